From an optimization exercise on the open Yosys and OpenROAD flow, aimed at small area; shortcuts taken in it are not production practice.
RTL that was checked went through simulation tests only; none was proved equivalent to the original.
Order is by start time. A run may have started before the one above it ended, and the first run may already hold edits.
Not every run is shown, and edits may drop behaviour that the tests do not exercise.
For runs 8 and 10, only the layout was checked, not whether the RTL still works.
Power and IR drop assume default switching activity.

==> flow/design.v <==
`timescale 1ns / 1ps
module alu #
(
     parameter DATA_WIDTH = 8,
     parameter ADDR_WIDTH = 4
)
(
     input [DATA_WIDTH-1:0]a_in_temp,
     input [DATA_WIDTH-1:0]b_in_temp,
     input [ADDR_WIDTH-1:0]opcode_temp,
     input clk, rst,
     output [DATA_WIDTH-1:0]data_out_temp,
     output carry_out_temp
);
 reg [DATA_WIDTH:0]res_temp;
 always@(*)
 begin
    case(opcode_temp)
         4'b0000 : res_temp = a_in_temp;
         4'b0001 : res_temp = a_in_temp + b_in_temp;
         4'b0010 : res_temp = a_in_temp + b_in_temp + 1;
         4'b0011 : res_temp = a_in_temp - b_in_temp;
         4'b0100 : res_temp = a_in_temp - b_in_temp - 1;
         4'b0101 : res_temp = a_in_temp + 1;
         4'b0110 : res_temp = a_in_temp - 1;
         4'b0111 : res_temp = b_in_temp;
         4'b1000 : res_temp = a_in_temp | b_in_temp;
         4'b1001 : res_temp = a_in_temp ^ b_in_temp;
         4'b1010 : res_temp = a_in_temp & b_in_temp;
         4'b1011 : res_temp = ~a_in_temp;
         default : res_temp = 0;
    endcase
 end
 assign {carry_out_temp,data_out_temp} = res_temp;
endmodule
`timescale 1ns / 1ps
module memory #
(
 parameter DATA_WIDTH = 8,
 parameter ADDR_WIDTH = 4
)
(
 input clk,
 input CS,wr_en,
 input [DATA_WIDTH-1:0] data_in,
 input [ADDR_WIDTH-1:0] addr_in,
 output [DATA_WIDTH-1:0] data_out
);
 reg [DATA_WIDTH-1:0]memory[0:15];
 reg [DATA_WIDTH-1:0]temp_reg;
 always@(posedge clk)
 begin
     if(CS && wr_en)
         memory[addr_in]<=data_in;
end
 always@(posedge clk)
 begin
     if(CS && !wr_en)
         temp_reg<=memory[addr_in];
 end
 assign data_out = (CS&&!wr_en)?temp_reg:{DATA_WIDTH{1'b0}};
endmodule
`timescale 1ns / 1ps
module top #
(
 parameter DATA_WIDTH = 8,
 parameter ADDR_WIDTH = 4
)
(
 input clk,
 input reset_n,
 input [ADDR_WIDTH-1:0]opcode_in,
 input CS_0,CS_1,
 input wr_en_0,wr_en_1,
 input [ADDR_WIDTH-1:0]addr_in_0,addr_in_1,
 input [DATA_WIDTH-1:0]a_in,
 input [DATA_WIDTH-1:0]b_in,
 output reg carry_out,
 output reg [DATA_WIDTH-1:0]result_out
);
 wire [DATA_WIDTH-1:0]data_out_0,data_out_1;
 wire [DATA_WIDTH-1:0]data_out_temp;
 wire carry_out_temp;
 reg [ADDR_WIDTH-1:0]opcode_temp;
 memory ram_0(
     .clk(clk),
     .CS(CS_0),
     .wr_en(wr_en_0),
     .data_in(a_in),
     .addr_in(addr_in_0),
     .data_out(data_out_0)
);
 memory ram_1(
     .clk(clk),
     .CS(CS_1),
     .wr_en(wr_en_1),
     .data_in(b_in),
     .addr_in(addr_in_1),
     .data_out(data_out_1)
);
 always@(posedge clk,negedge reset_n)
 begin
    if(!reset_n)
        opcode_temp <= 4'd0;
    else
        opcode_temp <= opcode_in;
 end
 alu alu0(
     .a_in_temp(data_out_0),
     .b_in_temp(data_out_1),
     .opcode_temp(opcode_temp),
     .data_out_temp(data_out_temp),
     .carry_out_temp(carry_out_temp)
);
always@(posedge clk,negedge reset_n)
 begin
    if(!reset_n)
        {carry_out,result_out} <= 0;
    else
        {carry_out,result_out} <= {carry_out_temp,data_out_temp};
 end 
endmodule
==> flow/run.sh <==
#!/bin/bash
# synth_recipe.tcl (not shown) runs the flow's synth.tcl, then flattens the netlist and writes it again
# the make line also repeats each setting of config.mk as NAME=value (left out here)
make -C /OpenROAD-flow-scripts/flow DESIGN_CONFIG=/design/flow/config.mk WORK_HOME=/design/flow/orfs CLKGATE_MAP_FILE= SYNTH_SCRIPT=/design/flow/synth_recipe.tcl finish
==> flow/config.mk <==
export PLATFORM = sky130hd
export DESIGN_NAME = top
export DESIGN_NICKNAME = top
export VERILOG_FILES = /design/flow/design.v
export SDC_FILE = /design/flow/constraint.sdc
export NUM_CORES = 4
export LEC_CHECK = 0
export CAP_MARGIN = 20
export CORE_MARGIN = 2
export CORE_UTILIZATION = 40
export SLEW_MARGIN = 20
==> flow/constraint.sdc <==
create_clock -name core_clock -period 3.8 [get_ports {clk}]
set_input_delay 0.7600 -clock core_clock [delete_from_list [all_inputs] [get_ports {clk}]]
set_output_delay 0.7600 -clock core_clock [all_outputs]
set_load 0.01 [all_outputs]
==> results of run 1 <==
==> kinds of logic (layout without fill, tap and decap cells) <==
group,Yosys count,in the layout,synth area share
buffers and inverters,69,200,0.0285
AOI/OAI and AO/OA,123,123,0.0613
DFF,285,285,0.649
and+or+nand+nor,166,166,0.0617
xor gates and xnor gates,13,13,0.00870
adders and majority gates,36,36,0.0361
muxes,86,86,0.155
==> report_power, final <==
part	switching [mW]	internal, mW	leakage (nW)
clock network	1.17	1.85	0.507
logic	0.332	0.293	2.25
registers	0.0247	3.51	2.62
==> synth_stat cells, types with 3 or more instances <==
cell type  count
xnor2_1       10
a21o_1         4
clkbuf_1      11
inv_1         28
o31a_1         3
mux2i_1        6
nand2_1       38
buf_2         16
o21a_1         3
buf_1          5
xor2_1         3
edfxtp_1     272
nand4_1        3
nand2b_1      18
a31oi_1        6
nor4_1         3
a21oi_1       31
a32oi_1        3
buf_8          4
or3_1          4
fa_1           3
nor2_1        52
mux4_1        44
and3_1         3
ha_1          33
dfrtp_1       13
a22oi_1        8
nor2b_1       11
o21ai_0       30
nor3_1        20
nand3b_1       3
o31ai_1        3
a211oi_1       4
mux4_2        36
o22ai_1        9
==> per-stage QoR <==
step,instances,instance area [µm²],utilization,hold WS [ns]
3_5_place_dp,1295,14400,0.443,0.710
5_1_grt,1351,15400,0.475,0.608
2_1_floorplan,778,13100,-,0.464
3_3_place_gp,1295,14400,0.443,0.705
4_1_cts,1351,15400,0.475,0.605
6_report,1351,15400,0.475,0.599
==> worst max-delay path, cell delays in order (launching register included) <==
cell and delay [ns]:
dfrtp_1 0.59, nor2b_1 0.32, nand2_1 0.08, a21o_1 0.33, a31oi_1 0.23, o21ai_0 0.14
ha_1 0.37, o21ai_0 0.10, a21oi_1 0.19, o21ai_0 0.13, buf_4 0.15, a21boi_0 0.17
o31ai_1 0.09, a221o_1 0.28
==> layer usage <==
layer,global-route usage,wire length [µm]
met1,0.231,12300
met2,0.266,12900
met3,0.0254,1370
met4,0.0444,580
met5,0,0
==> cell type report <==
type | count | share of cell area
flip-flops and latches | 285 | 0.552
multi-input cells | 424 | 0.274
repair buffers | 116 | 0.0636
clock buffers | 33 | 0.0495
well taps | 442 | 0.0359
clock inverters | 23 | 0.0180
inverters | 28 | 0.00683
==> final timing paths <==
kind                                     startpoint                        to  slack (ns)  cells past startpoint
max in group asynchronous                   reset_n   result_out[7]$_DFF_PN0_        2.79                      1
min reg2reg                opcode_temp[1]$_DFF_PN0_   result_out[0]$_DFF_PN0_        0.72                      2
min                                         reset_n   result_out[0]$_DFF_PN0_        0.60                      1
max                        opcode_temp[0]$_DFF_PN0_   result_out[5]$_DFF_PN0_        0.49                     13
min in group core_clock                opcode_in[2]  opcode_temp[2]$_DFF_PN0_        0.63                      1
max reg2reg                opcode_temp[0]$_DFF_PN0_   result_out[5]$_DFF_PN0_        0.49                     13
==> impl_metrics.tcl, run 1 <==
set metrics [dict create \
    outcome "finished clean" \
    root_buffer "clkbuf_16" \
    fillers 2796 \
    path_clk_slew_ns 0.06 \
    syn_to_final_growth_pct 17.6 \
    syn_inst 778 \
    start_kind "flip-flop" \
    core-area_um2 32400 \
    hold_buffers 0 \
    grt_max_degree 37 \
    die_w_um 185 \
    synth-main-ff-cell "edfxtp_1" \
    hold_viol 0 \
    finalSetupViolCount 0 \
    syn_avg_cell_area_um2 16.8 \
    worst_slew_pin_slew_ns 0.985 \
    worstSetupEndpointType "flip-flop" \
    antenna_found_initial 0 \
    syn-num-nets 848 \
    vias 7232 \
    yosysWarningCount 3 \
    irDropWorstVdd_mv 0.381 \
    critPathKind "flip-flop to flip-flop" \
    maxCapViolCount 0 \
    netlist_area_um2 13100 \
    drtIter0Drc 590 \
    final_common_cell "edfxtp_1" \
    dp_hpwl_um 19300 \
    io_pins 43 \
    post-place-ws_ns 0.0491 \
    nNetsFinal 955 \
    required_ns 4.24 \
    synth_seq_cells 285 \
    avgRoutedWirePerCell_um 20.2 \
    dr.pass1.iters 5 \
    setup_tns_ns 0 \
    clock-sinks 285 \
    ys_types 62 \
    worst_ep_arrival_time_ns 3.75 \
    yosys-top-cells-area "edfxtp_1 (62%), mux4_1 (8.8%), mux4_2 (6.2%)" \
    grt_pass1_vias 7339 \
    power.total_mw 7.18 \
    seqCellArea_um2 8490 \
    hp-class "primary input to asynchronous set/reset pin" \
    p_per_area_nw_per_um2 466 \
    h-tree-depth 1 \
    drt-vias-per-instance 5.35 \
    layout_worst_path_cycle_share 0.871 \
    layout_common_cells "edfxtp_1 (272), buf_4 (73), nor2_1 (52), mux4_1 (44), clkdlybuf4s50_1 (40)" \
    port_buffers 42 \
    yosysSeqAreaShare 0.649 \
    post_cts.repair.setup_buffers 0 \
    cts_resized 0 \
    grt_pass1_wl_um 42600 \
    synth_edf_count 272 \
    start_util 0.404 \
    routed_wl_um 27200 \
    final-max-slew-violation-count 0 \
    grt.overflow.total 0 \
    drive_above_1_share 0.183 \
    synth_top_area_frac 0.624 \
    clock_latency_ns 0.56 \
    diodes 0 \
    crit_fanout 13 \
    rsz0062_at_grt "no" \
    synthArstFlopShare 0.0456 \
    core.rowCount 66 \
    fmax_mhz 302 \
    slew-limit-headroom 0.338 \
    period_minus_slack_ns 3.31 \
    layout_setup_ws_ns 0.488 \
    cts_buffers 30 \
    top_regs "ram_0.memory: 128 flops, ram_1.memory: 128 flops" \
    leakage_nw 5.37 \
    ant_nets 0 \
    synth_top_area_cell "edfxtp_1" \
    drc 0 \
    gp_congestion 0.890 \
    fin_worst_skew_ns 0.0139 \
    die_area_um2 34200 \
    clockBufferDepth 3 \
    tritoncts "built" \
    grt_use_total 0.164 \
    multiInputGateArea_um2 4220 \
    dieHeight_um 185 \
]
==> run 2: changes to the inputs <==
==> flow/design.v (replaced) <==
`timescale 1ns / 1ps
module alu #
(
     parameter DATA_WIDTH = 8,
     parameter ADDR_WIDTH = 4
)
(
     input [DATA_WIDTH-1:0]a_in_temp,
     input [DATA_WIDTH-1:0]b_in_temp,
     input ena, enb,
     input [ADDR_WIDTH-1:0]opcode_temp,
     output [DATA_WIDTH-1:0]data_out_temp,
     output carry_out_temp
);
 wire [3:0] op = opcode_temp;
 reg asel, bsel, yinv, cin, ce, lp, lg;
 always @(*) begin
   case (op)
     4'd0:  {asel,bsel,yinv,cin,ce,lp,lg} = 7'b1000110;
     4'd1:  {asel,bsel,yinv,cin,ce,lp,lg} = 7'b1100110;
     4'd2:  {asel,bsel,yinv,cin,ce,lp,lg} = 7'b1101110;
     4'd3:  {asel,bsel,yinv,cin,ce,lp,lg} = 7'b1111110;
     4'd4:  {asel,bsel,yinv,cin,ce,lp,lg} = 7'b1110110;
     4'd5:  {asel,bsel,yinv,cin,ce,lp,lg} = 7'b1001110;
     4'd6:  {asel,bsel,yinv,cin,ce,lp,lg} = 7'b1010110;
     4'd7:  {asel,bsel,yinv,cin,ce,lp,lg} = 7'b0100110;
     4'd8:  {asel,bsel,yinv,cin,ce,lp,lg} = 7'b1100011;
     4'd9:  {asel,bsel,yinv,cin,ce,lp,lg} = 7'b1100010;
     4'd10: {asel,bsel,yinv,cin,ce,lp,lg} = 7'b1100001;
     4'd11: {asel,bsel,yinv,cin,ce,lp,lg} = 7'b1010010;
     default: {asel,bsel,yinv,cin,ce,lp,lg} = 7'b0000000;
   endcase
 end
 wire [DATA_WIDTH-1:0] a = a_in_temp & {DATA_WIDTH{asel & ena}};
 wire [DATA_WIDTH-1:0] y = (b_in_temp & {DATA_WIDTH{bsel & enb}}) ^ {DATA_WIDTH{yinv}};
 wire [DATA_WIDTH-1:0] p = a ^ y;
 wire [DATA_WIDTH-1:0] g = a & y;
 wire [DATA_WIDTH:0] c;
 assign c[0] = cin;
 genvar k;
 generate
   for (k = 0; k < DATA_WIDTH; k = k + 1) begin : chain
     assign c[k+1] = ce & (g[k] | (p[k] & c[k]));
   end
 endgenerate
 assign data_out_temp = ((p & {DATA_WIDTH{lp}}) | (g & {DATA_WIDTH{lg}})) ^ c[DATA_WIDTH-1:0];
 assign carry_out_temp = c[DATA_WIDTH] ^ yinv;
endmodule
`timescale 1ns / 1ps
module memory #
(
 parameter DATA_WIDTH = 8,
 parameter ADDR_WIDTH = 4
)
(
 input clk,
 input CS,wr_en,
 input [DATA_WIDTH-1:0] data_in,
 input [ADDR_WIDTH-1:0] addr_in,
 output reg [DATA_WIDTH-1:0] temp_reg,
 output rd
);
 wire wr = CS & wr_en;
 assign rd = CS & ~wr_en;
 reg [16*DATA_WIDTH-1:0] mem;
 wire [15:0] sel;
 genvar w;
 generate
   for (w = 0; w < 16; w = w + 1) begin : word
     assign sel[w] = (addr_in == w);
     always @(posedge clk)
       if (wr & sel[w])
         mem[w*DATA_WIDTH +: DATA_WIDTH] <= data_in;
   end
 endgenerate
 reg [DATA_WIDTH-1:0] rdata;
 integer i;
 always @(*) begin
   rdata = {DATA_WIDTH{1'b0}};
   for (i = 0; i < 16; i = i + 1)
     rdata = rdata | ({DATA_WIDTH{sel[i]}} & mem[i*DATA_WIDTH +: DATA_WIDTH]);
 end
 always @(posedge clk)
   if (rd)
     temp_reg <= rdata;
endmodule
`timescale 1ns / 1ps
module top #
(
 parameter DATA_WIDTH = 8,
 parameter ADDR_WIDTH = 4
)
(
 input clk,
 input reset_n,
 input [ADDR_WIDTH-1:0]opcode_in,
 input CS_0,CS_1,
 input wr_en_0,wr_en_1,
 input [ADDR_WIDTH-1:0]addr_in_0,addr_in_1,
 input [DATA_WIDTH-1:0]a_in,
 input [DATA_WIDTH-1:0]b_in,
 output reg carry_out,
 output reg [DATA_WIDTH-1:0]result_out
);
 wire [DATA_WIDTH-1:0]data_out_0,data_out_1;
 wire rd_0, rd_1;
 wire [DATA_WIDTH-1:0]data_out_temp;
 wire carry_out_temp;
 reg [ADDR_WIDTH-1:0]opcode_temp;
 memory ram_0(
     .clk(clk),
     .CS(CS_0),
     .wr_en(wr_en_0),
     .data_in(a_in),
     .addr_in(addr_in_0),
     .temp_reg(data_out_0),
     .rd(rd_0)
);
 memory ram_1(
     .clk(clk),
     .CS(CS_1),
     .wr_en(wr_en_1),
     .data_in(b_in),
     .addr_in(addr_in_1),
     .temp_reg(data_out_1),
     .rd(rd_1)
);
 always@(posedge clk,negedge reset_n)
 begin
    if(!reset_n)
        opcode_temp <= 4'd0;
    else
        opcode_temp <= opcode_in;
 end
 alu alu0(
     .a_in_temp(data_out_0),
     .b_in_temp(data_out_1),
     .ena(rd_0),
     .enb(rd_1),
     .opcode_temp(opcode_temp),
     .data_out_temp(data_out_temp),
     .carry_out_temp(carry_out_temp)
);
always@(posedge clk,negedge reset_n)
 begin
    if(!reset_n)
        {carry_out,result_out} <= 0;
    else
        {carry_out,result_out} <= {carry_out_temp,data_out_temp};
 end
endmodule
--- a/flow/config.mk
+++ b/flow/config.mk
@@ -6,4 +6,5 @@
 export NUM_CORES = 4
 export LEC_CHECK = 0
+export ABC_AREA = 1
 export CAP_MARGIN = 20
 export CORE_MARGIN = 2
==> impl_metrics.tcl, run 2 <==
set metrics [dict create \
    drt-vias-per-instance 5.11 \
    post_cts.repair.setup_buffers 0 \
    final-max-slew-violation-count 0 \
    synthArstFlopShare 0.0456 \
    slew-limit-headroom 0.471 \
    final_cell_area_um2 13200 \
    netlist_area_um2 11100 \
    worst_slew_pin_slew_ns 0.791 \
    synth_edf_count 272 \
    h-tree-depth 1 \
    synth_top_area_cell "edfxtp_1" \
    yosysWarningCount 3 \
    worstSetupEndpointType "flip-flop" \
    grt_pass1_wl_um 36000 \
    ant_nets 0 \
    clock_latency_ns 0.55 \
    synth-main-ff-cell "edfxtp_1" \
    drive_above_1_share 0.111 \
    irDropWorstVdd_mv 0.415 \
    drtIter0Drc 466 \
    top_regs "ram_0.mem: 128 flops, ram_1.mem: 128 flops" \
    syn_avg_cell_area_um2 14.4 \
    layout_worst_path_cycle_share 0.813 \
    die_w_um 171 \
    syn_inst 773 \
    core.rowCount 61 \
    routed_wl_um 23600 \
    maxCapViolCount 0 \
    antenna_found_initial 0 \
    hp-class "flip-flop to flip-flop" \
    syn-num-nets 821 \
    synth_seq_cells 285 \
    root_buffer "clkbuf_16" \
    setup_tns_ns 0 \
    grt_pass1_vias 6323 \
    required_ns 4.23 \
    ys_types 30 \
    critPathKind "flip-flop to flip-flop" \
    io_pins 43 \
    worst_ep_arrival_time_ns 3.52 \
    diodes 0 \
    drc 0 \
    path_clk_slew_ns 0.06 \
    cts_buffers 29 \
    cts_resized 0 \
    layout_common_cells "edfxtp_1 (272), nand2_1 (118), nor2_1 (68), inv_1 (57), a221oi_1 (50)" \
    leakage_nw 4.53 \
    slowest_delay_ns 0.45 \
    syn_to_final_growth_pct 18.5 \
    placed_cell_area_um2 12300 \
    vias 6526 \
    die_area_um2 29200 \
    grt_use_total 0.163 \
    hold_buffers 0 \
    p_per_area_nw_per_um2 504 \
    fillers 2450 \
    clockBufferDepth 3 \
    port_buffers 42 \
    crit_fanout 8 \
    start_util 0.403 \
    gp_congestion 0.792 \
    nNetsFinal 924 \
    synth.most_common_cell "edfxtp_1" \
    rsz0062_at_grt "no" \
    hold_viol 0 \
    ys_top_cells_by_count "edfxtp_1 (272), nand2_1 (118), nor2_1 (68), inv_1 (57), a221oi_1 (50)" \
    synth_top_area_frac 0.733 \
    dp_hpwl_um 15600 \
    outcome "finished clean" \
    clock-sinks 285 \
    fmax_mhz 324 \
    cpMaxStageDelayCell "dfrtp_1" \
    dr.pass1.iters 7 \
    final_common_cell "edfxtp_1" \
    critPathMostFrequentCell "nand2_2" \
    fin_worst_skew_ns 0.0152 \
    period_minus_slack_ns 3.09 \
    start_kind "flip-flop" \
    avgRoutedWirePerCell_um 18.5 \
    grt.overflow.total 0 \
    yosys-top-cells-area "edfxtp_1 (73%), nand2_1 (4.0%), a221oi_1 (3.9%)" \
    grt_max_degree 29 \
    dieHeight_um 171 \
    finalSetupViolCount 0 \
    core-area_um2 27600 \
    tritoncts "built" \
    yosysSeqAreaShare 0.762 \
]
run 2: metal layers:
metal / global-route usage / part of all wire
met4: 0.0357 / 0.017
met5: 0 / 0
met2: 0.258 / 0.47
met3: 0.0250 / 0.052
met1: 0.240 / 0.46
run 2: report_power, final:
part	switching, mW	internal, mW
Combinational	0.237	0.132
Sequential	0.0161	3.50
Clock	1.15	1.62
Total	1.40	5.25
run 2: final cells by class:
type / count / area [µm²] / area share
sequential: 285 / 8490 / 0.643
multi-input combinational: 424 / 2380 / 0.180
clock buffer: 36 / 752 / 0.0569
timing repair buffer: 76 / 676 / 0.0512
tap: 378 / 473 / 0.0358
inverter: 60 / 251 / 0.0190
clock inverter: 17 / 183 / 0.0138
run 2: through the flow:
step / utilization / hold WS, ns / instances / power, mW / worst slack, ns
finish: 0.478 / 0.546 / 1276 / 6.65 / 0.712
global route: 0.478 / 0.583 / 1276 / 6.87 / 0.410
CTS: 0.478 / 0.551 / 1276 / 6.71 / 0.682
detailed placement: 0.444 / 0.531 / 1223 / 3.96 / 0.305
global placement: 0.444 / 0.531 / 1223 / 3.95 / 0.354
floorplan: - / 0.464 / 773 / 3.76 / 0.606
run 2: final timing paths:
path | startpoint | end | slack (ns) | depth (start not counted)
worst min register to register | ram_1.mem[106]$_DFFE_PP_ | ram_1.temp_reg[2]$_DFFE_PN_ | 0.55 | 2
min in group asynchronous | reset_n | opcode_temp[3]$_DFF_PN0_ | 0.59 | 1
worst max register to register | opcode_temp[1]$_DFF_PN0_ | carry_out$_DFF_PN0_ | 0.71 | 25
worst min-delay path | ram_1.mem[106]$_DFFE_PP_ | ram_1.temp_reg[2]$_DFFE_PN_ | 0.55 | 2
worst max-delay path | opcode_temp[1]$_DFF_PN0_ | carry_out$_DFF_PN0_ | 0.71 | 25
max in group asynchronous | reset_n | result_out[2]$_DFF_PN0_ | 2.83 | 1
run 2: cell families (layout without fill, tap and decap cells):
logic type,Yosys count,count (layout),synth area share
fa+ha+maj,14,14,0.0157
simple gates,279,279,0.110
compound gates,123,123,0.0813
buf+inv,64,189,0.0243
xor+xnor,8,8,0.00629
flops,285,285,0.762
run 2: critical path, delay by kind of cell, from the launching register on:
family | cells | cell delay [ns]
buffers and inverters | 2 | 0.27
AO/OA/AOI/OAI | 1 | 0.09
adder cells (fa/ha/maj) | 2 | 0.52
AND/OR/NAND/NOR | 19 | 1.46
XOR/XNOR | 1 | 0.17
flip-flops | 1 | 0.45
==> run 3: changes to the inputs <==
--- a/flow/config.mk
+++ b/flow/config.mk
@@ -9,4 +9,5 @@
 export CAP_MARGIN = 20
 export CORE_MARGIN = 2
-export CORE_UTILIZATION = 40
+export CORE_UTILIZATION = 60
+export CTS_BUF_LIST = sky130_fd_sc_hd__clkbuf_4
 export SLEW_MARGIN = 20
==> impl_metrics.tcl, run 3 <==
set metrics [dict create \
    setup_tns_ns 0 \
    syn_to_final_growth_pct 15.7 \
    worstSetupEndpointType "flip-flop" \
    slowest_delay_ns 0.51 \
    finalSetupViolCount 0 \
    post_cts.repair.setup_buffers 0 \
    multiInputGateArea_um2 2380 \
    ys_types 30 \
    fin_worst_skew_ns 0.0285 \
    yosysWarningCount 3 \
    syn-num-nets 821 \
    layout_common_cells "edfxtp_1 (272), nand2_1 (118), clkbuf_4 (102), nor2_1 (68), inv_1 (57)" \
    rsz0062_at_grt "no" \
    die_w_um 140 \
    power_frac_seq 0.559 \
    cts_resized 0 \
    synth_seq_cells 285 \
    diodes 0 \
    swShare 0.218 \
    outcome "finished clean" \
    clock_latency_ns 0.66 \
    clock-sinks 285 \
    path_clk_slew_ns 0.07 \
    critPathMostFrequentCell "nand2_2" \
    final-max-slew-violation-count 0 \
    hold_viol 0 \
    start_kind "flip-flop" \
    antenna_found_initial 0 \
    syn_inst 773 \
    irDropWorstVdd_mv 0.297 \
    ff2ff_path_depth 23 \
    core-area_um2 18100 \
    synth-main-ff-cell "edfxtp_1" \
    synth_edf_count 272 \
    power.switching_mw 1.38 \
    routed_wl_um 23800 \
    slew-limit-headroom 0.466 \
    tritoncts "built" \
    p_int_mw 4.92 \
    cpMaxStageDelayCell "o211ai_1" \
    grt_pass1_vias 6890 \
    grt.overflow.total 0 \
    start_util 0.616 \
    clkPwrFrac 0.383 \
    final_util 0.713 \
    yosysSeqAreaShare 0.762 \
    ys_top_cells_by_count "edfxtp_1 (272), nand2_1 (118), nor2_1 (68), inv_1 (57), a221oi_1 (50)" \
    die_area_um2 19700 \
    synth_top_area_cell "edfxtp_1" \
    dp_hpwl_um 15900 \
    drtIter0Drc 581 \
    drt-vias-per-instance 5.88 \
    synth.most_common_cell "edfxtp_1" \
    p_per_area_nw_per_um2 489 \
    worst_slew_pin_slew_ns 0.798 \
    synthArstFlopShare 0.0456 \
    netlist_area_um2 11100 \
    seqCellArea_um2 8490 \
    fmax_mhz 303 \
    critPathKind "flip-flop to flip-flop" \
    final_common_cell "edfxtp_1" \
    grt_pass1_wl_um 36800 \
    grt_use_total 0.250 \
    top_regs "ram_0.mem: 128 flops, ram_1.mem: 128 flops" \
    path_cells "inv_1 -> ha_1 -> o211ai_1 -> nand4_1 -> xor2_1 -> ha_1 -> nand3_2 -> nand2_2 -> nand2_2 -> nand2_2 -> nand2_2 -> nand2_2 -> nand2_2 -> nand2_2 -> nand2_2 -> nand2_2 -> nand2_2 -> nand2_2 -> nand3_2 -> nand2_2 -> nand2_2 -> nand3_1 -> nand2_1" \
    h-tree-depth 3 \
    maxCapViolCount 0 \
    dr.pass1.iters 5 \
    port_buffers 42 \
    grt_max_degree 29 \
    clockBufferDepth 3 \
    fillers 1236 \
    critPathLaunch "opcode_temp[1]$_DFF_PN0_" \
    ant_nets 0 \
    syn_avg_cell_area_um2 14.4 \
    reg2reg_from "opcode_temp[1]$_DFF_PN0_" \
    layout_worst_path_cycle_share 0.868 \
    nNetsFinal 961 \
    drc 0 \
    io_pins 43 \
    dieHeight_um 140 \
    combPwrFrac 0.059 \
    synth_top_area_frac 0.733 \
    worst_ep_arrival_time_ns 3.83 \
    hp-class "primary input to asynchronous set/reset pin" \
    core.rowCount 49 \
    vias 6970 \
    yosys-top-cells-area "edfxtp_1 (73%), nand2_1 (4.0%), a221oi_1 (3.9%)" \
    avgRoutedWirePerCell_um 20.1 \
    crit_fanout 8 \
    gp_congestion 0.830 \
    cts_buffers 72 \
    leakage_nw 4.56 \
    period_minus_slack_ns 3.30 \
    hold_buffers 0 \
    root_buffer "clkbuf_4" \
    required_ns 4.33 \
    drive_above_1_share 0.163 \
]
run 3: cell counts after synthesis:
No cell type changed its count.
run 3: cell type report:
type	instances	area share
sequential	285	0.659
inverter	60	0.0195
clock inverter	16	0.00679
tap	229	0.0222
timing repair buffer	70	0.0489
clock buffer	102	0.0594
multi-input combinational	424	0.184
run 3: stage by stage:
step | power, mW | worst slack [ns] | hold slack, ns | area (µm²) | std cells
2_1_floorplan | 3.76 | 0.606 | 0.464 | 11100 | 773
3_3_place_gp | 3.94 | 0.395 | 0.536 | 12000 | 1068
3_5_place_dp | 3.95 | 0.308 | 0.533 | 12000 | 1068
4_1_cts | 6.36 | 0.478 | 0.464 | 12900 | 1186
5_1_grt | 6.56 | 0.112 | 0.514 | 12900 | 1186
6_report | 6.30 | 0.501 | 0.485 | 12900 | 1186
run 3: worst paths after layout:
check                                         endpoint  slack [ns]
max reg2reg                        carry_out$_DFF_PN0_        0.50
max in group asynchronous     opcode_temp[0]$_DFF_PN0_        2.92
min                            result_out[3]$_DFF_PN0_        0.48
min in group core_clock    ram_1.temp_reg[2]$_DFFE_PN_        0.54
max                                carry_out$_DFF_PN0_        0.50
min reg2reg                ram_1.temp_reg[2]$_DFFE_PN_        0.54
run 3: metal layers:
| metal | vias to the layer above | share of wire | wire, µm | global-route usage |
|---|---|---|---|---|
| li1 | 3269 | - | - | - |
| met5 | - | 0 | 0 | 0 |
| met3 | 38 | 0.088 | 2100 | 0.0687 |
| met4 | 0 | 0.018 | 423 | 0.0872 |
| met2 | 301 | 0.46 | 10800 | 0.369 |
| met1 | 3362 | 0.44 | 10400 | 0.366 |
run 3: logic make-up after synthesis:
group / after synthesis / share of synthesized area
flip-flops: 285 / 0.762
AND/OR/NAND/NOR: 279 / 0.110
AO/OA/AOI/OAI: 123 / 0.0813
buffers and inverters: 64 / 0.0243
adder cells (fa/ha/maj): 14 / 0.0157
XOR/XNOR: 8 / 0.00629
run 3: critical path: cells and delay by family, from the launching register on:
kind,cells,cell delay [ns]
fa+ha+maj,2,0.61
buf+inv,1,0.09
simple gates,18,1.33
xor+xnor,1,0.19
flops,1,0.45
compound gates,1,0.51
run 3: power by group through the flow:
stage	clock network [mW]	registers, mW	logic [mW]
6_report	2.41	3.52	0.370
5_1_grt	2.63	3.52	0.405
4_1_cts	2.47	3.52	0.368
3_5_place_dp	0	3.59	0.366
3_3_place_gp	0	3.58	0.359
2_1_floorplan	0	3.59	0.173
==> run 4: changes to the inputs <==
==> flow/flow/run.sh (new file) <==
#!/bin/bash
# Own layout flow: the standard ORFS flow (standard.sh) with
#  - synthesis through synth_own.tcl (standard synthesis, own ABC mapping script),
#  - port buffers of buf_2 instead of the resizer's default pick,
#  - clock tree of clkbuf_8 leaf clusters, without dummy loads.
# All tool output goes to standard.log here; ORFS keeps its per-step logs in orfs/logs.
set -euo pipefail
F=$PWD/flow
bash standard.sh \
  SYNTH_SCRIPT=$F/synth_own.tcl \
  CORE_UTILIZATION=60 \
  CAP_MARGIN=0 SLEW_MARGIN=0 \
  "BUFFER_PORTS_ARGS=-buffer_cell sky130_fd_sc_hd__buf_2" \
  "CTS_ARGS=-sink_clustering_enable -repair_clock_nets -dont_use_dummy_load -buf_list sky130_fd_sc_hd__clkbuf_8 -sink_clustering_size 20 -sink_clustering_max_diameter 60" \
  finish > standard.log 2>&1
==> flow/flow/abc_own.script (new file) <==
&get -n
&st
&dch -f
&nf -R 2000 -C 32
&put
==> flow/flow/synth_own.tcl (new file) <==
set own_abc_script [file join [file dirname [file normalize [info script]]] abc_own.script]
proc synth {args} { yosys synth -nofsm -noshare {*}$args }
proc abc {args} {
  global own_abc_script
  set i [lsearch -exact $args -script]
  if { $i >= 0 } { lset args [expr {$i + 1}] $own_abc_script }
  yosys abc {*}$args
}
source $::env(SCRIPTS_DIR)/synth.tcl
# left out here: clear keep_hierarchy, flatten, clean up, hide names made inside functions, write 1_2_yosys.v
==> flow/standard.sh (new file) <==
#!/bin/bash
# synth_recipe.tcl (not shown) runs the flow's synth.tcl, then flattens the netlist and writes it again
# the make line also repeats each setting of config.mk as NAME=value (left out here)
make -C /OpenROAD-flow-scripts/flow DESIGN_CONFIG=/design/flow/config.mk WORK_HOME=/design/flow/orfs CLKGATE_MAP_FILE= SYNTH_SCRIPT=/design/flow/synth_recipe.tcl "${@:-finish}"
--- a/flow/config.mk
+++ b/flow/config.mk
@@ -6,8 +6,6 @@
 export NUM_CORES = 4
 export LEC_CHECK = 0
-export ABC_AREA = 1
 export CAP_MARGIN = 20
 export CORE_MARGIN = 2
-export CORE_UTILIZATION = 60
-export CTS_BUF_LIST = sky130_fd_sc_hd__clkbuf_4
+export CORE_UTILIZATION = 40
 export SLEW_MARGIN = 20
removed: flow/run.sh
==> impl_metrics.tcl, run 4 <==
set metrics [dict create \
    required_ns 4.16 \
    netlist_area_um2 10700 \
    synth-main-ff-cell "edfxtp_1" \
    rsz0062_at_grt "no" \
    worst_ep_arrival_time_ns 3.93 \
    routed_wl_um 21700 \
    drt-vias-per-instance 6.58 \
    hold_buffers 0 \
    synth_top_area_frac 0.765 \
    final_cell_area_um2 11600 \
    syn_avg_cell_area_um2 17.8 \
    setup_tns_ns 0 \
    leakage_nw 3.93 \
    yosysWarningCount 3 \
    final_util 0.671 \
    hold_viol 0 \
    yosysSeqAreaShare 0.796 \
    dieHeight_um 137 \
    final-max-slew-violation-count 0 \
    critPathLaunch "opcode_temp[0]$_DFF_PN0_" \
    layout_setup_ws_ns 0.228 \
    core.rowCount 48 \
    diodes 0 \
    die_area_um2 18900 \
    synth.most_common_cell "edfxtp_1" \
    yosys-top-cells-area "edfxtp_1 (77%), a222oi_1 (5.3%), dfrtp_1 (3.0%)" \
    tritoncts "built" \
    critPathKind "flip-flop to flip-flop" \
    hp-class "primary input to asynchronous set/reset pin" \
    clockBufferDepth 3 \
    placed_cell_area_um2 11400 \
    dr.pass1.iters 7 \
    post-place-ws_ns 0.0632 \
    top_regs "ram_0.mem: 128 flops, ram_1.mem: 128 flops" \
    port_buffers 42 \
    crit_fanout 4 \
    outcome "finished clean" \
    irDropWorstVdd_mv 0.358 \
    syn-num-nets 647 \
    start_kind "flip-flop" \
    worst_slew_pin_slew_ns 0.897 \
    drc 0 \
    path_clk_slew_ns 0.10 \
    fillers 1198 \
    post_cts.repair.setup_buffers 0 \
    syn_inst 599 \
    drive_above_1_share 0.132 \
    grt_pass1_vias 5899 \
    slew-limit-headroom 0.397 \
    synth_seq_cells 285 \
    p_per_area_nw_per_um2 441 \
    worstSetupEndpointType "flip-flop" \
    clock_latency_ns 0.53 \
    grt_use_total 0.237 \
    vias 6010 \
    final_common_cell "edfxtp_1" \
    fin_hold_ws_ns 0.116 \
    grt_pass1_wl_um 32700 \
    io_pins 43 \
    fin_worst_skew_ns 0.0458 \
    synthArstFlopShare 0.0456 \
    finalSetupViolCount 0 \
    root_buffer "clkbuf_8" \
    clock-sinks 285 \
    cts_resized 0 \
    ys_types 26 \
    ant_nets 0 \
    maxCapViolCount 0 \
    core-area_um2 17400 \
    gp_congestion 0.889 \
    antenna_found_initial 0 \
    grt_max_degree 21 \
    start_util 0.615 \
    ys_top_cells_by_count "edfxtp_1 (272), a222oi_1 (56), nand2_1 (52), and3_1 (42), nor2_1 (24)" \
    synth_edf_count 272 \
    die_w_um 137 \
    dp_hpwl_um 14400 \
    h-tree-depth 1 \
    period_minus_slack_ns 3.57 \
    layout_worst_path_cycle_share 0.940 \
    synth_top_area_cell "edfxtp_1" \
    cts_buffers 19 \
    grt.overflow.total 0 \
    syn_to_final_growth_pct 9.13 \
    drtIter0Drc 796 \
    layout_common_cells "edfxtp_1 (272), a222oi_1 (56), nand2_1 (52), and3_1 (42), buf_2 (42)" \
    fmax_mhz 280 \
    avgRoutedWirePerCell_um 23.8 \
    nNetsFinal 738 \
    reg2reg_from "opcode_temp[0]$_DFF_PN0_" \
]
[run 4: logic make-up after synthesis]
logic type,Yosys count,share of synthesized area
DFF,285,0.796
and+or+nand+nor,174,0.0857
AOI/OAI and AO/OA,113,0.0926
adders and majority gates,14,0.0164
xor gates and xnor gates,9,0.00739
buffers and inverters,3,0.00106
muxes,1,0.000938
[run 4: through the flow]
stage	power (mW)	instances
after global routing	5.32	913
after floorplan	3.74	599
after CTS	5.18	913
after global placement	3.90	894
after detailed placement	3.91	894
final	5.14	913
[run 4: path summary, 6_finish.rpt]
| path | slack [ns] | cells past startpoint | to |
|---|---|---|---|
| max in group asynchronous | 3.45 | 1 | result_out[6]$_DFF_PN0_ |
| max | 0.23 | 19 | result_out[7]$_DFF_PN0_ |
| min in group core_clock | 0.38 | 1 | opcode_temp[3]$_DFF_PN0_ |
| min | 0.12 | 1 | result_out[5]$_DFF_PN0_ |
| min reg2reg | 0.54 | 2 | ram_0.temp_reg[5]$_DFFE_PN_ |
| max reg2reg | 0.23 | 19 | result_out[7]$_DFF_PN0_ |
[run 4: layer usage]
layer  global-route usage  wire length (µm)
met1                0.345              8880
met3               0.0316              1640
met5                    0                 0
met4               0.0584               414
met2                0.388             10800
[run 4: worst max-delay path: stages, from the launching register on]
cell and delay, ns:
dfrtp_1 0.43, clkinv_1 0.15, ha_1 0.31, nand2_1 0.07, nand3_1 0.09, a21oi_2 0.14
nand2_1 0.08, xor2_1 0.14, ha_1 0.32, a21o_1 0.17, a21o_1 0.19, a21o_1 0.20
a21o_1 0.19, a21o_1 0.20, a21oi_1 0.15, nor2_1 0.08, a21oi_1 0.14, nor2_1 0.08
a221oi_1 0.25, a21oi_1 0.07
[run 4: final cells by class]
| type | instances | area [µm²] | area share |
|---|---|---|---|
| multi-input cells | 311 | 2180 | 0.187 |
| repair buffers | 70 | 420 | 0.0361 |
| flip-flops and latches | 285 | 8490 | 0.729 |
| well taps | 225 | 282 | 0.0242 |
| inverters | 3 | 11.3 | 0.000967 |
| clock buffers | 19 | 262 | 0.0225 |
[run 4: report_power, final]
group / switching, mW / internal [mW]
Combinational: 0.213 / 0.114
Sequential: 0.0179 / 3.50
Clock: 0.844 / 0.453
==> run 5: changes to the inputs <==
--- a/flow/flow/run.sh
+++ b/flow/flow/run.sh
@@ -12,4 +12,4 @@
   CAP_MARGIN=0 SLEW_MARGIN=0 \
   "BUFFER_PORTS_ARGS=-buffer_cell sky130_fd_sc_hd__buf_2" \
-  "CTS_ARGS=-sink_clustering_enable -repair_clock_nets -dont_use_dummy_load -buf_list sky130_fd_sc_hd__clkbuf_8 -sink_clustering_size 20 -sink_clustering_max_diameter 60" \
+  "CTS_ARGS=-sink_clustering_enable -repair_clock_nets -dont_use_dummy_load -buf_list sky130_fd_sc_hd__clkbuf_4 -sink_clustering_size 12 -sink_clustering_max_diameter 50" \
   finish > standard.log 2>&1
==> impl_metrics.tcl, run 5 <==
set metrics [dict create \
    synth_top_area_cell "edfxtp_1" \
    ant_nets 0 \
    core.rowCount 48 \
    core-area_um2 17400 \
    start_kind "flip-flop" \
    dieHeight_um 137 \
    port_buffers 42 \
    required_ns 4.32 \
    grt.overflow.total 0 \
    final-max-slew-violation-count 0 \
    netlist_area_um2 10700 \
    power.total_mw 5.02 \
    gp_congestion 0.889 \
    avgRoutedWirePerCell_um 23.5 \
    setup_tns_ns 0 \
    yosys-top-cells-area "edfxtp_1 (77%), a222oi_1 (5.3%), dfrtp_1 (3.0%)" \
    antenna_found_initial 1 \
    path_buf_inv 1 \
    synth_top_family_by_area "compound AO/OA/AOI/OAI gates" \
    routed_wl_um 21800 \
    top_regs "ram_0.mem: 128 flops, ram_1.mem: 128 flops" \
    clock-sinks 285 \
    path_clk_slew_ns 0.12 \
    slew-limit-headroom 0.406 \
    cts_buffers 28 \
    syn-num-nets 647 \
    synth_compound_area_frac 0.0926 \
    synth_xor_xnor_area_share 0.00739 \
    synth-main-ff-cell "edfxtp_1" \
    vias 6080 \
    clock_latency_ns 0.67 \
    syn_inst 599 \
    ys_top_cells_by_count "edfxtp_1 (272), a222oi_1 (56), nand2_1 (52), and3_1 (42), nor2_1 (24)" \
    p_per_area_nw_per_um2 432 \
    root_buffer "clkbuf_4" \
    worstSetupEndpointType "flip-flop" \
    worst_slew_pin_slew_ns 0.884 \
    fmax_mhz 281 \
    worst_ep_arrival_time_ns 4.08 \
    post-place-ws_ns 0.0632 \
    final_common_cell "edfxtp_1" \
    path_depth 20 \
    yosysWarningCount 3 \
    cpMaxStageDelayCell "dfrtp_1" \
    finalSetupViolCount 0 \
    final_util 0.670 \
    hold_viol 0 \
    yosys.area_share.adder 0.0164 \
    outcome "finished clean" \
    drc 0 \
    ff2ff_setup_slack_ns 0.24 \
    regToRegEndpoint "carry_out$_DFF_PN0_" \
    die_w_um 137 \
    synth_top_area_frac 0.765 \
    syn_to_final_growth_pct 8.92 \
    leakage_nw 3.94 \
    path_cells "clkinv_1 -> ha_1 -> nand2_1 -> nand3_1 -> a21oi_2 -> nand2_1 -> xor2_1 -> ha_1 -> a21o_1 -> a21o_1 -> a21o_1 -> a21o_1 -> a21o_1 -> a21oi_1 -> nor2_1 -> a21oi_1 -> nor2_1 -> a21oi_1 -> nor2_1 -> xnor2_1" \
    start_util 0.615 \
    endpoint "carry_out$_DFF_PN0_" \
    nNetsFinal 750 \
    crit_fanout 3 \
    synth.most_common_cell "edfxtp_1" \
    io_pins 43 \
    maxCapViolCount 0 \
    tritoncts "built" \
    clockBufferDepth 3 \
    synthArstFlopShare 0.0456 \
    syn_avg_cell_area_um2 17.8 \
    rsz0062_at_grt "no" \
    drtIter0Drc 794 \
    synth_simple_gate_area_frac 0.0857 \
    slowest_delay_ns 0.41 \
    grt_use_total 0.238 \
    dp_hpwl_um 14400 \
    fin_worst_skew_ns 0.0411 \
    hp-class "primary input to flip-flop" \
    h-tree-depth 1 \
    synth_seq_cells 285 \
    yosysSeqAreaShare 0.796 \
    die_area_um2 18900 \
    irDropWorstVdd_mv 0.328 \
    grt_max_degree 17 \
    critical-path-top-delay-family "compound AO/OA/AOI/OAI gates" \
    yosys-mux-area-fraction 0.000938 \
    layout_setup_ws_ns 0.238 \
    grt_pass1_vias 5952 \
    layout_worst_path_cycle_share 0.937 \
    ys_types 26 \
    dr.pass1.iters 8 \
    reg2reg_from "opcode_temp[0]$_DFF_PN0_" \
    drt-vias-per-instance 6.57 \
    critPathKind "flip-flop to flip-flop" \
    critPathLaunch "opcode_temp[0]$_DFF_PN0_" \
    grt_pass1_wl_um 32900 \
    drive_above_1_share 0.147 \
    ff2ff_path_depth 20 \
    layout_common_cells "edfxtp_1 (272), a222oi_1 (56), nand2_1 (52), and3_1 (42), buf_2 (42)" \
    critPathMostFrequentCell "a21o_1" \
    period_minus_slack_ns 3.56 \
    synth_edf_count 272 \
]
## run 5: cell types whose count changed in the layout (fill, tap and decap cells not counted), sizes merged
cell         before  now
diode             0    1
buf              70   72
clkbuf           19   28
dlygate4sd3       0    1
## run 5: cell families (layout without fill, tap and decap cells)
group | Yosys count | in the layout
adders and majority gates | 14 | 14
DFF | 285 | 285
muxes | 1 | 1
other | 0 | 1
buffers and inverters | 3 | 104
AOI/OAI and AO/OA | 113 | 113
and+or+nand+nor | 174 | 174
xor gates and xnor gates | 9 | 9
## run 5: worst min path at each step
stage / from / end / slack [ns] / cells past startpoint
2_1_floorplan: reset_n / carry_out$_DFF_PN0_ / 0.46 / 0
3_3_place_gp: ram_0.mem[104]$_DFFE_PP_ / ram_0.temp_reg[0]$_DFFE_PN_ / 0.53 / 2
3_5_place_dp: ram_0.mem[101]$_DFFE_PP_ / ram_0.temp_reg[5]$_DFFE_PN_ / 0.52 / 2
4_1_cts: opcode_in[2] / opcode_temp[2]$_DFF_PN0_ / 0.15 / 1
5_1_grt: opcode_in[0] / opcode_temp[0]$_DFF_PN0_ / 0.15 / 1
6_report: opcode_in[0] / opcode_temp[0]$_DFF_PN0_ / 0.21 / 1
## run 5: repair_timing
| item | CTS | global route |
|---|---|---|
| endpoints found under the hold margin | 13 | 0 |
| resized for setup | 0 | 1 |
| setup endpoints to repair | 0 | 1 |
| hold buffers | 1 | 0 |
| setup buffers | 0 | 2 |
## run 5: final cells by class
class	count	area, µm²
sequential	285	8490
fill	1212	5730
multi-input combinational	311	2180
timing repair buffer	73	445
tap	225	282
clock buffer	28	210
inverter	3	11.3
antenna	1	2.50
## run 5: stage by stage
| stage | hold WS (ns) | area [µm²] | instances |
|---|---|---|---|
| floorplan | 0.464 | 10700 | 599 |
| global placement | 0.531 | 11400 | 894 |
| detailed placement | 0.524 | 11400 | 894 |
| CTS | 0.148 | 11600 | 923 |
| global route | 0.154 | 11600 | 926 |
| finish | 0.210 | 11600 | 926 |
## run 5: power breakdown
group	total, mW	internal [mW]	switching, mW
clock network	1.18	0.339	0.839
registers	3.52	3.50	0.0177
logic	0.330	0.116	0.214
## run 5: per-layer routing
layer | share of wire | global-route usage | vias to the layer above
li1 | - | - | 2767
met1 | 0.42 | 0.345 | 3054
met2 | 0.49 | 0.385 | 221
met3 | 0.071 | 0.0353 | 38
met4 | 0.023 | 0.0664 | 0
met5 | 0 | 0 | -
==> run 6: changes to the inputs <==
--- a/flow/design.v
+++ b/flow/design.v
@@ -64,21 +64,26 @@
  assign rd = CS & ~wr_en;
  reg [16*DATA_WIDTH-1:0] mem;
- wire [15:0] sel;
+ wire [DATA_WIDTH-1:0] m [0:15];
+ wire [DATA_WIDTH-1:0] s [0:15];
+ wire [3:0] lo = 4'b0001 << addr_in[1:0];
+ wire [3:0] hi = 4'b0001 << addr_in[3:2];
  genvar w;
  generate
    for (w = 0; w < 16; w = w + 1) begin : word
-     assign sel[w] = (addr_in == w);
+     wire sel = lo[w % 4] & hi[w / 4];
+     assign m[w] = mem[w*DATA_WIDTH +: DATA_WIDTH];
+     assign s[w] = {DATA_WIDTH{sel}};
      always @(posedge clk)
-       if (wr & sel[w])
+       if (wr & sel)
          mem[w*DATA_WIDTH +: DATA_WIDTH] <= data_in;
    end
  endgenerate
- reg [DATA_WIDTH-1:0] rdata;
- integer i;
- always @(*) begin
-   rdata = {DATA_WIDTH{1'b0}};
-   for (i = 0; i < 16; i = i + 1)
-     rdata = rdata | ({DATA_WIDTH{sel[i]}} & mem[i*DATA_WIDTH +: DATA_WIDTH]);
- end
+ wire [DATA_WIDTH-1:0] n0 = ~((s[0]  & m[0])  | (s[1]  & m[1])  | (s[2]  & m[2]));
+ wire [DATA_WIDTH-1:0] n1 = ~((s[3]  & m[3])  | (s[4]  & m[4])  | (s[5]  & m[5]));
+ wire [DATA_WIDTH-1:0] n2 = ~((s[6]  & m[6])  | (s[7]  & m[7])  | (s[8]  & m[8]));
+ wire [DATA_WIDTH-1:0] n3 = ~((s[9]  & m[9])  | (s[10] & m[10]) | (s[11] & m[11]));
+ wire [DATA_WIDTH-1:0] n4 = ~((s[12] & m[12]) | (s[13] & m[13]) | (s[14] & m[14]));
+ wire [DATA_WIDTH-1:0] n5 = ~(s[15] & m[15]);
+ wire [DATA_WIDTH-1:0] rdata = ~(n0 & n1 & n2 & n3 & n4 & n5);
  always @(posedge clk)
    if (rd)
--- a/flow/flow/run.sh
+++ b/flow/flow/run.sh
@@ -9,5 +9,5 @@
 bash standard.sh \
   SYNTH_SCRIPT=$F/synth_own.tcl \
-  CORE_UTILIZATION=60 \
+  CORE_UTILIZATION=60 GPL_TIMING_DRIVEN=0 \
   CAP_MARGIN=0 SLEW_MARGIN=0 \
   "BUFFER_PORTS_ARGS=-buffer_cell sky130_fd_sc_hd__buf_2" \
==> impl_metrics.tcl, run 6 <==
set metrics [dict create \
    hp-class "primary input to flip-flop" \
    grt_max_degree 18 \
    routed_wl_um 21400 \
    synth_edf_count 272 \
    critPathLaunch "opcode_temp[0]$_DFF_PN0_" \
    clockBufferDepth 3 \
    clock_latency_ns 0.69 \
    yosysWarningCount 3 \
    port_buffers 42 \
    die_area_um2 18700 \
    worst_ep_arrival_time_ns 4.12 \
    fin_worst_skew_ns 0.0732 \
    drt-vias-per-instance 6.67 \
    nNetsFinal 701 \
    reg2reg_from "opcode_temp[0]$_DFF_PN0_" \
    grt_use_total 0.232 \
    dp_hpwl_um 13500 \
    path_depth 20 \
    synth_seq_cells 285 \
    core-area_um2 17200 \
    yosysSeqAreaShare 0.804 \
    final_util 0.663 \
    start_kind "flip-flop" \
    path_cells "inv_2 -> ha_1 -> nand2_1 -> nand3_2 -> a31oi_4 -> nand2_2 -> xor2_2 -> ha_4 -> a21o_1 -> a21o_1 -> a21o_1 -> a21o_1 -> a21o_1 -> a21oi_1 -> nor2_1 -> a21oi_1 -> nor2_1 -> a21oi_1 -> nor2_1 -> xnor2_1" \
    ff2ff_path_depth 20 \
    synth.most_common_cell "edfxtp_1" \
    crit_fanout 3 \
    top_regs "ram_0.mem: 128 flops, ram_1.mem: 128 flops" \
    dr.pass1.iters 9 \
    post-place-ws_ns -0.750 \
    grt_pass1_vias 5717 \
    slew-limit-headroom 0.227 \
    fillers 1183 \
    ys_types 22 \
    final_common_cell "edfxtp_1" \
    synth_top_area_frac 0.773 \
    die_w_um 137 \
    avgRoutedWirePerCell_um 24.3 \
    dieHeight_um 137 \
    clock-sinks 285 \
    regToRegEndpoint "carry_out$_DFF_PN0_" \
    worstSetupEndpointType "flip-flop" \
    critPathKind "flip-flop to flip-flop" \
    fmax_mhz 275 \
    layout_worst_path_cycle_share 0.955 \
    syn_avg_cell_area_um2 18.4 \
    drtIter0Drc 768 \
    synthArstFlopShare 0.0456 \
    required_ns 4.29 \
    core.rowCount 48 \
    hold_viol 0 \
    critPathMostFrequentCell "a21o_1" \
    period_minus_slack_ns 3.63 \
    yosys-top-cells-area "edfxtp_1 (77%), a222oi_1 (8.0%), and3_1 (3.3%)" \
    synth_top_area_cell "edfxtp_1" \
    start_util 0.613 \
    drive_above_1_share 0.141 \
    syn_inst 573 \
    outcome "finished clean" \
    io_pins 43 \
    layout_setup_ws_ns 0.170 \
    path_buf_inv 1 \
    path_clk_slew_ns 0.08 \
    finalSetupViolCount 0 \
    cts_buffers 29 \
    ant_nets 0 \
    endpoint "carry_out$_DFF_PN0_" \
    grt_pass1_wl_um 31700 \
    final-max-slew-violation-count 0 \
    critical-path-top-delay-family "compound AO/OA/AOI/OAI gates" \
    leakage_nw 3.78 \
    worst_slew_pin_slew_ns 1.15 \
    layout_common_cells "edfxtp_1 (272), a222oi_1 (85), and3_1 (56), buf_2 (42), clkbuf_4 (29)" \
    irDropWorstVdd_mv 0.313 \
    synth-main-ff-cell "edfxtp_1" \
    ff2ff_setup_slack_ns 0.17 \
    h-tree-depth 1 \
    netlist_area_um2 10600 \
    syn_to_final_growth_pct 8.06 \
    antenna_found_initial 1 \
    syn-num-nets 621 \
    maxCapViolCount 0 \
    grt.overflow.total 0 \
    p_per_area_nw_per_um2 440 \
    drc 0 \
    ys_top_cells_by_count "edfxtp_1 (272), a222oi_1 (85), and3_1 (56), nand2_1 (29), nor2_1 (23)" \
    slowest_delay_ns 0.40 \
    root_buffer "clkbuf_4" \
    vias 5851 \
    tritoncts "built" \
    gp_congestion 0.806 \
    cpMaxStageDelayCell "dfrtp_1" \
]
-- run 6: per-layer routing --
metal / vias to the layer above / part of all wire / wire (µm) / GRT usage
li1: 2663 / - / - / -
met1: 2938 / 0.42 / 9040 / 0.340
met2: 214 / 0.48 / 10300 / 0.369
met3: 36 / 0.068 / 1460 / 0.0359
met4: 0 / 0.024 / 522 / 0.0625
met5: - / 0 / 0 / 0
-- run 6: stage by stage --
stage          power [mW]  hold WS, ns  TNS, ns  instance area, µm²  instances
6_report             5.02        0.263        0               11400        877
5_1_grt              5.21        0.200  -0.0558               11400        877
4_1_cts              5.05        0.214        0               11300        873
3_5_place_dp         3.89        0.511    -2.18               11100        840
3_3_place_gp         3.88        0.512    -1.83               11100        840
2_1_floorplan        3.74        0.464        0               10600        573
-- run 6: worst min-delay path by stage --
stage	endpoint	from	cells past startpoint
after floorplan	carry_out$_DFF_PN0_	reset_n	0
after global placement	ram_0.temp_reg[0]$_DFFE_PN_	ram_0.mem[120]$_DFFE_PP_	2
after detailed placement	ram_0.temp_reg[0]$_DFFE_PN_	ram_0.mem[120]$_DFFE_PP_	2
after CTS	opcode_temp[3]$_DFF_PN0_	opcode_in[3]	1
after global routing	opcode_temp[3]$_DFF_PN0_	opcode_in[3]	1
final	opcode_temp[3]$_DFF_PN0_	opcode_in[3]	1
-- run 6: cell type report --
class,count,area (µm²),area share
Sequential cell,285,8490,0.744
Clock buffer,29,218,0.0191
Multi-Input combinational cell,284,2140,0.187
Tap cell,225,282,0.0246
Antenna cell,1,2.50,0.000219
Inverter,4,18.8,0.00164
Timing Repair Buffer,49,269,0.0236
-- run 6: kinds of logic after synthesis --
kind of cell             synth area share
AO/OA/AOI/OAI                      0.0953
XOR/XNOR                          0.00746
adder cells (fa/ha/maj)            0.0166
buffers and inverters             0.00142
flip-flops                          0.804
multiplexers                     0.000947
AND/OR/NAND/NOR                    0.0748
-- run 6: what timing repair did --
action | CTS | global route
setup endpoints to repair | 3 | 2
setup buffers | 3 | 3
pin swaps | 0 | 4
hold endpoints to repair | 13 | 0
cloned | 0 | 0
resized for setup | 2 | 13
hold buffers | 1 | 0
-- run 6: power breakdown --
part	internal, mW	switching (mW)	leakage (nW)
logic	0.108	0.215	1.03
registers	3.50	0.0172	2.62
clock network	0.350	0.835	0.133
total	3.96	1.07	3.78
==> run 7: changes to the inputs <==
==> flow/flow/run.sh (replaced) <==
#!/bin/bash
# Own layout flow: the standard ORFS flow (standard.sh) with
#  - no timing-driven global placement,
#  - synthesis through synth_own.tcl (standard synthesis, own ABC mapping script),
#  - port buffers of buf_2 instead of the resizer's default pick,
#  - clock tree of clkbuf_4 leaf clusters of up to 10 sinks, without dummy loads.
# All tool output goes to standard.log here; ORFS keeps its per-step logs in orfs/logs.
set -euo pipefail
F=$PWD/flow
bash standard.sh \
  SYNTH_SCRIPT=$F/synth_own.tcl \
  CORE_UTILIZATION=60 GPL_TIMING_DRIVEN=0 \
  CAP_MARGIN=0 SLEW_MARGIN=0 \
  "BUFFER_PORTS_ARGS=-buffer_cell sky130_fd_sc_hd__buf_2" \
  "CTS_ARGS=-sink_clustering_enable -repair_clock_nets -dont_use_dummy_load -buf_list sky130_fd_sc_hd__clkbuf_4 -sink_clustering_size 10 -sink_clustering_max_diameter 40" \
  finish > standard.log 2>&1
==> impl_metrics.tcl, run 7 <==
set metrics [dict create \
    syn_inst 573 \
    h-tree-depth 2 \
    final_cell_area_um2 11500 \
    netlist_area_um2 10600 \
    slew-limit-headroom 0.200 \
    clock_latency_ns 0.64 \
    grt_max_degree 18 \
    fin_worst_skew_ns 0.0687 \
    synth_edf_count 272 \
    antenna_found_initial 1 \
    hp-class "primary input to asynchronous set/reset pin" \
    grt_pass1_wl_um 32000 \
    top_regs "ram_0.mem: 128 flops, ram_1.mem: 128 flops" \
    gp_congestion 0.806 \
    layout_common_cells "edfxtp_1 (272), a222oi_1 (85), and3_1 (56), buf_2 (42), clkbuf_4 (37)" \
    dp_hpwl_um 13500 \
    ant_nets 0 \
    required_ns 4.25 \
    yosysSeqAreaShare 0.804 \
    worst_slew_pin_slew_ns 1.19 \
    clock-sinks 285 \
    path_clk_slew_ns 0.08 \
    dr.pass1.iters 8 \
    yosysWarningCount 3 \
    drive_above_1_share 0.152 \
    worstSetupEndpointType "flip-flop" \
    die_area_um2 18700 \
    drc 0 \
    drt-vias-per-instance 6.68 \
    irDropWorstVdd_mv 0.326 \
    hold_buffers 0 \
    period_minus_slack_ns 3.64 \
    tritoncts "built" \
    setup_tns_ns 0 \
    port_buffers 42 \
    p_per_area_nw_per_um2 451 \
    grt_use_total 0.236 \
    cts_buffers 37 \
    hold_viol 0 \
    root_buffer "clkbuf_4" \
    start_kind "primary input" \
    io_pins 43 \
    clockBufferDepth 3 \
    ys_top_cells_by_count "edfxtp_1 (272), a222oi_1 (85), and3_1 (56), nand2_1 (29), nor2_1 (23)" \
    placed_cell_area_um2 11100 \
    ff2ff_path_depth 20 \
    finalSetupViolCount 0 \
    drtIter0Drc 745 \
    ys_types 22 \
    nNetsFinal 708 \
    core-area_um2 17200 \
    crit_fanout 17 \
    yosys-top-cells-area "edfxtp_1 (77%), a222oi_1 (8.0%), and3_1 (3.3%)" \
    syn-num-nets 621 \
    routed_wl_um 21600 \
    syn_to_final_growth_pct 8.54 \
    synthArstFlopShare 0.0456 \
    dieHeight_um 137 \
    core.rowCount 48 \
    vias 5903 \
    synth_top_area_frac 0.773 \
    fmax_mhz 275 \
    synth_top_area_cell "edfxtp_1" \
    start_util 0.613 \
    leakage_nw 3.82 \
    syn_avg_cell_area_um2 18.4 \
    outcome "finished clean" \
    synth-main-ff-cell "edfxtp_1" \
    avgRoutedWirePerCell_um 24.4 \
    grt_pass1_vias 5778 \
    worst_ep_arrival_time_ns 4.09 \
    final_util 0.666 \
    synth_seq_cells 285 \
    power.total_mw 5.17 \
    synth.most_common_cell "edfxtp_1" \
    critPathKind "primary input to flip-flop" \
    final_common_cell "edfxtp_1" \
    maxCapViolCount 0 \
    die_w_um 137 \
    layout_worst_path_cycle_share 0.958 \
    final-max-slew-violation-count 0 \
    grt.overflow.total 0 \
]
## run 7: cell counts after synthesis
No cell type changed its count.
## run 7: critical path, cell delays in order
cell	delay, ns
buf_2	0.25
nor2b_4	0.38
nand3_2	0.15
a31oi_4	0.20
nand2_2	0.09
xor2_2	0.22
ha_4	0.24
a21o_1	0.18
a21o_1	0.20
a21o_1	0.21
a21o_1	0.20
a21o_1	0.21
a21oi_1	0.14
nor2_1	0.08
a21oi_1	0.14
nor2_1	0.08
a21oi_1	0.14
nor2_1	0.07
xnor2_1	0.14
## run 7: kinds of logic (layout without fill, tap and decap cells)
logic type / Yosys count / in the layout / share of synthesized area
other: 0 / 1 / 0
buffers and inverters: 4 / 89 / 0.00142
flip-flops: 285 / 285 / 0.804
AND/OR/NAND/NOR: 150 / 150 / 0.0748
multiplexers: 1 / 1 / 0.000947
XOR/XNOR: 9 / 9 / 0.00746
AO/OA/AOI/OAI: 110 / 110 / 0.0953
adder cells (fa/ha/maj): 14 / 14 / 0.0166
## run 7: report_power, final
part | leakage (nW) | internal (mW) | switching [mW]
clock network | 0.170 | 0.451 | 0.885
registers | 2.62 | 3.50 | 0.0171
logic | 1.03 | 0.107 | 0.214
total | 3.82 | 4.06 | 1.12
## run 7: routing by layer
layer	track usage	vias to the layer above	routed length, µm
met5	0	-	0
met4	0.0793	0	482
met3	0.0422	38	1570
met2	0.371	233	10400
met1	0.341	2951	9060
li1	-	2681	-
## run 7: what timing repair did
| action | CTS | global route |
|---|---|---|
| endpoints found under the setup margin | 2 | 2 |
| pin swaps | 0 | 4 |
| buffers inserted | 3 | 3 |
| resized for setup | 2 | 13 |
## run 7: cell type report
cell class,instances,area [µm²]
antenna,1,2.50
sequential,285,8490
tap,225,282
inverter,4,18.8
clock buffer,37,278
timing repair buffer,48,259
multi-input combinational,284,2140
fill,1181,5760
## run 7: worst paths after layout
path / from / to / slack, ns
max: CS_1 / carry_out$_DFF_PN0_ / 0.16
min: reset_n / result_out[7]$_DFF_PN0_ / 0.04
max reg2reg: opcode_temp[0]$_DFF_PN0_ / carry_out$_DFF_PN0_ / 0.18
min reg2reg: ram_1.mem[121]$_DFFE_PP_ / ram_1.temp_reg[1]$_DFFE_PN_ / 0.55
max in group asynchronous: reset_n / opcode_temp[1]$_DFF_PN0_ / 3.50
min in group core_clock: opcode_in[3] / opcode_temp[3]$_DFF_PN0_ / 0.28
## run 7: through the flow
step / instances / hold slack [ns] / setup WS, ns
after floorplan: 573 / 0.464 / 0.00716
after global placement: 840 / 0.512 / -0.705
after detailed placement: 840 / 0.511 / -0.750
after CTS: 880 / 0.00790 / 0.0318
after global routing: 884 / 0.0188 / -0.0560
final: 884 / 0.0450 / 0.160
==> run 8: changes to the inputs <==
--- a/flow/design.v
+++ b/flow/design.v
@@ -79,14 +79,14 @@
    end
  endgenerate
- wire [DATA_WIDTH-1:0] n0 = ~((s[0]  & m[0])  | (s[1]  & m[1])  | (s[2]  & m[2]));
- wire [DATA_WIDTH-1:0] n1 = ~((s[3]  & m[3])  | (s[4]  & m[4])  | (s[5]  & m[5]));
- wire [DATA_WIDTH-1:0] n2 = ~((s[6]  & m[6])  | (s[7]  & m[7])  | (s[8]  & m[8]));
- wire [DATA_WIDTH-1:0] n3 = ~((s[9]  & m[9])  | (s[10] & m[10]) | (s[11] & m[11]));
- wire [DATA_WIDTH-1:0] n4 = ~((s[12] & m[12]) | (s[13] & m[13]) | (s[14] & m[14]));
- wire [DATA_WIDTH-1:0] n5 = ~(s[15] & m[15]);
- wire [DATA_WIDTH-1:0] rdata = ~(n0 & n1 & n2 & n3 & n4 & n5);
+ wire [DATA_WIDTH-1:0] r  = {DATA_WIDTH{rd}};
+ wire [DATA_WIDTH-1:0] h  = {DATA_WIDTH{~rd}};
+ wire [DATA_WIDTH-1:0] n0 = ~((r & s[0]  & m[0])  | (r & s[1]  & m[1])  | (r & s[2]  & m[2]));
+ wire [DATA_WIDTH-1:0] n1 = ~((r & s[3]  & m[3])  | (r & s[4]  & m[4])  | (r & s[5]  & m[5]));
+ wire [DATA_WIDTH-1:0] n2 = ~((r & s[6]  & m[6])  | (r & s[7]  & m[7])  | (r & s[8]  & m[8]));
+ wire [DATA_WIDTH-1:0] n3 = ~((r & s[9]  & m[9])  | (r & s[10] & m[10]) | (r & s[11] & m[11]));
+ wire [DATA_WIDTH-1:0] n4 = ~((r & s[12] & m[12]) | (r & s[13] & m[13]) | (r & s[14] & m[14]));
+ wire [DATA_WIDTH-1:0] n5 = ~((r & s[15] & m[15]) | (h & temp_reg));
  always @(posedge clk)
-   if (rd)
-     temp_reg <= rdata;
+   temp_reg <= ~(n0 & n1 & n2 & n3 & n4 & n5);
 endmodule
 `timescale 1ns / 1ps
==> impl_metrics.tcl, run 8 <==
set metrics [dict create \
    start_util 0.612 \
    gp_congestion 0.775 \
    syn_avg_cell_area_um2 18.2 \
    layout_common_cells "edfxtp_1 (256), a222oi_1 (85), buf_2 (43), clkbuf_4 (38), nor3_1 (35)" \
    layout_worst_path_cycle_share 0.933 \
    power_frac_seq 0.678 \
    outcome "finished clean" \
    ff2ff_setup_slack_ns 0.25 \
    drc 0 \
    nNetsFinal 730 \
    netlist_area_um2 10500 \
    path_clk_slew_ns 0.08 \
    clkPwrFrac 0.258 \
    fin_worst_skew_ns 0.0433 \
    grt_pass1_vias 5925 \
    clock_latency_ns 0.62 \
    period_minus_slack_ns 3.55 \
    die_area_um2 18600 \
    cts_buffers 38 \
    regToRegEndpoint "carry_out$_DFF_PN0_" \
    worstSetupEndpointType "flip-flop" \
    setup_tns_ns 0 \
    io_pins 43 \
    combPwrFrac 0.065 \
    drive_above_1_share 0.197 \
    ff2ff_path_depth 20 \
    avgRoutedWirePerCell_um 24.3 \
    yosys-top-cells-area "edfxtp_1 (73%), a222oi_1 (8.1%), dfrtp_1 (3.1%)" \
    synth_edf_count 256 \
    final_common_cell "edfxtp_1" \
    holdPathEnd "opcode_temp[3]$_DFF_PN0_" \
    swShare 0.217 \
    yosysWarningCount 3 \
    worst_ep_arrival_time_ns 4.06 \
    drtIter0Drc 741 \
    synthArstFlopShare 0.0456 \
    vias 6190 \
    power.switching_mw 1.13 \
    rsz0062_at_grt "no" \
    yosysSeqAreaShare 0.793 \
    antenna_found_initial 1 \
    synth_top_area_cell "edfxtp_1" \
    dr.pass1.iters 8 \
    drt-vias-per-instance 6.83 \
    grt_use_total 0.240 \
    final-max-slew-violation-count 0 \
    synth_seq_cells 285 \
    syn_to_final_growth_pct 10.7 \
    maxCapViolCount 0 \
    clock-sinks 285 \
    die_w_um 136 \
    reg2reg_from "opcode_temp[0]$_DFF_PN0_" \
    dieHeight_um 136 \
    worst_slew_pin_slew_ns 1.29 \
    fmax_mhz 282 \
    dp_hpwl_um 14100 \
    synth-main-ff-cell "edfxtp_1" \
    top_regs "ram_0.mem: 128 flops, ram_1.mem: 128 flops" \
    hold_depth 1 \
    h-tree-depth 2 \
    critPathKind "flip-flop to flip-flop" \
    port_buffers 42 \
    required_ns 4.32 \
    final_util 0.677 \
    hp-start "opcode_in[3]" \
    fillers 1213 \
    leakage_nw 3.65 \
    tritoncts "built" \
    clockBufferDepth 3 \
    root_buffer "clkbuf_4" \
    finalSetupViolCount 0 \
    start_kind "flip-flop" \
    grt.overflow.total 0 \
    grt_max_degree 26 \
    crit_fanout 3 \
    syn-num-nets 625 \
    p_per_area_nw_per_um2 448 \
    core-area_um2 17200 \
    synth.most_common_cell "edfxtp_1" \
    ys_top_cells_by_count "edfxtp_1 (256), a222oi_1 (85), nor3_1 (37), nor4_1 (24)" \
    grt_pass1_wl_um 32600 \
    core.rowCount 48 \
    irDropWorstVdd_mv 0.316 \
    synth_top_area_frac 0.732 \
    ant_nets 0 \
    hp-class "primary input to flip-flop" \
    slew-limit-headroom 0.133 \
    syn_inst 577 \
    hold_viol 0 \
    p_int_mw 4.08 \
    routed_wl_um 22000 \
    ys_types 25 \
]
## run 8: cell families (layout without fill, tap and decap cells)
kind of cell             after synthesis  count (layout)  share of synthesized area
multiplexers                           2               2                    0.00191
XOR/XNOR                               9               9                    0.00750
other                                  0               1                          0
flip-flops                           285             285                      0.793
AO/OA/AOI/OAI                        126             126                      0.107
adder cells (fa/ha/maj)               14              14                     0.0167
AND/OR/NAND/NOR                      138             138                     0.0721
buffers and inverters                  3             106                    0.00107
## run 8: layout make-up
| class | count | area [µm²] | share of cell area |
|---|---|---|---|
| Antenna cell | 1 | 2.50 | 0.000215 |
| Clock buffer | 38 | 285 | 0.0245 |
| Multi-Input combinational cell | 289 | 2320 | 0.200 |
| Timing Repair Buffer | 65 | 389 | 0.0335 |
| Tap cell | 225 | 282 | 0.0242 |
| Sequential cell | 285 | 8330 | 0.717 |
| Inverter | 3 | 12.5 | 0.00108 |
## run 8: routing by layer
layer | up-vias | routed length [µm] | track usage
met1 | 3113 | 9340 | 0.346
met2 | 260 | 10700 | 0.379
met3 | 34 | 1490 | 0.0373
met4 | 0 | 464 | 0.0810
met5 | - | 0 | 0
li1 | 2783 | - | -
## run 8: worst max path at each step
| stage | from | end | slack [ns] | cells past startpoint |
|---|---|---|---|---|
| after detailed placement | wr_en_0 | carry_out$_DFF_PN0_ | -0.62 | 17 |
| after floorplan | wr_en_0 | carry_out$_DFF_PN0_ | 0.02 | 16 |
| after global placement | wr_en_0 | carry_out$_DFF_PN0_ | -0.59 | 17 |
| after global routing | opcode_temp[1]$_DFF_PN0_ | result_out[7]$_DFF_PN0_ | 0.02 | 19 |
| final | opcode_temp[0]$_DFF_PN0_ | carry_out$_DFF_PN0_ | 0.25 | 20 |
| after CTS | opcode_temp[0]$_DFF_PN0_ | carry_out$_DFF_PN0_ | 0.03 | 20 |
## run 8: what timing repair did
action,4_1_cts,5_1_grt
endpoints found under the setup margin,3,2
hold buffers,1,0
resized for setup,9,8
endpoints found under the hold margin,1,0
setup buffers,4,10
pin swaps,2,13
## run 8: stage by stage
step	cells	setup WS (ns)	hold slack (ns)	cell area [µm²]	total power, mW
floorplan	577	0.0208	0.444	10500	3.76
global placement	844	-0.586	0.453	11000	3.89
detailed placement	850	-0.624	0.459	11100	3.91
CTS	893	0.0254	0.228	11500	5.24
global route	906	0.0203	0.243	11600	5.42
finish	906	0.255	0.258	11600	5.21
## run 8: power by group through the flow
stage	combinational, mW	clock (mW)	sequential [mW]
6_report	0.337	1.34	3.53
5_1_grt	0.371	1.51	3.54
4_1_cts	0.319	1.39	3.53
3_5_place_dp	0.308	0	3.60
3_3_place_gp	0.289	0	3.60
2_1_floorplan	0.156	0	3.60
## run 8: critical path, cell delays in order (launching register included)
cell and delay [ns]:
dfrtp_1 0.40, clkinv_2 0.11, ha_4 0.24, mux2i_1 0.17, o21ai_2 0.11, nor2_2 0.15, nand2_2 0.08, xor2_2 0.16
ha_1 0.33, a21o_1 0.18, a21o_1 0.18, a21o_1 0.18, a21o_1 0.18, a21o_1 0.19, a21oi_2 0.15, nor2_2 0.07
a21oi_2 0.14, nor2_2 0.06, a21oi_2 0.13, nor2_1 0.06, xnor2_1 0.18
==> run 9: changes to the inputs <==
--- a/flow/design.v
+++ b/flow/design.v
@@ -79,14 +79,14 @@
    end
  endgenerate
- wire [DATA_WIDTH-1:0] r  = {DATA_WIDTH{rd}};
- wire [DATA_WIDTH-1:0] h  = {DATA_WIDTH{~rd}};
- wire [DATA_WIDTH-1:0] n0 = ~((r & s[0]  & m[0])  | (r & s[1]  & m[1])  | (r & s[2]  & m[2]));
- wire [DATA_WIDTH-1:0] n1 = ~((r & s[3]  & m[3])  | (r & s[4]  & m[4])  | (r & s[5]  & m[5]));
- wire [DATA_WIDTH-1:0] n2 = ~((r & s[6]  & m[6])  | (r & s[7]  & m[7])  | (r & s[8]  & m[8]));
- wire [DATA_WIDTH-1:0] n3 = ~((r & s[9]  & m[9])  | (r & s[10] & m[10]) | (r & s[11] & m[11]));
- wire [DATA_WIDTH-1:0] n4 = ~((r & s[12] & m[12]) | (r & s[13] & m[13]) | (r & s[14] & m[14]));
- wire [DATA_WIDTH-1:0] n5 = ~((r & s[15] & m[15]) | (h & temp_reg));
+ wire [DATA_WIDTH-1:0] n0 = ~((s[0]  & m[0])  | (s[1]  & m[1])  | (s[2]  & m[2]));
+ wire [DATA_WIDTH-1:0] n1 = ~((s[3]  & m[3])  | (s[4]  & m[4])  | (s[5]  & m[5]));
+ wire [DATA_WIDTH-1:0] n2 = ~((s[6]  & m[6])  | (s[7]  & m[7])  | (s[8]  & m[8]));
+ wire [DATA_WIDTH-1:0] n3 = ~((s[9]  & m[9])  | (s[10] & m[10]) | (s[11] & m[11]));
+ wire [DATA_WIDTH-1:0] n4 = ~((s[12] & m[12]) | (s[13] & m[13]) | (s[14] & m[14]));
+ wire [DATA_WIDTH-1:0] n5 = ~(s[15] & m[15]);
+ wire [DATA_WIDTH-1:0] rdata = ~(n0 & n1 & n2 & n3 & n4 & n5);
  always @(posedge clk)
-   temp_reg <= ~(n0 & n1 & n2 & n3 & n4 & n5);
+   if (rd)
+     temp_reg <= rdata;
 endmodule
 `timescale 1ns / 1ps
==> flow/flow/abc_own.script (replaced) <==
&get -n
&st
&dch -f
&nf -R 2000 -C 32
&put
topo
stime -c
buffer -c
upsize -c
dnsize -c
==> impl_metrics.tcl, run 9 <==
set metrics [dict create \
    required_ns 4.30 \
    netlist_area_um2 10600 \
    final_cells 897 \
    drtIter0Drc 755 \
    final-max-slew-violation-count 0 \
    synth_xor_xnor_area_share 0.00743 \
    placed_cell_area_um2 11100 \
    crit_fanout 6 \
    hp-class "primary input to flip-flop" \
    die_w_um 137 \
    synth.most_common_cell "edfxtp_1" \
    grt.overflow.total 0 \
    worstSetupEndpointType "flip-flop" \
    dr.pass1.iters 6 \
    core.rowCount 48 \
    yosysSeqAreaShare 0.801 \
    tritoncts "built" \
    start_util 0.613 \
    irDropWorstVdd_mv 0.279 \
    drive_above_1_share 0.154 \
    final_common_cell "edfxtp_1" \
    critPathMostFrequentCell "a21o_1" \
    clockBufferDepth 3 \
    cts_buffers 37 \
    ff2ff_path_depth 20 \
    grt_max_degree 17 \
    hp-start "opcode_in[0]" \
    fillers 1188 \
    yosys-top-cells-area "edfxtp_1 (77%), a222oi_1 (8.0%), and3_1 (3.3%)" \
    leakage_nw 3.86 \
    synth_compound_area_frac 0.0950 \
    synth_simple_gate_area_frac 0.0746 \
    setup_tns_ns 0 \
    slowest_delay_ns 0.45 \
    yosys-mux-area-fraction 0.000944 \
    dp_hpwl_um 13800 \
    dieHeight_um 137 \
    core-area_um2 17300 \
    port_buffers 42 \
    final_cell_area_um2 11500 \
    synthArstFlopShare 0.0456 \
    vias 5968 \
    ys_types 26 \
    endpoint "carry_out$_DFF_PN0_" \
    syn_to_final_growth_pct 8.69 \
    cpMaxStageDelayCell "dfrtp_2" \
    ant_nets 0 \
    routed_wl_um 21600 \
    start_kind "flip-flop" \
    syn_avg_cell_area_um2 18.2 \
    worst_slew_pin_slew_ns 1.26 \
    reg2reg_from "opcode_temp[1]$_DFF_PN0_" \
    period_minus_slack_ns 3.66 \
    ff2ff_setup_slack_ns 0.14 \
    grt_use_total 0.236 \
    syn_inst 582 \
    avgRoutedWirePerCell_um 24.1 \
    die_area_um2 18800 \
    synth_edf_count 272 \
    critPathKind "flip-flop to flip-flop" \
    layout_worst_path_cycle_share 0.962 \
    path_clk_slew_ns 0.08 \
    path_cells "inv_1 -> ha_2 -> nand2_1 -> nand3_2 -> a31oi_4 -> nand2_2 -> xor2_2 -> ha_4 -> a21o_1 -> a21o_1 -> a21o_1 -> a21o_1 -> a21o_1 -> a21oi_1 -> nor2_1 -> a21oi_1 -> nor2_1 -> a21oi_1 -> nor2_1 -> xnor2_1" \
    synth-main-ff-cell "edfxtp_1" \
    fin_hold_ws_ns 0.258 \
    synth_top_area_frac 0.770 \
    synth_top_family_by_area "compound AO/OA/AOI/OAI gates" \
    worst_ep_arrival_time_ns 4.15 \
    clock-sinks 285 \
    drt-vias-per-instance 6.65 \
    grt_pass1_wl_um 31900 \
    hold_viol 0 \
    layout_common_cells "edfxtp_1 (272), a222oi_1 (85), and3_1 (56), buf_2 (44), clkbuf_4 (37)" \
    h-tree-depth 2 \
    outcome "finished clean" \
    io_pins 43 \
    fmax_mhz 274 \
    seqCellArea_um2 8490 \
    p_per_area_nw_per_um2 448 \
    power.total_mw 5.17 \
    yosys.area_share.adder 0.0165 \
    dp.cells 849 \
    critPathLaunch "opcode_temp[1]$_DFF_PN0_" \
    drc 0 \
    grt_pass1_vias 5812 \
    antenna_found_initial 1 \
    ys_top_cells_by_count "edfxtp_1 (272), a222oi_1 (85), and3_1 (56), nand2_1 (29), nor2_1 (23)" \
    yosysWarningCount 3 \
    nNetsFinal 721 \
    clock_latency_ns 0.63 \
    slew-limit-headroom 0.154 \
    gp_congestion 0.783 \
    finalSetupViolCount 0 \
    top_regs "ram_0.mem: 128 flops, ram_1.mem: 128 flops" \
    multiInputGateArea_um2 2130 \
    root_buffer "clkbuf_4" \
    synth_seq_cells 285 \
    syn-num-nets 630 \
    regToRegEndpoint "carry_out$_DFF_PN0_" \
    synth_top_area_cell "edfxtp_1" \
    maxCapViolCount 0 \
    fin_worst_skew_ns 0.0510 \
]
run 9: cell types whose count changed after synthesis, moves of 3 or more:
cell and change:
clkinv_1 -3, nand2_1 +15, inv_1 +4, dfxtp_1 -16, and2_0 -8, nor2_1 +12
a22oi_1 -16, edfxtp_1 +16, nor3_1 -24, clkbuf_1 +6, and3_1 +40, nor4_1 -22
run 9: where the power goes:
part,switching [mW],total [mW],internal (mW)
registers,0.0145,3.51,3.50
clock network,0.872,1.32,0.451
logic,0.219,0.331,0.113
run 9: what timing repair did:
item,CTS,global route
pin swaps,0,4
hold buffers,1,0
endpoints found under the setup margin,2,2
setup buffers,2,6
endpoints found under the hold margin,12,0
resized for setup,5,9
run 9: cells by family after synthesis:
family | after synthesis
flip-flops | 285
AND/OR/NAND/NOR | 150
AO/OA/AOI/OAI | 110
adder cells (fa/ha/maj) | 14
buffers and inverters | 13
XOR/XNOR | 9
multiplexers | 1
run 9: worst max-delay path: cells and delay by family, from the launching register on:
kind / cells / cell delay, ns
and+or+nand+nor: 6 / 0.50
DFF: 1 / 0.45
buffers and inverters: 1 / 0.09
xor gates and xnor gates: 2 / 0.35
AOI/OAI and AO/OA: 9 / 1.65
adders and majority gates: 2 / 0.51
run 9: worst min path at each step:
stage	to	slack, ns	cells after the start
finish	opcode_temp[0]$_DFF_PN0_	0.26	1
CTS	opcode_temp[0]$_DFF_PN0_	0.21	1
detailed placement	ram_1.temp_reg[0]$_DFFE_PN_	0.51	2
global placement	ram_0.temp_reg[6]$_DFFE_PN_	0.51	2
global route	opcode_temp[0]$_DFF_PN0_	0.22	1
floorplan	carry_out$_DFF_PN0_	0.46	0
run 9: per-layer routing:
layer / up-vias / GRT usage / part of all wire
li1: 2707 / - / -
met1: 2988 / 0.335 / 0.42
met2: 228 / 0.365 / 0.48
met3: 45 / 0.0533 / 0.071
met4: 0 / 0.0808 / 0.027
met5: - / 0 / 0
run 9: per-stage QoR:
step	util	worst slack (ns)
floorplan	-	0.0510
global route	0.667	-0.00778
CTS	0.661	0.000540
finish	0.667	0.145
detailed placement	0.642	-0.596
global placement	0.642	-0.505
run 9: area by class of cell:
class,count,area share
sequential,285,0.737
multi-input combinational,284,0.185
timing repair buffer,52,0.0247
tap,225,0.0244
clock buffer,37,0.0241
buffer,9,0.00347
inverter,4,0.00130
antenna,1,0.000217
==> run 10: changes to the inputs <==
--- a/flow/design.v
+++ b/flow/design.v
@@ -79,14 +79,14 @@
    end
  endgenerate
- wire [DATA_WIDTH-1:0] n0 = ~((s[0]  & m[0])  | (s[1]  & m[1])  | (s[2]  & m[2]));
- wire [DATA_WIDTH-1:0] n1 = ~((s[3]  & m[3])  | (s[4]  & m[4])  | (s[5]  & m[5]));
- wire [DATA_WIDTH-1:0] n2 = ~((s[6]  & m[6])  | (s[7]  & m[7])  | (s[8]  & m[8]));
- wire [DATA_WIDTH-1:0] n3 = ~((s[9]  & m[9])  | (s[10] & m[10]) | (s[11] & m[11]));
- wire [DATA_WIDTH-1:0] n4 = ~((s[12] & m[12]) | (s[13] & m[13]) | (s[14] & m[14]));
- wire [DATA_WIDTH-1:0] n5 = ~(s[15] & m[15]);
- wire [DATA_WIDTH-1:0] rdata = ~(n0 & n1 & n2 & n3 & n4 & n5);
+ wire [DATA_WIDTH-1:0] r  = {DATA_WIDTH{rd}};
+ wire [DATA_WIDTH-1:0] h  = {DATA_WIDTH{~rd}};
+ wire [DATA_WIDTH-1:0] n0 = ~((r & s[0]  & m[0])  | (r & s[1]  & m[1])  | (r & s[2]  & m[2]));
+ wire [DATA_WIDTH-1:0] n1 = ~((r & s[3]  & m[3])  | (r & s[4]  & m[4])  | (r & s[5]  & m[5]));
+ wire [DATA_WIDTH-1:0] n2 = ~((r & s[6]  & m[6])  | (r & s[7]  & m[7])  | (r & s[8]  & m[8]));
+ wire [DATA_WIDTH-1:0] n3 = ~((r & s[9]  & m[9])  | (r & s[10] & m[10]) | (r & s[11] & m[11]));
+ wire [DATA_WIDTH-1:0] n4 = ~((r & s[12] & m[12]) | (r & s[13] & m[13]) | (r & s[14] & m[14]));
+ wire [DATA_WIDTH-1:0] n5 = ~((r & s[15] & m[15]) | (h & temp_reg));
  always @(posedge clk)
-   if (rd)
-     temp_reg <= rdata;
+   temp_reg <= ~(n0 & n1 & n2 & n3 & n4 & n5);
 endmodule
 `timescale 1ns / 1ps
==> impl_metrics.tcl, run 10 <==
set metrics [dict create \
    outcome "finished clean" \
    synth_compound_area_frac 0.106 \
    dr.pass1.iters 7 \
    synth_seq_cells 285 \
    power_frac_seq 0.674 \
    drtIter0Drc 849 \
    path_buf_inv 1 \
    syn_avg_cell_area_um2 17.5 \
    fin_hold_ws_ns 0.228 \
    start_kind "flip-flop" \
    hold_viol 0 \
    required_ns 4.29 \
    syn_to_final_growth_pct 9.93 \
    tritoncts "built" \
    leakage_nw 3.68 \
    p_int_mw 4.08 \
    grt_pass1_wl_um 33200 \
    die_w_um 137 \
    dieHeight_um 137 \
    path_cells "inv_2 -> ha_1 -> mux2i_1 -> o21ai_2 -> nor2_4 -> nand2_1 -> xor2_2 -> ha_1 -> a21o_1 -> a21o_1 -> a21o_1 -> a21o_1 -> a21o_1 -> a21oi_2 -> nor2_1 -> a21oi_1 -> nor2_2 -> a21oi_2 -> nor2_1 -> xnor2_1" \
    synth_top_family_by_area "compound AO/OA/AOI/OAI gates" \
    slowest_delay_ns 0.43 \
    yosysSeqAreaShare 0.785 \
    h-tree-depth 2 \
    gp_congestion 0.814 \
    swShare 0.222 \
    routed_wl_um 22600 \
    critical-path-top-delay-family "compound AO/OA/AOI/OAI gates" \
    top_regs "ram_0.mem: 128 flops, ram_1.mem: 128 flops" \
    final_common_cell "edfxtp_1" \
    core-area_um2 17300 \
    clock_latency_ns 0.67 \
    grt.overflow.total 0 \
    slew-limit-headroom 0.105 \
    dp_hpwl_um 14500 \
    netlist_area_um2 10600 \
    final_util 0.674 \
    clkPwrFrac 0.262 \
    yosys-mux-area-fraction 0.00189 \
    ys_types 29 \
    port_buffers 34 \
    clockBufferDepth 3 \
    critPathMostFrequentCell "a21o_1" \
    power.switching_mw 1.16 \
    synth_top_area_cell "edfxtp_1" \
    synthArstFlopShare 0.0456 \
    hp-class "primary input to flip-flop" \
    syn_inst 605 \
    layout_worst_path_cycle_share 0.964 \
    fin_worst_skew_ns 0.0609 \
    worstSetupEndpointType "flip-flop" \
    worst_slew_pin_slew_ns 1.33 \
    maxCapViolCount 0 \
    vias 6292 \
    root_buffer "clkbuf_4" \
    antenna_found_initial 1 \
    cpMaxStageDelayCell "dfrtp_1" \
    clock-sinks 285 \
    drive_above_1_share 0.183 \
    synth-main-ff-cell "edfxtp_1" \
    synth.most_common_cell "edfxtp_1" \
    avgRoutedWirePerCell_um 24.6 \
    nNetsFinal 744 \
    yosys-top-cells-area "edfxtp_1 (72%), a222oi_1 (8.0%), dfrtp_1 (3.1%)" \
    start_util 0.613 \
    synth_edf_count 256 \
    core.rowCount 48 \
    yosysWarningCount 3 \
    cts_buffers 38 \
    crit_fanout 4 \
    grt_max_degree 17 \
    drc 0 \
    synth_simple_gate_area_frac 0.0713 \
    combPwrFrac 0.064 \
    io_pins 43 \
    yosys.area_share.adder 0.0165 \
    grt_pass1_vias 5964 \
    grt_use_total 0.242 \
    syn-num-nets 653 \
    ant_nets 0 \
    irDropWorstVdd_mv 0.295 \
    drt-vias-per-instance 6.84 \
    die_area_um2 18800 \
    final_cells 920 \
    layout_common_cells "edfxtp_1 (256), a222oi_1 (85), clkbuf_4 (39), buf_2 (39), nor3_1 (35)" \
    finalSetupViolCount 0 \
    p_per_area_nw_per_um2 449 \
    ys_top_cells_by_count "edfxtp_1 (256), a222oi_1 (85), nor3_1 (37), clkbuf_1 (25), nor4_1 (24)" \
    synth_top_area_frac 0.724 \
    path_clk_slew_ns 0.11 \
    synth_xor_xnor_area_share 0.00743 \
    fmax_mhz 273 \
    worst_ep_arrival_time_ns 4.15 \
    final-max-slew-violation-count 0 \
    dp.cells 874 \
    period_minus_slack_ns 3.66 \
    critPathKind "flip-flop to flip-flop" \
]
==> run 10: changes by cell type in the layout (fill, tap and decap cells not counted), sizes merged, moves of 19 or more <==
cell,before,now
and3,56,16
nor4,2,24
clkbuf,44,63
nor3,13,37
==> run 10: worst paths after layout <==
path / to / slack, ns / startpoint / depth (start not counted)
worst max-delay path: carry_out$_DFF_PN0_ / 0.14 / opcode_temp[1]$_DFF_PN0_ / 20
worst min-delay path: opcode_temp[1]$_DFF_PN0_ / 0.23 / opcode_in[1] / 1
worst max register to register: carry_out$_DFF_PN0_ / 0.14 / opcode_temp[1]$_DFF_PN0_ / 20
worst min register to register: ram_1.temp_reg[3]$_DFF_P_ / 0.47 / ram_1.mem[123]$_DFFE_PP_ / 2
max in group asynchronous: result_out[7]$_DFF_PN0_ / 3.02 / reset_n / 2
min in group asynchronous: opcode_temp[1]$_DFF_PN0_ / 0.53 / reset_n / 2
==> run 10: metal layers <==
layer	global-route usage	vias up	wire length (µm)
met2	0.380	286	11000
met3	0.0411	42	1920
met1	0.359	3159	9280
met4	0.0630	0	439
li1	-	2805	-
met5	0	-	0
==> run 10: cell type report <==
type | count | area, µm²
sequential | 285 | 8330
fill | 1234 | 5630
multi-input combinational | 289 | 2320
timing repair buffer | 51 | 293
clock buffer | 38 | 285
tap | 225 | 282
buffer | 28 | 139
inverter | 3 | 11.3
antenna | 1 | 2.50
==> run 10: power by group through the flow <==
| stage | Clock [mW] | Sequential (mW) | Combinational [mW] |
|---|---|---|---|
| 6_report | 1.37 | 3.53 | 0.337 |
| 5_1_grt | 1.51 | 3.54 | 0.371 |
| 4_1_cts | 1.39 | 3.53 | 0.325 |
| 3_5_place_dp | 0 | 3.60 | 0.319 |
| 3_3_place_gp | 0 | 3.60 | 0.301 |
| 2_1_floorplan | 0 | 3.60 | 0.178 |
==> run 10: per-stage QoR <==
step	setup TNS [ns]	setup slack, ns	instance area (µm²)	power [mW]
floorplan	0	0.0157	10600	3.78
global placement	-0.906	-0.430	11100	3.90
detailed placement	-1.11	-0.493	11200	3.92
CTS	0	0.00956	11600	5.25
global route	-0.0311	-0.0202	11700	5.42
finish	0	0.135	11700	5.24
==> run 10: repair_timing <==
action / 4_1_cts / 5_1_grt
setup endpoints to repair: 3 / 2
hold endpoints to repair: 1 / 0
buffers inserted: 2 / 3
hold buffers: 1 / 0
resized for setup: 4 / 9
pin swaps: 1 / 10
==> run 10: worst register-to-register path, delay by kind of cell (launching register included) <==
| family | cells | cell delay, ns |
|---|---|---|
| and+or+nand+nor | 5 | 0.43 |
| xor gates and xnor gates | 2 | 0.29 |
| adders and majority gates | 2 | 0.61 |
| muxes | 1 | 0.20 |
| AOI/OAI and AO/OA | 9 | 1.49 |
| buffers and inverters | 1 | 0.06 |
| DFF | 1 | 0.43 |
==> run 10: cell families (layout without fill, tap and decap cells) <==
group,count (synthesis),in the layout
simple gates,138,138
buf+inv,31,120
fa+ha+maj,14,14
mux,2,2
xor+xnor,9,9
flops,285,285
other cells,0,1
compound gates,126,126
==> run 11: changes to the inputs <==
--- a/flow/design.v
+++ b/flow/design.v
@@ -79,14 +79,14 @@
    end
  endgenerate
- wire [DATA_WIDTH-1:0] r  = {DATA_WIDTH{rd}};
- wire [DATA_WIDTH-1:0] h  = {DATA_WIDTH{~rd}};
- wire [DATA_WIDTH-1:0] n0 = ~((r & s[0]  & m[0])  | (r & s[1]  & m[1])  | (r & s[2]  & m[2]));
- wire [DATA_WIDTH-1:0] n1 = ~((r & s[3]  & m[3])  | (r & s[4]  & m[4])  | (r & s[5]  & m[5]));
- wire [DATA_WIDTH-1:0] n2 = ~((r & s[6]  & m[6])  | (r & s[7]  & m[7])  | (r & s[8]  & m[8]));
- wire [DATA_WIDTH-1:0] n3 = ~((r & s[9]  & m[9])  | (r & s[10] & m[10]) | (r & s[11] & m[11]));
- wire [DATA_WIDTH-1:0] n4 = ~((r & s[12] & m[12]) | (r & s[13] & m[13]) | (r & s[14] & m[14]));
- wire [DATA_WIDTH-1:0] n5 = ~((r & s[15] & m[15]) | (h & temp_reg));
+ wire [DATA_WIDTH-1:0] n0 = ~((s[0]  & m[0])  | (s[1]  & m[1])  | (s[2]  & m[2]));
+ wire [DATA_WIDTH-1:0] n1 = ~((s[3]  & m[3])  | (s[4]  & m[4])  | (s[5]  & m[5]));
+ wire [DATA_WIDTH-1:0] n2 = ~((s[6]  & m[6])  | (s[7]  & m[7])  | (s[8]  & m[8]));
+ wire [DATA_WIDTH-1:0] n3 = ~((s[9]  & m[9])  | (s[10] & m[10]) | (s[11] & m[11]));
+ wire [DATA_WIDTH-1:0] n4 = ~((s[12] & m[12]) | (s[13] & m[13]) | (s[14] & m[14]));
+ wire [DATA_WIDTH-1:0] n5 = ~(s[15] & m[15]);
+ wire [DATA_WIDTH-1:0] rdata = ~(n0 & n1 & n2 & n3 & n4 & n5);
  always @(posedge clk)
-   temp_reg <= ~(n0 & n1 & n2 & n3 & n4 & n5);
+   if (rd)
+     temp_reg <= rdata;
 endmodule
 `timescale 1ns / 1ps
==> flow/flow/run.sh (replaced) <==
#!/bin/bash
# Own layout flow: the standard ORFS flow (standard.sh) with
#  - no timing-driven global placement,
#  - synthesis through synth_own.tcl (standard synthesis, own ABC mapping script),
#  - port buffers of buf_2 instead of the resizer's default pick,
#  - clock tree of clkbuf_4 leaf clusters of up to 12 sinks, without dummy loads.
# All tool output goes to standard.log here; ORFS keeps its per-step logs in orfs/logs.
set -euo pipefail
F=$PWD/flow
bash standard.sh \
  SYNTH_SCRIPT=$F/synth_own.tcl \
  CORE_UTILIZATION=60 GPL_TIMING_DRIVEN=0 \
  CAP_MARGIN=0 SLEW_MARGIN=0 \
  "BUFFER_PORTS_ARGS=-buffer_cell sky130_fd_sc_hd__buf_2" \
  "CTS_ARGS=-sink_clustering_enable -repair_clock_nets -dont_use_dummy_load -buf_list sky130_fd_sc_hd__clkbuf_4 -sink_clustering_size 12 -sink_clustering_max_diameter 30" \
  finish > standard.log 2>&1
==> flow/flow/abc_own.script (replaced) <==
&get -n
&st
&dch -f
&nf -R 2000 -C 32
&put
==> impl_metrics.tcl, run 11 <==
set metrics [dict create \
    outcome "finished clean" \
    core.rowCount 48 \
    leakage_nw 3.86 \
    worstSetupEndpointType "flip-flop" \
    wl_met1_um 8730 \
    routed_wl_um 21500 \
    fin_hold_ws_ns 0.251 \
    top_layer_used "met4" \
    drt-vias-per-instance 6.71 \
    io_pins 43 \
    critical-path-top-delay-family "compound AO/OA/AOI/OAI gates" \
    drive_above_1_share 0.163 \
    h-tree-depth 2 \
    slew-limit-headroom 0.211 \
    irDropWorstVdd_mv 0.320 \
    yosysSeqAreaShare 0.804 \
    fin_worst_skew_ns 0.0600 \
    final-max-slew-violation-count 0 \
    layout_common_cells "edfxtp_1 (272), a222oi_1 (85), and3_1 (56), clkbuf_4 (46), buf_2 (42)" \
    avgRoutedWirePerCell_um 24.1 \
    yosys-top-cells-area "edfxtp_1 (77%), a222oi_1 (8.0%), and3_1 (3.3%)" \
    required_ns 4.28 \
    power.switching_mw 1.13 \
    netlist_area_um2 10600 \
    slowest_delay_ns 0.39 \
    start_util 0.613 \
    placed_cell_area_um2 11100 \
    period_minus_slack_ns 3.62 \
    grt_max_degree 18 \
    clock_latency_ns 0.65 \
    critPathMostFrequentCell "a21o_1" \
    syn_inst 573 \
    maxCapViolCount 0 \
    gp_congestion 0.806 \
    top_regs "ram_0.mem: 128 flops, ram_1.mem: 128 flops" \
    die_area_um2 18700 \
    syn_avg_cell_area_um2 18.4 \
    path_clk_slew_ns 0.06 \
    critPathKind "flip-flop to flip-flop" \
    synth-main-ff-cell "edfxtp_1" \
    syn-num-nets 621 \
    swShare 0.213 \
    synth_seq_cells 285 \
    yosysWarningCount 3 \
    synth.most_common_cell "edfxtp_1" \
    ant_nets 0 \
    layout_worst_path_cycle_share 0.953 \
    cts_buffers 46 \
    crit_fanout 3 \
    grt_pass1_vias 5830 \
    grt_pass1_wl_um 31800 \
    setup_tns_ns 0 \
    clkPwrFrac 0.274 \
    path_buf_inv 1 \
    combPwrFrac 0.061 \
    dp_hpwl_um 13500 \
    power.total_mw 5.29 \
    die_w_um 137 \
    p_per_area_nw_per_um2 458 \
    p_int_mw 4.16 \
    root_buffer "clkbuf_4" \
    ys_top_cells_by_count "edfxtp_1 (272), a222oi_1 (85), and3_1 (56), nand2_1 (29), nor2_1 (23)" \
    final_cell_area_um2 11500 \
    synthArstFlopShare 0.0456 \
    synth_top_area_frac 0.773 \
    ys_types 22 \
    final_cells 894 \
    worst_ep_arrival_time_ns 4.11 \
    dieHeight_um 137 \
    vias 6002 \
    drtIter0Drc 863 \
    grt_use_total 0.235 \
    dr.pass1.iters 8 \
    drc 0 \
    path_cells "inv_2 -> ha_1 -> nand2_1 -> nand3_2 -> a31oi_4 -> nand2_2 -> xor2_2 -> ha_4 -> a21o_1 -> a21o_1 -> a21o_1 -> a21o_1 -> a21o_1 -> a21oi_1 -> nor2_1 -> a21oi_1 -> nor2_1 -> a21oi_1 -> nor2_1 -> xnor2_1" \
    clock-sinks 285 \
    tritoncts "built" \
    cpMaxStageDelayCell "dfrtp_1" \
    antenna_found_initial 1 \
    seqCellArea_um2 8490 \
    final_common_cell "edfxtp_1" \
    hp-class "primary input to flip-flop" \
    dp.cells 840 \
    fmax_mhz 276 \
    clockBufferDepth 3 \
    synth_top_area_cell "edfxtp_1" \
    fillers 1166 \
    nNetsFinal 718 \
    dr_wl_met2_um 10500 \
    grt.overflow.total 0 \
    core-area_um2 17200 \
    met3WireLength_um 1800 \
    worst_slew_pin_slew_ns 1.18 \
    multiInputGateArea_um2 2140 \
    start_kind "flip-flop" \
    power_frac_seq 0.665 \
    finalSetupViolCount 0 \
    hold_viol 0 \
    syn_to_final_growth_pct 9.27 \
    synth_edf_count 272 \
    port_buffers 42 \
]
[run 11: cell count changes in the layout (fill, tap and decap cells not counted), moves of 6 or more]
cell	before	now
nor2_1	8	23
nor4_1	6	0
buf_4	14	5
nand2_1	14	28
nor3_1	35	13
a22oi_1	16	0
edfxtp_1	256	272
and2_1	8	0
clkbuf_1	19	0
and3_1	16	56
dfxtp_1	16	0
clkbuf_4	39	46
nor4_2	18	2
[run 11: cell type report]
class	count	share of cell area
clock buffers	46	0.0299
diodes	1	0.000217
multi-input cells	284	0.185
inverters	4	0.00162
well taps	225	0.0244
flip-flops and latches	285	0.735
repair buffers	49	0.0233
[run 11: repair_timing]
item / in CTS / in global routing
pin swaps: 0 / 5
hold buffers: 1 / 0
endpoints found under the setup margin: 3 / 2
hold endpoints to repair: 11 / 0
setup buffers: 3 / 3
resized for setup: 2 / 13
[run 11: through the flow]
step	utilization	setup WS [ns]
finish	0.670	0.178
global route	0.670	-0.0524
CTS	0.665	0.00494
detailed placement	0.643	-0.750
global placement	0.643	-0.705
floorplan	-	0.00716
[run 11: final timing paths]
check | startpoint | endpoint | slack [ns] | cells past startpoint
worst max-delay path | opcode_temp[0]$_DFF_PN0_ | carry_out$_DFF_PN0_ | 0.18 | 20
min in group asynchronous | reset_n | result_out[0]$_DFF_PN0_ | 0.55 | 2
worst min-delay path | opcode_in[3] | opcode_temp[3]$_DFF_PN0_ | 0.25 | 1
worst max register to register | opcode_temp[0]$_DFF_PN0_ | carry_out$_DFF_PN0_ | 0.18 | 20
max in group asynchronous | reset_n | opcode_temp[1]$_DFF_PN0_ | 3.00 | 2
worst min register to register | ram_1.mem[126]$_DFFE_PP_ | ram_1.temp_reg[6]$_DFFE_PN_ | 0.51 | 2
[run 11: power by group through the flow]
stage / registers (mW) / clock network (mW) / logic, mW
after floorplan: 3.59 / 0 / 0.144
after global placement: 3.58 / 0 / 0.297
after detailed placement: 3.59 / 0 / 0.304
after global routing: 3.52 / 1.62 / 0.353
final: 3.52 / 1.45 / 0.322
after CTS: 3.52 / 1.49 / 0.312
[run 11: cells by family after synthesis]
family	Yosys count	share of synthesized area
fa+ha+maj	14	0.0166
simple gates	150	0.0748
mux	1	0.000947
xor+xnor	9	0.00746
flops	285	0.804
compound gates	110	0.0953
buf+inv	4	0.00142
[run 11: per-layer routing]
| layer | vias to the layer above | track usage |
|---|---|---|
| li1 | 2711 | - |
| met1 | 3003 | 0.335 |
| met2 | 252 | 0.371 |
| met3 | 36 | 0.0407 |
| met4 | 0 | 0.0828 |
| met5 | - | 0 |
==> run 12: changes to the inputs <==
==> flow/flow/run.sh (replaced) <==
#!/bin/bash
# Own layout flow: the standard ORFS flow (standard.sh) with
#  - no timing-driven global placement,
#  - synthesis through synth_own.tcl (standard synthesis, own ABC mapping script),
#  - port buffers of buf_1 instead of the resizer's default pick,
#  - clock tree of clkbuf_4 leaf clusters of up to 10 sinks, without dummy loads.
# All tool output goes to standard.log here; ORFS keeps its per-step logs in orfs/logs.
set -euo pipefail
F=$PWD/flow
bash standard.sh \
  SYNTH_SCRIPT=$F/synth_own.tcl \
  CORE_UTILIZATION=60 GPL_TIMING_DRIVEN=0 \
  CAP_MARGIN=0 SLEW_MARGIN=0 \
  "BUFFER_PORTS_ARGS=-buffer_cell sky130_fd_sc_hd__buf_1" \
  "CTS_ARGS=-sink_clustering_enable -repair_clock_nets -dont_use_dummy_load -buf_list sky130_fd_sc_hd__clkbuf_4 -sink_clustering_size 10 -sink_clustering_max_diameter 40" \
  finish > standard.log 2>&1
==> impl_metrics.tcl, run 12 <==
set metrics [dict create \
    ys_top_cells_by_count "edfxtp_1 (272), a222oi_1 (85), and3_1 (56), nand2_1 (29), nor2_1 (23)" \
    critPathMostFrequentCell "a21o_1" \
    grt_pass1_vias 5696 \
    critPathLaunch "wr_en_1" \
    yosys-top-cells-area "edfxtp_1 (77%), a222oi_1 (8.0%), and3_1 (3.3%)" \
    syn_inst 573 \
    p_per_area_nw_per_um2 449 \
    seqCellArea_um2 8490 \
    power_frac_seq 0.681 \
    dp_hpwl_um 13700 \
    port_buffers 42 \
    h-tree-depth 2 \
    finalSetupViolCount 0 \
    critical-path-top-delay-family "compound AO/OA/AOI/OAI gates" \
    routed_wl_um 21700 \
    worst_ep_arrival_time_ns 4.12 \
    synthArstFlopShare 0.0456 \
    synth.most_common_cell "edfxtp_1" \
    worstSetupEndpointType "flip-flop" \
    required_ns 4.27 \
    synth_seq_cells 285 \
    core.rowCount 48 \
    swShare 0.215 \
    die_w_um 137 \
    final_common_cell "edfxtp_1" \
    multiInputGateArea_um2 2170 \
    slew-limit-headroom 0.212 \
    p_int_mw 4.06 \
    clock-sinks 285 \
    critPathKind "primary input to flip-flop" \
    power.switching_mw 1.11 \
    drc 0 \
    hold_viol 0 \
    slowest_delay_ns 0.33 \
    start_kind "primary input" \
    yosysSeqAreaShare 0.804 \
    path_buf_inv 1 \
    syn_to_final_growth_pct 8.89 \
    cpMaxStageDelayCell "nor2b_4" \
    synth-main-ff-cell "edfxtp_1" \
    antenna_found_initial 1 \
    core-area_um2 17200 \
    synth_top_area_frac 0.773 \
    hold_buffers 0 \
    ys_types 22 \
    grt_use_total 0.239 \
    irDropWorstVdd_mv 0.353 \
    crit_fanout 17 \
    clkPwrFrac 0.257 \
    drive_above_1_share 0.105 \
    dr.pass1.iters 8 \
    tritoncts "built" \
    layout_worst_path_cycle_share 0.961 \
    hp-class "primary input to asynchronous set/reset pin" \
    grt_pass1_wl_um 32200 \
    io_pins 43 \
    fillers 1160 \
    syn_avg_cell_area_um2 18.4 \
    layout_common_cells "edfxtp_1 (272), a222oi_1 (85), and3_1 (56), buf_1 (41), clkbuf_4 (37)" \
    fin_worst_skew_ns 0.0684 \
    worst_slew_pin_slew_ns 1.17 \
    leakage_nw 3.75 \
    grt_max_degree 18 \
    clock_latency_ns 0.63 \
    fmax_mhz 274 \
    regToRegEndpoint "carry_out$_DFF_PN0_" \
    nNetsFinal 716 \
    synth_edf_count 272 \
    reg2reg_from "opcode_temp[0]$_DFF_PN0_" \
    combPwrFrac 0.062 \
    drtIter0Drc 967 \
    path_clk_slew_ns 0.08 \
    root_buffer "clkbuf_4" \
    synth_top_area_cell "edfxtp_1" \
    die_area_um2 18700 \
    grt.overflow.total 0 \
    period_minus_slack_ns 3.65 \
    ff2ff_path_depth 20 \
    cts_buffers 37 \
    netlist_area_um2 10600 \
    final-max-slew-violation-count 0 \
    vias 5941 \
    drt-vias-per-instance 6.66 \
    clockBufferDepth 3 \
    path_cells "buf_1 -> nor2b_4 -> nand3_2 -> a31oi_4 -> nand2_2 -> xor2_2 -> ha_4 -> a21o_1 -> a21o_1 -> a21o_1 -> a21o_1 -> a21o_1 -> a21oi_2 -> nor2_1 -> a21oi_1 -> nor2_2 -> a21oi_1 -> nor2_1 -> xnor2_1" \
    yosysWarningCount 3 \
    fin_hold_ws_ns 0.183 \
    start_util 0.613 \
    ff2ff_setup_slack_ns 0.17 \
    setup_tns_ns 0 \
    syn-num-nets 621 \
    gp_congestion 0.791 \
    ant_nets 0 \
    maxCapViolCount 0 \
    avgRoutedWirePerCell_um 24.4 \
    dieHeight_um 137 \
    outcome "finished clean" \
    top_regs "ram_0.mem: 128 flops, ram_1.mem: 128 flops" \
]
==> run 12: cell count changes in the layout (fill, tap and decap cells not counted), sizes merged <==
cell	previous run	this run
buf	48	56
dlygate4sd3	1	0
clkbuf	46	37
==> run 12: area by class of cell <==
cell class,count,area share
diodes,1,0.000217
clock buffers,37,0.0241
inverters,4,0.00163
multi-input cells,284,0.188
flip-flops and latches,285,0.738
well taps,225,0.0245
repair buffers,56,0.0233
==> run 12: metrics by stage <==
| step | utilization | setup slack [ns] | total power, mW | cell area [µm²] | cells |
|---|---|---|---|---|---|
| floorplan | - | 0.00716 | 3.74 | 10600 | 573 |
| global placement | 0.640 | -0.954 | 3.87 | 11000 | 840 |
| detailed placement | 0.640 | -1.03 | 3.88 | 11000 | 840 |
| CTS | 0.658 | 0.00716 | 5.18 | 11300 | 880 |
| global route | 0.668 | -0.0389 | 5.36 | 11500 | 892 |
| finish | 0.668 | 0.149 | 5.17 | 11500 | 892 |
==> run 12: power by group through the flow <==
stage | Combinational, mW | Sequential (mW) | Clock, mW
final | 0.322 | 3.52 | 1.33
after floorplan | 0.144 | 3.59 | 0
after CTS | 0.302 | 3.52 | 1.36
after detailed placement | 0.295 | 3.59 | 0
after global routing | 0.355 | 3.52 | 1.48
after global placement | 0.288 | 3.59 | 0
==> run 12: worst max-delay path by stage <==
stage,endpoint,slack [ns],cells after the start
2_1_floorplan,carry_out$_DFF_PN0_,0.007,18
3_3_place_gp,carry_out$_DFF_PN0_,-0.95,19
3_5_place_dp,carry_out$_DFF_PN0_,-1.03,19
4_1_cts,carry_out$_DFF_PN0_,0.007,20
5_1_grt,carry_out$_DFF_PN0_,-0.04,20
6_report,carry_out$_DFF_PN0_,0.15,19
==> run 12: timing repair <==
item | 4_1_cts | 5_1_grt
gates resized for setup | 6 | 16
pin swaps | 0 | 5
endpoints found under the setup margin | 3 | 3
buffers inserted | 3 | 11
==> run 12: routing by layer <==
layer | wire length (µm) | track usage | up-vias
li1 | - | - | 2694
met1 | 9050 | 0.349 | 2964
met2 | 10500 | 0.371 | 254
met3 | 1860 | 0.0493 | 29
met4 | 360 | 0.0666 | 0
met5 | 0 | 0 | -
==> run 12: kinds of logic (layout without fill, tap and decap cells) <==
family | count (synthesis) | in the layout | share of synthesized area
AO/OA/AOI/OAI | 110 | 110 | 0.0953
XOR/XNOR | 9 | 9 | 0.00746
adder cells (fa/ha/maj) | 14 | 14 | 0.0166
buffers and inverters | 4 | 97 | 0.00142
flip-flops | 285 | 285 | 0.804
multiplexers | 1 | 1 | 0.000947
other | 0 | 1 | 0
AND/OR/NAND/NOR | 150 | 150 | 0.0748
==> run 13: changes to the inputs <==
--- a/flow/design.v
+++ b/flow/design.v
@@ -58,4 +58,5 @@
  input [DATA_WIDTH-1:0] data_in,
  input [ADDR_WIDTH-1:0] addr_in,
+ input [ADDR_WIDTH-1:0] rot,
  output reg [DATA_WIDTH-1:0] temp_reg,
  output rd
@@ -63,30 +64,30 @@
  wire wr = CS & wr_en;
  assign rd = CS & ~wr_en;
- reg [16*DATA_WIDTH-1:0] mem;
+ wire [ADDR_WIDTH-1:0] pos = addr_in + rot + {{(ADDR_WIDTH-1){1'b0}}, wr_en};
+ reg [16*DATA_WIDTH-1:0] ring;
  wire [DATA_WIDTH-1:0] m [0:15];
- wire [DATA_WIDTH-1:0] s [0:15];
- wire [3:0] lo = 4'b0001 << addr_in[1:0];
- wire [3:0] hi = 4'b0001 << addr_in[3:2];
+ wire [15:0] sel;
  genvar w;
  generate
    for (w = 0; w < 16; w = w + 1) begin : word
-     wire sel = lo[w % 4] & hi[w / 4];
-     assign m[w] = mem[w*DATA_WIDTH +: DATA_WIDTH];
-     assign s[w] = {DATA_WIDTH{sel}};
+     localparam integer PREV = (w + 15) % 16;
+     assign sel[w] = (pos == w);
+     assign m[w] = ring[w*DATA_WIDTH +: DATA_WIDTH];
      always @(posedge clk)
-       if (wr & sel)
-         mem[w*DATA_WIDTH +: DATA_WIDTH] <= data_in;
+       ring[w*DATA_WIDTH +: DATA_WIDTH] <= (wr & sel[w])
+         ? (data_in ^ {DATA_WIDTH{w[0]}})
+         : ~ring[PREV*DATA_WIDTH +: DATA_WIDTH];
    end
  endgenerate
- wire [DATA_WIDTH-1:0] n0 = ~((s[0]  & m[0])  | (s[1]  & m[1])  | (s[2]  & m[2]));
- wire [DATA_WIDTH-1:0] n1 = ~((s[3]  & m[3])  | (s[4]  & m[4])  | (s[5]  & m[5]));
- wire [DATA_WIDTH-1:0] n2 = ~((s[6]  & m[6])  | (s[7]  & m[7])  | (s[8]  & m[8]));
- wire [DATA_WIDTH-1:0] n3 = ~((s[9]  & m[9])  | (s[10] & m[10]) | (s[11] & m[11]));
- wire [DATA_WIDTH-1:0] n4 = ~((s[12] & m[12]) | (s[13] & m[13]) | (s[14] & m[14]));
- wire [DATA_WIDTH-1:0] n5 = ~(s[15] & m[15]);
- wire [DATA_WIDTH-1:0] rdata = ~(n0 & n1 & n2 & n3 & n4 & n5);
+ reg [DATA_WIDTH-1:0] rdata;
+ integer i;
+ always @(*) begin
+   rdata = {DATA_WIDTH{1'b0}};
+   for (i = 0; i < 16; i = i + 1)
+     rdata = rdata | ({DATA_WIDTH{sel[i]}} & m[i]);
+ end
  always @(posedge clk)
    if (rd)
-     temp_reg <= rdata;
+     temp_reg <= rdata ^ {DATA_WIDTH{pos[0]}};
 endmodule
 `timescale 1ns / 1ps
@@ -113,4 +114,7 @@
  wire carry_out_temp;
  reg [ADDR_WIDTH-1:0]opcode_temp;
+ reg [ADDR_WIDTH-1:0] rot;
+ always @(posedge clk)
+   rot <= rot + 1'b1;
  memory ram_0(
      .clk(clk),
@@ -119,4 +123,5 @@
      .data_in(a_in),
      .addr_in(addr_in_0),
+     .rot(rot),
      .temp_reg(data_out_0),
      .rd(rd_0)
@@ -128,4 +133,5 @@
      .data_in(b_in),
      .addr_in(addr_in_1),
+     .rot(rot),
      .temp_reg(data_out_1),
      .rd(rd_1)
==> flow/flow/run.sh (replaced) <==
#!/bin/bash
# Own layout flow: the standard ORFS flow (standard.sh) with
#  - no timing-driven global placement,
#  - synthesis through synth_own.tcl (standard synthesis, own two-pass ABC mapping),
#  - port buffers of buf_2 instead of the resizer's default pick,
#  - clock tree of clkbuf_4 leaf clusters of up to 10 sinks, without dummy loads.
# All tool output goes to standard.log here; ORFS keeps its per-step logs in orfs/logs.
set -euo pipefail
F=$PWD/flow
bash standard.sh \
  SYNTH_SCRIPT=$F/synth_own.tcl \
  CORE_UTILIZATION=60 GPL_TIMING_DRIVEN=0 \
  CAP_MARGIN=0 SLEW_MARGIN=0 \
  "BUFFER_PORTS_ARGS=-buffer_cell sky130_fd_sc_hd__buf_2" \
  "CTS_ARGS=-sink_clustering_enable -repair_clock_nets -dont_use_dummy_load -buf_list sky130_fd_sc_hd__clkbuf_4 -sink_clustering_size 10 -sink_clustering_max_diameter 40" \
  finish > standard.log 2>&1
==> flow/flow/abc_ring.script (new file) <==
strash
dch -f
amap
==> flow/flow/synth_own.tcl (replaced) <==
set own_dir [file dirname [file normalize [info script]]]
proc synth {args} { yosys synth -nofsm -noshare {*}$args }
proc abc {args} {
  global own_dir
  set i [lsearch -exact $args -script]
  if { $i < 0 } { yosys abc {*}$args; return }
  set ring_args $args
  lset ring_args [expr {$i + 1}] [file join $own_dir abc_ring.script]
  yosys select -set ringcone {*}[list c:*ring* {%ci1:+[D]} %ci1 %ci2]
  yosys select {*}[list @ringcone {t:$_MUX_} {t:$_NOT_} {t:$_NMUX_} %u %u %i]
  yosys select -count %
  yosys abc {*}$ring_args
  yosys select -clear
  lset args [expr {$i + 1}] [file join $own_dir abc_own.script]
  yosys abc {*}$args
}
source $::env(SCRIPTS_DIR)/synth.tcl
# left out here: clear keep_hierarchy, flatten, clean up, hide names made inside functions, write 1_2_yosys.v
==> impl_metrics.tcl, run 13 <==
set metrics [dict create \
    multiInputGateArea_um2 4230 \
    nNetsFinal 1125 \
    port_buffers 42 \
    top_regs "ram_0.ring: 128 flops, ram_1.ring: 128 flops" \
    die_area_um2 18400 \
    critPathLaunch "rot[0]$_DFF_P_" \
    layout_common_cells "dfxtp_1 (260), o22ai_1 (256), clkinv_1 (67), nand2_1 (58), nor2_1 (50)" \
    fillers 1451 \
    drive_above_1_share 0.102 \
    grt_use_total 0.348 \
    final-max-slew-violation-count 0 \
    hold_viol 0 \
    crit_fanout 9 \
    syn_to_final_growth_pct 9.30 \
    yosys-top-cells-area "dfxtp_1 (50%), o22ai_1 (15%), edfxtp_1 (4.6%)" \
    worst_ep_arrival_time_ns 4.10 \
    drc 0 \
    final_util 0.663 \
    routed_wl_um 32300 \
    p_per_area_nw_per_um2 665 \
    worst_slew_pin_slew_ns 1.25 \
    slew-limit-headroom 0.163 \
    seqCellArea_um2 6010 \
    drtIter0Drc 1286 \
    io_pins 43 \
    h-tree-depth 2 \
    dr.pass1.iters 7 \
    worstSetupEndpointType "flip-flop" \
    dieHeight_um 136 \
    outcome "finished clean" \
    required_ns 4.18 \
    slowest_delay_ns 0.65 \
    leakage_nw 4.27 \
    synthArstFlopShare 0.0450 \
    fmax_mhz 269 \
    ys_types 29 \
    clock_latency_ns 0.66 \
    synth.most_common_cell "dfxtp_1" \
    synth_seq_cells 289 \
    grt_pass1_vias 8476 \
    clockBufferDepth 3 \
    grt.overflow.total 0 \
    grt_max_degree 17 \
    synth-main-ff-cell "dfxtp_1" \
    start_kind "flip-flop" \
    antenna_found_initial 1 \
    hp-class "primary input to flip-flop" \
    fin_worst_skew_ns 0.0577 \
    maxCapViolCount 0 \
    yosysSeqAreaShare 0.579 \
    dp_hpwl_um 21700 \
    hold_depth 1 \
    ant_nets 0 \
    ys_top_cells_by_count "dfxtp_1 (260), o22ai_1 (256), clkinv_1 (68), nand2_1 (58), nor2_1 (52)" \
    gp_congestion 0.896 \
    vias 9098 \
    period_minus_slack_ns 3.72 \
    path_cells "fa_2 -> fa_2 -> nand2b_2 -> nor2_2 -> nand2_1 -> o21ai_0 -> a221o_1 -> a221o_1 -> a221oi_4 -> nand4_1 -> xor2_1" \
    layout_worst_path_cycle_share 0.979 \
    irDropWorstVdd_mv 0.388 \
    drt-vias-per-instance 7.04 \
    final_common_cell "dfxtp_1" \
    rsz0062_at_grt "yes" \
    critPathKind "flip-flop to flip-flop" \
    yosysWarningCount 3 \
    reg2reg_from "rot[0]$_DFF_P_" \
    syn-num-nets 1034 \
    final_cell_area_um2 11400 \
    start_util 0.607 \
    tritoncts "built" \
    cpMaxStageDelayCell "fa_2" \
    avgRoutedWirePerCell_um 25.0 \
    syn_inst 977 \
    power.total_mw 7.55 \
    core-area_um2 17100 \
    netlist_area_um2 10400 \
    hp-start "opcode_in[2]" \
    die_w_um 136 \
    core.rowCount 48 \
    ff2ff_path_depth 11 \
    cts_buffers 39 \
    clock-sinks 289 \
    path_clk_slew_ns 0.10 \
    grt_pass1_wl_um 48300 \
    synth_top_area_cell "dfxtp_1" \
    synth_top_area_frac 0.501 \
    root_buffer "clkbuf_4" \
    synth_edf_count 16 \
    placed_cell_area_um2 10900 \
    finalSetupViolCount 0 \
    syn_avg_cell_area_um2 10.6 \
]
## run 13: changes by cell type in the layout (fill, tap and decap cells not counted), sizes merged, moves of 29 or more
cell    change
dfxtp     +260
edfxtp    -256
o22ai     +256
clkinv     +67
and3       -47
a222oi     -43
a22oi      +33
nand2      +29
nor2       +29
## run 13: metrics by stage
step	setup TNS (ns)	worst slack (ns)	std cells	hold slack (ns)
after detailed placement	-19.50	-0.758	1244	0.423
final	0	0.0803	1292	0.238
after floorplan	0	0.0634	977	0.410
after CTS	0	0.00836	1284	0.220
after global placement	-17.77	-0.773	1244	0.416
after global routing	-0.127	-0.118	1292	0.208
## run 13: area by class of cell
| type | instances | share of cell area |
|---|---|---|
| sequential | 289 | 0.530 |
| inverter | 68 | 0.0226 |
| clock buffer | 39 | 0.0258 |
| antenna | 1 | 0.000220 |
| multi-input combinational | 620 | 0.373 |
| timing repair buffer | 50 | 0.0240 |
| tap | 225 | 0.0248 |
## run 13: kinds of logic (layout without fill, tap and decap cells)
logic type,Yosys count,after routing,share of synthesized area
mux,1,1,0.000964
xor+xnor,36,36,0.0304
fa+ha+maj,23,23,0.0306
buf+inv,68,157,0.0246
flops,289,289,0.579
compound gates,391,391,0.261
other cells,0,1,0
simple gates,169,169,0.0736
## run 13: path summary, 6_finish.rpt
path | to | slack (ns)
worst min-delay path | opcode_temp[2]$_DFF_PN0_ | 0.24
worst max register to register | ram_1.temp_reg[6]$_DFFE_PN_ | 0.08
worst max-delay path | ram_1.temp_reg[6]$_DFFE_PN_ | 0.08
max in group asynchronous | opcode_temp[0]$_DFF_PN0_ | 2.99
min in group asynchronous | opcode_temp[2]$_DFF_PN0_ | 0.54
worst min register to register | ram_1.ring[106]$_DFF_P_ | 0.40
## run 13: power by group
| group | switching [mW] | leakage [nW] | internal [mW] |
|---|---|---|---|
| Sequential | 0.678 | 2.54 | 4.12 |
| Clock | 0.961 | 0.179 | 0.474 |
| Combinational | 0.727 | 1.56 | 0.589 |
## run 13: routing by layer
| metal | track usage | up-vias | part of all wire |
|---|---|---|---|
| li1 | - | 4072 | - |
| met1 | 0.499 | 4395 | 0.42 |
| met2 | 0.504 | 557 | 0.43 |
| met3 | 0.102 | 74 | 0.12 |
| met4 | 0.115 | 0 | 0.025 |
| met5 | 0 | - | 0 |
## run 13: repair_timing
action	in CTS	in global routing
hold buffers	1	0
resized for setup	9	16
endpoints found under the hold margin	9	0
pin swaps	3	2
setup buffers	0	7
endpoints found under the setup margin	5	38
## run 13: worst max-delay path, delay by kind of cell (launching register included)
| family | cells | cell delay, ns |
|---|---|---|
| simple gates | 4 | 0.75 |
| xor+xnor | 1 | 0.24 |
| compound gates | 4 | 1.00 |
| fa+ha+maj | 2 | 1.07 |
| flops | 1 | 0.42 |
==> run 14: changes to the inputs <==
--- a/flow/design.v
+++ b/flow/design.v
@@ -80,14 +80,17 @@
    end
  endgenerate
- reg [DATA_WIDTH-1:0] rdata;
+ reg [DATA_WIDTH-1:0] r_even, r_odd;
  integer i;
  always @(*) begin
-   rdata = {DATA_WIDTH{1'b0}};
-   for (i = 0; i < 16; i = i + 1)
-     rdata = rdata | ({DATA_WIDTH{sel[i]}} & m[i]);
+   r_even = {DATA_WIDTH{1'b0}};
+   r_odd = {DATA_WIDTH{1'b0}};
+   for (i = 0; i < 16; i = i + 2) begin
+     r_even = r_even | ({DATA_WIDTH{sel[i]}} & m[i]);
+     r_odd = r_odd | ({DATA_WIDTH{sel[i+1]}} & m[i+1]);
+   end
  end
  always @(posedge clk)
    if (rd)
-     temp_reg <= rdata ^ {DATA_WIDTH{pos[0]}};
+     temp_reg <= pos[0] ? ~r_odd : r_even;
 endmodule
 `timescale 1ns / 1ps
==> impl_metrics.tcl, run 14 <==
set metrics [dict create \
    required_ns 4.29 \
    layout_common_cells "dfxtp_1 (260), o22ai_1 (256), clkinv_1 (66), nand2_1 (62), a222oi_1 (62)" \
    final_common_cell "dfxtp_1" \
    grt_max_degree 17 \
    start_util 0.616 \
    clock-sinks 289 \
    synth.most_common_cell "dfxtp_1" \
    routed_wl_um 34400 \
    outcome "failed layout checks" \
    reg2reg_from "rot[0]$_DFF_P_" \
    ant_nets 0 \
    multiInputGateArea_um2 4090 \
    netlist_area_um2 10200 \
    seqCellArea_um2 6010 \
    leakage_nw 4.16 \
    fmax_mhz 261 \
    port_buffers 42 \
    final_cell_area_um2 11200 \
    fillers 1373 \
    syn_inst 956 \
    rsz0062_at_grt "yes" \
    synth_top_area_cell "dfxtp_1" \
    synthArstFlopShare 0.0450 \
    tritoncts "built" \
    die_area_um2 18100 \
    worstSetupEndpointType "flip-flop" \
    grt.overflow.total 0 \
    layout_worst_path_cycle_share 1.01 \
    syn-num-nets 1013 \
    dieHeight_um 134 \
    synth_seq_cells 289 \
    hold_depth 1 \
    slew-limit-headroom 0.224 \
    synth_top_area_frac 0.510 \
    io_pins 43 \
    gp_congestion 0.985 \
    violations "negative setup slack" \
    layout_setup_ws_ns -0.0279 \
    grt_pass1_wl_um 51500 \
    core.rowCount 47 \
    period_minus_slack_ns 3.83 \
    p_per_area_nw_per_um2 655 \
    syn_avg_cell_area_um2 10.7 \
    final-max-slew-violation-count 0 \
    hold_viol 0 \
    drive_above_1_share 0.120 \
    antenna_found_initial 1 \
    syn_to_final_growth_pct 9.75 \
    drc 0 \
    grt_pass1_vias 8888 \
    critPathKind "flip-flop to flip-flop" \
    root_buffer "clkbuf_4" \
    drt-vias-per-instance 7.35 \
    worst_slew_pin_slew_ns 1.16 \
    hp-start "opcode_in[3]" \
    top_regs "ram_0.ring: 128 flops, ram_1.ring: 128 flops" \
    yosys-top-cells-area "dfxtp_1 (51%), o22ai_1 (16%), a222oi_1 (6.1%)" \
    placed_cell_area_um2 10700 \
    cts_buffers 38 \
    dp_hpwl_um 23200 \
    ys_top_cells_by_count "dfxtp_1 (260), o22ai_1 (256), clkinv_1 (68), a222oi_1 (62), nand2_1 (62)" \
    yosysWarningCount 3 \
    grt_use_total 0.377 \
    diodes 0 \
    ys_types 29 \
    synth-main-ff-cell "dfxtp_1" \
    slowest_delay_ns 0.75 \
    path_clk_slew_ns 0.11 \
    maxCapViolCount 0 \
    h-tree-depth 2 \
    setup_tns_ns -0.0279 \
    finalSetupViolCount 1 \
    hp-class "primary input to flip-flop" \
    fin_worst_skew_ns 0.0502 \
    start_kind "flip-flop" \
    avgRoutedWirePerCell_um 27.2 \
    clock_latency_ns 0.68 \
    die_w_um 134 \
    ff2ff_path_depth 7 \
    core-area_um2 16600 \
    crit_fanout 9 \
    nNetsFinal 1105 \
    dr.pass1.iters 12 \
    synth_edf_count 16 \
    cpMaxStageDelayCell "nor2_1" \
    drtIter0Drc 1766 \
    irDropWorstVdd_mv 0.350 \
    path_cells "fa_1 -> fa_1 -> nand2_1 -> nor2_1 -> nand2_1 -> clkinv_1 -> o22ai_1" \
    clockBufferDepth 3 \
    critPathLaunch "rot[0]$_DFF_P_" \
    vias 9304 \
    yosysSeqAreaShare 0.589 \
    worst_ep_arrival_time_ns 4.32 \
]
==> run 14: changes by cell type in the layout (fill, tap and decap cells not counted), sizes merged, moves of 8 or more <==
cell    delta
nor2      -23
a222oi    +20
a22oi     -20
a21oi     +12
xnor2     -12
o21ai     +11
a221oi    -10
a221o      -8
==> run 14: final cells by class <==
cell class,count,share of cell area
Clock buffer,38,0.0255
Inverter,68,0.0229
Multi-Input combinational cell,599,0.365
Sequential cell,289,0.537
Tap cell,220,0.0246
Timing Repair Buffer,52,0.0255
==> run 14: timing repair <==
item,in CTS,in global routing
hold buffers,1,0
endpoints found under the hold margin,11,0
setup buffers,1,7
gates cloned,0,0
endpoints found under the setup margin,43,79
pin swaps,0,5
gates resized for setup,14,24
==> run 14: kinds of logic (layout without fill, tap and decap cells) <==
group                      Yosys count  count (layout)  synth area share
AOI/OAI and AO/OA                  395             395             0.265
DFF                                289             289             0.589
and+or+nand+nor                    161             161            0.0731
buffers and inverters               68             158            0.0250
adders and majority gates           23              23            0.0311
xor gates and xnor gates            19              19            0.0163
muxes                                1               1          0.000981
==> run 14: report_power, final <==
group / total [mW] / internal [mW] / switching, mW / leakage [nW]
Sequential: 4.73 / 4.10 / 0.625 / 2.54
Clock: 1.44 / 0.462 / 0.979 / 0.175
Combinational: 1.18 / 0.525 / 0.651 / 1.45
Total: 7.34 / 5.09 / 2.26 / 4.16
==> run 14: final timing paths <==
path / endpoint / slack (ns)
worst min-delay path: opcode_temp[3]$_DFF_PN0_ / 0.19
worst min register to register: ram_0.ring[43]$_DFF_P_ / 0.42
worst max register to register: ram_0.ring[61]$_DFF_P_ / -0.03
worst max-delay path: ram_0.ring[61]$_DFF_P_ / -0.03
min in group asynchronous: opcode_temp[3]$_DFF_PN0_ / 0.49
max in group asynchronous: result_out[5]$_DFF_PN0_ / 3.04
==> run 14: critical path: cells and delay by family (launching register included) <==
family | cells | cell delay [ns]
and+or+nand+nor | 3 | 1.53
adders and majority gates | 2 | 1.13
buffers and inverters | 1 | 0.45
DFF | 1 | 0.40
AOI/OAI and AO/OA | 1 | 0.16
==> run 14: per-stage QoR <==
stage          hold slack, ns   util  instances  total power, mW  worst slack [ns]
3_3_place_gp            0.417  0.645       1218             5.82            -0.807
4_1_cts                 0.192  0.668       1259             7.25           0.00647
6_report                0.194  0.675       1266             7.34           -0.0279
5_1_grt                 0.189  0.675       1266             7.64           -0.0318
2_1_floorplan           0.410      -        956             5.32            0.0634
3_5_place_dp            0.422  0.646       1219             5.86            -0.803
==> run 14: routing by layer <==
metal | global-route usage | routed length, µm | vias up
met5 | 0 | 17 | -
met4 | 0.208 | 2100 | 2
met3 | 0.0605 | 3760 | 159
met2 | 0.607 | 16100 | 714
met1 | 0.490 | 12400 | 4386
li1 | - | - | 4043
==> run 15: changes to the inputs <==
--- a/flow/design.v
+++ b/flow/design.v
@@ -64,5 +64,5 @@
  wire wr = CS & wr_en;
  assign rd = CS & ~wr_en;
- wire [ADDR_WIDTH-1:0] pos = addr_in + rot + {{(ADDR_WIDTH-1){1'b0}}, wr_en};
+ wire [ADDR_WIDTH-1:0] pos = addr_in + rot;
  reg [16*DATA_WIDTH-1:0] ring;
  wire [DATA_WIDTH-1:0] m [0:15];
@@ -75,5 +75,5 @@
      assign m[w] = ring[w*DATA_WIDTH +: DATA_WIDTH];
      always @(posedge clk)
-       ring[w*DATA_WIDTH +: DATA_WIDTH] <= (wr & sel[w])
+       ring[w*DATA_WIDTH +: DATA_WIDTH] <= (wr & sel[PREV])
          ? (data_in ^ {DATA_WIDTH{w[0]}})
          : ~ring[PREV*DATA_WIDTH +: DATA_WIDTH];
==> flow/flow/abc_own.script (replaced) <==
&get -n
&st
&dch -f
&nf -R 2000 -C 32
&put
topo
stime -c
buffer -c
upsize -c
dnsize -c
==> impl_metrics.tcl, run 15 <==
set metrics [dict create \
    outcome "finished clean" \
    endpoint "carry_out$_DFF_PN0_" \
    path_cells "inv_2 -> ha_4 -> nand2_1 -> nand3_1 -> a21oi_4 -> nand2_2 -> xor2_2 -> ha_1 -> a21o_1 -> a21o_1 -> a21o_1 -> a21o_1 -> a21o_1 -> a21oi_2 -> nor2_1 -> a21oi_1 -> nor2_1 -> a21oi_1 -> nor2_1 -> xnor2_1" \
    final_cells 1299 \
    syn-num-nets 1045 \
    synthArstFlopShare 0.0450 \
    period_minus_slack_ns 3.58 \
    slew-limit-headroom 0.214 \
    dieHeight_um 135 \
    cts_buffers 41 \
    drc 0 \
    antenna_found_initial 1 \
    fmax_mhz 279 \
    irDropWorstVdd_mv 0.356 \
    netlist_area_um2 10300 \
    synth_top_area_frac 0.505 \
    worst_ep_arrival_time_ns 4.07 \
    regToRegEndpoint "carry_out$_DFF_PN0_" \
    path_clk_slew_ns 0.06 \
    core.rowCount 47 \
    tritoncts "built" \
    io_pins 43 \
    critPathKind "flip-flop to flip-flop" \
    start_util 0.617 \
    nNetsFinal 1137 \
    clockBufferDepth 3 \
    layout_worst_path_cycle_share 0.942 \
    gp_congestion 0.969 \
    final_cell_area_um2 11300 \
    finalSetupViolCount 0 \
    crit_fanout 4 \
    ff2ff_path_depth 20 \
    ff2ff_setup_slack_ns 0.22 \
    fin_worst_skew_ns 0.0668 \
    ys_types 33 \
    clock-sinks 289 \
    grt_max_degree 17 \
    syn_avg_cell_area_um2 10.4 \
    syn_inst 988 \
    die_area_um2 18200 \
    ant_nets 0 \
    cpMaxStageDelayCell "dfrtp_1" \
    met3WireLength_um 2340 \
    yosysWarningCount 3 \
    wl_met1_um 12200 \
    clock_latency_ns 0.67 \
    post-place-ws_ns -0.348 \
    core-area_um2 16700 \
    layout_common_cells "dfxtp_1 (260), o22ai_1 (256), nand2_1 (72), clkinv_1 (64), a222oi_1 (62)" \
    routed_wl_um 31500 \
    top_regs "ram_0.ring: 128 flops, ram_1.ring: 128 flops" \
    grt_use_total 0.348 \
    dr.pass1.iters 9 \
    dp_hpwl_um 22700 \
    h-tree-depth 2 \
    grt.overflow.total 0 \
    yosysSeqAreaShare 0.584 \
    dp.cells 1250 \
    grt_pass1_wl_um 49000 \
    grt_pass1_vias 8889 \
    synth-main-ff-cell "dfxtp_1" \
    path_buf_inv 1 \
    critPathLaunch "opcode_temp[0]$_DFF_PN0_" \
    critPathMostFrequentCell "a21o_1" \
    syn_to_final_growth_pct 9.44 \
    synth_top_area_cell "dfxtp_1" \
    worst_slew_pin_slew_ns 1.17 \
    placed_cell_area_um2 10800 \
    ys_top_cells_by_count "dfxtp_1 (260), o22ai_1 (256), nand2_1 (73), clkinv_1 (64), a222oi_1 (62)" \
    final_common_cell "dfxtp_1" \
    dr_wl_met2_um 15300 \
    port_buffers 42 \
    top_layer_used "met4" \
    drive_above_1_share 0.109 \
    synth.most_common_cell "dfxtp_1" \
    p_per_area_nw_per_um2 573 \
    reg2reg_from "opcode_temp[0]$_DFF_PN0_" \
    final-max-slew-violation-count 0 \
    vias 9092 \
    die_w_um 135 \
    root_buffer "clkbuf_4" \
    maxCapViolCount 0 \
    yosys-top-cells-area "dfxtp_1 (51%), o22ai_1 (16%), a222oi_1 (6.0%)" \
    power.total_mw 6.45 \
    path_depth 20 \
    hp-class "primary input to flip-flop" \
    drt-vias-per-instance 7.00 \
    drtIter0Drc 1236 \
    slowest_delay_ns 0.43 \
    synth_seq_cells 289 \
    avgRoutedWirePerCell_um 24.3 \
    required_ns 4.29 \
    leakage_nw 4.24 \
    critical-path-top-delay-family "compound AO/OA/AOI/OAI gates" \
    worstSetupEndpointType "flip-flop" \
    synth_edf_count 16 \
    layout_setup_ws_ns 0.219 \
    hold_viol 0 \
    start_kind "flip-flop" \
]
## run 15: changes by cell type in the layout (fill, tap and decap cells not counted), sizes merged, moves of 2 or more
cell	before	now
fa	4	2
inv	1	4
a22oi	13	8
nand4	20	14
clkinv	67	64
nand2	62	73
clkbuf	38	56
a21oi	21	28
ha	19	21
nand3	14	20
## run 15: worst min-delay path by stage
stage	startpoint	to	slack, ns	cells after the start
after floorplan	rot[0]$_DFF_P_	rot[0]$_DFF_P_	0.40	1
after global placement	ram_0.ring[61]$_DFF_P_	ram_0.ring[69]$_DFF_P_	0.42	1
after detailed placement	ram_0.ring[61]$_DFF_P_	ram_0.ring[69]$_DFF_P_	0.42	1
after CTS	opcode_in[1]	opcode_temp[1]$_DFF_PN0_	0.23	1
after global routing	opcode_in[1]	opcode_temp[1]$_DFF_PN0_	0.23	1
final	opcode_in[1]	opcode_temp[1]$_DFF_PN0_	0.24	1
## run 15: logic make-up (layout without fill, tap and decap cells)
group	Yosys count	in the layout	synth area share
simple gates	172	172	0.0757
mux	1	1	0.000972
buf+inv	87	177	0.0320
xor+xnor	20	20	0.0170
fa+ha+maj	23	23	0.0294
compound gates	396	396	0.261
other cells	0	1	0
flops	289	289	0.584
## run 15: through the flow
stage	util	hold slack, ns	TNS (ns)
floorplan	-	0.400	0
finish	0.675	0.240	0
global route	0.675	0.226	-0.00981
global placement	0.646	0.416	-15.44
detailed placement	0.647	0.422	-13.71
CTS	0.667	0.227	0
## run 15: area by class of cell
type / count / area, µm²
Inverter: 68 / 255
Sequential cell: 289 / 6010
Fill cell: 1381 / 5430
Antenna cell: 1 / 2.50
Multi-Input combinational cell: 612 / 4070
Buffer: 19 / 77.6
Clock buffer: 41 / 308
Tap cell: 220 / 275
Timing Repair Buffer: 49 / 265
## run 15: where the power goes
part           switching (mW)  total (mW)  internal [mW]  leakage (nW)
Sequential              0.414        4.17           3.75          2.54
Clock                   0.973        1.47          0.497         0.189
Combinational           0.451       0.817          0.366          1.51
Total                    1.84        6.45           4.61          4.24
## run 15: routing by layer
layer / vias up / global-route usage
met5: - / 0
met4: 0 / 0.193
met3: 136 / 0.0507
met2: 543 / 0.595
met1: 4299 / 0.423
li1: 4114 / -
## run 15: what timing repair did
item	in CTS	in global routing
buffers inserted	0	6
pin swaps	0	3
gates resized for setup	3	25
hold buffers	1	0
endpoints found under the hold margin	2	0
endpoints found under the setup margin	2	56
==> run 16: changes to the inputs <==
--- a/flow/flow/run.sh
+++ b/flow/flow/run.sh
@@ -1,5 +1,5 @@
 #!/bin/bash
 # Own layout flow: the standard ORFS flow (standard.sh) with
-#  - no timing-driven global placement,
+#  - no timing-driven global placement, timing repair aiming 0.2 ns above zero slack,
 #  - synthesis through synth_own.tcl (standard synthesis, own two-pass ABC mapping),
 #  - port buffers of buf_2 instead of the resizer's default pick,
@@ -11,5 +11,5 @@
   SYNTH_SCRIPT=$F/synth_own.tcl \
   CORE_UTILIZATION=60 GPL_TIMING_DRIVEN=0 \
-  CAP_MARGIN=0 SLEW_MARGIN=0 \
+  CAP_MARGIN=0 SLEW_MARGIN=0 SETUP_SLACK_MARGIN=0.2 \
   "BUFFER_PORTS_ARGS=-buffer_cell sky130_fd_sc_hd__buf_2" \
   "CTS_ARGS=-sink_clustering_enable -repair_clock_nets -dont_use_dummy_load -buf_list sky130_fd_sc_hd__clkbuf_4 -sink_clustering_size 10 -sink_clustering_max_diameter 40" \
==> flow/flow/abc_own.script (replaced) <==
&get -n
&st
&dch -f
&nf -R 2000 -C 32
&put
==> impl_metrics.tcl, run 16 <==
set metrics [dict create \
    yosysSeqAreaShare 0.588 \
    ff2ff_setup_slack_ns 0.29 \
    leakage_nw 4.22 \
    final_common_cell "dfxtp_1" \
    avgRoutedWirePerCell_um 25.3 \
    clkPwrFrac 0.223 \
    drc 0 \
    ff2ff_path_depth 9 \
    synth_top_area_cell "dfxtp_1" \
    post-place-ws_ns -0.520 \
    final-max-slew-violation-count 0 \
    top_regs "ram_0.ring: 128 flops, ram_1.ring: 128 flops" \
    synth-main-ff-cell "dfxtp_1" \
    drive_above_1_share 0.112 \
    cts_buffers 39 \
    syn_inst 969 \
    hold_viol 0 \
    dr.pass1.iters 9 \
    syn-num-nets 1026 \
    clock_latency_ns 0.67 \
    rsz0062_at_grt "yes" \
    layout_common_cells "dfxtp_1 (260), o22ai_1 (256), nand2_1 (73), clkinv_1 (66), a222oi_1 (62)" \
    root_buffer "clkbuf_4" \
    regToRegEndpoint "ram_1.temp_reg[7]$_DFFE_PN_" \
    finalSetupViolCount 0 \
    swShare 0.292 \
    fin_worst_skew_ns 0.0583 \
    routed_wl_um 32400 \
    netlist_area_um2 10200 \
    ant_nets 0 \
    start_util 0.614 \
    ys_types 28 \
    core.rowCount 47 \
    power.total_mw 6.48 \
    drtIter0Drc 1851 \
    layout_setup_ws_ns 0.291 \
    core-area_um2 16600 \
    synth_compound_area_frac 0.263 \
    synth_top_area_frac 0.509 \
    antenna_found_initial 1 \
    clockBufferDepth 3 \
    ys_top_cells_by_count "dfxtp_1 (260), o22ai_1 (256), nand2_1 (73), clkinv_1 (68), a222oi_1 (62)" \
    power_frac_seq 0.650 \
    critPathLaunch "rot[0]$_DFF_P_" \
    syn_to_final_growth_pct 9.74 \
    die_w_um 135 \
    synth_edf_count 16 \
    drt-vias-per-instance 7.16 \
    setup_tns_ns 0 \
    yosysWarningCount 3 \
    slew-limit-headroom 0.151 \
    grt.overflow.total 0 \
    synthArstFlopShare 0.0450 \
    required_ns 4.15 \
    vias 9182 \
    nNetsFinal 1120 \
    synth_seq_cells 289 \
    grt_pass1_vias 8395 \
    worst_slew_pin_slew_ns 1.26 \
    crit_fanout 9 \
    synth_xor_xnor_area_share 0.0171 \
    outcome "finished clean" \
    start_kind "flip-flop" \
    yosys-mux-area-fraction 0.000979 \
    worst_ep_arrival_time_ns 3.86 \
    critPathKind "flip-flop to flip-flop" \
    irDropWorstVdd_mv 0.489 \
    port_buffers 42 \
    synth_simple_gate_area_frac 0.0762 \
    dp_hpwl_um 23300 \
    layout_worst_path_cycle_share 0.924 \
    grt_use_total 0.354 \
    maxCapViolCount 0 \
    p_per_area_nw_per_um2 577 \
    io_pins 43 \
    dieHeight_um 135 \
    worstSetupEndpointType "flip-flop" \
    h-tree-depth 2 \
    p_int_mw 4.59 \
    combPwrFrac 0.128 \
    grt_pass1_wl_um 48900 \
    grt_max_degree 18 \
    hp-class "primary input to flip-flop" \
    path_clk_slew_ns 0.11 \
    final_cells 1282 \
    endpoint "ram_1.temp_reg[7]$_DFFE_PN_" \
    gp_congestion 0.995 \
    synth_top_family_by_area "compound AO/OA/AOI/OAI gates" \
    die_area_um2 18100 \
    clock-sinks 289 \
    hold_depth 1 \
    dp.cells 1233 \
    synth.most_common_cell "dfxtp_1" \
    reg2reg_from "rot[0]$_DFF_P_" \
    fmax_mhz 285 \
    tritoncts "built" \
    yosys-top-cells-area "dfxtp_1 (51%), o22ai_1 (16%), a222oi_1 (6.1%)" \
    syn_avg_cell_area_um2 10.6 \
    period_minus_slack_ns 3.51 \
    yosys.area_share.adder 0.0296 \
    power.switching_mw 1.89 \
]
==> run 16: cell types whose count changed after synthesis <==
cell,delta
clkbuf_1,-15
inv_1,-4
and2_1,-2
clkinv_1,+4
buf_1,-2
and2_0,+2
buf_2,-2
o21ai_1,-7
o21ai_0,+7
==> run 16: cell families after synthesis <==
family,after synthesis
fa+ha+maj,23
flops,289
compound gates,396
mux,1
buf+inv,68
xor+xnor,20
simple gates,172
==> run 16: power by group through the flow <==
| stage | clock network, mW | logic, mW | registers (mW) |
|---|---|---|---|
| 2_1_floorplan | 0 | 0.537 | 4.07 |
| 3_3_place_gp | 0 | 0.750 | 4.22 |
| 3_5_place_dp | 0 | 0.780 | 4.22 |
| 4_1_cts | 1.44 | 0.789 | 4.16 |
| 5_1_grt | 1.56 | 0.904 | 4.24 |
| 6_report | 1.44 | 0.828 | 4.21 |
==> run 16: layer usage <==
layer,GRT usage,vias up,routed length (µm)
met2,0.483,707,12900
met1,0.544,4315,13700
met3,0.103,68,5090
met4,0.0953,0,738
li1,-,4092,-
met5,0,-,0
==> run 16: layout make-up <==
type	count	area, µm²
multi-input combinational	612	4090
tap	220	275
sequential	289	6010
clock buffer	39	293
fill	1363	5420
inverter	68	255
antenna	1	2.50
timing repair buffer	53	295
==> run 16: repair_timing <==
item | in CTS | in global routing
hold endpoints to repair | 8 | 0
gates resized for setup | 10 | 16
hold buffers | 1 | 0
gates cloned | 0 | 0
pin swaps | 0 | 4
buffers inserted | 3 | 5
endpoints found under the setup margin | 29 | 65
==> run 16: critical path, cell delays in order, from the launching register on <==
cell      delay (ns)
dfxtp_1         0.38
ha_1            0.24
fa_1            0.81
nand2_1         0.25
nor2_1          0.80
nand2_1         0.10
o21ai_0         0.18
a221oi_1        0.12
nand4_1         0.16
nand4_1         0.18
==> run 16: how the worst min path moves through the flow <==
stage                                 from                       end  slack, ns
finish                        opcode_in[1]  opcode_temp[1]$_DFF_PN0_       0.23
global route                  opcode_in[1]  opcode_temp[1]$_DFF_PN0_       0.22
CTS                           opcode_in[3]  opcode_temp[3]$_DFF_PN0_       0.21
detailed placement  ram_0.ring[84]$_DFF_P_    ram_0.ring[92]$_DFF_P_       0.42
global placement    ram_0.ring[29]$_DFF_P_    ram_0.ring[37]$_DFF_P_       0.41
floorplan                   rot[0]$_DFF_P_            rot[0]$_DFF_P_       0.40
==> run 16: metrics by stage <==
stage / instance area [µm²] / util / hold WS, ns
final: 11200 / 0.674 / 0.233
after global routing: 11200 / 0.674 / 0.216
after CTS: 11100 / 0.669 / 0.211
after detailed placement: 10800 / 0.647 / 0.421
after global placement: 10700 / 0.645 / 0.414
after floorplan: 10200 / - / 0.396

re-timing with driven ports:
In the flow no input, the clock included, has a driving cell. The finished layouts below were timed again as built, in two steps. Step 1 assumes that a clkbuf_16 drives the clock port and a buf_2 every other input. Step 2 times the ports against the registers' clock, not the clock port: input delays grow and output delays shrink by t, the midpoint of the rising clock arrivals with the driver on. Slacks: no drivers / after step 1 / after step 2; pairs: no drivers / after step 1.
run | shift t [ns] | setup WS [ns] | worst hold slack (ns)
run 1 | 0.601 | 0.488 / 0.488 / -0.014 | 0.599 / 0.574 / 0.721
run 2 | 0.595 | 0.712 / 0.712 / 0.345 | 0.546 / 0.546 / 0.546
run 3 | 0.676 | 0.501 / 0.501 / 0.303 | 0.485 / 0.473 / 0.543
run 4 | 0.551 | 0.228 / 0.228 / 0.046 | 0.116 / 0.098 / 0.544
run 5 | 0.687 | 0.238 / 0.238 / 0.046 | 0.210 / 0.190 / 0.551
run 6 | 0.683 | 0.170 / 0.170 / -0.487 | 0.263 / 0.248 / 0.538
run 7 | 0.645 | 0.160 / 0.180 / -0.465 | 0.045 / 0.028 / 0.546
run 8 | 0.643 | 0.255 / 0.255 / -0.167 | 0.258 / 0.239 / 0.466
run 9 | 0.641 | 0.145 / 0.145 / -0.276 | 0.258 / 0.242 / 0.524
run 10 | 0.667 | 0.135 / 0.135 / -0.301 | 0.228 / 0.217 / 0.468
run 11 | 0.661 | 0.178 / 0.178 / -0.431 | 0.251 / 0.235 / 0.513
run 12 | 0.639 | 0.149 / 0.165 / -0.474 | 0.183 / 0.167 / 0.541
run 13 | 0.675 | 0.080 / 0.080 / -0.452 | 0.238 / 0.222 / 0.395
run 14 | 0.689 | -0.028 / -0.028 / -0.561 | 0.194 / 0.180 / 0.417
run 15 | 0.676 | 0.219 / 0.219 / -0.285 | 0.240 / 0.227 / 0.404
run 16 | 0.678 | 0.291 / 0.291 / -0.184 | 0.233 / 0.212 / 0.408
With both steps, setup timing fails in 11 of these runs, where it was met with ideal ports. The setup slack of run 6, which loses most, moves by 0.000 ns with the drivers and by -0.657 ns with both steps.
